This is an optimization exercise on Yosys and OpenROAD, whose aim is small area, not a production implementation. At most, simulation tests tie the RTL to the original design; equivalence was not proved. Order is by start time. A run may have started before the one above it ended, and the first run may already hold edits. The series may have gaps, and a smaller design here may also do less where the tests do not look. The RTL of runs 1, 3, 7 and 12 was laid out without a check of its function. Power is estimated from default activity; no workload was simulated.

## flow/run.sh

```bash
#!/bin/bash
# synth_recipe.tcl (not shown) runs the flow's synth.tcl, then flattens the netlist and writes it again
# the make line also repeats each setting of config.mk as NAME=value (left out here)
make -C /OpenROAD-flow-scripts/flow DESIGN_CONFIG=/design/flow/config.mk WORK_HOME=/design/flow/orfs CLKGATE_MAP_FILE= SYNTH_SCRIPT=/design/flow/synth_recipe.tcl finish
```

## flow/constraint.sdc

```tcl
create_clock -name core_clock -period 10.0 [get_ports {clock}]
set_input_delay 2.0000 -clock core_clock [delete_from_list [all_inputs] [get_ports {clock}]]
set_output_delay 2.0000 -clock core_clock [all_outputs]
set_load 0.01 [all_outputs]
```

## flow/config.mk

```make
export PLATFORM = sky130hd
export DESIGN_NAME = PongGame_Board1
export DESIGN_NICKNAME = PongGame_Board1
export VERILOG_FILES = /design/flow/design.v
export SDC_FILE = /design/flow/constraint.sdc
export NUM_CORES = 4
export LEC_CHECK = 0
export CAP_MARGIN = 20
export CORE_MARGIN = 2
export CORE_UTILIZATION = 40
export SLEW_MARGIN = 20
```

## flow/design.v

```verilog
module FrequencyDivider #(
    parameter IN_CLOCK_FREQ  = 50000000,    
    parameter OUT_CLOCK_FREQ = 128000       
)(
    input     in_clock,          
    input     reset,             
    output    out_clock,         
    output    tick               
);
    localparam REG_WIDTH    = 32;       
    localparam ZERO         = {(REG_WIDTH){1'b0}};
    localparam CLOCK_RATIO = IN_CLOCK_FREQ/OUT_CLOCK_FREQ;  
    reg [REG_WIDTH-1:0] counter;
    reg out_clock_reg;
    wire wrap = (counter >= (CLOCK_RATIO/2 - 1));
    always @ (posedge in_clock) begin
        if (reset) begin
            counter <= ZERO;
            out_clock_reg <= 1'b0;
        end else begin
            counter <= counter + 1'b1;
            if (wrap) begin
                counter <= ZERO;
                out_clock_reg <= ~out_clock_reg;
            end
        end
    end
    assign out_clock = out_clock_reg;
    assign tick = wrap & ~out_clock_reg;
endmodule
module PlayerMovement #(
    parameter INIT_YPOS = 10'd220,
    parameter MAX_YPOS = 10'd459,
    parameter MIN_YPOS = 10'd21
)(
    input clock,
    input enable,    
    input reset,
    input inPlay,    
    input up,        
    input down,      
    output reg [9:0] yPos    
);
    localparam STATIONARY = 2'd0;
    localparam MOVEUP = 2'd1;
    localparam MOVEDOWN = 2'd2;
    reg [1:0] mode;
    always @ (up or down) begin
        if (up) begin
            mode = MOVEUP;
        end else if (down) begin
            mode = MOVEDOWN;
        end else begin
            mode = STATIONARY;
        end
    end
    always @ (posedge clock) begin
        if (reset) begin
            yPos <= INIT_YPOS;
        end else if (enable & inPlay) begin
            if (mode==MOVEUP) begin
                yPos <= yPos - 1'b1;
                if (yPos <= MIN_YPOS) begin
                    yPos <= MIN_YPOS;
                end
            end else if (mode == MOVEDOWN) begin
                yPos <= yPos + 1'b1;
                if (yPos >= MAX_YPOS) begin
                    yPos <= MAX_YPOS;
                end
            end
        end
    end
endmodule
module GameDynamics #(
    parameter INIT_XPOS = 10'd310,
    parameter INIT_YPOS = 10'd230,
    parameter MIN_YPOS = 10'd21,
    parameter MAX_YPOS = 10'd459,
    parameter MIN_XPOS = 10'd10,
    parameter MAX_XPOS = 10'd630,
    parameter PLAYER_H = 10'd80,
    parameter BALL_H = 10'd20
)(
    input clock,                 
    input rst,                   
    input Xtick,                 
    input Ytick,                 
    input reset,                 
    input newGame,               
    input inPlay,                
    input [9:0] p0_Ypos,
    input [9:0] p1_Ypos,
    output reg [9:0] ballXpos,
    output reg [9:0] ballYpos,
    output reg [3:0] p0_score,
    output reg [3:0] p1_score
);
    localparam XINC = 1'b1;
    localparam YINC = 1'b1;
    localparam INC = 1'b1;
    localparam DEC = 1'b0;
    localparam SCORE = 4'd1;
    localparam ZERO = 4'd0;
    reg xDir;
    reg yDir;
    wire p0_coll1 = (ballYpos >= p0_Ypos)&(ballYpos < (p0_Ypos + PLAYER_H));
    wire p0_coll2 = ((ballYpos + BALL_H - 1'b1) >= p0_Ypos)&((ballYpos + BALL_H - 1'b1) < (p0_Ypos + PLAYER_H));
    wire p0_collision = p0_coll1 | p0_coll2;
    wire p1_coll1 = (ballYpos >= p1_Ypos)&(ballYpos < (p1_Ypos + PLAYER_H));
    wire p1_coll2 = ((ballYpos + BALL_H - 1'b1) >= p1_Ypos)&((ballYpos + BALL_H - 1'b1) < (p1_Ypos + PLAYER_H));
    wire p1_collision = p1_coll1 | p1_coll2;
    always @(posedge clock) begin
        if (rst) begin
            ballYpos <= INIT_YPOS;
            yDir <= DEC;
        end else if (reset) begin
            ballYpos <= INIT_YPOS;
        end else if (Ytick & inPlay) begin
            if (yDir == DEC) begin
                ballYpos <= ballYpos - YINC;
                if (ballYpos <= MIN_YPOS) begin
                    yDir <= INC;
                    ballYpos <= MIN_YPOS;
                end
            end else begin
                ballYpos <= ballYpos + YINC;
                if (ballYpos >= MAX_YPOS) begin
                    yDir <= DEC;
                    ballYpos <= MAX_YPOS;
                end
            end
        end
    end
    always @(posedge clock) begin
        if (rst) begin
            ballXpos <= INIT_XPOS;
            xDir <= DEC;
            p0_score <= ZERO;
            p1_score <= ZERO;
        end else if (reset) begin
            ballXpos <= INIT_XPOS;
        end else if (Xtick) begin
            if (newGame) begin
                ballXpos <= INIT_XPOS;
                p0_score <= ZERO;
                p1_score <= ZERO;
            end else if (inPlay) begin
                if (xDir == DEC) begin
                    ballXpos <= ballXpos - XINC;
                    if (ballXpos <= MIN_XPOS) begin
                        if (p0_collision) begin
                            xDir <= INC;
                            ballXpos <= MIN_XPOS;
                        end else begin   
                            ballXpos <= INIT_XPOS;
                            p1_score <= p1_score + SCORE;
                        end
                    end
                end else begin
                    ballXpos <= ballXpos + XINC;
                    if (ballXpos >= MAX_XPOS) begin
                        if (p1_collision) begin
                            xDir <= DEC;
                            ballXpos <= MAX_XPOS;
                        end else begin
                            ballXpos <= INIT_XPOS;   
                            p0_score <= p0_score + SCORE;
                        end
                    end
                end
            end
        end
    end
endmodule
module DrawBorder #(
    parameter X1 = 10,
    parameter Y1 = 20,
    parameter X2 = 630,
    parameter Y2 = 460,
    parameter COLOUR = 24'hFFFFFF
) (
    input clock,
    input enable,        
    input reset,
    input [9:0] xAddr,
    input [9:0] yAddr,
    input inDisplay,
    output reg [23:0] colour_RGB
);
    localparam BLACK = 24'h0;
    wire left = (xAddr==X1)&(yAddr>=Y1)&(yAddr<Y2);
    wire right = (xAddr == X2)&(yAddr >= Y1)& (yAddr < Y2);
    wire top = (yAddr == Y1)&(xAddr >= X1)&(xAddr < X2);
    wire bottom = (yAddr == Y2)&(xAddr >= X1)&(xAddr < X2);
    wire inBorder = inDisplay & (left | right | top | bottom);
    always @(posedge clock) begin
        if (reset) begin
            colour_RGB <= BLACK;
        end else if (enable) begin
            if (inBorder) begin
                colour_RGB <= COLOUR;
            end else begin
                colour_RGB <= BLACK;
            end
        end
    end
endmodule
module DrawFillBox #(
    parameter WIDTH  = 5,
    parameter HEIGHT = 5
)(
    input clock,
    input enable,             
    input reset,
    input [9:0] xPos,
    input [9:0] yPos,
    input [2:0] colour,       
    input [9:0] xAddr,
    input [9:0] yAddr,
    input inDisplay,
    output reg [23:0] colour_RGB
);
    localparam BLACK   = 24'h0;
    localparam RED     = 24'hFF0000;
    localparam GREEN   = 24'h00FF00;
    localparam BLUE    = 24'h0000FF;
    localparam YELLOW  = RED|GREEN;
    localparam CYAN    = GREEN|BLUE;
    localparam MAGENTA = RED|BLUE;
    localparam WHITE   = 24'hFFFFFF;
    reg [23:0] colour_reg;
    wire inBox = inDisplay&(xAddr>=xPos)&(xAddr<(xPos+WIDTH))&(yAddr>=yPos)&(yAddr<(yPos+HEIGHT));
    always @(colour) begin
        case(colour)
            3'b100: colour_reg = RED;
            3'b010: colour_reg = GREEN;
            3'b001: colour_reg = BLUE;
            3'b110: colour_reg = YELLOW;
            3'b011: colour_reg = CYAN;
            3'b101: colour_reg = MAGENTA;
            3'b111: colour_reg = WHITE;
            default: colour_reg = RED;
        endcase
    end
    always @(posedge clock) begin
        if (reset) begin
            colour_RGB <= BLACK;
        end else if (enable) begin
            if (inBox) begin
                colour_RGB <= colour_reg;
            end else begin
                colour_RGB <= BLACK;
            end
        end
    end
endmodule
module VGA_Controller (
    input clock,             
    input enable,            
    input reset,             
    input [23:0] vga_RGB,       
    output reg [9:0] xAddr,      
    output reg [9:0] yAddr,      
    output reg inDisplay,        
    output reg vga_hs,
    output reg vga_vs,
    output reg [7:0] vga_R,
    output reg [7:0] vga_G,
    output reg [7:0] vga_B
);
    localparam H_MAX = 800;          
    localparam H_A = 96;
    localparam H_B = 48;
    localparam H_C = 640;
    localparam H_D = 16;
    localparam V_MAX = 525;          
    localparam V_A = 2;
    localparam V_B = 33;
    localparam V_C = 480;
    localparam V_D = 10;
    localparam X_START = H_A + H_B;
    localparam X_END   = H_A + H_B + H_C;
    localparam Y_START = V_A + V_B;
    localparam Y_END   = V_A + V_B + V_C;
    localparam ZERO = 10'd0;
    localparam INC = 10'd1;
    reg [9:0] h_count;
    reg [9:0] v_count;
    always@ (posedge clock) begin
      if (reset) begin
        h_count <= ZERO;
        v_count <= ZERO;
        vga_R <= 8'h00;
        vga_G <= 8'h00;
        vga_B <= 8'h00;
        vga_hs <= 1'b0;
        vga_vs <= 1'b0;
        xAddr <= ZERO;
        yAddr <= ZERO;
        inDisplay <= 1'b0;
      end else if (enable) begin
        h_count <= h_count + INC;    
        if (h_count >= H_MAX) begin
            h_count <= ZERO;
            v_count <= v_count + INC;    
            if (v_count >= V_MAX) begin
                v_count <= ZERO;
            end
        end
        if (h_count < H_A) vga_hs <= 1'b0;
        else vga_hs <= 1'b1;
        if (v_count < V_A) vga_vs <= 1'b0;
        else vga_vs <= 1'b1;
        if ((h_count >= X_START) && (h_count < X_END) && (v_count >= Y_START) && (v_count < Y_END)) begin
            xAddr <= h_count - X_START;
            yAddr <= v_count - Y_START;
            inDisplay <= 1'b1;
        end else begin
            inDisplay <= 1'b0;
            xAddr <= ZERO;
            yAddr <= ZERO;
        end
        if (inDisplay) begin
            vga_R <= vga_RGB[16+:8];
            vga_G <= vga_RGB[8+:8];
            vga_B <= vga_RGB[0+:8];
        end else begin
            vga_R <= 8'h00;
            vga_G <= 8'h00;
            vga_B <= 8'h00;
        end
      end
    end
endmodule
module WinScene (
    input clock,
    input enable,            
    input reset,             
    input inPlay,            
    input [3:0] p0_score,
    input [3:0] p1_score,
    input [2:0] p0_colour,
    input [2:0] p1_colour,
    input [9:0] xAddr,
    input [9:0] yAddr,
    input inDisplay,
    output reg [23:0] colour_RGB,
    output gameOver,
    output newGame
);
    localparam BLACK   = 24'h0;
    localparam RED     = 24'hFF0000;
    localparam GREEN   = 24'h00FF00;
    localparam BLUE    = 24'h0000FF;
    localparam YELLOW  = RED|GREEN;
    localparam CYAN    = GREEN|BLUE;
    localparam MAGENTA = RED|BLUE;
    localparam WHITE   = 24'hFFFFFF;
    localparam WIN_SCORE = 4'd10;    
    localparam T_H = 10'd80;
    localparam T_W = 10'd30;
    localparam P_X = 10'd242;
    localparam NUM_X = 10'd286;
    localparam W_X = 10'd208;
    localparam I_X = 10'd252;
    localparam N_X = 10'd276;
    localparam S_X = 10'd320;
    localparam L1_Y = 10'd150;
    localparam L2_Y = 10'd250;
    reg [2:0] colour;    
    reg [23:0] colour_reg;
    wire p = (((xAddr==P_X)&(yAddr>=L1_Y)&(yAddr<(L1_Y+T_H)))|((xAddr==P_X+T_W))&(yAddr>=L1_Y)&(yAddr<(L1_Y+T_H/2)))|(((yAddr==L1_Y)|(yAddr==L1_Y+T_H/2))&(xAddr>=P_X)&(xAddr<(P_X+T_W)));
    wire no_1 = (xAddr == NUM_X)&(yAddr>=L1_Y)&(yAddr<(L1_Y+T_H));
    wire no_2 = (((xAddr==NUM_X)&(yAddr>=L1_Y+T_H/2)&(yAddr<(L1_Y+T_H)))|((xAddr==NUM_X+T_W)&(yAddr>=L1_Y)&(yAddr<(L1_Y+T_H/2)))|(((yAddr==L1_Y)|(yAddr==L1_Y+T_H/2)|(yAddr==L1_Y+T_H))&(xAddr>=NUM_X)&(xAddr<(NUM_X+T_W))));
    wire w = (((xAddr==W_X)|(xAddr==W_X+T_W))&(yAddr>=L2_Y)&(yAddr<L2_Y+T_H))|((yAddr==L2_Y+T_H)&(xAddr>=W_X)&(xAddr<(W_X+T_W)))|((xAddr==W_X+T_W/2)&(yAddr>=L2_Y+T_H/2)&(yAddr<L2_Y+T_H));
    wire i = (xAddr == I_X)&(yAddr>=L2_Y)&(yAddr<(L2_Y+T_H));
    wire n = (((xAddr==N_X)|(xAddr==N_X+T_W))&(yAddr>=L2_Y)&(yAddr<L2_Y+T_H))|((yAddr==L2_Y)&(xAddr>=N_X)&(xAddr<(N_X+T_W)));
    wire s = (((xAddr==S_X)&(yAddr>=L2_Y)&(yAddr<(L2_Y+T_H/2)))|((xAddr==S_X+T_W)&(yAddr>=L2_Y+T_H/2)&(yAddr<(L2_Y+T_H)))|(((yAddr==L2_Y)|(yAddr==L2_Y+T_H/2)|(yAddr==L2_Y+T_H))&(xAddr>=S_X)&(xAddr<(S_X+T_W))));
    wire p0_wintext = p|no_1|w|i|n|s;
    wire p1_wintext = p|no_2|w|i|n|s;
    wire p0_win = (p0_score >= WIN_SCORE);
    wire p1_win = (p1_score >= WIN_SCORE);
    wire win = p0_win | p1_win;
    wire gameEnd = win & inPlay;
    wire drawEnable = inDisplay & gameEnd;
    assign gameOver = gameEnd;
    assign newGame = win & ~inPlay;
    always @* begin
        if (p0_win) begin
            colour = p0_colour;
        end else begin
            colour = p1_colour;
        end
    end
    always @(colour) begin
        case(colour)
            3'b100: colour_reg = RED;
            3'b010: colour_reg = GREEN;
            3'b001: colour_reg = BLUE;
            3'b110: colour_reg = YELLOW;
            3'b011: colour_reg = CYAN;
            3'b101: colour_reg = MAGENTA;
            3'b111: colour_reg = WHITE;
            default: colour_reg = RED;
        endcase
    end
    always @(posedge clock) begin
      if (reset) begin
        colour_RGB <= BLACK;
      end else if (enable) begin
        colour_RGB <= BLACK;
        if (drawEnable) begin
            if (p0_win & p0_wintext) begin
                colour_RGB <= colour_reg;
            end else if (p1_win & p1_wintext) begin
                colour_RGB <= colour_reg;
            end else begin
                colour_RGB <= BLACK;
            end
        end
      end
    end
endmodule
module HexTo7Seg #(
    parameter INVERT_OUTPUT = 0
)(
    input      [3:0] hexValue,
    output reg [6:0] sevenSeg
);
    always @ * begin
        if (INVERT_OUTPUT == 0) begin
            case (hexValue)
                4'h0: sevenSeg = 7'b0111111;
                4'h1: sevenSeg = 7'b0000110;
                4'h2: sevenSeg = 7'b1011011;
                4'h3: sevenSeg = 7'b1001111;
                4'h4: sevenSeg = 7'b1100110;
                4'h5: sevenSeg = 7'b1101101;
                4'h6: sevenSeg = 7'b1111101;
                4'h7: sevenSeg = 7'b0000111;
                4'h8: sevenSeg = 7'b1111111;
                4'h9: sevenSeg = 7'b1100111;
                4'hA: sevenSeg = 7'b1110111;
                4'hB: sevenSeg = 7'b1111100;
                4'hC: sevenSeg = 7'b0111001;
                4'hD: sevenSeg = 7'b1011110;
                4'hE: sevenSeg = 7'b1111001;
                4'hF: sevenSeg = 7'b1110001;
                default: sevenSeg = 7'b0000000;
            endcase
        end else begin
            case (hexValue)
                4'h0: sevenSeg = 7'b1000000;
                4'h1: sevenSeg = 7'b1111001;
                4'h2: sevenSeg = 7'b0100100;
                4'h3: sevenSeg = 7'b0110000;
                4'h4: sevenSeg = 7'b0011001;
                4'h5: sevenSeg = 7'b0010010;
                4'h6: sevenSeg = 7'b0000010;
                4'h7: sevenSeg = 7'b1111000;
                4'h8: sevenSeg = 7'b0000000;
                4'h9: sevenSeg = 7'b0011000;
                4'hA: sevenSeg = 7'b0001000;
                4'hB: sevenSeg = 7'b0000011;
                4'hC: sevenSeg = 7'b1000110;
                4'hD: sevenSeg = 7'b0100001;
                4'hE: sevenSeg = 7'b0000110;
                4'hF: sevenSeg = 7'b0001110;
                default: sevenSeg = 7'b1111111;
            endcase
        end
    end
endmodule
 module ScoreToLed (
    input      [3:0] scoreValue,
    output reg [9:0] led
 );
     always @ * begin
        case (scoreValue)
            4'h0: led = 10'b0000000000;
            4'h1: led = 10'b0000000001;
            4'h2: led = 10'b0000000011;
            4'h3: led = 10'b0000000111;
            4'h4: led = 10'b0000001111;
            4'h5: led = 10'b0000011111;
            4'h6: led = 10'b0000111111;
            4'h7: led = 10'b0001111111;
            4'h8: led = 10'b0011111111;
            4'h9: led = 10'b0111111111;
            4'hA: led = 10'b1111111111;
            default: led = 10'b0000000000;
        endcase
     end
endmodule
module PongGame_Board1 (
    input clock,
    input reset,             
    input [1:0] p0_move,
    input [1:0] p1_move,     
    input [2:0] p0_colour,
    input [2:0] p1_colour,   
    input p0_play,
    input p1_play,            
    output [6:0] hex0,
    output [6:0] hex5,
    output [6:0] hex4,
    output [9:0] led,
    output [3:0] p1_scoreOut,
    output vga_clk,
    output vga_hs,
    output vga_vs,
    output [7:0] vga_R,
    output [7:0] vga_G,
    output [7:0] vga_B
);
    localparam IN_FREQ = 50000000;       
    localparam VGA_FREQ   = 25000000;
    localparam PMOVE_FREQ = 250000;
    localparam BALLY_FREQ = 200000;
    localparam BALLX_FREQ = 100000;
    localparam ENV_X1 = 10'd10;
    localparam ENV_X2 = 10'd630;
    localparam ENV_Y1 = 10'd20;
    localparam ENV_Y2 = 10'd460;
    localparam PLAYER_W = 5;                 
    localparam PLAYER_H = 80;                
    localparam P0_XPOS = ENV_X1+1'b1;        
    localparam P1_XPOS = ENV_X2-PLAYER_W;    
    localparam P_INIT_YPOS = 10'd229;        
    localparam P_MAX_YPOS = ENV_Y2 - PLAYER_H - 1'b1;    
    localparam P_MIN_YPOS = ENV_Y1 + 1'b1;               
    localparam BALL_W = 15;
    localparam BALL_H = 20;
    localparam B_INIT_XPOS = 10'd310;
    localparam B_INIT_YPOS = 10'd230;
    localparam BALL_COLOUR = 3'b111;     
    localparam B_MIN_XPOS = P0_XPOS + PLAYER_W;
    localparam B_MAX_XPOS = P1_XPOS - BALL_W;
    localparam B_MIN_YPOS = ENV_Y1 + 1'b1;
    localparam B_MAX_YPOS = ENV_Y2 - BALL_H - 1'b1;
    wire vga_tick, pmove_tick, bally_tick, ballx_tick;
    wire pmove_clk, bally_clk, ballx_clk;    
    wire [9:0] p0_Ypos;
    wire [9:0] p1_Ypos;
    wire [9:0] ballXpos;
    wire [9:0] ballYpos;
    wire inPlay = p0_play&p1_play;       
    wire [3:0] p0_score;                 
    wire [3:0] p1_score;
    wire [23:0] border_RGB;
    wire [23:0] ball_RGB;
    wire [23:0] p0_RGB;
    wire [23:0] p1_RGB;
    wire [23:0] winScreen_RGB;
    wire [23:0] vga_RGB = border_RGB|ball_RGB|p0_RGB|p1_RGB|winScreen_RGB;
    wire [9:0] xAddr;
    wire [9:0] yAddr;
    wire inDisplay;   
    wire gameOver;
    wire newGame;
    wire boxReset = reset | gameOver;
    assign p1_scoreOut = p1_score;  
    assign hex5 = 7'b0001100;    
    assign hex4 = 7'b1111001;    
    VGA_Controller display(
        .clock(clock),
        .enable(vga_tick),
        .reset(reset),
        .vga_hs(vga_hs),
        .vga_vs(vga_vs),
        .vga_R(vga_R),
        .vga_B(vga_B),
        .vga_G(vga_G),
        .xAddr(xAddr),
        .yAddr(yAddr),
        .vga_RGB(vga_RGB),
        .inDisplay(inDisplay)
    );
    DrawBorder #(
        .X1(ENV_X1),
        .Y1(ENV_Y1),
        .X2(ENV_X2),
        .Y2(ENV_Y2),
        .COLOUR(24'hFFFFFF)
    )Enviro(
        .clock(clock),
        .enable(vga_tick),
        .reset(reset),
        .xAddr(xAddr),
        .yAddr(yAddr),
        .inDisplay(inDisplay),
        .colour_RGB(border_RGB)
    );
    DrawFillBox #(
        .WIDTH(BALL_W),
        .HEIGHT(BALL_H)
    )Ball(
        .clock(clock),
        .enable(vga_tick),
        .reset(boxReset),
        .xPos(ballXpos),
        .yPos(ballYpos),
        .colour(BALL_COLOUR),
        .xAddr(xAddr),
        .yAddr(yAddr),
        .inDisplay(inDisplay),
        .colour_RGB(ball_RGB)
    );
    GameDynamics #(
        .INIT_XPOS(B_INIT_XPOS),
        .INIT_YPOS(B_INIT_YPOS),
        .PLAYER_H(PLAYER_H),
        .BALL_H(BALL_H),
        .MIN_YPOS(B_MIN_YPOS),
        .MIN_XPOS(B_MIN_XPOS),
        .MAX_YPOS(B_MAX_YPOS),
        .MAX_XPOS(B_MAX_XPOS)
    )playGame(
        .clock(clock),
        .rst(reset),
        .Xtick(ballx_tick),
        .Ytick(bally_tick),
        .reset(gameOver),
        .inPlay(inPlay),
        .newGame(newGame),
        .p0_Ypos(p0_Ypos),
        .p1_Ypos(p1_Ypos),
        .ballXpos(ballXpos),
        .ballYpos(ballYpos),
        .p0_score(p0_score),
        .p1_score(p1_score)
    );
    WinScene winScene(
        .clock(clock),
        .enable(vga_tick),
        .reset(reset),
        .inPlay(inPlay),
        .p0_score(p0_score),
        .p1_score(p1_score),
        .p0_colour(p0_colour),
        .p1_colour(p1_colour),
        .xAddr(xAddr),
        .yAddr(yAddr),
        .inDisplay(inDisplay),
        .colour_RGB(winScreen_RGB),
        .gameOver(gameOver),
        .newGame(newGame)
    );
    DrawFillBox #(
        .WIDTH(PLAYER_W),
        .HEIGHT(PLAYER_H)
    )p0_paddle(
        .clock(clock),
        .enable(vga_tick),
        .reset(boxReset),
        .xPos(P0_XPOS),
        .yPos(p0_Ypos),
        .colour(p0_colour),
        .xAddr(xAddr),
        .yAddr(yAddr),
        .inDisplay(inDisplay),
        .colour_RGB(p0_RGB)
    );
    PlayerMovement #(
        .INIT_YPOS(P_INIT_YPOS),
        .MAX_YPOS(P_MAX_YPOS),
        .MIN_YPOS(P_MIN_YPOS)
    )p0_control(
        .clock(clock),
        .enable(pmove_tick),
        .reset(boxReset),
        .inPlay(inPlay),
        .up(~p0_move[0]),
        .down(~p0_move[1]),
        .yPos(p0_Ypos)
    );
    DrawFillBox #(
        .WIDTH(PLAYER_W),
        .HEIGHT(PLAYER_H)
    )p1_paddle(
        .clock(clock),
        .enable(vga_tick),
        .reset(boxReset),
        .xPos(P1_XPOS),
        .yPos(p1_Ypos),
        .colour(p1_colour),
        .xAddr(xAddr),
        .yAddr(yAddr),
        .inDisplay(inDisplay),
        .colour_RGB(p1_RGB)
    );
    PlayerMovement #(
        .INIT_YPOS(P_INIT_YPOS),
        .MAX_YPOS(P_MAX_YPOS),
        .MIN_YPOS(P_MIN_YPOS)
    )p1_control(
        .clock(clock),
        .enable(pmove_tick),
        .reset(boxReset),
        .inPlay(inPlay),
        .up(~p1_move[0]),
        .down(~p1_move[1]),
        .yPos(p1_Ypos)
    );
    FrequencyDivider #(.IN_CLOCK_FREQ(IN_FREQ), .OUT_CLOCK_FREQ(VGA_FREQ))
        div_vga (.in_clock(clock), .reset(reset), .out_clock(vga_clk), .tick(vga_tick));
    FrequencyDivider #(.IN_CLOCK_FREQ(IN_FREQ), .OUT_CLOCK_FREQ(PMOVE_FREQ))
        div_pmove (.in_clock(clock), .reset(reset), .out_clock(pmove_clk), .tick(pmove_tick));
    FrequencyDivider #(.IN_CLOCK_FREQ(IN_FREQ), .OUT_CLOCK_FREQ(BALLY_FREQ))
        div_bally (.in_clock(clock), .reset(reset), .out_clock(bally_clk), .tick(bally_tick));
    FrequencyDivider #(.IN_CLOCK_FREQ(IN_FREQ), .OUT_CLOCK_FREQ(BALLX_FREQ))
        div_ballx (.in_clock(clock), .reset(reset), .out_clock(ballx_clk), .tick(ballx_tick));
    HexTo7Seg #(
        .INVERT_OUTPUT(1)
    )player1(
        .hexValue(p0_score),
        .sevenSeg(hex0)
    );
    ScoreToLed p0_scoreled (
        .scoreValue(p0_score),
        .led(led)
    );
endmodule
```

==> out/metrics.cfg, run 1 <==
[outcome]
status = complete, no violations

[sta]
fin_worst_skew_ns = 0.0123
hold_violations = 0
period_minus_slack_ns = 5.99
max_freq_ghz = 0.167
tightest_slew_ns = 0.946
final.setup.tns_ns = 0
timing.final.crit_share_pct = 59.9
max_slew_margin_pct = 36.8
setup_viol = 0
drv_slew = 0
rsz0062_at_grt = no
finalWorstSetupSlack_ns = 4.01

[grt]
grt_usage_pct = 20.0
grt_pass1_vias = 12300
grt_start_max_net_pins = 53
globalRouteOverflowTotal = 0
grt_first_pass_wirelength_um = 63700
antenna_found_initial = 0

[cts]
cts_setup_buffers = 0
cts_sinks = 224
clk_pin_slew_ns = 0.06
clock_tree.buffer_depth = 3
cts_hold_buf = 0
cts_tree = done
clkLatencyLatePin_ns = 0.54
cts_htree_levels = 1
numCtsBuffers = 25
cts-resized-gates = 0
cts_root_buffer = clkbuf_16

[job]
max_cap_viol_count = 0

[min_path]
hold_depth = 1
min_path_type = reg -> reg
hold_start = div_pmove.counter[0]
hold_path_end = div_pmove.counter[0]

[synthesis]
ys_ff_latch = 224
synth_top_family_by_area = compound AO/OA/AOI/OAI gates
syn_area_per_cell_um2 = 8.26
synthMuxAreaShare_pct = 0.730
synth_xor_area_share_pct = 5.17
synth_flop_cell = dfxtp_1
seq_area_frac_synth_pct = 30.4
synth_edf_count = 0
synth.distinct_cells = 99
synth_adder_area_share_pct = 15.2
synth_compound_area_share_pct = 22.0
syn_inst = 1786
synth-simple-area-share_pct = 19.7
synth_top_area_cell = dfxtp_1
synth_top_area_share_pct = 30.4
yosys_warnings = 13
ys_async_sr_fraction_pct = 0
synth_area_um2 = 14700
yosys-top-cells-area = dfxtp_1 30%, ha_1 15%, nor2_1 4.7%

[final_layout]
final_common_cell = dfxtp_1
nets = 2040
design_area_um2 = 16600
reg_top3 = div_ballx.counter: 32 flops, div_bally.counter: 32 flops, div_pmove.counter: 32 flops
antennaDiodeCount = 0
layout_common_cells = 223 x dfxtp_1, 184 x nor2_1, 179 x ha_1
syn2layout_area_growth_pct = 12.4
drive_above_1_share_pct = 5.74

[critical_path]
reg2reg_depth = 17
start_kind = flop
startpoint = playGame.ballYpos[2]
critPathKind = reg -> reg
cp_max_fo = 19
end_kind = flop
cp.arrival_ns = 6.42
worstPathRequired_ns = 10.43
reg2reg_from = playGame.ballYpos[2]
r2r-end = hex0[3]
rrSetupSlack_ns = 4.01

[power_and_ir_drop]
powerDensity_nw_per_um2 = 126
p_leak_nw = 6.82
total_power_w = 0.00209
ir_worst_vdd_v = 0.000105

[drt]
viasPerCell = 5.55
antenna_left = 0
first_iter_violations = 1017
wl_um = 38400
firstDrtPassIters = 5
drc = 0
num_vias = 12900
routedWlPerCell_um = 16.5

[die]
start_util_pct = 40.5
die_w_um = 196
core_um2 = 36400
dieArea_um2 = 38400
io_pins = 76
die_y_um = 196
rows = 70

[place]
place_ws_ns = 4.08
portBuffers = 61
placed_area_um2 = 15700
routabilityCongestion = 0.927
dp_hpwl_um = 27900

==> report_power, final <==
part | internal [W] | total [W] | switching (W) | leakage (nW)
Sequential | 0.000916 | 0.000937 | 0.0000214 | 1.84
Combinational | 0.0000778 | 0.000206 | 0.000128 | 4.57
Clock | 0.000560 | 0.000941 | 0.000381 | 0.411
Total | 0.00155 | 0.00209 | 0.000531 | 6.82
==> area by class of cell <==
type	instances	area, um2
Clock buffer	35	723
Clock inverter	9	126
Fill cell	3598	19900
Inverter	99	372
Multi-Input combinational cell	1427	9600
Sequential cell	224	4490
Tap cell	468	586
Timing Repair Buffer	70	673
==> critical path, stage by stage, from the launching register on <==
cell,delay (ns)
dfxtp_1,0.75
ha_1,0.50
o2111ai_1,0.24
xnor2_1,0.45
nor3b_1,0.28
xnor2_1,0.26
ha_1,0.32
a2111o_1,0.42
o21a_1,0.21
a2111oi_4,0.45
nand2_4,0.13
a21oi_4,0.33
o21ai_1,0.14
a21oi_1,0.32
inv_1,0.14
ha_1,0.33
mux2_1,0.30
a211o_1,0.28
==> worst max-delay path by stage <==
stage,cells past startpoint,endpoint
floorplan,19,hex0[3]
CTS,17,hex0[3]
global placement,17,hex0[3]
finish,17,hex0[3]
detailed placement,17,hex0[3]
global route,17,hex0[3]
==> metal layers <==
| metal | wire length [um] | global-route usage [%] | up-vias |
|---|---|---|---|
| met5 | 0 | 0 | - |
| met4 | 837 | 4.88 | 0 |
| met3 | 1770 | 2.42 | 56 |
| met2 | 17500 | 33.2 | 354 |
| met1 | 18300 | 27.5 | 6048 |
| li1 | - | - | 6475 |
==> cells by family after synthesis <==
| logic type | Yosys count |
|---|---|
| other cells | 2 |
| fa+ha+maj | 179 |
| xor+xnor | 87 |
| buf+inv | 221 |
| mux | 9 |
| compound gates | 478 |
| flops | 224 |
| simple gates | 586 |
==> Yosys cell counts, types with 40 or more instances <==
cell / instances
buf_4: 40
ha_1: 179
xnor2_1: 53
o21ai_0: 89
nor2_1: 184
inv_1: 92
nand2_1: 113
a21oi_1: 126
clkbuf_1: 68
dfxtp_1: 224
nand3_1: 57
nor3_1: 52
==> per-stage QoR <==
stage               utilization [%]  std cells  hold slack (ns)
global route                   45.5       2332            0.467
global placement               43.1       2288            0.426
finish                         45.5       2332            0.450
CTS                            45.5       2332            0.449
detailed placement             43.1       2288            0.438
floorplan                         -       1872            0.413
==> inputs of run 2 (changes only) <==
==> flow/design.v (replaced) <==
module PongGame_Board1 (
    input clock,
    input reset,             
    input [1:0] p0_move,
    input [1:0] p1_move,
    input [2:0] p0_colour,
    input [2:0] p1_colour,
    input p0_play,
    input p1_play,
    output [6:0] hex0,
    output [6:0] hex5,
    output [6:0] hex4,
    output [9:0] led,
    output [3:0] p1_scoreOut,
    output vga_clk,
    output vga_hs,
    output vga_vs,
    output [7:0] vga_R,
    output [7:0] vga_G,
    output [7:0] vga_B
);
    localparam XO = 145;     
    localparam YO = 35;      
    reg [2:0] q8;
    reg [4:0] a25;
    reg [2:0] b5;
    wire a_wrap = a25[4] & a25[3];       
    wire b_wrap = b5[2];                 
    wire pix        = ~q8[0];
    wire pmove_tick = a_wrap & ~q8[2] & q8[1] & q8[0];           
    wire bally_tick = a_wrap & b_wrap & ~q8[0];                  
    wire ballx_tick = a_wrap & b_wrap & ~q8[1] & q8[0];          
    always @(posedge clock) begin
        if (reset) begin
            q8 <= 3'd0;
            a25 <= 5'd0;
            b5 <= 3'd0;
        end else begin
            q8 <= q8 + 3'd1;
            a25 <= a_wrap ? 5'd0 : a25 + 5'd1;
            if (a_wrap) b5 <= b_wrap ? 3'd0 : b5 + 3'd1;
        end
    end
    assign vga_clk = q8[0];
    reg [9:0] h;
    reg [9:0] v;
    reg hs, vs;
    wire h_end = h[9] & h[8] & h[5];             
    wire v_end = v[9] & v[3] & v[2] & v[0];      
    always @(posedge clock) begin
        if (reset) begin
            h <= 10'd0;
            v <= 10'd0;
            hs <= 1'b0;
            vs <= 1'b0;
        end else if (pix) begin
            h <= h_end ? 10'd0 : h + 10'd1;
            if (h_end) v <= v_end ? 10'd0 : v + 10'd1;
            hs <= (h >= 10'd96);
            vs <= (v >= 10'd2);
        end
    end
    assign vga_hs = hs;
    assign vga_vs = vs;
    wire inD = (h >= 10'd145) & (h < 10'd785) & (v >= 10'd35) & (v < 10'd515);
    reg [9:0] bx;
    reg [8:0] by;
    reg xDir, yDir;
    reg [3:0] s0, s1;
    reg [8:0] p0, p1;
    wire inPlay = p0_play & p1_play;
    wire p0_win = s0[3] & s0[1];         
    wire p1_win = s1[3] & s1[1];
    wire win = p0_win | p1_win;
    wire gameOver = win & inPlay;
    wire newGame = win & ~inPlay;
    localparam [9:0] BX_INIT = 10'd310 + XO;
    localparam [9:0] BX_MIN  = 10'd16 + XO;
    localparam [9:0] BX_MAX  = 10'd610 + XO;
    localparam [8:0] BY_INIT = 9'd230 + YO;
    localparam [8:0] BY_MIN  = 9'd21 + YO;
    localparam [8:0] BY_MAX  = 9'd439 + YO;
    localparam [8:0] P_INIT  = 9'd229 + YO;
    localparam [8:0] P_MIN   = 9'd21 + YO;
    localparam [8:0] P_MAX   = 9'd379 + YO;
    wire [9:0] c0 = {1'b0, by} - {1'b0, p0} + 10'd19;
    wire [9:0] c1 = {1'b0, by} - {1'b0, p1} + 10'd19;
    wire p0_coll = (c0 < 10'd99);
    wire p1_coll = (c1 < 10'd99);
    always @(posedge clock) begin
        if (reset) begin
            by <= BY_INIT;
            yDir <= 1'b0;
        end else if (gameOver) begin
            by <= BY_INIT;
        end else if (bally_tick & inPlay) begin
            if (!yDir) begin
                if (by == BY_MIN) yDir <= 1'b1;
                else by <= by - 9'd1;
            end else begin
                if (by == BY_MAX) yDir <= 1'b0;
                else by <= by + 9'd1;
            end
        end
    end
    always @(posedge clock) begin
        if (reset) begin
            bx <= BX_INIT;
            xDir <= 1'b0;
            s0 <= 4'd0;
            s1 <= 4'd0;
        end else if (gameOver) begin
            bx <= BX_INIT;
        end else if (ballx_tick) begin
            if (newGame) begin
                bx <= BX_INIT;
                s0 <= 4'd0;
                s1 <= 4'd0;
            end else if (inPlay) begin
                if (!xDir) begin
                    if (bx == BX_MIN) begin
                        if (p0_coll) xDir <= 1'b1;
                        else begin
                            bx <= BX_INIT;
                            s1 <= s1 + 4'd1;
                        end
                    end else bx <= bx - 10'd1;
                end else begin
                    if (bx == BX_MAX) begin
                        if (p1_coll) xDir <= 1'b0;
                        else begin
                            bx <= BX_INIT;
                            s0 <= s0 + 4'd1;
                        end
                    end else bx <= bx + 10'd1;
                end
            end
        end
    end
    wire pmove = pmove_tick & inPlay;
    always @(posedge clock) begin
        if (reset | gameOver) begin
            p0 <= P_INIT;
            p1 <= P_INIT;
        end else if (pmove) begin
            if (~p0_move[0]) begin
                if (p0 != P_MIN) p0 <= p0 - 9'd1;
            end else if (~p0_move[1]) begin
                if (p0 != P_MAX) p0 <= p0 + 9'd1;
            end
            if (~p1_move[0]) begin
                if (p1 != P_MIN) p1 <= p1 - 9'd1;
            end else if (~p1_move[1]) begin
                if (p1 != P_MAX) p1 <= p1 + 9'd1;
            end
        end
    end
    wire [9:0] dbx = h - bx;
    wire [9:0] dby = v - {1'b0, by};
    wire [9:0] dp0 = v - {1'b0, p0};
    wire [9:0] dp1 = v - {1'b0, p1};
    wire ballHit = inD & (dbx < 10'd15) & (dby < 10'd20);
    wire p0Hit = inD & (h >= 10'd11 + XO) & (h < 10'd16 + XO) & (dp0 < 10'd80);
    wire p1Hit = inD & (h >= 10'd625 + XO) & (h < 10'd630 + XO) & (dp1 < 10'd80);
    wire anyBox = ballHit | p0Hit | p1Hit;
    wire [2:0] f0 = p0_colour | {~|p0_colour, 2'b00};
    wire [2:0] f1 = p1_colour | {~|p1_colour, 2'b00};
    wire [2:0] boxCol = {3{ballHit}} | ({3{p0Hit}} & f0) | ({3{p1Hit}} & f1);
    wire inBorder = inD & (
        (((h == 10'd10 + XO) | (h == 10'd630 + XO)) & (v >= 10'd20 + YO) & (v < 10'd460 + YO)) |
        (((v == 10'd20 + YO) | (v == 10'd460 + YO)) & (h >= 10'd10 + XO) & (h < 10'd630 + XO)));
    wire t_p = ((h == (242) + XO) & ((v >= (150) + YO) & (v < (230) + YO))) | ((h == (272) + XO) & ((v >= (150) + YO) & (v < (190) + YO))) |
               (((v == (150) + YO) | (v == (190) + YO)) & ((h >= (242) + XO) & (h < (272) + XO)));
    wire t_1 = (h == (286) + XO) & ((v >= (150) + YO) & (v < (230) + YO));
    wire t_2 = ((h == (286) + XO) & ((v >= (190) + YO) & (v < (230) + YO))) | ((h == (316) + XO) & ((v >= (150) + YO) & (v < (190) + YO))) |
               (((v == (150) + YO) | (v == (190) + YO) | (v == (230) + YO)) & ((h >= (286) + XO) & (h < (316) + XO)));
    wire t_w = (((h == (208) + XO) | (h == (238) + XO)) & ((v >= (250) + YO) & (v < (330) + YO))) | ((v == (330) + YO) & ((h >= (208) + XO) & (h < (238) + XO))) |
               ((h == (223) + XO) & ((v >= (290) + YO) & (v < (330) + YO)));
    wire t_i = (h == (252) + XO) & ((v >= (250) + YO) & (v < (330) + YO));
    wire t_n = (((h == (276) + XO) | (h == (306) + XO)) & ((v >= (250) + YO) & (v < (330) + YO))) | ((v == (250) + YO) & ((h >= (276) + XO) & (h < (306) + XO)));
    wire t_s = ((h == (320) + XO) & ((v >= (250) + YO) & (v < (290) + YO))) | ((h == (350) + XO) & ((v >= (290) + YO) & (v < (330) + YO))) |
               (((v == (250) + YO) | (v == (290) + YO) | (v == (330) + YO)) & ((h >= (320) + XO) & (h < (350) + XO)));
    wire t_common = t_p | t_w | t_i | t_n | t_s;
    wire winDraw = inD & ((p0_win & (t_common | t_1)) | (p1_win & (t_common | t_2)));
    wire [2:0] winCol = p0_win ? f0 : f1;
    reg [2:0] col;
    reg isBox;
    reg [2:0] rgb;
    always @(posedge clock) begin
        if (pix) begin
            col <= {3{inBorder}} | (gameOver ? ({3{winDraw}} & winCol) : boxCol);
            isBox <= ~gameOver & anyBox;
        end else if (gameOver & isBox) begin
            col <= 3'd0;
            isBox <= 1'b0;
        end
    end
    always @(posedge clock) begin
        if (reset) rgb <= 3'd0;
        else if (pix) rgb <= inD ? col : 3'd0;
    end
    assign vga_R = {8{rgb[2]}};
    assign vga_G = {8{rgb[1]}};
    assign vga_B = {8{rgb[0]}};
    assign p1_scoreOut = s1;
    assign hex5 = 7'b0001100;
    assign hex4 = 7'b1111001;
    reg [6:0] seg;
    always @* begin
        case (s0)
            4'h0: seg = 7'b1000000;
            4'h1: seg = 7'b1111001;
            4'h2: seg = 7'b0100100;
            4'h3: seg = 7'b0110000;
            4'h4: seg = 7'b0011001;
            4'h5: seg = 7'b0010010;
            4'h6: seg = 7'b0000010;
            4'h7: seg = 7'b1111000;
            4'h8: seg = 7'b0000000;
            4'h9: seg = 7'b0011000;
            4'hA: seg = 7'b0001000;
            4'hB: seg = 7'b0000011;
            4'hC: seg = 7'b1000110;
            4'hD: seg = 7'b0100001;
            4'hE: seg = 7'b0000110;
            default: seg = 7'b0001110;
        endcase
    end
    assign hex0 = seg;
    assign led = {s0 >= 4'd10, s0 >= 4'd9, s0 >= 4'd8, s0 >= 4'd7, s0 >= 4'd6,
                  s0 >= 4'd5, s0 >= 4'd4, s0 >= 4'd3, s0 >= 4'd2, s0 >= 4'd1};
endmodule
==> run 2 against run 1 <==
Sequential share of layout area down 8.6 points. Critical path type is now in -> reg. Utilization down 0.98 points. Still clean. Non-clock buffer count shrank 3. Power down 61%. Worst hold slack improved by 0.0061 ns. Synthesized cell count down 31%. Clock skew about the same. Clock power down 63%. Fmax up 24%.
==> out/metrics.cfg, run 2 <==
[outcome]
status = complete, no violations

[sta]
setup_viol = 0
hold_violations = 0
fin_worst_skew_ns = 0.0120
period_minus_slack_ns = 4.82
rsz0062_at_grt = no
tightest_slew_ns = 1.04
max_freq_ghz = 0.207
timing.final.crit_share_pct = 48.2
max_slew_margin_pct = 30.8
drv_slew = 0
final.setup.tns_ns = 0

[final_layout]
reg_top3 = bx: 10 flops, h: 10 flops, v: 10 flops
nFillCells = 2373
antennaDiodeCount = 0
fin_util_pct = 44.5
nets = 1365
syn2layout_area_growth_pct = 9.72
final_common_cell = nor2_1
drive_above_1_share_pct = 4.77
layout_common_cells = 134 x nor2_1, 112 x ha_1, 96 x inv_1

[die]
die_y_um = 158
core_um2 = 23300
rows = 56
io_pins = 76
dieArea_um2 = 24900
die_w_um = 158
start_util_pct = 40.5

[synthesis]
synth_adder_area_share_pct = 16.1
synth_top_area_share_pct = 19.0
syn_area_per_cell_um2 = 7.69
yosys-top-cells-area = dfxtp_1 19%, ha_1 15%, nor2_1 5.3%
ys_async_sr_fraction_pct = 0
synth.distinct_cells = 93
synth_edf_count = 4
synth_flop_cell = dfxtp_1
synth-simple-area-share_pct = 24.8
synthMuxAreaShare_pct = 1.88
syn_inst = 1230
ys_ff_latch = 94
synth_xor_area_share_pct = 6.00
seq_area_frac_synth_pct = 20.3
synth_top_family_by_area = simple AND/OR/NAND/NOR gates
synth_area_um2 = 9460
synth_commonest_cells = 134 x nor2_1, 112 x ha_1, 96 x inv_1
synth_top_area_cell = dfxtp_1
synth_most_common_cell = nor2_1
synth_compound_area_share_pct = 22.0
yosys_warnings = 1

[grt]
globalRouteOverflowTotal = 0
antenna_found_initial = 0
grt_pass1_vias = 7859
grt_start_max_net_pins = 34
grt_first_pass_wirelength_um = 40600
grt_usage_pct = 20.1

[min_path]
min_path_type = reg -> reg
hold_depth = 1
hold_path_end = a25[0]
hold_start = a25[0]

[cts]
cts_hold_buf = 0
clkLatencyLatePin_ns = 0.36
cts_tree = done
cts-resized-gates = 0
cts_setup_buffers = 0
numCtsBuffers = 9
cts_htree_levels = 3
cts_sinks = 94
cts_root_buffer = clkbuf_16
clk_pin_slew_ns = 0.07
clock_tree.buffer_depth = 2

[critical_path]
reg2reg_depth = 19
worstPathRequired_ns = 10.26
end_kind = flop
cp_max_fo = 6
critPathKind = in -> reg
start_kind = input port
r2r-end = hex0[3]
reg2reg_from = p1[1]
cp.arrival_ns = 5.08
rrSetupSlack_ns = 5.24

[job]
max_cap_viol_count = 0

[place]
routabilityCongestion = 0.916
portBuffers = 61
dp_hpwl_um = 18600

[drt]
firstDrtPassIters = 5
antenna_left = 0
routedWlPerCell_um = 15.8
viasPerCell = 5.65
drc = 0
first_iter_violations = 683
wl_um = 24700
num_vias = 8792

[power_and_ir_drop]
p_leak_nw = 4.25
powerDensity_nw_per_um2 = 78.7
ir_worst_vdd_v = 0.0000677

## run 2: final cells by class
class	instances	area, um2	share of cell area (%)
timing repair buffer	67	653	6.29
inverter	96	360	3.47
sequential	94	1920	18.5
clock inverter	5	57.6	0.554
multi-input combinational	965	6760	65.1
clock buffer	10	229	2.21
tap	319	399	3.85
## run 2: worst max path at each step
stage,start,end,slack [ns]
floorplan,p1[1],hex0[3],5.83
CTS,p0_play,hex0[3],5.24
global placement,p0_play,p1[8],4.94
global route,p1[1],hex0[3],4.94
detailed placement,p1_play,p1[8],4.86
finish,p1_play,hex0[3],5.18
## run 2: where the power goes
part	total [W]	leakage (nW)	internal [W]	switching (W)
clock network	0.000350	0.143	0.000194	0.000156
registers	0.000390	0.772	0.000383	0.00000686
logic	0.0000777	3.34	0.0000332	0.0000445
## run 2: cells by family (layout without fill, tap and decap cells)
group | after synthesis | after routing
AO/OA/AOI/OAI | 301 | 301
XOR/XNOR | 64 | 64
adder cells (fa/ha/maj) | 118 | 118
buffers and inverters | 183 | 178
flip-flops | 94 | 94
multiplexers | 17 | 17
other | 2 | 14
AND/OR/NAND/NOR | 451 | 451
## run 2: worst max-delay path, stage by stage
cell             delay (ns)
clkdlybuf4s50_1        0.56
nand2_1                0.21
a21oi_1                0.42
nand2_1                0.16
nor2_1                 0.17
nand3_1                0.12
a21oi_1                0.39
inv_1                  0.16
ha_1                   0.29
inv_1                  0.11
nand2_1                0.05
mux2_2                 0.26
a22o_1                 0.19
## run 2: stage by stage
stage	setup WS, ns	hold slack [ns]	cell area, um2	std cells	total power [W]
3_5_place_dp	4.86	0.450	10100	1539	0.000476
6_report	5.18	0.456	10400	1556	0.000817
5_1_grt	4.94	0.497	10400	1556	0.000851
2_1_floorplan	5.83	0.424	9510	1242	0.000452
4_1_cts	5.24	0.459	10400	1554	0.000826
3_3_place_gp	4.94	0.446	10100	1539	0.000475
## run 2: metal layers
layer  vias up  global-route usage [%]  share of wire, %
li1       4409                       -                 -
met1      4116                    28.2                49
met2       227                    32.1                45
met3        40                    1.89               3.6
met4         0                    7.53               2.7
met5         -                       0                 0
==> inputs of run 3 (changes only) <==
--- a/flow/design.v
+++ b/flow/design.v
@@ -83,89 +83,78 @@
     localparam [8:0] P_INIT  = 9'd229 + YO;
     localparam [8:0] P_MIN   = 9'd21 + YO;
     localparam [8:0] P_MAX   = 9'd379 + YO;
-    wire [9:0] c0 = {1'b0, by} - {1'b0, p0} + 10'd19;
-    wire [9:0] c1 = {1'b0, by} - {1'b0, p1} + 10'd19;
-    wire p0_coll = (c0 < 10'd99);
-    wire p1_coll = (c1 < 10'd99);
-    always @(posedge clock) begin
-        if (reset) begin
-            by <= BY_INIT;
-            yDir <= 1'b0;
-        end else if (gameOver) begin
-            by <= BY_INIT;
-        end else if (bally_tick & inPlay) begin
-            if (!yDir) begin
-                if (by == BY_MIN) yDir <= 1'b1;
-                else by <= by - 9'd1;
-            end else begin
-                if (by == BY_MAX) yDir <= 1'b0;
-                else by <= by + 9'd1;
-            end
-        end
-    end
-    always @(posedge clock) begin
-        if (reset) begin
-            bx <= BX_INIT;
-            xDir <= 1'b0;
+    wire pcol = ((h >= 10'd11 + XO) & (h < 10'd16 + XO)) |
+                ((h >= 10'd625 + XO) & (h < 10'd630 + XO));
+    wire selP1 = pix ? h[9] : xDir;
+    wire [8:0] psel = selP1 ? p1 : p0;
+    wire [8:0] bsel = (pix & ~pcol) ? by : psel;
+    wire [9:0] asel = pix ? v : {1'b0, by};
+    wire [9:0] d = asel - {1'b0, bsel};
+    wire in20 = (d < 10'd20);
+    wire in80 = (d < 10'd80);
+    wire coll = in80 | (d >= 10'd1005);      
+    wire yt = bally_tick & inPlay & ~gameOver;
+    wire yEdge = yDir ? (by == BY_MAX) : (by == BY_MIN);
+    wire [8:0] ty;
+    assign ty[0] = yt & ~yEdge;
+    genvar gi;
+    generate for (gi = 1; gi < 9; gi = gi + 1) begin : g_ty
+        assign ty[gi] = ty[gi-1] & (by[gi-1] ^ ~yDir);
+    end endgenerate
+    always @(posedge clock) begin
+        if (reset | gameOver) by <= BY_INIT;
+        else by <= by ^ ty;
+        if (reset) yDir <= 1'b0;
+        else if (yt & yEdge) yDir <= ~yDir;
+    end
+    wire xt = ballx_tick & inPlay & ~gameOver;
+    wire xEdge = xDir ? (bx == BX_MAX) : (bx == BX_MIN);
+    wire [9:0] tx;
+    assign tx[0] = xt & ~xEdge;
+    generate for (gi = 1; gi < 10; gi = gi + 1) begin : g_tx
+        assign tx[gi] = tx[gi-1] & (bx[gi-1] ^ ~xDir);
+    end endgenerate
+    wire miss = xt & xEdge & ~coll;
+    wire newG = ballx_tick & newGame;
+    always @(posedge clock) begin
+        if (reset | gameOver | newG | miss) bx <= BX_INIT;
+        else bx <= bx ^ tx;
+        if (reset) xDir <= 1'b0;
+        else if (xt & xEdge & coll) xDir <= ~xDir;
+        if (reset | newG) begin
             s0 <= 4'd0;
             s1 <= 4'd0;
-        end else if (gameOver) begin
-            bx <= BX_INIT;
-        end else if (ballx_tick) begin
-            if (newGame) begin
-                bx <= BX_INIT;
-                s0 <= 4'd0;
-                s1 <= 4'd0;
-            end else if (inPlay) begin
-                if (!xDir) begin
-                    if (bx == BX_MIN) begin
-                        if (p0_coll) xDir <= 1'b1;
-                        else begin
-                            bx <= BX_INIT;
-                            s1 <= s1 + 4'd1;
-                        end
-                    end else bx <= bx - 10'd1;
-                end else begin
-                    if (bx == BX_MAX) begin
-                        if (p1_coll) xDir <= 1'b0;
-                        else begin
-                            bx <= BX_INIT;
-                            s0 <= s0 + 4'd1;
-                        end
-                    end else bx <= bx + 10'd1;
-                end
-            end
+        end else if (miss) begin
+            if (xDir) s0 <= s0 + 4'd1;
+            else s1 <= s1 + 4'd1;
         end
     end
     wire pmove = pmove_tick & inPlay;
+    wire up0 = ~p0_move[0], dn0 = p0_move[0] & ~p0_move[1];
+    wire up1 = ~p1_move[0], dn1 = p1_move[0] & ~p1_move[1];
+    wire [8:0] t0, t1;
+    assign t0[0] = pmove & (up0 ? (p0 != P_MIN) : (dn0 & (p0 != P_MAX)));
+    assign t1[0] = pmove & (up1 ? (p1 != P_MIN) : (dn1 & (p1 != P_MAX)));
+    generate for (gi = 1; gi < 9; gi = gi + 1) begin : g_tp
+        assign t0[gi] = t0[gi-1] & (p0[gi-1] ^ up0);
+        assign t1[gi] = t1[gi-1] & (p1[gi-1] ^ up1);
+    end endgenerate
     always @(posedge clock) begin
         if (reset | gameOver) begin
             p0 <= P_INIT;
             p1 <= P_INIT;
-        end else if (pmove) begin
-            if (~p0_move[0]) begin
-                if (p0 != P_MIN) p0 <= p0 - 9'd1;
-            end else if (~p0_move[1]) begin
-                if (p0 != P_MAX) p0 <= p0 + 9'd1;
-            end
-            if (~p1_move[0]) begin
-                if (p1 != P_MIN) p1 <= p1 - 9'd1;
-            end else if (~p1_move[1]) begin
-                if (p1 != P_MAX) p1 <= p1 + 9'd1;
-            end
+        end else begin
+            p0 <= p0 ^ t0;
+            p1 <= p1 ^ t1;
         end
     end
     wire [9:0] dbx = h - bx;
-    wire [9:0] dby = v - {1'b0, by};
-    wire [9:0] dp0 = v - {1'b0, p0};
-    wire [9:0] dp1 = v - {1'b0, p1};
-    wire ballHit = inD & (dbx < 10'd15) & (dby < 10'd20);
-    wire p0Hit = inD & (h >= 10'd11 + XO) & (h < 10'd16 + XO) & (dp0 < 10'd80);
-    wire p1Hit = inD & (h >= 10'd625 + XO) & (h < 10'd630 + XO) & (dp1 < 10'd80);
-    wire anyBox = ballHit | p0Hit | p1Hit;
+    wire ballHit = inD & (dbx < 10'd15) & in20;
+    wire padHit = inD & pcol & in80;
+    wire anyBox = ballHit | padHit;
     wire [2:0] f0 = p0_colour | {~|p0_colour, 2'b00};
     wire [2:0] f1 = p1_colour | {~|p1_colour, 2'b00};
-    wire [2:0] boxCol = {3{ballHit}} | ({3{p0Hit}} & f0) | ({3{p1Hit}} & f1);
+    wire [2:0] boxCol = {3{ballHit}} | ({3{padHit}} & (h[9] ? f1 : f0));
     wire inBorder = inD & (
         (((h == 10'd10 + XO) | (h == 10'd630 + XO)) & (v >= 10'd20 + YO) & (v < 10'd460 + YO)) |
         (((v == 10'd20 + YO) | (v == 10'd460 + YO)) & (h >= 10'd10 + XO) & (h < 10'd630 + XO)));
@@ -205,28 +194,15 @@
     assign p1_scoreOut = s1;
     assign hex5 = 7'b0001100;
     assign hex4 = 7'b1111001;
-    reg [6:0] seg;
-    always @* begin
-        case (s0)
-            4'h0: seg = 7'b1000000;
-            4'h1: seg = 7'b1111001;
-            4'h2: seg = 7'b0100100;
-            4'h3: seg = 7'b0110000;
-            4'h4: seg = 7'b0011001;
-            4'h5: seg = 7'b0010010;
-            4'h6: seg = 7'b0000010;
-            4'h7: seg = 7'b1111000;
-            4'h8: seg = 7'b0000000;
-            4'h9: seg = 7'b0011000;
-            4'hA: seg = 7'b0001000;
-            4'hB: seg = 7'b0000011;
-            4'hC: seg = 7'b1000110;
-            4'hD: seg = 7'b0100001;
-            4'hE: seg = 7'b0000110;
-            default: seg = 7'b0001110;
-        endcase
-    end
-    assign hex0 = seg;
-    assign led = {s0 >= 4'd10, s0 >= 4'd9, s0 >= 4'd8, s0 >= 4'd7, s0 >= 4'd6,
-                  s0 >= 4'd5, s0 >= 4'd4, s0 >= 4'd3, s0 >= 4'd2, s0 >= 4'd1};
+    wire [3:0] s = s0;
+    assign hex0[0] = ~s[3] & ~s[1] & (s[2] ^ s[0]);
+    assign hex0[1] = s[2] & (s[1] ^ s[0]);
+    assign hex0[2] = ~s[3] & ~s[2] & s[1] & ~s[0];
+    assign hex0[3] = (s[0] & ~(s[2] ^ s[1])) | (s[2] & ~s[1] & ~s[0]) | (s[3] & s[1]);
+    assign hex0[4] = s[0] | (s[2] & ~s[1]);
+    assign hex0[5] = (s[1] & s[0]) | (~s[3] & ~s[2] & (s[1] | s[0]));
+    assign hex0[6] = (~s[3] & ~s[2] & ~s[1]) | (s[2] & s[1] & s[0]);
+    assign led = {s[3] & s[1], s[3] & (s[1] | s[0]), s[3], s[3] | (s[2] & s[1] & s[0]),
+                  s[3] | (s[2] & s[1]), s[3] | (s[2] & (s[1] | s[0])), s[3] | s[2],
+                  s[3] | s[2] | (s[1] & s[0]), s[3] | s[2] | s[1], |s};
 endmodule
==> flow/flow/run.sh (new file) <==
#!/bin/bash
# Layout flow: the standard ORFS flow (standard.sh) with three changes
# that only affect cell sizing/selection, not the design or constraints:
#  - synthesis maps logic with an area-oriented ABC script (flow/abc_area.script)
#    instead of ORFS's speed script; everything else in synthesis is unchanged
#    (same synth_recipe.tcl, same registers and names);
#  - port buffers use the smallest buffer cell (buf_1);
#  - clock tree uses small clock buffers and no dummy loads.
set -euo pipefail
HERE=$(pwd)
SCRIPT=$HERE/flow/abc_area.script

# ORFS synth.tcl with the ABC script swapped
sed "s#log_cmd abc {\*}\$abc_args#log_cmd abc {*}[lreplace \$abc_args 1 1 $SCRIPT]#" \
    "$FLOW_HOME/scripts/synth.tcl" > "$HERE/synth_area.tcl"
grep -q "abc_area.script" "$HERE/synth_area.tcl"
# The standard flow's synthesis script, sourcing the patched synth.tcl
sed "s#\$::env(SCRIPTS_DIR)/synth.tcl#$HERE/synth_area.tcl#" synth_recipe.tcl > "$HERE/synth_recipe_area.tcl"
grep -q "synth_area.tcl" "$HERE/synth_recipe_area.tcl"

bash standard.sh \
    SYNTH_SCRIPT="$HERE/synth_recipe_area.tcl" \
    "BUFFER_PORTS_ARGS=-buffer_cell sky130_fd_sc_hd__buf_1" \
    "CTS_ARGS=-sink_clustering_enable -repair_clock_nets -dont_use_dummy_load -buf_list sky130_fd_sc_hd__clkbuf_8" \
    finish > "$HERE/standard.log" 2>&1
==> flow/flow/abc_area.script (new file) <==
strash
dc2
balance
rewrite
refactor
balance
rewrite
rewrite -z
balance
refactor -z
rewrite -z
balance
dc2
&get -n
&dch -f
&nf -R 1000
&put
==> flow/standard.sh (new file) <==
#!/bin/bash
# synth_recipe.tcl (not shown) runs the flow's synth.tcl, then flattens the netlist and writes it again
# the make line also repeats each setting of config.mk as NAME=value (left out here)
make -C /OpenROAD-flow-scripts/flow DESIGN_CONFIG=/design/flow/config.mk WORK_HOME=/design/flow/orfs CLKGATE_MAP_FILE= SYNTH_SCRIPT=/design/flow/synth_recipe.tcl "${@:-finish}"
removed: flow/run.sh
==> run 3 against run 2 <==
Still clean on timing, DRC and antenna. Critical path depth grew 10. Global-route usage shrank 0.97 points. Clock power shrank 43%. Power shrank 24%. Flip-flop and latch count shrank 7. Largest cell class unchanged. Largest power group unchanged.
==> out/metrics.cfg, run 3 <==
[critical_path]
crit_slowest_cell = dfxtp_1
critPathTopFamily = compound AO/OA/AOI/OAI gates
crit_path_frequent_cell = a21oi_1
critPathBufInv = 0
slowest_delay_ns = 0.59
start_kind = flop
crit_chain = nand2_1 > nor3_1 > nand4_1 > o21ai_0 > o21ai_0 > nor2_2 > nor2_1 > a21oi_1 > ha_1 > a21o_1 > a21o_1 > a21oi_1 > o21bai_1 > a21oi_1 > o21bai_1 > a21o_1 > a21oi_1 > xnor2_1 > or3_1 > o22ai_1 > nor3_1 > nor3_1 > o211ai_1
cp_max_fo = 18
cp.arrival_ns = 6.10
critPathKind = reg -> reg
end_kind = flop
worstPathRequired_ns = 10.21

[power_and_ir_drop]
total_power_w = 0.000623
ir_worst_vdd_v = 0.0000544
powerDensity_nw_per_um2 = 94.0
p_leak_nw = 2.45

[cts]
cts_tree = done
cts-resized-gates = 0
cts_htree_levels = 3
cts_setup_buffers = 0
cts_sinks = 87
cts_root_buffer = clkbuf_8
cts_hold_buf = 0
clock_tree.buffer_depth = 2
clkLatencyLatePin_ns = 0.38
numCtsBuffers = 9
clk_pin_slew_ns = 0.09

[synthesis]
synthMuxAreaShare_pct = 3.19
synth_compound_area_share_pct = 18.8
synth_most_common_cell = nor2_1
synth_xor_area_share_pct = 7.87
synth_top_area_cell = dfxtp_1
ys_async_sr_fraction_pct = 0
syn_area_per_cell_um2 = 7.61
yosys-top-cells-area = dfxtp_1 27%, ha_1 6.8%, a21oi_1 6.6%
synth-simple-area-share_pct = 27.3
synth.distinct_cells = 55
seq_area_frac_synth_pct = 28.6
synth_adder_area_share_pct = 7.47
synth_commonest_cells = 99 x nor2_1, 83 x dfxtp_1, 82 x a21oi_1
synth_top_area_share_pct = 26.7
synth_top_family_by_area = simple AND/OR/NAND/NOR gates
synth_edf_count = 4
ys_ff_latch = 87
syn_inst = 818
synth_flop_cell = dfxtp_1
synth_area_um2 = 6230
yosys_warnings = 1

[sta]
tightest_slew_ns = 1.07
drv_slew = 0
hold_violations = 0
period_minus_slack_ns = 5.88
final.setup.tns_ns = 0
max_freq_ghz = 0.170
setup_viol = 0
rsz0062_at_grt = no
timing.final.crit_share_pct = 58.8
fin_worst_skew_ns = 0.0226
max_slew_margin_pct = 27.8

[die]
io_pins = 76
die_w_um = 129
core_um2 = 15200
die_y_um = 129
start_util_pct = 41.0
rows = 45
dieArea_um2 = 16600

[final_layout]
nFillCells = 1597
syn2layout_area_growth_pct = 6.33
multi_input_area_um2 = 4090
layout_common_cells = 98 x nor2_1, 83 x dfxtp_1, 82 x a21oi_1
final_cells = 1055
final_common_cell = nor2_1
antennaDiodeCount = 0
drive_above_1_share_pct = 1.73
nets = 919
final-seq-area_um2 = 1780
reg_top3 = bx: 10 flops, h: 10 flops, v: 10 flops

[drt]
drc = 0
viasPerCell = 5.52
wl_um = 15500
routedWlPerCell_um = 14.7
num_vias = 5820
antenna_left = 0
firstDrtPassIters = 5
first_iter_violations = 301

[outcome]
status = complete, no violations

[place]
routabilityCongestion = 0.906
portBuffers = 61
dp_cells = 1046
dp_hpwl_um = 11800

[grt]
globalRouteOverflowTotal = 0
grt_start_max_net_pins = 31
grt_first_pass_wirelength_um = 25500
grt_usage_pct = 19.2
antenna_found_initial = 0
grt_pass1_vias = 5122

[job]
max_cap_viol_count = 0

[min_path]
min_path_type = reg -> reg

-- run 3: cell count changes in the layout (fill, tap and decap cells not counted), moves of 10 or more --
cell             before  now
a21o_1               19    8
buf_1                 0   61
clkdlybuf4s50_1      61    0
clkinv_1              0   35
ha_1                112   34
inv_1                96    0
nand3b_1             12    2
nor2_1              134   98
o21ai_0              38   50
xnor2_1              43   31
-- run 3: where the power goes --
part	internal, W	switching, W	total (W)
Sequential	0.000353	0.00000508	0.000358
Clock	0.0000807	0.000117	0.000198
Combinational	0.0000252	0.0000419	0.0000671
Total	0.000459	0.000164	0.000623
-- run 3: cell families (layout without fill, tap and decap cells) --
group	count (synthesis)	after routing
AOI/OAI and AO/OA	200	200
DFF	87	87
buffers and inverters	72	109
muxes	19	19
adders and majority gates	36	36
and+or+nand+nor	346	346
other	2	14
xor gates and xnor gates	56	56
-- run 3: through the flow --
stage                     hold slack, ns  worst slack [ns]  cell area (um2)  utilization, %
final                              0.458              4.12             6620            43.6
after global placement             0.436              4.17             6490            42.7
after floorplan                    0.418              4.61             6270               -
after global routing               0.472              3.41             6620            43.6
after CTS                          0.462              3.89             6610            43.5
after detailed placement           0.442              3.90             6490            42.7
-- run 3: final cells by class --
class / instances / area share [%]
multi-input combinational: 671 / 61.8
sequential: 87 / 26.9
timing repair buffer: 65 / 3.91
tap: 188 / 3.55
inverter: 35 / 1.98
clock buffer: 9 / 1.87
-- run 3: worst paths after layout --
kind | start | cells after the start | slack (ns) | to
worst min-delay path | a25[0] | 1 | 0.46 | a25[0]
worst max-delay path | h[9] | 23 | 4.12 | bx[0]
worst max register to register | h[9] | 23 | 4.12 | bx[0]
worst min register to register | a25[0] | 1 | 0.46 | a25[0]
-- run 3: per-layer routing --
layer,vias up,global-route usage [%],part of all wire [%]
met2,182,30.4,44
met5,-,0,0
met3,25,3.62,4.9
li1,3017,-,-
met1,2596,26.4,49
met4,0,6.01,2.0
==> inputs of run 4 (changes only) <==
==> flow/design.v (replaced) <==
module M_ticks(input clock, input reset, output pix, output pmove_tick, output bally_tick, output ballx_tick, output vga_clk);
    reg [2:0] q8;
    reg [4:0] a25;
    reg [2:0] b5;
    wire a_wrap = a25[4] & a25[3];
    wire b_wrap = b5[2];
    assign pix        = ~q8[0];
    assign pmove_tick = a_wrap & ~q8[2] & q8[1] & q8[0];
    assign bally_tick = a_wrap & b_wrap & ~q8[0];
    assign ballx_tick = a_wrap & b_wrap & ~q8[1] & q8[0];
    always @(posedge clock) begin
        if (reset) begin q8 <= 3'd0; a25 <= 5'd0; b5 <= 3'd0; end
        else begin
            q8 <= q8 + 3'd1;
            a25 <= a_wrap ? 5'd0 : a25 + 5'd1;
            if (a_wrap) b5 <= b_wrap ? 3'd0 : b5 + 3'd1;
        end
    end
    assign vga_clk = q8[0];
endmodule
module M_vga(input clock, input reset, input pix, output reg [9:0] h, output reg [9:0] v, output reg hs, output reg vs, output inD);
    wire h_end = h[9] & h[8] & h[5];
    wire v_end = v[9] & v[3] & v[2] & v[0];
    wire [9:0] th, tv;
    assign th[0] = pix;
    assign tv[0] = pix & h_end;
    genvar i;
    generate for (i = 1; i < 10; i = i + 1) begin : g
        assign th[i] = th[i-1] & h[i-1];
        assign tv[i] = tv[i-1] & v[i-1];
    end endgenerate
    always @(posedge clock) begin
        if (reset | (pix & h_end)) h <= 10'd0;
        else h <= h ^ th;
        if (reset | (pix & h_end & v_end)) v <= 10'd0;
        else v <= v ^ tv;
        if (reset) begin hs <= 1'b0; vs <= 1'b0; end
        else if (pix) begin
            hs <= (h >= 10'd96);
            vs <= (v >= 10'd2);
        end
    end
    assign inD = (h >= 10'd145) & (h < 10'd785) & (v >= 10'd35) & (v < 10'd515);
endmodule
module M_bally(input clock, input reset, input gameOver, input yt0, output reg [8:0] by);
    localparam [8:0] BY_INIT = 9'd265, BY_MIN = 9'd56, BY_MAX = 9'd474;
    reg yDir;
    wire yt = yt0 & ~gameOver;
    wire yEdge = yDir ? (by == BY_MAX) : (by == BY_MIN);
    wire [8:0] ty;
    assign ty[0] = yt & ~yEdge;
    genvar gi;
    generate for (gi = 1; gi < 9; gi = gi + 1) begin : g_ty
        assign ty[gi] = ty[gi-1] & (by[gi-1] ^ ~yDir);
    end endgenerate
    always @(posedge clock) begin
        if (reset | gameOver) by <= BY_INIT;
        else by <= by ^ ty;
        if (reset) yDir <= 1'b0;
        else if (yt & yEdge) yDir <= ~yDir;
    end
endmodule
module M_ballx(input clock, input reset, input gameOver, input newGame, input inPlay, input ballx_tick, input coll,
               output reg [9:0] bx, output reg xDir, output reg [3:0] s0, output reg [3:0] s1);
    localparam [9:0] BX_INIT = 10'd455, BX_MIN = 10'd161, BX_MAX = 10'd755;
    wire xt = ballx_tick & inPlay & ~gameOver;
    wire xEdge = xDir ? (bx == BX_MAX) : (bx == BX_MIN);
    wire [9:0] tx;
    assign tx[0] = xt & ~xEdge;
    genvar gi;
    generate for (gi = 1; gi < 10; gi = gi + 1) begin : g_tx
        assign tx[gi] = tx[gi-1] & (bx[gi-1] ^ ~xDir);
    end endgenerate
    wire miss = xt & xEdge & ~coll;
    wire newG = ballx_tick & newGame;
    always @(posedge clock) begin
        if (reset | gameOver | newG | miss) bx <= BX_INIT;
        else bx <= bx ^ tx;
        if (reset) xDir <= 1'b0;
        else if (xt & xEdge & coll) xDir <= ~xDir;
        if (reset | newG) begin s0 <= 4'd0; s1 <= 4'd0; end
        else if (miss) begin
            if (xDir) s0 <= s0 + 4'd1;
            else s1 <= s1 + 4'd1;
        end
    end
endmodule
module M_paddle(input clock, input rst, input pmove, input [1:0] mv, output reg [8:0] p0);
    localparam [8:0] P_INIT = 9'd264, P_MIN = 9'd56, P_MAX = 9'd414;
    wire up0 = ~mv[0], dn0 = mv[0] & ~mv[1];
    wire [8:0] t0;
    assign t0[0] = pmove & (up0 ? (p0 != P_MIN) : (dn0 & (p0 != P_MAX)));
    genvar gi;
    generate for (gi = 1; gi < 9; gi = gi + 1) begin : g_tp
        assign t0[gi] = t0[gi-1] & (p0[gi-1] ^ up0);
    end endgenerate
    always @(posedge clock) begin
        if (rst) p0 <= P_INIT;
        else p0 <= p0 ^ t0;
    end
endmodule
module M_sub(input pix, input [9:0] h, input [9:0] v, input [9:0] bx, input [8:0] by, input [8:0] p0, input [8:0] p1,
             input xDir, input pcol, output in20, output in80, output coll, output xin);
    wire selP1 = pix ? h[9] : xDir;
    wire [8:0] psel = selP1 ? p1 : p0;
    wire [8:0] bsel = (pix & ~pcol) ? by : psel;
    wire [9:0] asel = pix ? v : {1'b0, by};
    wire [9:0] bb = ~{1'b0, bsel};
    wire [10:0] c;
    assign c[0] = 1'b1;
    wire [9:0] d;
    genvar i;
    generate for (i = 0; i < 10; i = i + 1) begin : g
        wire p = asel[i] ^ bb[i];
        assign d[i] = p ^ c[i];
        assign c[i+1] = p ? c[i] : asel[i];
    end endgenerate
    assign in20 = (d < 10'd20);
    assign in80 = (d < 10'd80);
    assign coll = in80 | (d >= 10'd1005);
    wire [9:0] bb2 = ~bx;
    wire [10:0] c2;
    assign c2[0] = 1'b1;
    wire [9:0] dbx;
    generate for (i = 0; i < 10; i = i + 1) begin : g2
        wire p = h[i] ^ bb2[i];
        assign dbx[i] = p ^ c2[i];
        assign c2[i+1] = p ? c2[i] : h[i];
    end endgenerate
    assign xin = dbx < 10'd15;
endmodule
module M_text(input [9:0] h, input [9:0] v, output t_common, output t_1, output t_2, output inBorder, output pcol);
    localparam XO = 145;
    localparam YO = 35;
    wire t_p = ((h == (242) + XO) & ((v >= (150) + YO) & (v < (230) + YO))) | ((h == (272) + XO) & ((v >= (150) + YO) & (v < (190) + YO))) |
               (((v == (150) + YO) | (v == (190) + YO)) & ((h >= (242) + XO) & (h < (272) + XO)));
    assign t_1 = (h == (286) + XO) & ((v >= (150) + YO) & (v < (230) + YO));
    assign t_2 = ((h == (286) + XO) & ((v >= (190) + YO) & (v < (230) + YO))) | ((h == (316) + XO) & ((v >= (150) + YO) & (v < (190) + YO))) |
               (((v == (150) + YO) | (v == (190) + YO) | (v == (230) + YO)) & ((h >= (286) + XO) & (h < (316) + XO)));
    wire t_w = (((h == (208) + XO) | (h == (238) + XO)) & ((v >= (250) + YO) & (v < (330) + YO))) | ((v == (330) + YO) & ((h >= (208) + XO) & (h < (238) + XO))) |
               ((h == (223) + XO) & ((v >= (290) + YO) & (v < (330) + YO)));
    wire t_i = (h == (252) + XO) & ((v >= (250) + YO) & (v < (330) + YO));
    wire t_n = (((h == (276) + XO) | (h == (306) + XO)) & ((v >= (250) + YO) & (v < (330) + YO))) | ((v == (250) + YO) & ((h >= (276) + XO) & (h < (306) + XO)));
    wire t_s = ((h == (320) + XO) & ((v >= (250) + YO) & (v < (290) + YO))) | ((h == (350) + XO) & ((v >= (290) + YO) & (v < (330) + YO))) |
               (((v == (250) + YO) | (v == (290) + YO) | (v == (330) + YO)) & ((h >= (320) + XO) & (h < (350) + XO)));
    assign t_common = t_p | t_w | t_i | t_n | t_s;
    assign inBorder =
        (((h == 10'd10 + XO) | (h == 10'd630 + XO)) & (v >= 10'd20 + YO) & (v < 10'd460 + YO)) |
        (((v == 10'd20 + YO) | (v == 10'd460 + YO)) & (h >= 10'd10 + XO) & (h < 10'd630 + XO));
    assign pcol = ((h >= 10'd11 + XO) & (h < 10'd16 + XO)) | ((h >= 10'd625 + XO) & (h < 10'd630 + XO));
endmodule
module M_out(input clock, input reset, input pix, input inD, input gameOver, input p0_win, input p1_win,
             input [2:0] p0_colour, input [2:0] p1_colour, input h9, input xin, input in20, input in80, input pcol,
             input t_common, input t_1, input t_2, input inBorder, output reg [2:0] rgb);
    wire ballHit = inD & xin & in20;
    wire padHit = inD & pcol & in80;
    wire anyBox = ballHit | padHit;
    wire [2:0] f0 = p0_colour | {~|p0_colour, 2'b00};
    wire [2:0] f1 = p1_colour | {~|p1_colour, 2'b00};
    wire [2:0] boxCol = {3{ballHit}} | ({3{padHit}} & (h9 ? f1 : f0));
    wire winDraw = inD & ((p0_win & (t_common | t_1)) | (p1_win & (t_common | t_2)));
    wire [2:0] winCol = p0_win ? f0 : f1;
    reg [2:0] col;
    reg isBox;
    always @(posedge clock) begin
        if (pix) begin
            col <= {3{inD & inBorder}} | (gameOver ? ({3{winDraw}} & winCol) : boxCol);
            isBox <= ~gameOver & anyBox;
        end else if (gameOver & isBox) begin
            col <= 3'd0;
            isBox <= 1'b0;
        end
    end
    always @(posedge clock) begin
        if (reset) rgb <= 3'd0;
        else if (pix) rgb <= inD ? col : 3'd0;
    end
endmodule
module M_hex(input [3:0] s, output [6:0] hex0, output [9:0] led);
    assign hex0[0] = ~s[3] & ~s[1] & (s[2] ^ s[0]);
    assign hex0[1] = s[2] & (s[1] ^ s[0]);
    assign hex0[2] = ~s[3] & ~s[2] & s[1] & ~s[0];
    assign hex0[3] = (s[0] & ~(s[2] ^ s[1])) | (s[2] & ~s[1] & ~s[0]) | (s[3] & s[1]);
    assign hex0[4] = s[0] | (s[2] & ~s[1]);
    assign hex0[5] = (s[1] & s[0]) | (~s[3] & ~s[2] & (s[1] | s[0]));
    assign hex0[6] = (~s[3] & ~s[2] & ~s[1]) | (s[2] & s[1] & s[0]);
    assign led = {s[3] & s[1], s[3] & (s[1] | s[0]), s[3], s[3] | (s[2] & s[1] & s[0]),
                  s[3] | (s[2] & s[1]), s[3] | (s[2] & (s[1] | s[0])), s[3] | s[2],
                  s[3] | s[2] | (s[1] & s[0]), s[3] | s[2] | s[1], |s};
endmodule
module PongGame_Board1 (
    input clock, input reset,
    input [1:0] p0_move, input [1:0] p1_move,
    input [2:0] p0_colour, input [2:0] p1_colour,
    input p0_play, input p1_play,
    output [6:0] hex0, output [6:0] hex5, output [6:0] hex4,
    output [9:0] led, output [3:0] p1_scoreOut,
    output vga_clk, output vga_hs, output vga_vs,
    output [7:0] vga_R, output [7:0] vga_G, output [7:0] vga_B
);
    wire pix, pmove_tick, bally_tick, ballx_tick;
    M_ticks u_ticks(.clock(clock), .reset(reset), .pix(pix), .pmove_tick(pmove_tick), .bally_tick(bally_tick),
                    .ballx_tick(ballx_tick), .vga_clk(vga_clk));
    wire [9:0] h, v;
    wire inD;
    M_vga u_vga(.clock(clock), .reset(reset), .pix(pix), .h(h), .v(v), .hs(vga_hs), .vs(vga_vs), .inD(inD));
    wire [9:0] bx; wire [8:0] by, p0, p1; wire xDir; wire [3:0] s0, s1;
    wire inPlay = p0_play & p1_play;
    wire p0_win = s0[3] & s0[1];
    wire p1_win = s1[3] & s1[1];
    wire win = p0_win | p1_win;
    wire gameOver = win & inPlay;
    wire newGame = win & ~inPlay;
    wire in20, in80, coll, xin, pcol, t_common, t_1, t_2, inBorder;
    M_bally u_bally(.clock(clock), .reset(reset), .gameOver(gameOver), .yt0(bally_tick & inPlay), .by(by));
    M_ballx u_ballx(.clock(clock), .reset(reset), .gameOver(gameOver), .newGame(newGame), .inPlay(inPlay),
                    .ballx_tick(ballx_tick), .coll(coll), .bx(bx), .xDir(xDir), .s0(s0), .s1(s1));
    M_paddle u_p0(.clock(clock), .rst(reset | gameOver), .pmove(pmove_tick & inPlay), .mv(p0_move), .p0(p0));
    M_paddle u_p1(.clock(clock), .rst(reset | gameOver), .pmove(pmove_tick & inPlay), .mv(p1_move), .p0(p1));
    M_sub u_sub(.pix(pix), .h(h), .v(v), .bx(bx), .by(by), .p0(p0), .p1(p1), .xDir(xDir), .pcol(pcol),
                .in20(in20), .in80(in80), .coll(coll), .xin(xin));
    M_text u_text(.h(h), .v(v), .t_common(t_common), .t_1(t_1), .t_2(t_2), .inBorder(inBorder), .pcol(pcol));
    wire [2:0] rgb;
    M_out u_out(.clock(clock), .reset(reset), .pix(pix), .inD(inD), .gameOver(gameOver), .p0_win(p0_win), .p1_win(p1_win),
                .p0_colour(p0_colour), .p1_colour(p1_colour), .h9(h[9]), .xin(xin), .in20(in20), .in80(in80), .pcol(pcol),
                .t_common(t_common), .t_1(t_1), .t_2(t_2), .inBorder(inBorder), .rgb(rgb));
    M_hex u_hex(.s(s0), .hex0(hex0), .led(led));
    assign p1_scoreOut = s1;
    assign hex5 = 7'b0001100;
    assign hex4 = 7'b1111001;
    assign vga_R = {8{rgb[2]}};
    assign vga_G = {8{rgb[1]}};
    assign vga_B = {8{rgb[0]}};
endmodule
--- a/flow/flow/run.sh
+++ b/flow/flow/run.sh
@@ -2,8 +2,10 @@
 # Layout flow: the standard ORFS flow (standard.sh) with three changes
 # that only affect cell sizing/selection, not the design or constraints:
 #  - synthesis maps logic with an area-oriented ABC script (flow/abc_area.script)
-#    instead of ORFS's speed script; everything else in synthesis is unchanged
-#    (same synth_recipe.tcl, same registers and names);
+#    instead of ORFS's speed script, and leaves adders to ABC instead of
+#    extracting them into half/full-adder cells (ADDER_MAP_FILE empty);
+#    everything else in synthesis is unchanged (same synth_recipe.tcl, same
+#    registers and names);
 #  - port buffers use the smallest buffer cell (buf_1);
 #  - clock tree uses small clock buffers and no dummy loads.
 set -euo pipefail
@@ -20,6 +22,7 @@
 
 bash standard.sh \
     SYNTH_SCRIPT="$HERE/synth_recipe_area.tcl" \
+    ADDER_MAP_FILE= \
     "BUFFER_PORTS_ARGS=-buffer_cell sky130_fd_sc_hd__buf_1" \
     "CTS_ARGS=-sink_clustering_enable -repair_clock_nets -dont_use_dummy_load -buf_list sky130_fd_sc_hd__clkbuf_8" \
     finish > "$HERE/standard.log" 2>&1
==> flow/flow/abc_area.script (replaced) <==
strash
&get -n
&deepsyn -T 20
&put
&get -n
&dch -f
&nf -R 1000
&put
==> run 4 against run 3 <==
Non-clock buffer count decreased by 2. Worst setup slack got worse by 1.1 ns. Cell count decreased by 4.5%. Combinational power shrank 6.6%. Register-to-register slack worse by 1.1 ns. Count of clock-buffer cells in the layout unchanged. Sequential share of layout area is 2.1 points higher.
==> out/metrics.cfg, run 4 <==
[final_layout]
antennaDiodeCount = 0
design_area_um2 = 6140
reg_top3 = u_ballx.bx: 10 flops, u_vga.h: 10 flops, u_vga.v: 10 flops
nFillCells = 1467
layout_common_cells = 130 x nor2_1, 83 x dfxtp_1, 71 x nand2_1
syn2layout_area_growth_pct = 6.28
drive_above_1_share_pct = 1.45
final_common_cell = nor2_1
nets = 843
final_cells = 1007

[die]
die_y_um = 124
io_pins = 76
start_util_pct = 41.3
die_w_um = 124
core_um2 = 14000
rows = 43
dieArea_um2 = 15400

[sta]
max_freq_ghz = 0.143
period_minus_slack_ns = 7.01
drv_slew = 0
setup_viol = 0
rsz0062_at_grt = no
finalWorstSetupSlack_ns = 2.99
tightest_slew_ns = 0.833
max_slew_margin_pct = 43.9
timing.final.crit_share_pct = 70.1
fin_worst_skew_ns = 0.0296
hold_violations = 0
final.setup.tns_ns = 0

[drt]
met1Wirelength_um = 7390
firstDrtPassIters = 5
highest_layer = met4
first_iter_violations = 559
routedWlPerCell_um = 14.8
viasPerCell = 5.61
wl_um = 14900
antenna_left = 0
dr_wl_met2_um = 6510
wl_met3_um = 794
drc = 0
num_vias = 5651

[cts]
cts_htree_levels = 3
numCtsBuffers = 9
cts_tree = done
cts_hold_buf = 0
cts-resized-gates = 0
clock_tree.buffer_depth = 2
cts_sinks = 87
clkLatencyLatePin_ns = 0.38
cts_setup_buffers = 0
clk_pin_slew_ns = 0.10
cts_root_buffer = clkbuf_8

[synthesis]
synth_top_area_share_pct = 28.7
synth_most_common_cell = nor2_1
yosys-top-cells-area = dfxtp_1 29%, nor2_1 8.5%, buf_4 4.8%
synth_flop_cell = dfxtp_1
synth_area_um2 = 5780
syn_area_per_cell_um2 = 7.41
synth_edf_count = 4
seq_area_frac_synth_pct = 30.8
synth_top_area_cell = dfxtp_1
ys_ff_latch = 87
synth.distinct_cells = 57
yosys_warnings = 6
syn_inst = 780
synth_commonest_cells = 131 x nor2_1, 83 x dfxtp_1, 71 x nand2_1
ys_async_sr_fraction_pct = 0

[outcome]
status = complete, no violations

[job]
max_cap_viol_count = 0

[place]
dp_hpwl_um = 11200
portBuffers = 61
placed_area_um2 = 6020
dp_cells = 998
place_ws_ns = 3.04
routabilityCongestion = 0.896

[grt]
antenna_found_initial = 0
globalRouteOverflowTotal = 0
grt_first_pass_wirelength_um = 24400
grt_pass1_vias = 4776
grt_usage_pct = 18.9
grt_start_max_net_pins = 21

[power_and_ir_drop]
p_leak_nw = 2.15
powerDensity_nw_per_um2 = 101
ir_worst_vdd_v = 0.0000805
total_power_w = 0.000619

[critical_path]
critPathKind = reg -> reg
crit_slowest_cell = dfxtp_1
worstPathRequired_ns = 10.26
end_kind = flop
cp.arrival_ns = 7.27
crit_chain = o21ai_0 > a32o_1 > nor2_1 > nor2_1 > a22oi_1 > o21ai_0 > a311oi_1 > maj3_1 > nand2b_1 > and3_1 > nor2_1 > nor2_1 > maj3_1 > maj3_1 > xor2_1 > a21boi_0 > a21oi_1 > nand2b_1 > mux2_1 > o32ai_1 > nor2_1 > or3_1 > a21oi_1 > o21ai_0
start_kind = flop
cp_max_fo = 19
crit_path_frequent_cell = nor2_1
slowest_delay_ns = 0.69

[min_path]
min_path_type = reg -> reg

[run 4: cell types whose count changed after synthesis, sizes merged, moves of 6 or more]
cell | previous run | this run
o21bai | 9 | 2
nand3 | 32 | 20
ha | 34 | 0
nor4 | 13 | 7
mux2 | 7 | 1
a21oi | 82 | 53
clkinv | 35 | 15
nor3 | 38 | 47
nand4 | 15 | 7
nand2b | 10 | 24
nor2 | 99 | 131
a22o | 0 | 7
[run 4: final cells by class]
class                      count  area, um2  area share [%]
multi-input combinational    653       3710            60.4
sequential                    87       1780            29.0
timing repair buffer          63        244            3.97
tap                          180        225            3.67
clock buffer                   9        124            2.02
inverter                      15       56.3           0.916
[run 4: where the power goes]
group	leakage [nW]	internal [W]	total [W]	switching, W
sequential	0.714	0.000353	0.000358	0.00000502
clock	0.0647	0.0000808	0.000198	0.000118
combinational	1.37	0.0000219	0.0000627	0.0000408
[run 4: kinds of logic after synthesis]
group	Yosys count	synth area share, %
DFF	87	30.8
xor gates and xnor gates	51	7.73
other	2	0.130
buffers and inverters	52	5.78
adders and majority gates	4	0.693
muxes	11	1.93
and+or+nand+nor	380	31.6
AOI/OAI and AO/OA	193	21.3
[run 4: worst paths after layout]
check	startpoint	endpoint	slack, ns	depth (start not counted)
min reg2reg	u_ticks.q8[2]	u_ticks.q8[2]	0.46	2
min	u_ticks.q8[2]	u_ticks.q8[2]	0.46	2
max	u_vga.h[5]	u_ballx.bx[7]	2.99	24
max reg2reg	u_vga.h[5]	u_ballx.bx[7]	2.99	24
[run 4: metrics by stage]
step                      util, %  hold WS (ns)
after floorplan                 -         0.416
after global placement       43.0         0.438
after detailed placement     43.0         0.440
after CTS                    43.9         0.467
after global routing         43.9         0.476
final                        43.9         0.461
[run 4: layer usage]
layer / track usage [%] / vias up
li1: - / 2880
met4: 4.63 / 0
met1: 27.4 / 2584
met5: 0 / -
met2: 29.0 / 172
met3: 3.61 / 15
[run 4: critical path, delay by kind of cell (launching register included)]
kind / cells / cell delay [ns]
AO/OA/AOI/OAI: 10 / 2.75
multiplexers: 1 / 0.30
adder cells (fa/ha/maj): 3 / 1.06
flip-flops: 1 / 0.69
AND/OR/NAND/NOR: 9 / 1.84
XOR/XNOR: 1 / 0.25
==> inputs of run 5 (changes only) <==
--- a/flow/flow/run.sh
+++ b/flow/flow/run.sh
@@ -24,5 +24,5 @@
     SYNTH_SCRIPT="$HERE/synth_recipe_area.tcl" \
     ADDER_MAP_FILE= \
     "BUFFER_PORTS_ARGS=-buffer_cell sky130_fd_sc_hd__buf_1" \
-    "CTS_ARGS=-sink_clustering_enable -repair_clock_nets -dont_use_dummy_load -buf_list sky130_fd_sc_hd__clkbuf_8" \
+    "CTS_ARGS=-sink_clustering_enable -repair_clock_nets -dont_use_dummy_load -root_buf sky130_fd_sc_hd__clkbuf_8 -buf_list sky130_fd_sc_hd__clkbuf_4" \
     finish > "$HERE/standard.log" 2>&1
==> run 5 against run 4 <==
Still clean on timing, DRC and antenna. Global-route usage is the same. Register-to-register slack is essentially flat. Fmax did not move. Die area is the same. Count of clock-buffer cells in the layout is the same. Non-clock buffer count unchanged. Critical path depth did not move. Area after synthesis did not move. Routed wire length unchanged. Flip-flop and latch count did not move. Cell count is the same. Largest cell class unchanged. Largest power group unchanged.
==> out/metrics.cfg, run 5 <==
[final_layout]
nets = 843
antennaDiodeCount = 0
final_common_cell = nor2_1
final-seq-area_um2 = 1780
layout_common_cells = 130 x nor2_1, 83 x dfxtp_1, 71 x nand2_1
multi_input_area_um2 = 3710
reg_top3 = u_ballx.bx: 10 flops, u_vga.h: 10 flops, u_vga.v: 10 flops
fin_util_pct = 43.9
drive_above_1_share_pct = 1.45
nFillCells = 1467
syn2layout_area_growth_pct = 6.28

[job]
max_cap_viol_count = 0

[cts]
cts_htree_levels = 3
clock_tree.buffer_depth = 2
cts_hold_buf = 0
cts_root_buffer = clkbuf_8
cts-resized-gates = 0
cts_sinks = 87
numCtsBuffers = 9
cts_setup_buffers = 0
clkLatencyLatePin_ns = 0.38
clk_pin_slew_ns = 0.10
cts_tree = done

[sta]
drv_slew = 0
final.setup.tns_ns = 0
max_slew_margin_pct = 43.9
period_minus_slack_ns = 7.01
fin_worst_skew_ns = 0.0296
timing.final.crit_share_pct = 70.1
holdWs_ns = 0.461
setup_viol = 0
tightest_slew_ns = 0.833
rsz0062_at_grt = no
hold_violations = 0
max_freq_ghz = 0.143

[synthesis]
syn_inst = 780
synth_top_area_cell = dfxtp_1
synth_top_family_by_area = simple AND/OR/NAND/NOR gates
synth_compound_area_share_pct = 21.3
synth_flop_cell = dfxtp_1
synth-simple-area-share_pct = 31.6
yosys-top-cells-area = dfxtp_1 29%, nor2_1 8.5%, buf_4 4.8%
synth_commonest_cells = 131 x nor2_1, 83 x dfxtp_1, 71 x nand2_1
syn_area_per_cell_um2 = 7.41
seq_area_frac_synth_pct = 30.8
synth.distinct_cells = 57
synth_xor_area_share_pct = 7.73
synth_area_um2 = 5780
synth_adder_area_share_pct = 0.693
ys_async_sr_fraction_pct = 0
yosys_warnings = 6
synthMuxAreaShare_pct = 1.93
ys_ff_latch = 87
synth_top_area_share_pct = 28.7
synth_edf_count = 4
synth_most_common_cell = nor2_1

[min_path]
min_path_type = reg -> reg
hold_start = u_ticks.q8[2]

[power_and_ir_drop]
total_power_w = 0.000619
powerDensity_nw_per_um2 = 101
ir_worst_vdd_v = 0.0000805
p_leak_nw = 2.15

[grt]
grt_start_max_net_pins = 21
grt_first_pass_wirelength_um = 24400
globalRouteOverflowTotal = 0
antenna_found_initial = 0
grt_usage_pct = 18.9
grt_pass1_vias = 4776

[critical_path]
worstPathRequired_ns = 10.26
reg2reg_from = u_vga.h[5]
end_kind = flop
cp_max_fo = 19
start_kind = flop
startpoint = u_vga.h[5]
reg2reg_depth = 24
cp.arrival_ns = 7.27
critPathKind = reg -> reg
rrSetupSlack_ns = 2.99
r2r-end = u_ballx.bx[7]
endpoint = u_ballx.bx[7]

[drt]
wl_um = 14900
firstDrtPassIters = 5
routedWlPerCell_um = 14.8
drc = 0
viasPerCell = 5.61
first_iter_violations = 559
antenna_left = 0
num_vias = 5651

[die]
start_util_pct = 41.3
rows = 43
io_pins = 76
die_y_um = 124
die_w_um = 124
dieArea_um2 = 15400
core_um2 = 14000

[place]
portBuffers = 61
routabilityCongestion = 0.896
dp_hpwl_um = 11200

[outcome]
status = complete, no violations

-- run 5: cell counts after synthesis --
Identical to the previous run, type by type.
-- run 5: per-layer routing --
| layer | part of all wire (%) | global-route usage (%) | up-vias | routed length, um |
|---|---|---|---|---|
| met5 | 0 | 0 | - | 0 |
| met4 | 1.1 | 4.63 | 0 | 167 |
| met3 | 5.3 | 3.61 | 15 | 794 |
| met2 | 44 | 29.0 | 172 | 6510 |
| met1 | 50 | 27.4 | 2584 | 7390 |
| li1 | - | - | 2880 | - |
-- run 5: metrics by stage --
step / area, um2 / instances / setup WS [ns]
floorplan: 5830 / 792 / 4.04
global placement: 6020 / 998 / 3.34
detailed placement: 6020 / 998 / 3.04
CTS: 6140 / 1007 / 3.03
global route: 6140 / 1007 / 2.37
finish: 6140 / 1007 / 2.99
-- run 5: cells by family (layout without fill, tap and decap cells) --
logic type / count (synthesis) / after routing
multiplexers: 11 / 11
adder cells (fa/ha/maj): 4 / 4
flip-flops: 87 / 87
XOR/XNOR: 51 / 51
AND/OR/NAND/NOR: 380 / 380
buffers and inverters: 52 / 87
AO/OA/AOI/OAI: 193 / 193
other: 2 / 14
-- run 5: layout make-up --
cell class,count,area share (%)
clock buffers,9,2.02
inverters,15,0.916
multi-input cells,653,60.4
flip-flops and latches,87,29.0
well taps,180,3.67
repair buffers,63,3.97
-- run 5: worst min-delay path by stage --
stage | slack, ns | depth (start not counted) | end
2_1_floorplan | 0.42 | 2 | u_ticks.q8[2]
3_3_place_gp | 0.44 | 2 | u_ticks.q8[2]
3_5_place_dp | 0.44 | 2 | u_ticks.q8[2]
4_1_cts | 0.47 | 2 | u_ticks.q8[2]
5_1_grt | 0.48 | 2 | u_ticks.q8[2]
6_report | 0.46 | 2 | u_ticks.q8[2]
-- run 5: power by group --
| group | internal, W | total, W | switching [W] |
|---|---|---|---|
| Clock | 0.0000808 | 0.000198 | 0.000118 |
| Combinational | 0.0000219 | 0.0000627 | 0.0000408 |
| Sequential | 0.000353 | 0.000358 | 0.00000502 |
| Total | 0.000455 | 0.000619 | 0.000163 |
-- run 5: worst max-delay path: stages, from the launching register on --
cell and delay, ns:
dfxtp_1 0.69, o21ai_0 0.34, a32o_1 0.36, nor2_1 0.38
nor2_1 0.19, a22oi_1 0.36, o21ai_0 0.14, a311oi_1 0.30
maj3_1 0.26, nand2b_1 0.07, and3_1 0.17, nor2_1 0.10
nor2_1 0.07, maj3_1 0.40, maj3_1 0.40, xor2_1 0.25
a21boi_0 0.37, a21oi_1 0.16, nand2b_1 0.21, mux2_1 0.30
o32ai_1 0.51, nor2_1 0.18, or3_1 0.47, a21oi_1 0.13
o21ai_0 0.08
==> inputs of run 6 (changes only) <==
==> flow/design.v (replaced) <==
module M_ticks(input clock, input reset, output pix, output pmove_tick, output bally_tick,
               output ballx_tick, output vga_clk);
    reg [2:0] q8;
    reg [4:0] a25;
    reg [2:0] b5;
    wire a_wrap = a25[4] & a25[3];                           
    wire b_wrap = b5[2];                                     
    assign pix        = ~q8[0];
    assign pmove_tick = a_wrap & ~q8[2] & q8[1] & q8[0];     
    assign bally_tick = a_wrap & b_wrap & ~q8[0];            
    assign ballx_tick = a_wrap & b_wrap & ~q8[1] & q8[0];    
    always @(posedge clock) begin
        if (reset) begin
            q8 <= 3'd0;
            a25 <= 5'd0;
            b5 <= 3'd0;
        end else begin
            q8 <= q8 + 3'd1;
            a25 <= a_wrap ? 5'd0 : a25 + 5'd1;
            if (a_wrap) b5 <= b_wrap ? 3'd0 : b5 + 3'd1;
        end
    end
    assign vga_clk = q8[0];
endmodule
module M_vga(input clock, input reset, input pix, output reg [9:0] h, output reg [9:0] v,
             output reg hs, output reg vs, output inD);
    wire h_end = (h[9] & ~h[8] & h[7] & h[4] & h[3] & h[2] & h[1] & h[0]);      
    wire v_end = (~v[9] & v[8] & v[7] & v[6] & v[5] & v[4] & v[2] & v[1]);      
    wire [9:0] th, tv;
    assign th[0] = pix;
    assign tv[0] = pix & h_end;
    genvar i;
    generate for (i = 1; i < 10; i = i + 1) begin : g
        assign th[i] = th[i-1] & h[i-1];
        assign tv[i] = tv[i-1] & v[i-1];
    end endgenerate
    always @(posedge clock) begin
        if (reset | (pix & h_end)) h <= 10'd895;
        else h <= h ^ th;
        if (reset | (pix & h_end & v_end)) v <= 10'd1001;
        else v <= v ^ tv;
        if (reset) begin
            hs <= 1'b0;
            vs <= 1'b0;
        end else if (pix) begin
            hs <= ((h >= 10'd991) | (h < 10'd672));
            vs <= ((v >= 10'd1003) | (v < 10'd503));
        end
    end
    assign inD = ((h >= 10'd16) & (h < 10'd656)) & ((v >= 10'd12) & (v < 10'd492));
endmodule
module M_bally(input clock, input reset, input gameOver, input yt0, output reg [8:0] by);
    reg yDir;
    wire yt = yt0 & ~gameOver;
    wire yEdge = yDir ? (by[8] & by[7] & by[6] & by[1] & by[0]) : (~by[8] & ~by[7] & ~by[6] & ~by[4] & ~by[3] & ~by[2] & ~by[1]);
    wire [8:0] ty;
    assign ty[0] = yt & ~yEdge;
    genvar gi;
    generate for (gi = 1; gi < 9; gi = gi + 1) begin : g_ty
        assign ty[gi] = ty[gi-1] & (by[gi-1] ^ ~yDir);
    end endgenerate
    always @(posedge clock) begin
        if (reset | gameOver) by <= 9'd242;
        else by <= by ^ ty;
        if (reset) yDir <= 1'b0;
        else if (yt & yEdge) yDir <= ~yDir;
    end
endmodule
module M_ballx(input clock, input reset, input gameOver, input newGame, input inPlay, input ballx_tick,
               input coll, output reg [9:0] bx, output reg xDir, output reg [3:0] s0, output reg [3:0] s1);
    wire xt = ballx_tick & inPlay & ~gameOver;
    wire xEdge = xDir ? (bx[9] & bx[6] & bx[5] & bx[4] & bx[1]) : (~bx[9] & ~bx[8] & ~bx[7] & ~bx[6] & ~bx[4] & ~bx[3] & ~bx[2] & ~bx[1] & ~bx[0]);
    wire [9:0] tx;
    assign tx[0] = xt & ~xEdge;
    genvar gi;
    generate for (gi = 1; gi < 10; gi = gi + 1) begin : g_tx
        assign tx[gi] = tx[gi-1] & (bx[gi-1] ^ ~xDir);
    end endgenerate
    wire miss = xt & xEdge & ~coll;
    wire newG = ballx_tick & newGame;
    always @(posedge clock) begin
        if (reset | gameOver | newG | miss) bx <= 10'd326;
        else bx <= bx ^ tx;
        if (reset) xDir <= 1'b0;
        else if (xt & xEdge & coll) xDir <= ~xDir;
        if (reset | newG) begin
            s0 <= 4'd0;
            s1 <= 4'd0;
        end else if (miss) begin
            if (xDir) s0 <= s0 + 4'd1;
            else s1 <= s1 + 4'd1;
        end
    end
endmodule
module M_paddle(input clock, input rst, input pmove, input [1:0] mv, output reg [8:0] p);
    wire up = ~mv[0];
    wire dn = mv[0] & ~mv[1];
    wire [8:0] t;
    assign t[0] = pmove & (up ? ~(~p[8] & ~p[7] & ~p[6] & ~p[4] & ~p[3] & ~p[2] & ~p[1]) : (dn & ~(p[8] & p[7] & p[2] & p[1] & p[0])));
    genvar gi;
    generate for (gi = 1; gi < 9; gi = gi + 1) begin : g_tp
        assign t[gi] = t[gi-1] & (p[gi-1] ^ up);
    end endgenerate
    always @(posedge clock) begin
        if (rst) p <= 9'd241;
        else p <= p ^ t;
    end
endmodule
module M_sub(input pix, input psel1, input [9:0] h, input [9:0] v, input [9:0] bx, input [8:0] by,
             input [8:0] p0, input [8:0] p1, input xDir, input pcol,
             output in20, output in80, output coll, output xin);
    wire selP1 = pix ? psel1 : xDir;
    wire [8:0] psel = selP1 ? p1 : p0;
    wire [8:0] bsel = (pix & ~pcol) ? by : psel;
    wire [9:0] asel = pix ? v : {1'b0, by};
    wire [9:0] bb = ~{1'b0, bsel};
    wire [10:0] c;
    wire [9:0] d;
    assign c[0] = 1'b1;
    genvar i;
    generate for (i = 0; i < 10; i = i + 1) begin : g
        wire p = asel[i] ^ bb[i];
        assign d[i] = p ^ c[i];
        assign c[i+1] = p ? c[i] : asel[i];
    end endgenerate
    assign in20 = (d < 10'd20);
    assign in80 = (d < 10'd80);
    assign coll = in80 | (d >= 10'd1005);    
    wire [9:0] bb2 = ~bx;
    wire [10:0] c2;
    wire [9:0] dbx;
    assign c2[0] = 1'b1;
    generate for (i = 0; i < 10; i = i + 1) begin : g2
        wire p = h[i] ^ bb2[i];
        assign dbx[i] = p ^ c2[i];
        assign c2[i+1] = p ? c2[i] : h[i];
    end endgenerate
    assign xin = (dbx < 10'd15);
endmodule
module M_text(input [9:0] h, input [9:0] v, output t_common, output t_1, output t_2,
              output inBorder, output pcol);
    wire t_p = ((h == 10'd258) & ((v >= 10'd162) & (v < 10'd242))) | ((h == 10'd288) & ((v >= 10'd162) & (v < 10'd202))) |
               (((v == 10'd162) | (v == 10'd202)) & ((h >= 10'd258) & (h < 10'd288)));
    assign t_1 = (h == 10'd302) & ((v >= 10'd162) & (v < 10'd242));
    assign t_2 = ((h == 10'd302) & ((v >= 10'd202) & (v < 10'd242))) | ((h == 10'd332) & ((v >= 10'd162) & (v < 10'd202))) |
               (((v == 10'd162) | (v == 10'd202) | (v == 10'd242)) & ((h >= 10'd302) & (h < 10'd332)));
    wire t_w = (((h == 10'd224) | (h == 10'd254)) & ((v >= 10'd262) & (v < 10'd342))) | ((v == 10'd342) & ((h >= 10'd224) & (h < 10'd254))) |
               ((h == 10'd239) & ((v >= 10'd302) & (v < 10'd342)));
    wire t_i = (h == 10'd268) & ((v >= 10'd262) & (v < 10'd342));
    wire t_n = (((h == 10'd292) | (h == 10'd322)) & ((v >= 10'd262) & (v < 10'd342))) | ((v == 10'd262) & ((h >= 10'd292) & (h < 10'd322)));
    wire t_s = ((h == 10'd336) & ((v >= 10'd262) & (v < 10'd302))) | ((h == 10'd366) & ((v >= 10'd302) & (v < 10'd342))) |
               (((v == 10'd262) | (v == 10'd302) | (v == 10'd342)) & ((h >= 10'd336) & (h < 10'd366)));
    assign t_common = t_p | t_w | t_i | t_n | t_s;
    assign inBorder =
        (((h == 10'd26) | (h == 10'd646)) & ((v >= 10'd32) & (v < 10'd472))) |
        (((v == 10'd32) | (v == 10'd472)) & ((h >= 10'd26) & (h < 10'd646)));
    assign pcol = ((h >= 10'd27) & (h < 10'd32)) | ((h >= 10'd641) & (h < 10'd646));
endmodule
module M_out(input clock, input reset, input pix, input inD, input gameOver, input p0_win, input p1_win,
             input [2:0] p0_colour, input [2:0] p1_colour, input psel1, input xin, input in20, input in80,
             input pcol, input t_common, input t_1, input t_2, input inBorder, output reg [2:0] rgb);
    wire ballHit = inD & xin & in20;
    wire padHit = inD & pcol & in80;
    wire anyBox = ballHit | padHit;
    wire [2:0] f0 = p0_colour | {~|p0_colour, 2'b00};     
    wire [2:0] f1 = p1_colour | {~|p1_colour, 2'b00};
    wire [2:0] boxCol = {3{ballHit}} | ({3{padHit}} & (psel1 ? f1 : f0));
    wire winDraw = inD & ((p0_win & (t_common | t_1)) | (p1_win & (t_common | t_2)));
    wire [2:0] winCol = p0_win ? f0 : f1;
    reg [2:0] col;
    reg isBox;
    always @(posedge clock) begin
        if (pix) begin
            col <= {3{inD & inBorder}} | (gameOver ? ({3{winDraw}} & winCol) : boxCol);
            isBox <= ~gameOver & anyBox;
        end else if (gameOver & isBox) begin
            col <= 3'd0;
            isBox <= 1'b0;
        end
    end
    always @(posedge clock) begin
        if (reset) rgb <= 3'd0;
        else if (pix) rgb <= inD ? col : 3'd0;
    end
endmodule
module M_hex(input [3:0] s, output [6:0] hex0, output [9:0] led);
    assign hex0[0] = ~s[3] & ~s[1] & (s[2] ^ s[0]);
    assign hex0[1] = s[2] & (s[1] ^ s[0]);
    assign hex0[2] = ~s[3] & ~s[2] & s[1] & ~s[0];
    assign hex0[3] = (s[0] & ~(s[2] ^ s[1])) | (s[2] & ~s[1] & ~s[0]) | (s[3] & s[1]);
    assign hex0[4] = s[0] | (s[2] & ~s[1]);
    assign hex0[5] = (s[1] & s[0]) | (~s[3] & ~s[2] & (s[1] | s[0]));
    assign hex0[6] = (~s[3] & ~s[2] & ~s[1]) | (s[2] & s[1] & s[0]);
    assign led = {s[3] & s[1], s[3] & (s[1] | s[0]), s[3], s[3] | (s[2] & s[1] & s[0]),
                  s[3] | (s[2] & s[1]), s[3] | (s[2] & (s[1] | s[0])), s[3] | s[2],
                  s[3] | s[2] | (s[1] & s[0]), s[3] | s[2] | s[1], |s};
endmodule
module PongGame_Board1 (
    input clock,
    input reset,             
    input [1:0] p0_move,
    input [1:0] p1_move,
    input [2:0] p0_colour,
    input [2:0] p1_colour,
    input p0_play,
    input p1_play,
    output [6:0] hex0,
    output [6:0] hex5,
    output [6:0] hex4,
    output [9:0] led,
    output [3:0] p1_scoreOut,
    output vga_clk,
    output vga_hs,
    output vga_vs,
    output [7:0] vga_R,
    output [7:0] vga_G,
    output [7:0] vga_B
);
    wire pix, pmove_tick, bally_tick, ballx_tick;
    M_ticks u_ticks(.clock(clock), .reset(reset), .pix(pix), .pmove_tick(pmove_tick),
                    .bally_tick(bally_tick), .ballx_tick(ballx_tick), .vga_clk(vga_clk));
    wire [9:0] h, v;
    wire inD;
    M_vga u_vga(.clock(clock), .reset(reset), .pix(pix), .h(h), .v(v), .hs(vga_hs), .vs(vga_vs), .inD(inD));
    wire [9:0] bx;
    wire [8:0] by, p0, p1;
    wire xDir;
    wire [3:0] s0, s1;
    wire inPlay = p0_play & p1_play;
    wire p0_win = s0[3] & s0[1];         
    wire p1_win = s1[3] & s1[1];
    wire win = p0_win | p1_win;
    wire gameOver = win & inPlay;
    wire newGame = win & ~inPlay;
    wire psel1 = h[9];      
    wire in20, in80, coll, xin, pcol, t_common, t_1, t_2, inBorder;
    M_bally u_bally(.clock(clock), .reset(reset), .gameOver(gameOver), .yt0(bally_tick & inPlay), .by(by));
    M_ballx u_ballx(.clock(clock), .reset(reset), .gameOver(gameOver), .newGame(newGame), .inPlay(inPlay),
                    .ballx_tick(ballx_tick), .coll(coll), .bx(bx), .xDir(xDir), .s0(s0), .s1(s1));
    M_paddle u_p0(.clock(clock), .rst(reset | gameOver), .pmove(pmove_tick & inPlay), .mv(p0_move), .p(p0));
    M_paddle u_p1(.clock(clock), .rst(reset | gameOver), .pmove(pmove_tick & inPlay), .mv(p1_move), .p(p1));
    M_sub u_sub(.pix(pix), .psel1(psel1), .h(h), .v(v), .bx(bx), .by(by), .p0(p0), .p1(p1), .xDir(xDir),
                .pcol(pcol), .in20(in20), .in80(in80), .coll(coll), .xin(xin));
    M_text u_text(.h(h), .v(v), .t_common(t_common), .t_1(t_1), .t_2(t_2), .inBorder(inBorder), .pcol(pcol));
    wire [2:0] rgb;
    M_out u_out(.clock(clock), .reset(reset), .pix(pix), .inD(inD), .gameOver(gameOver), .p0_win(p0_win),
                .p1_win(p1_win), .p0_colour(p0_colour), .p1_colour(p1_colour), .psel1(psel1), .xin(xin),
                .in20(in20), .in80(in80), .pcol(pcol), .t_common(t_common), .t_1(t_1), .t_2(t_2),
                .inBorder(inBorder), .rgb(rgb));
    M_hex u_hex(.s(s0), .hex0(hex0), .led(led));
    assign p1_scoreOut = s1;
    assign hex5 = 7'b0001100;    
    assign hex4 = 7'b1111001;    
    assign vga_R = {8{rgb[2]}};
    assign vga_G = {8{rgb[1]}};
    assign vga_B = {8{rgb[0]}};
endmodule
--- a/flow/flow/run.sh
+++ b/flow/flow/run.sh
@@ -24,5 +24,5 @@
     SYNTH_SCRIPT="$HERE/synth_recipe_area.tcl" \
     ADDER_MAP_FILE= \
     "BUFFER_PORTS_ARGS=-buffer_cell sky130_fd_sc_hd__buf_1" \
-    "CTS_ARGS=-sink_clustering_enable -repair_clock_nets -dont_use_dummy_load -root_buf sky130_fd_sc_hd__clkbuf_8 -buf_list sky130_fd_sc_hd__clkbuf_4" \
+    "CTS_ARGS=-sink_clustering_enable -repair_clock_nets -dont_use_dummy_load -buf_list sky130_fd_sc_hd__clkbuf_8" \
     finish > "$HERE/standard.log" 2>&1
==> run 6 against run 5 <==
Critical endpoint is now u_ballx.bx[2]. Via count fell by 4.3%. Still clean on timing, DRC and antenna. Combinational power up 100%. Die area decreased by 4.4%. Sequential share of layout area rose by 1.3 points. Register-to-register slack better by 0.47 ns. Largest power group unchanged. Synthesized cell count is 5.6% lower. Flip-flop and latch count did not move. Area after synthesis down 4.5%. Global-route usage up 0.83 points.
==> out/metrics.cfg, run 6 <==
[outcome]
status = complete, no violations

[drt]
first_iter_violations = 457
viasPerCell = 5.65
drc = 0
firstDrtPassIters = 5
num_vias = 5409
routedWlPerCell_um = 14.6
wl_um = 14000
antenna_left = 0

[cts]
cts_hold_buf = 0
cts_root_buffer = clkbuf_8
clock_tree.buffer_depth = 2
cts_tree = done
cts_htree_levels = 3
cts-resized-gates = 0
cts_sinks = 87
clk_pin_slew_ns = 0.10
clkLatencyLatePin_ns = 0.39
cts_setup_buffers = 0
numCtsBuffers = 9

[power_and_ir_drop]
total_power_w = 0.000712
power_switching_w = 0.000223
p_comb_share_pct = 17.8
internal-power_w = 0.000490
p_seq_share_pct = 54.4
p_sw_share_pct = 31.2
powerDensity_nw_per_um2 = 121
p_leak_nw = 2.02
p_clk_share_pct = 27.9
ir_worst_vdd_v = 0.0000597

[synthesis]
syn_inst = 736
ys_ff_latch = 87
ys_async_sr_fraction_pct = 0
synth.distinct_cells = 56
synth_commonest_cells = 105 x nor2_1, 83 x dfxtp_1, 76 x nand2_1
syn_area_per_cell_um2 = 7.50
synth_area_um2 = 5520
synth_top_area_cell = dfxtp_1
yosys-top-cells-area = dfxtp_1 30%, nor2_1 7.1%, o21ai_0 6.0%
seq_area_frac_synth_pct = 32.3
yosys_warnings = 6
synth_most_common_cell = nor2_1
synth_flop_cell = dfxtp_1
synth_edf_count = 4
synth_top_area_share_pct = 30.1

[critical_path]
reg2reg_from = u_vga.h[5]
worstPathRequired_ns = 10.26
cp.arrival_ns = 6.80
critPathKind = reg -> reg
start_kind = flop
startpoint = u_vga.h[5]
end_kind = flop
crit_slowest_cell = a21oi_1
cp_max_fo = 15
slowest_delay_ns = 0.65

[die]
start_util_pct = 41.3
die_y_um = 121
die_w_um = 121
core_um2 = 13300
rows = 42
dieArea_um2 = 14800
io_pins = 76

[sta]
tightest_slew_ns = 1.02
drv_slew = 0
setup_viol = 0
max_slew_margin_pct = 31.7
hold_violations = 0
fin_worst_skew_ns = 0.0229
timing.final.crit_share_pct = 65.4
holdWs_ns = 0.482
period_minus_slack_ns = 6.54
rsz0062_at_grt = no
final.setup.tns_ns = 0
max_freq_ghz = 0.153

[final_layout]
design_area_um2 = 5870
nFillCells = 1381
reg_top3 = u_ballx.bx: 10 flops, u_vga.h: 10 flops, u_vga.v: 10 flops
syn2layout_area_growth_pct = 6.39
final-seq-area_um2 = 1780
final_common_cell = nor2_1
multi_input_area_um2 = 3460
layout_common_cells = 105 x nor2_1, 83 x dfxtp_1, 76 x nand2_1
drive_above_1_share_pct = 1.41
nets = 798
fin_util_pct = 44.0
antennaDiodeCount = 0

[place]
routabilityCongestion = 0.927
dp_hpwl_um = 10400
portBuffers = 61
placed_area_um2 = 5740

[grt]
grt_usage_pct = 19.8
grt_start_max_net_pins = 23
grt_pass1_vias = 4812
antenna_found_initial = 0
globalRouteOverflowTotal = 0
grt_first_pass_wirelength_um = 23400

[min_path]
hold_start = u_ticks.a25[0]
min_path_type = reg -> reg

[job]
max_cap_viol_count = 0

## run 6: cell count changes after synthesis, moves of 7 or more
| cell | before | now |
|---|---|---|
| nand3_1 | 20 | 28 |
| o21ai_0 | 51 | 66 |
| a21oi_1 | 53 | 61 |
| nand2b_1 | 24 | 17 |
| nor3_1 | 47 | 28 |
| nor2_1 | 131 | 105 |
## run 6: worst paths after layout
path	to	slack, ns	cells after the start
max	u_ballx.bx[2]	3.46	27
max reg2reg	u_ballx.bx[2]	3.46	27
min	u_ticks.a25[0]	0.48	1
min reg2reg	u_ticks.a25[0]	0.48	1
## run 6: per-stage QoR
| step | instances | worst slack [ns] |
|---|---|---|
| detailed placement | 949 | 3.57 |
| CTS | 958 | 3.56 |
| finish | 958 | 3.46 |
| global route | 958 | 2.73 |
| global placement | 949 | 3.96 |
| floorplan | 748 | 4.59 |
## run 6: cell type report
type | count | area share, %
Clock buffer | 9 | 2.11
Tap cell | 176 | 3.75
Multi-Input combinational cell | 611 | 58.9
Timing Repair Buffer | 62 | 4.03
Inverter | 13 | 0.831
Sequential cell | 87 | 30.3
## run 6: metal layers
layer	track usage (%)	routed length, um	vias to the layer above
li1	-	-	2701
met1	25.1	6450	2500
met2	32.5	6490	182
met3	5.17	761	26
met4	6.75	295	0
met5	0	0	-
## run 6: power by group through the flow
| stage | combinational, W | clock, W | sequential, W |
|---|---|---|---|
| after CTS | 0.000125 | 0.000205 | 0.000386 |
| after global routing | 0.000143 | 0.000218 | 0.000391 |
| final | 0.000126 | 0.000199 | 0.000387 |
| after global placement | 0.000122 | 0 | 0.000393 |
| after detailed placement | 0.000124 | 0 | 0.000394 |
| after floorplan | 0.000100 | 0 | 0.000388 |
## run 6: critical path, delay by kind of cell (launching register included)
kind	cells	cell delay (ns)
xor gates and xnor gates	1	0.25
DFF	1	0.48
and+or+nand+nor	12	2.71
AOI/OAI and AO/OA	13	2.71
adders and majority gates	1	0.25
## run 6: kinds of logic after synthesis
kind of cell	Yosys count	synth area share, %
and+or+nand+nor	334	28.8
buffers and inverters	50	5.92
muxes	10	1.86
xor gates and xnor gates	59	9.63
AOI/OAI and AO/OA	193	21.2
adders and majority gates	1	0.181
other	2	0.136
DFF	87	32.3
==> inputs of run 7 (changes only) <==
--- a/flow/design.v
+++ b/flow/design.v
@@ -24,8 +24,8 @@
 endmodule
 module M_vga(input clock, input reset, input pix, output reg [9:0] h, output reg [9:0] v,
              output reg hs, output reg vs, output inD);
-    wire h_end = (h[9] & ~h[8] & h[7] & h[4] & h[3] & h[2] & h[1] & h[0]);      
-    wire v_end = (~v[9] & v[8] & v[7] & v[6] & v[5] & v[4] & v[2] & v[1]);      
+    wire h_end = (h[9] & ~h[8] & h[7] & h[3] & h[2] & h[1] & h[0]);      
+    wire v_end = (~v[9] & v[8] & v[7] & v[6] & v[5] & v[3] & v[1]);      
     wire [9:0] th, tv;
     assign th[0] = pix;
     assign tv[0] = pix & h_end;
@@ -35,24 +35,24 @@
         assign tv[i] = tv[i-1] & v[i-1];
     end endgenerate
     always @(posedge clock) begin
-        if (reset | (pix & h_end)) h <= 10'd895;
+        if (reset | (pix & h_end)) h <= 10'd879;
         else h <= h ^ th;
-        if (reset | (pix & h_end & v_end)) v <= 10'd1001;
+        if (reset | (pix & h_end & v_end)) v <= 10'd989;
         else v <= v ^ tv;
         if (reset) begin
             hs <= 1'b0;
             vs <= 1'b0;
         end else if (pix) begin
-            hs <= ((h >= 10'd991) | (h < 10'd672));
-            vs <= ((v >= 10'd1003) | (v < 10'd503));
-        end
-    end
-    assign inD = ((h >= 10'd16) & (h < 10'd656)) & ((v >= 10'd12) & (v < 10'd492));
+            hs <= ((h >= 10'd975) | (h < 10'd656));
+            vs <= ((v >= 10'd991) | (v < 10'd491));
+        end
+    end
+    assign inD = ((h < 10'd640)) & ((v < 10'd480));
 endmodule
 module M_bally(input clock, input reset, input gameOver, input yt0, output reg [8:0] by);
     reg yDir;
     wire yt = yt0 & ~gameOver;
-    wire yEdge = yDir ? (by[8] & by[7] & by[6] & by[1] & by[0]) : (~by[8] & ~by[7] & ~by[6] & ~by[4] & ~by[3] & ~by[2] & ~by[1]);
+    wire yEdge = yDir ? (by[8] & by[7] & by[5] & by[4] & by[2] & by[1] & by[0]) : (~by[8] & ~by[7] & ~by[6] & ~by[5] & ~by[3] & ~by[1]);
     wire [8:0] ty;
     assign ty[0] = yt & ~yEdge;
     genvar gi;
@@ -60,7 +60,7 @@
         assign ty[gi] = ty[gi-1] & (by[gi-1] ^ ~yDir);
     end endgenerate
     always @(posedge clock) begin
-        if (reset | gameOver) by <= 9'd242;
+        if (reset | gameOver) by <= 9'd230;
         else by <= by ^ ty;
         if (reset) yDir <= 1'b0;
         else if (yt & yEdge) yDir <= ~yDir;
@@ -69,7 +69,7 @@
 module M_ballx(input clock, input reset, input gameOver, input newGame, input inPlay, input ballx_tick,
                input coll, output reg [9:0] bx, output reg xDir, output reg [3:0] s0, output reg [3:0] s1);
     wire xt = ballx_tick & inPlay & ~gameOver;
-    wire xEdge = xDir ? (bx[9] & bx[6] & bx[5] & bx[4] & bx[1]) : (~bx[9] & ~bx[8] & ~bx[7] & ~bx[6] & ~bx[4] & ~bx[3] & ~bx[2] & ~bx[1] & ~bx[0]);
+    wire xEdge = xDir ? (bx[9] & bx[6] & bx[5] & bx[1]) : (~bx[9] & ~bx[8] & ~bx[7] & ~bx[6] & ~bx[5] & ~bx[3] & ~bx[2] & ~bx[1] & ~bx[0]);
     wire [9:0] tx;
     assign tx[0] = xt & ~xEdge;
     genvar gi;
@@ -79,7 +79,7 @@
     wire miss = xt & xEdge & ~coll;
     wire newG = ballx_tick & newGame;
     always @(posedge clock) begin
-        if (reset | gameOver | newG | miss) bx <= 10'd326;
+        if (reset | gameOver | newG | miss) bx <= 10'd310;
         else bx <= bx ^ tx;
         if (reset) xDir <= 1'b0;
         else if (xt & xEdge & coll) xDir <= ~xDir;
@@ -96,13 +96,13 @@
     wire up = ~mv[0];
     wire dn = mv[0] & ~mv[1];
     wire [8:0] t;
-    assign t[0] = pmove & (up ? ~(~p[8] & ~p[7] & ~p[6] & ~p[4] & ~p[3] & ~p[2] & ~p[1]) : (dn & ~(p[8] & p[7] & p[2] & p[1] & p[0])));
+    assign t[0] = pmove & (up ? ~(~p[8] & ~p[7] & ~p[6] & ~p[5] & ~p[3] & ~p[1]) : (dn & ~(p[8] & p[6] & p[5] & p[4] & p[3] & p[1] & p[0])));
     genvar gi;
     generate for (gi = 1; gi < 9; gi = gi + 1) begin : g_tp
         assign t[gi] = t[gi-1] & (p[gi-1] ^ up);
     end endgenerate
     always @(posedge clock) begin
-        if (rst) p <= 9'd241;
+        if (rst) p <= 9'd229;
         else p <= p ^ t;
     end
 endmodule
@@ -139,22 +139,22 @@
 endmodule
 module M_text(input [9:0] h, input [9:0] v, output t_common, output t_1, output t_2,
               output inBorder, output pcol);
-    wire t_p = ((h == 10'd258) & ((v >= 10'd162) & (v < 10'd242))) | ((h == 10'd288) & ((v >= 10'd162) & (v < 10'd202))) |
-               (((v == 10'd162) | (v == 10'd202)) & ((h >= 10'd258) & (h < 10'd288)));
-    assign t_1 = (h == 10'd302) & ((v >= 10'd162) & (v < 10'd242));
-    assign t_2 = ((h == 10'd302) & ((v >= 10'd202) & (v < 10'd242))) | ((h == 10'd332) & ((v >= 10'd162) & (v < 10'd202))) |
-               (((v == 10'd162) | (v == 10'd202) | (v == 10'd242)) & ((h >= 10'd302) & (h < 10'd332)));
-    wire t_w = (((h == 10'd224) | (h == 10'd254)) & ((v >= 10'd262) & (v < 10'd342))) | ((v == 10'd342) & ((h >= 10'd224) & (h < 10'd254))) |
-               ((h == 10'd239) & ((v >= 10'd302) & (v < 10'd342)));
-    wire t_i = (h == 10'd268) & ((v >= 10'd262) & (v < 10'd342));
-    wire t_n = (((h == 10'd292) | (h == 10'd322)) & ((v >= 10'd262) & (v < 10'd342))) | ((v == 10'd262) & ((h >= 10'd292) & (h < 10'd322)));
-    wire t_s = ((h == 10'd336) & ((v >= 10'd262) & (v < 10'd302))) | ((h == 10'd366) & ((v >= 10'd302) & (v < 10'd342))) |
-               (((v == 10'd262) | (v == 10'd302) | (v == 10'd342)) & ((h >= 10'd336) & (h < 10'd366)));
+    wire t_p = ((h == 10'd242) & ((v >= 10'd150) & (v < 10'd230))) | ((h == 10'd272) & ((v >= 10'd150) & (v < 10'd190))) |
+               (((v == 10'd150) | (v == 10'd190)) & ((h >= 10'd242) & (h < 10'd272)));
+    assign t_1 = (h == 10'd286) & ((v >= 10'd150) & (v < 10'd230));
+    assign t_2 = ((h == 10'd286) & ((v >= 10'd190) & (v < 10'd230))) | ((h == 10'd316) & ((v >= 10'd150) & (v < 10'd190))) |
+               (((v == 10'd150) | (v == 10'd190) | (v == 10'd230)) & ((h >= 10'd286) & (h < 10'd316)));
+    wire t_w = (((h == 10'd208) | (h == 10'd238)) & ((v >= 10'd250) & (v < 10'd330))) | ((v == 10'd330) & ((h >= 10'd208) & (h < 10'd238))) |
+               ((h == 10'd223) & ((v >= 10'd290) & (v < 10'd330)));
+    wire t_i = (h == 10'd252) & ((v >= 10'd250) & (v < 10'd330));
+    wire t_n = (((h == 10'd276) | (h == 10'd306)) & ((v >= 10'd250) & (v < 10'd330))) | ((v == 10'd250) & ((h >= 10'd276) & (h < 10'd306)));
+    wire t_s = ((h == 10'd320) & ((v >= 10'd250) & (v < 10'd290))) | ((h == 10'd350) & ((v >= 10'd290) & (v < 10'd330))) |
+               (((v == 10'd250) | (v == 10'd290) | (v == 10'd330)) & ((h >= 10'd320) & (h < 10'd350)));
     assign t_common = t_p | t_w | t_i | t_n | t_s;
     assign inBorder =
-        (((h == 10'd26) | (h == 10'd646)) & ((v >= 10'd32) & (v < 10'd472))) |
-        (((v == 10'd32) | (v == 10'd472)) & ((h >= 10'd26) & (h < 10'd646)));
-    assign pcol = ((h >= 10'd27) & (h < 10'd32)) | ((h >= 10'd641) & (h < 10'd646));
+        (((h == 10'd10) | (h == 10'd630)) & ((v >= 10'd20) & (v < 10'd460))) |
+        (((v == 10'd20) | (v == 10'd460)) & ((h >= 10'd10) & (h < 10'd630)));
+    assign pcol = ((h >= 10'd11) & (h < 10'd16)) | ((h >= 10'd625) & (h < 10'd630));
 endmodule
 module M_out(input clock, input reset, input pix, input inD, input gameOver, input p0_win, input p1_win,
              input [2:0] p0_colour, input [2:0] p1_colour, input psel1, input xin, input in20, input in80,
==> run 7 against run 6 <==
Register-to-register slack lost 0.26 ns. Cell area rose by 1.6%. Fmax fell by 3.8%. Worst hold slack got worse by 0.011 ns. Count of clock-buffer cells in the layout unchanged. Critical path depth is 5 higher. Sequential share of layout area decreased by 0.48 points. Worst setup slack worse by 0.26 ns. Global-route usage down 0.098 points.
==> out/metrics.cfg, run 7 <==
[synthesis]
synth-simple-area-share_pct = 28.9
synth_adder_area_share_pct = 0.357
yosys_warnings = 6
synth_most_common_cell = nor2_1
synth_commonest_cells = 106 x nor2_1, 83 x dfxtp_1, 76 x nand2_1
synth_flop_cell = dfxtp_1
synth_area_um2 = 5610
ys_ff_latch = 87
seq_area_frac_synth_pct = 31.8
synth.distinct_cells = 54
synth_top_area_cell = dfxtp_1
yosys-top-cells-area = dfxtp_1 30%, nor2_1 7.1%, xnor2_1 5.9%
syn_area_per_cell_um2 = 7.43
synth_xor_area_share_pct = 9.38
synth_edf_count = 4
ys_async_sr_fraction_pct = 0
synth_compound_area_share_pct = 21.7
syn_inst = 754
synth_top_area_share_pct = 29.6
synthMuxAreaShare_pct = 1.43
synth_top_family_by_area = simple AND/OR/NAND/NOR gates

[power_and_ir_drop]
p_clk_share_pct = 29.3
p_leak_nw = 2.01
ir_worst_vdd_v = 0.0000586
power_switching_w = 0.000193
powerDensity_nw_per_um2 = 112
internal-power_w = 0.000476
p_sw_share_pct = 28.8
p_comb_share_pct = 14.6
p_seq_share_pct = 56.1

[critical_path]
start_kind = flop
crit_slowest_cell = dfxtp_1
cp.arrival_ns = 7.06
end_kind = flop
critPathKind = reg -> reg
slowest_delay_ns = 0.63
worstPathRequired_ns = 10.26
cp_max_fo = 16
crit_path_frequent_cell = nor2_1
critPathBufInv = 3
critPathTopFamily = simple AND/OR/NAND/NOR gates

[cts]
clkLatencyLatePin_ns = 0.38
cts_setup_buffers = 0
cts_tree = done
cts_sinks = 87
numCtsBuffers = 9
cts_root_buffer = clkbuf_8
clock_tree.buffer_depth = 2
cts-resized-gates = 0
cts_hold_buf = 0
cts_htree_levels = 3
clk_pin_slew_ns = 0.07

[final_layout]
antennaDiodeCount = 0
syn2layout_area_growth_pct = 6.43
drive_above_1_share_pct = 1.37
design_area_um2 = 5970
final_common_cell = nor2_1
fin_util_pct = 43.3
nets = 817
layout_common_cells = 106 x nor2_1, 83 x dfxtp_1, 76 x nand2_1
nFillCells = 1470
reg_top3 = u_ballx.bx: 10 flops, u_vga.h: 10 flops, u_vga.v: 10 flops

[drt]
firstDrtPassIters = 5
viasPerCell = 5.53
drc = 0
first_iter_violations = 421
antenna_left = 0
num_vias = 5422
routedWlPerCell_um = 14.7
wl_um = 14400

[sta]
rsz0062_at_grt = no
finalWorstSetupSlack_ns = 3.20
timing.final.crit_share_pct = 68.0
tightest_slew_ns = 1.04
holdWs_ns = 0.471
final.setup.tns_ns = 0
setup_viol = 0
drv_slew = 0
max_slew_margin_pct = 30.4
hold_violations = 0
period_minus_slack_ns = 6.80
max_freq_ghz = 0.147
fin_worst_skew_ns = 0.0233

[die]
die_y_um = 122
die_w_um = 122
core_um2 = 13800
rows = 43
start_util_pct = 40.7
io_pins = 76
dieArea_um2 = 15000

[grt]
grt_pass1_vias = 4660
antenna_found_initial = 0
grt_start_max_net_pins = 35
grt_usage_pct = 19.7
globalRouteOverflowTotal = 0
grt_first_pass_wirelength_um = 23200

[min_path]
min_path_type = reg -> reg

[outcome]
status = complete, no violations

[place]
place_ws_ns = 3.25
dp_hpwl_um = 10600
portBuffers = 61
placed_area_um2 = 5840
routabilityCongestion = 0.917

[job]
max_cap_viol_count = 0

-- run 7: cell types whose count changed in the layout (fill, tap and decap cells not counted), sizes merged, moves of 6 or more --
cell	previous run	this run
o21ai	66	59
xor2	29	22
a21oi	61	54
xnor2	29	38
clkinv	13	20
and2	6	13
o21a	0	6
-- run 7: area by class of cell --
class                      instances  area, um2  share of cell area [%]
sequential                        87       1780                    29.9
tap                              180        225                    3.78
clock buffer                       9        124                    2.08
inverter                          20       75.1                    1.26
multi-input combinational        622       3520                    58.9
timing repair buffer              63        244                    4.09
-- run 7: per-layer routing --
layer,wire length (um),GRT usage [%],up-vias
met4,220,6.03,0
li1,-,-,2751
met3,1010,3.90,20
met1,6840,27.5,2465
met2,6350,30.5,186
met5,0,0,-
-- run 7: cells by family (layout without fill, tap and decap cells) --
kind of cell | Yosys count | count (layout)
mux | 8 | 8
other cells | 2 | 14
fa+ha+maj | 2 | 2
xor+xnor | 60 | 60
simple gates | 342 | 342
buf+inv | 57 | 92
compound gates | 196 | 196
flops | 87 | 87
-- run 7: worst min-delay path: cells and delay by family, from the launching register on --
kind                   cells  cell delay (ns)
buffers and inverters      1             0.04
AOI/OAI and AO/OA          1             0.06
DFF                        1             0.31
-- run 7: final timing paths --
| kind | slack (ns) | startpoint | end | cells after the start |
|---|---|---|---|---|
| min | 0.47 | u_vga.hs | u_vga.hs | 2 |
| max reg2reg | 3.20 | u_vga.h[4] | u_ballx.bx[8] | 32 |
| max | 3.20 | u_vga.h[4] | u_ballx.bx[8] | 32 |
| min reg2reg | 0.47 | u_vga.hs | u_vga.hs | 2 |
-- run 7: power by group through the flow --
| stage | clock network, W | logic [W] | registers, W |
|---|---|---|---|
| 6_report | 0.000196 | 0.0000976 | 0.000375 |
| 5_1_grt | 0.000218 | 0.000110 | 0.000377 |
| 4_1_cts | 0.000205 | 0.0000974 | 0.000375 |
| 3_5_place_dp | 0 | 0.0000969 | 0.000383 |
| 3_3_place_gp | 0 | 0.0000977 | 0.000383 |
| 2_1_floorplan | 0 | 0.0000777 | 0.000379 |
-- run 7: stage by stage --
stage               cells  power (W)
finish                981   0.000669
global route          981   0.000704
detailed placement    972   0.000480
floorplan             766   0.000457
global placement      972   0.000480
CTS                   981   0.000677
==> inputs of run 8 (changes only) <==
==> flow/design.v: back to that of run 6 <==
--- a/flow/flow/run.sh
+++ b/flow/flow/run.sh
@@ -23,6 +23,7 @@
 bash standard.sh \
     SYNTH_SCRIPT="$HERE/synth_recipe_area.tcl" \
     ADDER_MAP_FILE= \
+    SKIP_REPAIR_TIE_FANOUT=1 \
     "BUFFER_PORTS_ARGS=-buffer_cell sky130_fd_sc_hd__buf_1" \
     "CTS_ARGS=-sink_clustering_enable -repair_clock_nets -dont_use_dummy_load -buf_list sky130_fd_sc_hd__clkbuf_8" \
     finish > "$HERE/standard.log" 2>&1
==> run 8 against run 7 <==
Critical path type unchanged. Clock skew shrank 0.0093 ns. Sequential share of layout area grew 0.71 points. Still clean. Non-clock buffer count shrank 1. Register-to-register slack better by 0.08 ns. Cell count shrank 3.6%. Flip-flop and latch count stayed put.
==> out/metrics.cfg, run 8 <==
[cts]
cts_htree_levels = 3
cts_setup_buffers = 0
clkLatencyLatePin_ns = 0.38
cts_tree = done
cts_sinks = 87
cts-resized-gates = 0
cts_root_buffer = clkbuf_8
numCtsBuffers = 9
cts_hold_buf = 0
clk_pin_slew_ns = 0.09
clock_tree.buffer_depth = 2

[power_and_ir_drop]
p_comb_share_pct = 17.8
p_leak_nw = 1.98
p_seq_share_pct = 53.9
powerDensity_nw_per_um2 = 123
total_power_w = 0.000718
p_sw_share_pct = 31.8
p_clk_share_pct = 28.2
internal-power_w = 0.000490
ir_worst_vdd_v = 0.0000803
power_switching_w = 0.000228

[job]
max_cap_viol_count = 0

[critical_path]
startpoint = u_vga.h[5]
critPathTopFamily = compound AO/OA/AOI/OAI gates
cp_max_fo = 15
reg2reg_from = u_vga.h[5]
crit_slowest_cell = a21oi_1
critPathBufInv = 0
slowest_delay_ns = 0.68
start_kind = flop
worstPathRequired_ns = 10.26
cp.arrival_ns = 6.98
critPathKind = reg -> reg
end_kind = flop

[synthesis]
yosys-top-cells-area = dfxtp_1 30%, nor2_1 7.1%, o21ai_0 6.0%
seq_area_frac_synth_pct = 32.3
syn_area_per_cell_um2 = 7.50
synth_commonest_cells = 105 x nor2_1, 83 x dfxtp_1, 76 x nand2_1
synth.distinct_cells = 56
synth_edf_count = 4
syn_inst = 736
ys_async_sr_fraction_pct = 0
synth_top_area_share_pct = 30.1
synth_area_um2 = 5520
yosys_warnings = 6
synth_flop_cell = dfxtp_1
synth_most_common_cell = nor2_1
synth_top_area_cell = dfxtp_1
ys_ff_latch = 87

[sta]
holdWs_ns = 0.475
max_slew_margin_pct = 35.4
period_minus_slack_ns = 6.72
setup_viol = 0
rsz0062_at_grt = no
final.setup.tns_ns = 0
tightest_slew_ns = 0.966
finalWorstSetupSlack_ns = 3.28
max_freq_ghz = 0.149
fin_worst_skew_ns = 0.0140
timing.final.crit_share_pct = 67.2
hold_violations = 0
drv_slew = 0

[grt]
grt_start_max_net_pins = 23
grt_usage_pct = 19.9
antenna_found_initial = 0
use_met2_pct = 33.3
met3_usage_pct = 4.75
globalRouteOverflowTotal = 0
grt_first_pass_wirelength_um = 23200
global_route.peak_usage_layer = met2
grt_pass1_vias = 4756
gr-usage-met1_pct = 24.3

[final_layout]
final-seq-area_um2 = 1780
design_area_um2 = 5830
layout_common_cells = 105 x nor2_1, 83 x dfxtp_1, 76 x nand2_1
syn2layout_area_growth_pct = 5.58
antennaDiodeCount = 0
drive_above_1_share_pct = 1.43
final_common_cell = nor2_1
nets = 786
reg_top3 = u_ballx.bx: 10 flops, u_vga.h: 10 flops, u_vga.v: 10 flops
multi_input_area_um2 = 3420
nFillCells = 1380

[die]
core_um2 = 13300
die_y_um = 121
dieArea_um2 = 14800
start_util_pct = 41.3
io_pins = 76
die_w_um = 121
rows = 42

[drt]
firstDrtPassIters = 5
drc = 0
num_vias = 5346
viasPerCell = 5.65
wl_um = 14400
first_iter_violations = 359
antenna_left = 0
routedWlPerCell_um = 15.3

[place]
dp_hpwl_um = 10700
routabilityCongestion = 0.939
place_ws_ns = 3.49
placed_area_um2 = 5700
portBuffers = 61

[min_path]
min_path_type = reg -> reg
hold_start = u_ticks.a25[1]

[outcome]
status = complete, no violations

run 8: cell count changes in the layout (fill, tap and decap cells not counted), sizes merged, moves of 6 or more:
cell,delta
o21ai,+7
xnor2,-9
a21oi,+7
o21a,-6
clkinv,-7
and2,-7
xor2,+7
conb,-12
run 8: layout make-up:
class                           count  area share [%]
Clock buffer                        9            2.13
Inverter                           13           0.837
Multi-Input combinational cell    599            58.6
Sequential cell                    87            30.6
Tap cell                          176            3.78
Timing Repair Buffer               62            4.06
run 8: cell families after synthesis:
logic type / Yosys count / share of synthesized area (%)
simple gates: 334 / 28.8
compound gates: 193 / 21.2
flops: 87 / 32.3
xor+xnor: 59 / 9.63
buf+inv: 50 / 5.92
mux: 10 / 1.86
other cells: 2 / 0.136
fa+ha+maj: 1 / 0.181
run 8: path summary, 6_finish.rpt:
check                         to  slack (ns)  depth (start not counted)
hold reg to reg   u_ticks.a25[1]        0.47                          1
setup reg to reg   u_ballx.bx[2]        3.28                         27
hold / removal    u_ticks.a25[1]        0.47                          1
setup / recovery   u_ballx.bx[2]        3.28                         27
run 8: power groups by stage:
stage	registers [W]	logic (W)	clock network, W
6_report	0.000387	0.000128	0.000203
3_5_place_dp	0.000394	0.000125	0
5_1_grt	0.000390	0.000142	0.000222
4_1_cts	0.000386	0.000126	0.000210
3_3_place_gp	0.000393	0.000122	0
2_1_floorplan	0.000388	0.000100	0
run 8: worst reg2reg max path, delay by kind of cell, from the launching register on:
family / cells / cell delay [ns]
flops: 1 / 0.49
compound gates: 13 / 2.86
xor+xnor: 1 / 0.24
fa+ha+maj: 1 / 0.25
simple gates: 12 / 2.79
run 8: layer usage:
metal	part of all wire, %	wire length, um
met1	44	6370
met2	48	6950
met3	5.3	769
met4	2.3	338
met5	0	0
run 8: metrics by stage:
step           util [%]  instances
5_1_grt            43.7        946
4_1_cts            43.6        946
3_3_place_gp       42.7        937
3_5_place_dp       42.7        937
2_1_floorplan         -        736
6_report           43.7        946
==> inputs of run 9 (changes only) <==
--- a/flow/flow/run.sh
+++ b/flow/flow/run.sh
@@ -25,5 +25,5 @@
     ADDER_MAP_FILE= \
     SKIP_REPAIR_TIE_FANOUT=1 \
     "BUFFER_PORTS_ARGS=-buffer_cell sky130_fd_sc_hd__buf_1" \
-    "CTS_ARGS=-sink_clustering_enable -repair_clock_nets -dont_use_dummy_load -buf_list sky130_fd_sc_hd__clkbuf_8" \
+    "CTS_ARGS=-sink_clustering_enable -repair_clock_nets -dont_use_dummy_load -buf_list sky130_fd_sc_hd__clkbuf_16 -sink_clustering_size 50 -sink_clustering_max_diameter 500" \
     finish > "$HERE/standard.log" 2>&1
==> run 9 against run 8 <==
Area after synthesis unchanged. Flip-flop and latch count stayed put. Sequential power hardly changed. Combinational power is essentially flat. Clock power is 42% higher. Worst hold slack worse by 0.0038 ns. Die area unchanged. Power increased by 12%. Cell area up 1.7%. First-iteration DRC count is 15% higher. Register-to-register slack worse by 0.02 ns. Highest routed layer unchanged.
==> out/metrics.cfg, run 9 <==
[synthesis]
synth.distinct_cells = 56
synth_top_area_cell = dfxtp_1
syn_inst = 736
seq_area_frac_synth_pct = 32.3
yosys_warnings = 6
synth_most_common_cell = nor2_1
ys_ff_latch = 87
synth_area_um2 = 5520
synth_flop_cell = dfxtp_1
yosys-top-cells-area = dfxtp_1 30%, nor2_1 7.1%, o21ai_0 6.0%
ys_async_sr_fraction_pct = 0
synth_top_area_share_pct = 30.1
syn_area_per_cell_um2 = 7.50
synth_edf_count = 4
synth_commonest_cells = 105 x nor2_1, 83 x dfxtp_1, 76 x nand2_1

[final_layout]
antennaDiodeCount = 0
layout_common_cells = 105 x nor2_1, 83 x dfxtp_1, 76 x nand2_1
drive_above_1_share_pct = 1.43
final_common_cell = nor2_1
reg_top3 = u_ballx.bx: 10 flops, u_vga.h: 10 flops, u_vga.v: 10 flops
nets = 786
syn2layout_area_growth_pct = 7.41

[die]
die_w_um = 121
start_util_pct = 41.3
die_y_um = 121
core_um2 = 13300
rows = 42
dieArea_um2 = 14800
io_pins = 76

[drt]
routedWlPerCell_um = 15.2
first_iter_violations = 412
antenna_left = 0
viasPerCell = 5.66
drc = 0
firstDrtPassIters = 5
num_vias = 5355
wl_um = 14400

[power_and_ir_drop]
powerDensity_nw_per_um2 = 135
ir_worst_vdd_v = 0.0000858
p_leak_nw = 2.02

[grt]
globalRouteOverflowTotal = 0
grt_pass1_vias = 4752
antenna_found_initial = 0
grt_start_max_net_pins = 23
grt_first_pass_wirelength_um = 23200
grt_usage_pct = 19.9

[sta]
rsz0062_at_grt = no
max_freq_ghz = 0.149
final.setup.tns_ns = 0
fin_worst_skew_ns = 0.00951
tightest_slew_ns = 0.944
setup_viol = 0
hold_violations = 0
finalWorstSetupSlack_ns = 3.27
timing.final.crit_share_pct = 67.3
period_minus_slack_ns = 6.73
drv_slew = 0
max_slew_margin_pct = 36.8

[place]
portBuffers = 61
dp_hpwl_um = 10700
place_ws_ns = 3.49
routabilityCongestion = 0.939

[critical_path]
worstPathRequired_ns = 10.22
end_kind = flop
critPathKind = reg -> reg
start_kind = flop
cp.arrival_ns = 6.96
cp_max_fo = 15

[min_path]
min_path_type = reg -> reg

[cts]
cts_root_buffer = clkbuf_16
cts_tree = done
numCtsBuffers = 9
clkLatencyLatePin_ns = 0.35
cts-resized-gates = 0
clk_pin_slew_ns = 0.06
cts_setup_buffers = 0
cts_htree_levels = 3
cts_sinks = 87
clock_tree.buffer_depth = 2
cts_hold_buf = 0

[job]
max_cap_viol_count = 0

[outcome]
status = complete, no violations

-- run 9: worst max-delay path: stages, from the launching register on --
cell	delay [ns]
dfxtp_1	0.48
nor3_1	0.41
nand2_1	0.17
nor3b_1	0.30
nor2_1	0.07
a21oi_1	0.67
nor2_1	0.29
a22oi_1	0.35
o21ai_0	0.15
a22o_1	0.20
o21ai_0	0.12
nor2_1	0.07
a21oi_1	0.21
maj3_1	0.26
nor2_1	0.06
a21oi_1	0.22
a21oi_1	0.14
xnor2_1	0.24
a21oi_1	0.10
o21bai_1	0.20
nand2_1	0.12
a211oi_1	0.24
o21ai_0	0.15
nor2_1	0.16
a41oi_1	0.09
nor2b_1	0.21
or3_1	0.51
or3b_1	0.42
-- run 9: area by class of cell --
type	count	area (um2)
flip-flops and latches	87	1780
repair buffers	62	236
clock buffers	9	225
fillers	1367	7420
inverters	13	48.8
well taps	176	220
multi-input cells	599	3420
-- run 9: path summary, 6_finish.rpt --
path                  start              to  slack, ns  depth (start not counted)
max              u_vga.h[5]   u_ballx.bx[2]       3.27                         27
min          u_ticks.a25[1]  u_ticks.a25[1]       0.47                          1
max reg2reg      u_vga.h[5]   u_ballx.bx[2]       3.27                         27
min reg2reg  u_ticks.a25[1]  u_ticks.a25[1]       0.47                          1
-- run 9: stage by stage --
step           instances  cell area (um2)  hold slack (ns)  power (W)  utilization (%)
4_1_cts              946             5920            0.470   0.000810             44.4
3_3_place_gp         937             5700            0.445   0.000515             42.7
5_1_grt              946             5930            0.505   0.000844             44.4
6_report             946             5930            0.471   0.000803             44.4
2_1_floorplan        736             5520            0.430   0.000489                -
3_5_place_dp         937             5700            0.462   0.000520             42.7
-- run 9: kinds of logic (layout without fill, tap and decap cells) --
| group | count (synthesis) | after routing | synth area share (%) |
|---|---|---|---|
| compound gates | 193 | 193 | 21.2 |
| xor+xnor | 59 | 59 | 9.63 |
| fa+ha+maj | 1 | 1 | 0.181 |
| buf+inv | 50 | 84 | 5.92 |
| flops | 87 | 87 | 32.3 |
| mux | 10 | 10 | 1.86 |
| other cells | 2 | 2 | 0.136 |
| simple gates | 334 | 334 | 28.8 |
-- run 9: power breakdown --
part	switching (W)	internal, W
Combinational	0.0000780	0.0000497
Clock	0.000129	0.000158
Sequential	0.0000277	0.000360
Total	0.000235	0.000568
-- run 9: metal layers --
layer / vias up / wire, um / global-route usage, %
li1: 2702 / - / -
met1: 2481 / 6450 / 24.3
met2: 147 / 6930 / 33.4
met3: 25 / 741 / 5.73
met4: 0 / 294 / 6.75
met5: - / 0 / 0
==> inputs of run 10 (changes only) <==
--- a/flow/flow/run.sh
+++ b/flow/flow/run.sh
@@ -25,5 +25,5 @@
     ADDER_MAP_FILE= \
     SKIP_REPAIR_TIE_FANOUT=1 \
     "BUFFER_PORTS_ARGS=-buffer_cell sky130_fd_sc_hd__buf_1" \
-    "CTS_ARGS=-sink_clustering_enable -repair_clock_nets -dont_use_dummy_load -buf_list sky130_fd_sc_hd__clkbuf_16 -sink_clustering_size 50 -sink_clustering_max_diameter 500" \
+    "CTS_ARGS=-sink_clustering_enable -repair_clock_nets -dont_use_dummy_load -buf_list sky130_fd_sc_hd__clkbuf_8 -sink_clustering_size 30 -sink_clustering_max_diameter 300 -sink_clustering_levels 1" \
     finish > "$HERE/standard.log" 2>&1
==> run 10 against run 9 <==
Routed wire length rose by 0.13%. Register-to-register slack better by 0.02 ns. Sequential share of layout area is 0.52 points higher. Flip-flop and latch count unchanged. Worst setup slack improved by 0.015 ns. Global-route usage unchanged. Non-clock buffer count did not move. Clock power down about 30%. First-iteration DRC count decreased by 13%. Count of clock-buffer cells in the layout did not move.
==> out/metrics.cfg, run 10 <==
[synthesis]
synth_area_um2 = 5520
syn_inst = 736
synth_top_area_share_pct = 30.1
seq_area_frac_synth_pct = 32.3
syn_area_per_cell_um2 = 7.50
synth_top_area_cell = dfxtp_1
synth.distinct_cells = 56
yosys_warnings = 6
ys_ff_latch = 87
ys_async_sr_fraction_pct = 0
synth_most_common_cell = nor2_1
synth_flop_cell = dfxtp_1
yosys-top-cells-area = dfxtp_1 30%, nor2_1 7.1%, o21ai_0 6.0%
synth_commonest_cells = 105 x nor2_1, 83 x dfxtp_1, 76 x nand2_1
synth_edf_count = 4

[cts]
cts_setup_buffers = 0
cts_sinks = 87
numCtsBuffers = 9
clkLatencyLatePin_ns = 0.38
cts_hold_buf = 0
clk_pin_slew_ns = 0.09
cts_tree = done
cts-resized-gates = 0
cts_root_buffer = clkbuf_8
cts_htree_levels = 3
clock_tree.buffer_depth = 2

[drt]
first_iter_violations = 359
firstDrtPassIters = 5
drc = 0
wl_um = 14400
viasPerCell = 5.65
routedWlPerCell_um = 15.3
antenna_left = 0
num_vias = 5346

[die]
die_w_um = 121
io_pins = 76
dieArea_um2 = 14800
start_util_pct = 41.3
die_y_um = 121
core_um2 = 13300
rows = 42

[critical_path]
cp_max_fo = 15
crit_slowest_cell = a21oi_1
reg2reg_depth = 27
critPathKind = reg -> reg
end_kind = flop
worstPathRequired_ns = 10.26
rrSetupSlack_ns = 3.28
start_kind = flop
slowest_delay_ns = 0.68
cp.arrival_ns = 6.98

[place]
dp_cells = 937
routabilityCongestion = 0.939
portBuffers = 61
dp_hpwl_um = 10700

[final_layout]
nFillCells = 1380
final_common_cell = nor2_1
layout_common_cells = 105 x nor2_1, 83 x dfxtp_1, 76 x nand2_1
final_cells = 946
final-seq-area_um2 = 1780
syn2layout_area_growth_pct = 5.58
nets = 786
reg_top3 = u_ballx.bx: 10 flops, u_vga.h: 10 flops, u_vga.v: 10 flops
multi_input_area_um2 = 3420
drive_above_1_share_pct = 1.43
antennaDiodeCount = 0

[job]
max_cap_viol_count = 0

[sta]
fin_worst_skew_ns = 0.0140
final.setup.tns_ns = 0
max_slew_margin_pct = 35.4
rsz0062_at_grt = no
setup_viol = 0
timing.final.crit_share_pct = 67.2
drv_slew = 0
period_minus_slack_ns = 6.72
tightest_slew_ns = 0.966
max_freq_ghz = 0.149
hold_violations = 0

[outcome]
status = complete, no violations

[power_and_ir_drop]
powerDensity_nw_per_um2 = 123
p_leak_nw = 1.98
ir_worst_vdd_v = 0.0000803

[grt]
grt_usage_pct = 19.9
antenna_found_initial = 0
grt_pass1_vias = 4756
globalRouteOverflowTotal = 0
grt_start_max_net_pins = 23
grt_first_pass_wirelength_um = 23200

[min_path]
hold_depth = 1
min_path_type = reg -> reg

## run 10: final timing paths
check | start | to
hold reg to reg | u_ticks.a25[1] | u_ticks.a25[1]
setup reg to reg | u_vga.h[5] | u_ballx.bx[2]
hold / removal | u_ticks.a25[1] | u_ticks.a25[1]
setup / recovery | u_vga.h[5] | u_ballx.bx[2]
## run 10: through the flow
| step | setup WS, ns | power [W] | utilization (%) | hold slack, ns | cell area [um2] |
|---|---|---|---|---|---|
| finish | 3.28 | 0.000718 | 43.7 | 0.475 | 5830 |
| global route | 2.75 | 0.000753 | 43.7 | 0.508 | 5830 |
| CTS | 3.46 | 0.000723 | 43.6 | 0.474 | 5820 |
| detailed placement | 3.49 | 0.000520 | 42.7 | 0.462 | 5700 |
| global placement | 3.96 | 0.000515 | 42.7 | 0.445 | 5700 |
| floorplan | 4.59 | 0.000489 | - | 0.430 | 5520 |
## run 10: power breakdown
group / total [W] / internal [W] / leakage [nW] / switching, W
combinational: 0.000128 / 0.0000497 / 1.20 / 0.0000782
clock: 0.000203 / 0.0000807 / 0.0647 / 0.000122
sequential: 0.000387 / 0.000359 / 0.716 / 0.0000279
## run 10: area by class of cell
cell class / count / area share, %
tap: 176 / 3.78
timing repair buffer: 62 / 4.06
sequential: 87 / 30.6
multi-input combinational: 599 / 58.6
clock buffer: 9 / 2.13
inverter: 13 / 0.837
## run 10: critical path: cells and delay by family (launching register included)
kind,cells,cell delay (ns)
AO/OA/AOI/OAI,13,2.86
XOR/XNOR,1,0.24
adder cells (fa/ha/maj),1,0.25
flip-flops,1,0.49
AND/OR/NAND/NOR,12,2.77
## run 10: kinds of logic (layout without fill, tap and decap cells)
| family | count (synthesis) | count (layout) | synth area share, % |
|---|---|---|---|
| other | 2 | 2 | 0.136 |
| AND/OR/NAND/NOR | 334 | 334 | 28.8 |
| flip-flops | 87 | 87 | 32.3 |
| XOR/XNOR | 59 | 59 | 9.63 |
| adder cells (fa/ha/maj) | 1 | 1 | 0.181 |
| buffers and inverters | 50 | 84 | 5.92 |
| AO/OA/AOI/OAI | 193 | 193 | 21.2 |
| multiplexers | 10 | 10 | 1.86 |
## run 10: metal layers
layer  GRT usage (%)  share of wire [%]  vias to the layer above
met5               0                  0                        -
met4            8.33                2.3                        0
met3            4.75                5.3                       27
met2            33.3                 48                      157
met1            24.3                 44                     2468
li1                -                  -                     2694
==> inputs of run 11 (changes only) <==
==> flow/flow/run.sh (replaced) <==
#!/bin/bash
# Layout flow: the standard ORFS flow (standard.sh) with changes that only
# affect how the netlist is mapped and how cells are sized/selected, not the
# design, the constraints or the registers:
#  - synthesis maps logic with an area-oriented ABC script (flow/abc_area.script),
#    run with several random seeds, keeping the smallest result
#    (flow/multi_abc.tcl), instead of ORFS's speed script; adders are left to
#    ABC instead of being extracted into half/full-adder cells (ADDER_MAP_FILE
#    empty); everything else in synthesis is unchanged (same synth_recipe.tcl,
#    same registers and names);
#  - port buffers use the smallest buffer cell (buf_1);
#  - the constant outputs share one tie cell per value (no tie-fanout repair);
#  - the clock tree uses clkbuf_8 buffers and no dummy loads.
set -euo pipefail
HERE=$(pwd)
FLOWDIR=$HERE/flow

for s in 0 1 2 3 4 5; do
    sed "s/SEED/$s/" "$FLOWDIR/abc_area.script" > "$HERE/abc_seed_$s.script"
done

# ORFS synth.tcl with the ABC call replaced by the multi-seed mapping
sed "s#log_cmd abc {\*}\$abc_args#set my_flow_dir $HERE; source $FLOWDIR/multi_abc.tcl#" \
    "$FLOW_HOME/scripts/synth.tcl" > "$HERE/synth_area.tcl"
grep -q "multi_abc.tcl" "$HERE/synth_area.tcl"
# The standard flow's synthesis script, sourcing the patched synth.tcl
sed "s#\$::env(SCRIPTS_DIR)/synth.tcl#$HERE/synth_area.tcl#" synth_recipe.tcl > "$HERE/synth_recipe_area.tcl"
grep -q "synth_area.tcl" "$HERE/synth_recipe_area.tcl"

bash standard.sh \
    SYNTH_SCRIPT="$HERE/synth_recipe_area.tcl" \
    ADDER_MAP_FILE= \
    SKIP_REPAIR_TIE_FANOUT=1 \
    "BUFFER_PORTS_ARGS=-buffer_cell sky130_fd_sc_hd__buf_1" \
    "CTS_ARGS=-sink_clustering_enable -repair_clock_nets -dont_use_dummy_load -buf_list sky130_fd_sc_hd__clkbuf_8" \
    finish > "$HERE/standard.log" 2>&1
==> flow/flow/abc_area.script (replaced) <==
strash
&get -n
&deepsyn -S SEED -T 20
&put
&get -n
&dch -f
&nf -R 1000
&put
==> flow/flow/multi_abc.tcl (new file) <==
# Technology mapping with an area-oriented ABC script, tried with several
# random seeds of ABC's &deepsyn; the smallest mapped netlist is kept.
# Sourced by synth_area.tcl in place of ORFS's single "abc" call, with
# abc_args and lib_args as ORFS's synth.tcl sets them; my_flow_dir is
# set by run.sh.
design -save my_pre_abc
set my_best_area -1
set my_best_seed -1
foreach my_seed {0 1 2 3 4 5} {
  design -load my_pre_abc
  set my_script [file join $my_flow_dir abc_seed_$my_seed.script]
  log_cmd abc {*}[lreplace $abc_args 1 1 $my_script]
  set my_stat [tee -q -s result.string stat {*}$lib_args]
  if { ![regexp {Chip area for (?:top )?module '[^']*': ([0-9.]+)} $my_stat -> my_area] } {
    error "multi_abc: no area in stat output"
  }
  puts "multi_abc: seed $my_seed area $my_area"
  if { $my_best_area < 0 || $my_area < $my_best_area } {
    set my_best_area $my_area
    set my_best_seed $my_seed
    design -save my_best_abc
  }
}
design -load my_best_abc
puts "multi_abc: kept seed $my_best_seed area $my_best_area"
==> run 11 against run 10 <==
Synthesized cell count stayed put. Cell area unchanged. Sequential share of layout area is the same. Cell count did not move. Fmax did not move. Flip-flop and latch count is the same. Clock power is essentially flat. Clock skew stayed put. Still clean on timing, DRC and antenna. Count of clock-buffer cells in the layout is the same. Largest power group unchanged. Worst setup slack unchanged. Sequential power is essentially flat. Critical path depth stayed put.
==> out/metrics.cfg, run 11 <==
[sta]
max_slew_margin_pct = 35.4
max_freq_ghz = 0.149
tightest_slew_ns = 0.966
final.setup.tns_ns = 0
rsz0062_at_grt = no
period_minus_slack_ns = 6.72
setup_viol = 0
fin_worst_skew_ns = 0.0140
drv_slew = 0
hold_violations = 0
timing.final.crit_share_pct = 67.2

[grt]
grt_first_pass_wirelength_um = 23200
grt_start_max_net_pins = 23
globalRouteOverflowTotal = 0
grt_pass1_vias = 4756
grt_usage_pct = 19.9
antenna_found_initial = 0

[place]
dp_hpwl_um = 10700
routabilityCongestion = 0.939
portBuffers = 61

[cts]
numCtsBuffers = 9
cts-resized-gates = 0
clock_tree.buffer_depth = 2
cts_sinks = 87
cts_setup_buffers = 0
cts_root_buffer = clkbuf_8
cts_tree = done
cts_htree_levels = 3
clk_pin_slew_ns = 0.09
cts_hold_buf = 0
clkLatencyLatePin_ns = 0.38

[synthesis]
yosys_warnings = 6
synth_xor_area_share_pct = 9.64
seq_area_frac_synth_pct = 32.3
synth.distinct_cells = 56
synth_top_area_share_pct = 30.1
synth_area_um2 = 5520
synth_adder_area_share_pct = 0.181
synth_most_common_cell = nor2_1
syn_area_per_cell_um2 = 7.50
synth-simple-area-share_pct = 28.8
synth_commonest_cells = 105 x nor2_1, 83 x dfxtp_1, 76 x nand2_1
synthMuxAreaShare_pct = 1.86
ys_async_sr_fraction_pct = 0
synth_top_area_cell = dfxtp_1
syn_inst = 736
synth_compound_area_share_pct = 21.2
ys_ff_latch = 87
synth_edf_count = 4
synth_top_family_by_area = simple AND/OR/NAND/NOR gates
yosys-top-cells-area = dfxtp_1 30%, nor2_1 7.1%, o21ai_0 6.0%
synth_flop_cell = dfxtp_1

[critical_path]
worstPathRequired_ns = 10.26
critPathKind = reg -> reg
cp.arrival_ns = 6.98
end_kind = flop
cp_max_fo = 15
start_kind = flop

[final_layout]
nets = 786
fin_util_pct = 43.7
nFillCells = 1380
antennaDiodeCount = 0
reg_top3 = u_ballx.bx: 10 flops, u_vga.h: 10 flops, u_vga.v: 10 flops
drive_above_1_share_pct = 1.43
syn2layout_area_growth_pct = 5.58
layout_common_cells = 105 x nor2_1, 83 x dfxtp_1, 76 x nand2_1
final_common_cell = nor2_1

[die]
dieArea_um2 = 14800
core_um2 = 13300
die_w_um = 121
rows = 42
io_pins = 76
start_util_pct = 41.3
die_y_um = 121

[power_and_ir_drop]
p_seq_share_pct = 53.9
powerDensity_nw_per_um2 = 123
p_sw_share_pct = 31.8
p_clk_share_pct = 28.2
internal-power_w = 0.000490
ir_worst_vdd_v = 0.0000803
p_comb_share_pct = 17.8
power_switching_w = 0.000228
p_leak_nw = 1.98

[drt]
num_vias = 5346
wl_um = 14400
routedWlPerCell_um = 15.3
antenna_left = 0
firstDrtPassIters = 5
first_iter_violations = 359
drc = 0
viasPerCell = 5.65

[min_path]
min_path_type = reg -> reg

[outcome]
status = complete, no violations

[job]
max_cap_viol_count = 0

-- run 11: cell counts in the layout (fill, tap and decap cells not counted) --
Identical to the previous run, type by type.
-- run 11: final timing paths --
check,startpoint,end,slack (ns),cells past startpoint
max reg2reg,u_vga.h[5],u_ballx.bx[2],3.28,27
min reg2reg,u_ticks.a25[1],u_ticks.a25[1],0.47,1
max,u_vga.h[5],u_ballx.bx[2],3.28,27
min,u_ticks.a25[1],u_ticks.a25[1],0.47,1
-- run 11: area by class of cell --
| type | count | area, um2 | share of cell area, % |
|---|---|---|---|
| Clock buffer | 9 | 124 | 2.13 |
| Inverter | 13 | 48.8 | 0.837 |
| Multi-Input combinational cell | 599 | 3420 | 58.6 |
| Sequential cell | 87 | 1780 | 30.6 |
| Tap cell | 176 | 220 | 3.78 |
| Timing Repair Buffer | 62 | 236 | 4.06 |
-- run 11: power groups by stage --
stage	Clock, W	Sequential [W]	Combinational (W)
4_1_cts	0.000210	0.000386	0.000126
2_1_floorplan	0	0.000388	0.000100
3_3_place_gp	0	0.000393	0.000122
5_1_grt	0.000222	0.000390	0.000142
3_5_place_dp	0	0.000394	0.000125
6_report	0.000203	0.000387	0.000128
-- run 11: metrics by stage --
step	instances	power, W	hold slack [ns]	setup slack, ns	cell area [um2]
finish	946	0.000718	0.475	3.28	5830
global route	946	0.000753	0.508	2.75	5830
CTS	946	0.000723	0.474	3.46	5820
detailed placement	937	0.000520	0.462	3.49	5700
global placement	937	0.000515	0.445	3.96	5700
floorplan	736	0.000489	0.430	4.59	5520
-- run 11: worst max-delay path, cell delays in order, from the launching register on --
cell and delay, ns:
dfxtp_1 0.49, nor3_1 0.40, nand2_1 0.17, nor3b_1 0.30
nor2_1 0.07, a21oi_1 0.68, nor2_1 0.29, a22oi_1 0.34
o21ai_0 0.17, a22o_1 0.20, o21ai_0 0.12, nor2_1 0.07
a21oi_1 0.21, maj3_1 0.25, nor2_1 0.06, a21oi_1 0.22
a21oi_1 0.14, xnor2_1 0.24, a21oi_1 0.10, o21bai_1 0.20
nand2_1 0.12, a211oi_1 0.24, o21ai_0 0.15, nor2_1 0.16
a41oi_1 0.09, nor2b_1 0.21, or3_1 0.50, or3b_1 0.42
-- run 11: cells by family after synthesis --
kind of cell	after synthesis
other cells	2
compound gates	193
buf+inv	50
xor+xnor	59
simple gates	334
flops	87
fa+ha+maj	1
mux	10
-- run 11: routing by layer --
| metal | part of all wire, % | GRT usage (%) | up-vias |
|---|---|---|---|
| met5 | 0 | 0 | - |
| met4 | 2.3 | 8.33 | 0 |
| met3 | 5.3 | 4.75 | 27 |
| met2 | 48 | 33.3 | 157 |
| met1 | 44 | 24.3 | 2468 |
| li1 | - | - | 2694 |
==> inputs of run 12 (changes only) <==
--- a/flow/design.v
+++ b/flow/design.v
@@ -43,8 +43,8 @@
             hs <= 1'b0;
             vs <= 1'b0;
         end else if (pix) begin
-            hs <= ((h >= 10'd991) | (h < 10'd672));
-            vs <= ((v >= 10'd1003) | (v < 10'd503));
+            hs <= ((h >= 10'd991) | (h < 10'd768));
+            vs <= ((v >= 10'd1003) | (v < 10'd512));
         end
     end
     assign inD = ((h >= 10'd16) & (h < 10'd656)) & ((v >= 10'd12) & (v < 10'd492));
@@ -139,21 +139,21 @@
 endmodule
 module M_text(input [9:0] h, input [9:0] v, output t_common, output t_1, output t_2,
               output inBorder, output pcol);
-    wire t_p = ((h == 10'd258) & ((v >= 10'd162) & (v < 10'd242))) | ((h == 10'd288) & ((v >= 10'd162) & (v < 10'd202))) |
-               (((v == 10'd162) | (v == 10'd202)) & ((h >= 10'd258) & (h < 10'd288)));
-    assign t_1 = (h == 10'd302) & ((v >= 10'd162) & (v < 10'd242));
-    assign t_2 = ((h == 10'd302) & ((v >= 10'd202) & (v < 10'd242))) | ((h == 10'd332) & ((v >= 10'd162) & (v < 10'd202))) |
-               (((v == 10'd162) | (v == 10'd202) | (v == 10'd242)) & ((h >= 10'd302) & (h < 10'd332)));
-    wire t_w = (((h == 10'd224) | (h == 10'd254)) & ((v >= 10'd262) & (v < 10'd342))) | ((v == 10'd342) & ((h >= 10'd224) & (h < 10'd254))) |
-               ((h == 10'd239) & ((v >= 10'd302) & (v < 10'd342)));
-    wire t_i = (h == 10'd268) & ((v >= 10'd262) & (v < 10'd342));
-    wire t_n = (((h == 10'd292) | (h == 10'd322)) & ((v >= 10'd262) & (v < 10'd342))) | ((v == 10'd262) & ((h >= 10'd292) & (h < 10'd322)));
-    wire t_s = ((h == 10'd336) & ((v >= 10'd262) & (v < 10'd302))) | ((h == 10'd366) & ((v >= 10'd302) & (v < 10'd342))) |
-               (((v == 10'd262) | (v == 10'd302) | (v == 10'd342)) & ((h >= 10'd336) & (h < 10'd366)));
+    wire t_p = ((h[8] & ~h[7] & ~h[6] & ~h[5] & ~h[4] & ~h[3] & ~h[2] & h[1] & ~h[0]) & ((v >= 10'd162) & (v < 10'd242))) | ((h[8] & ~h[7] & ~h[6] & h[5] & ~h[4] & ~h[3] & ~h[2] & ~h[1] & ~h[0]) & ((v >= 10'd162) & (v < 10'd202))) |
+               (((~v[8] & v[7] & ~v[6] & v[5] & ~v[4] & ~v[3] & ~v[2] & v[1] & ~v[0]) | (~v[8] & v[7] & v[6] & ~v[5] & ~v[4] & v[3] & ~v[2] & v[1] & ~v[0])) & ((h >= 10'd258) & (h < 10'd288)));
+    assign t_1 = (h[8] & ~h[7] & ~h[6] & h[5] & ~h[4] & h[3] & h[2] & h[1] & ~h[0]) & ((v >= 10'd162) & (v < 10'd242));
+    assign t_2 = ((h[8] & ~h[7] & ~h[6] & h[5] & ~h[4] & h[3] & h[2] & h[1] & ~h[0]) & ((v >= 10'd202) & (v < 10'd242))) | ((h[8] & ~h[7] & h[6] & ~h[5] & ~h[4] & h[3] & h[2] & ~h[1] & ~h[0]) & ((v >= 10'd162) & (v < 10'd202))) |
+               (((~v[8] & v[7] & ~v[6] & v[5] & ~v[4] & ~v[3] & ~v[2] & v[1] & ~v[0]) | (~v[8] & v[7] & v[6] & ~v[5] & ~v[4] & v[3] & ~v[2] & v[1] & ~v[0]) | (~v[8] & v[7] & v[6] & v[5] & v[4] & ~v[3] & ~v[2] & v[1] & ~v[0])) & ((h >= 10'd302) & (h < 10'd332)));
+    wire t_w = (((~h[8] & h[7] & h[6] & h[5] & ~h[4] & ~h[3] & ~h[2] & ~h[1] & ~h[0]) | (~h[8] & h[7] & h[6] & h[5] & h[4] & h[3] & h[2] & h[1] & ~h[0])) & ((v >= 10'd262) & (v < 10'd342))) | ((v[8] & ~v[7] & v[6] & ~v[5] & v[4] & ~v[3] & v[2] & v[1] & ~v[0]) & ((h >= 10'd224) & (h < 10'd254))) |
+               ((~h[8] & h[7] & h[6] & h[5] & ~h[4] & h[3] & h[2] & h[1] & h[0]) & ((v >= 10'd302) & (v < 10'd342)));
+    wire t_i = (h[8] & ~h[7] & ~h[6] & ~h[5] & ~h[4] & h[3] & h[2] & ~h[1] & ~h[0]) & ((v >= 10'd262) & (v < 10'd342));
+    wire t_n = (((h[8] & ~h[7] & ~h[6] & h[5] & ~h[4] & ~h[3] & h[2] & ~h[1] & ~h[0]) | (h[8] & ~h[7] & h[6] & ~h[5] & ~h[4] & ~h[3] & ~h[2] & h[1] & ~h[0])) & ((v >= 10'd262) & (v < 10'd342))) | ((v[8] & ~v[7] & ~v[6] & ~v[5] & ~v[4] & ~v[3] & v[2] & v[1] & ~v[0]) & ((h >= 10'd292) & (h < 10'd322)));
+    wire t_s = ((h[8] & ~h[7] & h[6] & ~h[5] & h[4] & ~h[3] & ~h[2] & ~h[1] & ~h[0]) & ((v >= 10'd262) & (v < 10'd302))) | ((h[8] & ~h[7] & h[6] & h[5] & ~h[4] & h[3] & h[2] & h[1] & ~h[0]) & ((v >= 10'd302) & (v < 10'd342))) |
+               (((v[8] & ~v[7] & ~v[6] & ~v[5] & ~v[4] & ~v[3] & v[2] & v[1] & ~v[0]) | (v[8] & ~v[7] & ~v[6] & v[5] & ~v[4] & v[3] & v[2] & v[1] & ~v[0]) | (v[8] & ~v[7] & v[6] & ~v[5] & v[4] & ~v[3] & v[2] & v[1] & ~v[0])) & ((h >= 10'd336) & (h < 10'd366)));
     assign t_common = t_p | t_w | t_i | t_n | t_s;
     assign inBorder =
-        (((h == 10'd26) | (h == 10'd646)) & ((v >= 10'd32) & (v < 10'd472))) |
-        (((v == 10'd32) | (v == 10'd472)) & ((h >= 10'd26) & (h < 10'd646)));
+        (((~h[9] & ~h[8] & ~h[7] & ~h[6] & ~h[5] & h[4] & h[3] & ~h[2] & h[1] & ~h[0]) | (h[9] & ~h[8] & h[7] & ~h[4] & ~h[3] & h[2] & h[1] & ~h[0])) & ((v >= 10'd32) & (v < 10'd472))) |
+        (((~v[8] & ~v[7] & ~v[6] & v[5] & ~v[4] & ~v[3] & ~v[2] & ~v[1] & ~v[0]) | (~v[9] & v[8] & v[7] & v[6] & v[4] & v[3] & ~v[2] & ~v[1] & ~v[0])) & ((h >= 10'd26) & (h < 10'd646)));
     assign pcol = ((h >= 10'd27) & (h < 10'd32)) | ((h >= 10'd641) & (h < 10'd646));
 endmodule
 module M_out(input clock, input reset, input pix, input inD, input gameOver, input p0_win, input p1_win,
--- a/flow/flow/run.sh
+++ b/flow/flow/run.sh
@@ -2,8 +2,8 @@
 # Layout flow: the standard ORFS flow (standard.sh) with changes that only
 # affect how the netlist is mapped and how cells are sized/selected, not the
 # design, the constraints or the registers:
-#  - synthesis maps logic with an area-oriented ABC script (flow/abc_area.script),
-#    run with several random seeds, keeping the smallest result
+#  - synthesis maps logic with area-oriented ABC scripts (flow/abc_*.script,
+#    the &deepsyn one with several random seeds), keeping the smallest result
 #    (flow/multi_abc.tcl), instead of ORFS's speed script; adders are left to
 #    ABC instead of being extracted into half/full-adder cells (ADDER_MAP_FILE
 #    empty); everything else in synthesis is unchanged (same synth_recipe.tcl,
@@ -15,8 +15,11 @@
 HERE=$(pwd)
 FLOWDIR=$HERE/flow
 
-for s in 0 1 2 3 4 5; do
-    sed "s/SEED/$s/" "$FLOWDIR/abc_area.script" > "$HERE/abc_seed_$s.script"
+for s in 0 1 2 3 4 5 6 7; do
+    sed "s/SEED/$s/" "$FLOWDIR/abc_deepsyn.script" > "$HERE/abc_s$s.script"
+done
+for n in resyn amap map; do
+    cp "$FLOWDIR/abc_$n.script" "$HERE/abc_$n.script"
 done
 
 # ORFS synth.tcl with the ABC call replaced by the multi-seed mapping
==> flow/flow/abc_amap.script (new file) <==
strash
balance
rewrite
refactor
balance
rewrite
rewrite -z
balance
refactor -z
rewrite -z
balance
dch -f
amap
==> flow/flow/abc_deepsyn.script (new file) <==
strash
&get -n
&deepsyn -S SEED -T 20
&put
&get -n
&dch -f
&nf -R 1000
&put
==> flow/flow/abc_map.script (new file) <==
strash
dc2
balance
rewrite
refactor
balance
rewrite
rewrite -z
balance
refactor -z
rewrite -z
balance
dch -f
map -a
==> flow/flow/abc_resyn.script (new file) <==
strash
dc2
balance
rewrite
refactor
balance
rewrite
rewrite -z
balance
refactor -z
rewrite -z
balance
dc2
&get -n
&dch -f
&nf -R 1000
&put
==> flow/flow/multi_abc.tcl (replaced) <==
# Technology mapping with area-oriented ABC scripts: &deepsyn with several
# random seeds, and three classic area scripts; the smallest mapped netlist
# is kept.
# Sourced by synth_area.tcl in place of ORFS's single "abc" call, with
# abc_args and lib_args as ORFS's synth.tcl sets them; my_flow_dir is
# set by run.sh.
design -save my_pre_abc
set my_best_area -1
set my_best_seed -1
foreach my_seed {s0 s1 s2 s3 s4 s5 s6 s7 resyn amap map} {
  design -load my_pre_abc
  set my_script [file join $my_flow_dir abc_$my_seed.script]
  log_cmd abc {*}[lreplace $abc_args 1 1 $my_script]
  set my_stat [tee -q -s result.string stat {*}$lib_args]
  if { ![regexp {Chip area for (?:top )?module '[^']*': ([0-9.]+)} $my_stat -> my_area] } {
    error "multi_abc: no area in stat output"
  }
  puts "multi_abc: seed $my_seed area $my_area"
  if { $my_best_area < 0 || $my_area < $my_best_area } {
    set my_best_area $my_area
    set my_best_seed $my_seed
    design -save my_best_abc
  }
}
design -load my_best_abc
puts "multi_abc: kept seed $my_best_seed area $my_best_area"
removed: flow/flow/abc_area.script
==> run 12 against run 11 <==
Area after synthesis shrank 0.41%. Global-route usage up 0.47 points. Clock power decreased by 3%. Flip-flop and latch count did not move. Largest cell class unchanged. Cell count grew 1.2%. Synthesized cell count increased by 1.4%. Combinational power shrank about 10%. Routed wire length increased by 1.1%.
==> out/metrics.cfg, run 12 <==
[power_and_ir_drop]
p_sw_share_pct = 30.6
power_switching_w = 0.000213
internal-power_w = 0.000483
p_leak_nw = 2.01
p_seq_share_pct = 55.3
powerDensity_nw_per_um2 = 120
p_comb_share_pct = 16.6
total_power_w = 0.000696
p_clk_share_pct = 28.2
ir_worst_vdd_v = 0.0000895

[drt]
num_vias = 5418
first_iter_violations = 343
viasPerCell = 5.66
firstDrtPassIters = 5
drc = 0
antenna_left = 0
routedWlPerCell_um = 15.2
wl_um = 14600

[synthesis]
syn_area_per_cell_um2 = 7.37
synth_edf_count = 4
ys_async_sr_fraction_pct = 0
yosys_warnings = 6
syn_inst = 746
synth_area_um2 = 5500
seq_area_frac_synth_pct = 32.4
yosys-top-cells-area = dfxtp_1 30%, nor2_1 6.8%, a21oi_1 6.2%
synth_adder_area_share_pct = 0.364
synth_top_area_cell = dfxtp_1
synth.distinct_cells = 53
synth_commonest_cells = 100 x nor2_1, 84 x nand2_1, 83 x dfxtp_1
synth_top_area_share_pct = 30.2
synth_xor_area_share_pct = 7.01
synth_compound_area_share_pct = 21.7
synth-simple-area-share_pct = 29.2
synth_flop_cell = dfxtp_1
synthMuxAreaShare_pct = 2.78
synth_most_common_cell = nor2_1
ys_ff_latch = 87
synth_top_family_by_area = simple AND/OR/NAND/NOR gates

[critical_path]
critPathTopFamily = compound AO/OA/AOI/OAI gates
cp.depth = 24
start_kind = flop
worstPathRequired_ns = 10.24
critPathBufInv = 1
crit_chain = or3_1 > a31oi_1 > nand2_1 > nand2_1 > o22ai_1 > a31oi_1 > xor2_1 > nand2_1 > nor2_1 > a211oi_1 > maj3_1 > maj3_1 > nand2b_1 > a211oi_1 > nor2_1 > xnor2_1 > a221oi_1 > o21ai_0 > a31oi_1 > nor4b_1 > clkinv_1 > o22ai_1 > o21ai_0 > nand3_1
cp_max_fo = 17
reg2reg_depth = 24
end_kind = flop
crit_slowest_cell = nor4b_1
slowest_delay_ns = 0.60
critPathKind = reg -> reg
cp.arrival_ns = 7.04

[cts]
cts_root_buffer = clkbuf_8
clock_tree.buffer_depth = 2
cts_tree = done
cts_htree_levels = 3
numCtsBuffers = 9
clk_pin_slew_ns = 0.10
clkLatencyLatePin_ns = 0.39
cts_sinks = 87
cts_setup_buffers = 0
cts_hold_buf = 0
cts-resized-gates = 0

[die]
dieArea_um2 = 14700
io_pins = 76
start_util_pct = 41.2
die_y_um = 121
core_um2 = 13300
rows = 42
die_w_um = 121

[min_path]
min_path_type = reg -> reg
hold_depth = 1

[sta]
drv_slew = 0
hold_violations = 0
rsz0062_at_grt = no
final.setup.tns_ns = 0
timing.final.crit_share_pct = 68.0
setup_viol = 0
fin_worst_skew_ns = 0.0395
period_minus_slack_ns = 6.80
holdWs_ns = 0.448
max_slew_margin_pct = 35.3
tightest_slew_ns = 0.971
max_freq_ghz = 0.147

[final_layout]
nets = 797
nFillCells = 1396
final_common_cell = nor2_1
syn2layout_area_growth_pct = 5.69
layout_common_cells = 99 x nor2_1, 84 x nand2_1, 83 x dfxtp_1
drive_above_1_share_pct = 1.54
reg_top3 = u_ballx.bx: 10 flops, u_vga.h: 10 flops, u_vga.v: 10 flops
antennaDiodeCount = 0
fin_util_pct = 43.5

[grt]
antenna_found_initial = 1
grt_pass1_vias = 4830
grt_first_pass_wirelength_um = 23800
grt_usage_pct = 20.3
globalRouteOverflowTotal = 0
grt_start_max_net_pins = 26

[place]
dp_hpwl_um = 10900
portBuffers = 61
routabilityCongestion = 0.859

[job]
max_cap_viol_count = 0

[outcome]
status = complete, no violations

-- run 12: cell types whose count changed after synthesis, sizes merged, moves of 6 or more --
cell    previous run  this run
nand2             76        84
o211ai             4        11
xor2              29        22
a22oi              7         1
xnor2             29        22
a21oi             61        68
clkinv            13        20
-- run 12: cell type report --
class | count | area (um2) | area share [%]
multi-input cells | 602 | 3360 | 57.9
clock buffers | 9 | 124 | 2.13
flip-flops and latches | 87 | 1780 | 30.7
inverters | 20 | 75.1 | 1.29
well taps | 176 | 220 | 3.79
repair buffers | 63 | 244 | 4.20
-- run 12: power groups by stage --
| stage | Combinational (W) | Sequential (W) | Clock (W) |
|---|---|---|---|
| 3_3_place_gp | 0.000112 | 0.000391 | 0 |
| 2_1_floorplan | 0.0000879 | 0.000387 | 0 |
| 6_report | 0.000115 | 0.000385 | 0.000196 |
| 3_5_place_dp | 0.000113 | 0.000392 | 0 |
| 4_1_cts | 0.000114 | 0.000384 | 0.000205 |
| 5_1_grt | 0.000129 | 0.000388 | 0.000218 |
-- run 12: metrics by stage --
step           std cells  cell area, um2  worst slack [ns]
2_1_floorplan        746            5500              4.39
3_3_place_gp         948            5680              3.66
3_5_place_dp         948            5680              3.35
4_1_cts              957            5810              3.32
5_1_grt              957            5810              2.49
6_report             957            5810              3.20
-- run 12: final timing paths --
| kind | slack (ns) | endpoint | start |
|---|---|---|---|
| max | 3.20 | u_out.col[2] | u_vga.h[2] |
| min | 0.45 | u_out.rgb[0] | u_out.col[0] |
| max reg2reg | 3.20 | u_out.col[2] | u_vga.h[2] |
| min reg2reg | 0.45 | u_out.rgb[0] | u_out.col[0] |
-- run 12: per-layer routing --
metal / vias up / wire length [um] / track usage [%]
met4: 0 / 448 / 7.76
met5: - / 0 / 0
li1: 2728 / - / -
met3: 31 / 914 / 4.79
met2: 175 / 6780 / 33.0
met1: 2484 / 6440 / 26.1
-- run 12: cell families (layout without fill, tap and decap cells) --
| logic type | count (synthesis) | count (layout) |
|---|---|---|
| AOI/OAI and AO/OA | 201 | 201 |
| xor gates and xnor gates | 44 | 44 |
| adders and majority gates | 2 | 2 |
| buffers and inverters | 57 | 92 |
| DFF | 87 | 87 |
| muxes | 15 | 15 |
| other | 2 | 2 |
| and+or+nand+nor | 338 | 338 |
==> inputs of run 13 (changes only) <==
--- a/flow/design.v
+++ b/flow/design.v
@@ -161,18 +161,18 @@
              input pcol, input t_common, input t_1, input t_2, input inBorder, output reg [2:0] rgb);
     wire ballHit = inD & xin & in20;
     wire padHit = inD & pcol & in80;
-    wire anyBox = ballHit | padHit;
-    wire [2:0] f0 = p0_colour | {~|p0_colour, 2'b00};     
-    wire [2:0] f1 = p1_colour | {~|p1_colour, 2'b00};
-    wire [2:0] boxCol = {3{ballHit}} | ({3{padHit}} & (psel1 ? f1 : f0));
     wire winDraw = inD & ((p0_win & (t_common | t_1)) | (p1_win & (t_common | t_2)));
-    wire [2:0] winCol = p0_win ? f0 : f1;
+    wire useP1 = gameOver ? ~p0_win : psel1;
+    wire [2:0] pc = useP1 ? p1_colour : p0_colour;
+    wire [2:0] f = pc | {~|pc, 2'b00};                   
+    wire white = (inD & inBorder) | (~gameOver & ballHit);
+    wire coloured = gameOver ? winDraw : padHit;
     reg [2:0] col;
     reg isBox;
     always @(posedge clock) begin
         if (pix) begin
-            col <= {3{inD & inBorder}} | (gameOver ? ({3{winDraw}} & winCol) : boxCol);
-            isBox <= ~gameOver & anyBox;
+            col <= {3{white}} | ({3{coloured}} & f);
+            isBox <= ~gameOver & (ballHit | padHit);
         end else if (gameOver & isBox) begin
             col <= 3'd0;
             isBox <= 1'b0;
--- a/flow/flow/run.sh
+++ b/flow/flow/run.sh
@@ -2,9 +2,9 @@
 # Layout flow: the standard ORFS flow (standard.sh) with changes that only
 # affect how the netlist is mapped and how cells are sized/selected, not the
 # design, the constraints or the registers:
-#  - synthesis maps logic with area-oriented ABC scripts (flow/abc_*.script,
-#    the &deepsyn one with several random seeds), keeping the smallest result
-#    (flow/multi_abc.tcl), instead of ORFS's speed script; adders are left to
+#  - synthesis maps logic with an area-oriented ABC script
+#    (flow/abc_deepsyn.script) run with several random seeds, keeping the
+#    smallest result (flow/multi_abc.tcl), instead of ORFS's speed script; adders are left to
 #    ABC instead of being extracted into half/full-adder cells (ADDER_MAP_FILE
 #    empty); everything else in synthesis is unchanged (same synth_recipe.tcl,
 #    same registers and names);
@@ -15,11 +15,8 @@
 HERE=$(pwd)
 FLOWDIR=$HERE/flow
 
-for s in 0 1 2 3 4 5 6 7; do
+for s in 0 1 2 3 4 5 6 7 8 9; do
     sed "s/SEED/$s/" "$FLOWDIR/abc_deepsyn.script" > "$HERE/abc_s$s.script"
-done
-for n in resyn amap map; do
-    cp "$FLOWDIR/abc_$n.script" "$HERE/abc_$n.script"
 done
 
 # ORFS synth.tcl with the ABC call replaced by the multi-seed mapping
--- a/flow/flow/multi_abc.tcl
+++ b/flow/flow/multi_abc.tcl
@@ -1,13 +1,13 @@
-# Technology mapping with area-oriented ABC scripts: &deepsyn with several
-# random seeds, and three classic area scripts; the smallest mapped netlist
-# is kept.
+# Technology mapping with an area-oriented ABC script (flow/abc_deepsyn.script),
+# run with several random seeds of ABC's &deepsyn; the smallest mapped
+# netlist is kept.
 # Sourced by synth_area.tcl in place of ORFS's single "abc" call, with
 # abc_args and lib_args as ORFS's synth.tcl sets them; my_flow_dir is
 # set by run.sh.
 design -save my_pre_abc
 set my_best_area -1
 set my_best_seed -1
-foreach my_seed {s0 s1 s2 s3 s4 s5 s6 s7 resyn amap map} {
+foreach my_seed {s0 s1 s2 s3 s4 s5 s6 s7 s8 s9} {
   design -load my_pre_abc
   set my_script [file join $my_flow_dir abc_$my_seed.script]
   log_cmd abc {*}[lreplace $abc_args 1 1 $my_script]
removed: flow/flow/abc_amap.script
removed: flow/flow/abc_map.script
removed: flow/flow/abc_resyn.script
==> run 13 against run 12 <==
Sequential power about the same. Count of clock-buffer cells in the layout unchanged. Largest power group unchanged. Die area fell by 0.35%. Critical path type unchanged. Still clean. First-iteration DRC count increased by 4.7%. Register-to-register slack better by 0.66 ns. Non-clock buffer count rose by 2. Largest cell class unchanged. Via count down 4.5%. Clock power hardly changed. Worst setup slack gained 0.66 ns. Power up 0.43%. Critical path depth unchanged. Global-route usage fell by 0.82 points.
==> out/metrics.cfg, run 13 <==
[sta]
setup_viol = 0
max_slew_margin_pct = 29.2
period_minus_slack_ns = 6.15
hold_violations = 0
max_freq_ghz = 0.163
timing.final.crit_share_pct = 61.5
tightest_slew_ns = 1.06
fin_worst_skew_ns = 0.0259
finalWorstSetupSlack_ns = 3.85
drv_slew = 0
final.setup.tns_ns = 0
rsz0062_at_grt = no

[drt]
viasPerCell = 5.52
wl_met3_um = 609
highest_layer = met4
wl_um = 14000
firstDrtPassIters = 7
dr_wl_met2_um = 6670
met1Wirelength_um = 6380
routedWlPerCell_um = 15.0
drc = 0
first_iter_violations = 359
antenna_left = 0
num_vias = 5172

[cts]
cts-resized-gates = 0
cts_hold_buf = 0
numCtsBuffers = 9
cts_sinks = 87
cts_setup_buffers = 0
cts_root_buffer = clkbuf_8
clkLatencyLatePin_ns = 0.38
clock_tree.buffer_depth = 2
clk_pin_slew_ns = 0.08
cts_tree = done
cts_htree_levels = 3

[job]
max_cap_viol_count = 0

[synthesis]
seq_area_frac_synth_pct = 32.5
syn_inst = 724
ys_async_sr_fraction_pct = 0
synth_top_area_cell = dfxtp_1
synth_most_common_cell = nor2_1
synth_edf_count = 4
yosys_warnings = 6
synth_commonest_cells = 104 x nor2_1, 83 x dfxtp_1, 64 x nand2_1
synth_area_um2 = 5480
yosys-top-cells-area = dfxtp_1 30%, nor2_1 7.1%, xnor2_1 5.6%
syn_area_per_cell_um2 = 7.56
synth.distinct_cells = 52
synth_top_area_share_pct = 30.3
synth_flop_cell = dfxtp_1
ys_ff_latch = 87

[critical_path]
start_kind = flop
cp_max_fo = 17
slowest_delay_ns = 0.67
cp.arrival_ns = 6.41
worstPathRequired_ns = 10.26
critPathTopFamily = compound AO/OA/AOI/OAI gates
critPathBufInv = 1
crit_slowest_cell = dfxtp_1
crit_chain = o21ai_0 > nor3_1 > a21oi_1 > nor2b_1 > buf_4 > o21ai_0 > nand2_1 > maj3_1 > maj3_1 > o21ai_0 > maj3_1 > xor2_1 > o22ai_1 > xor2_1 > xor2_1 > o21a_1 > maj3_1 > nor2_1 > nand4bb_1 > o31ai_1 > nor2_1 > nor3_1 > o21ai_0 > a21o_1
end_kind = flop
critPathKind = reg -> reg

[final_layout]
final_common_cell = nor2_1
antennaDiodeCount = 0
design_area_um2 = 5810
reg_top3 = u_ballx.bx: 10 flops, u_vga.h: 10 flops, u_vga.v: 10 flops
layout_common_cells = 103 x nor2_1, 83 x dfxtp_1, 64 x nand2_1
final_cells = 937
multi_input_area_um2 = 3360
nFillCells = 1360
drive_above_1_share_pct = 1.97
final-seq-area_um2 = 1780
nets = 777
syn2layout_area_growth_pct = 6.05

[power_and_ir_drop]
ir_worst_vdd_v = 0.0000774
total_power_w = 0.000699
powerDensity_nw_per_um2 = 120
p_leak_nw = 2.06

[outcome]
status = complete, no violations

[place]
dp_cells = 928
place_ws_ns = 3.67
portBuffers = 61
routabilityCongestion = 0.915
dp_hpwl_um = 10400
placed_area_um2 = 5680

[grt]
grt_start_max_net_pins = 24
grt_pass1_vias = 4695
antenna_found_initial = 0
grt_first_pass_wirelength_um = 23000
globalRouteOverflowTotal = 0
grt_usage_pct = 19.5

[die]
dieArea_um2 = 14600
rows = 42
die_y_um = 121
io_pins = 76
core_um2 = 13300
die_w_um = 121
start_util_pct = 41.2

[min_path]
min_path_type = reg -> reg

==> run 13: cell count changes after synthesis, sizes merged, moves of 6 or more <==
cell,change
nor3,+12
xnor2,+13
o211ai,-9
a21oi,-10
a211oi,-6
nand2,-20
==> run 13: metal layers <==
layer	vias up	global-route usage [%]
li1	2616	-
met1	2407	25.5
met2	125	32.1
met3	24	3.90
met4	0	6.61
met5	-	0
==> run 13: report_power, final <==
| group | total [W] | leakage [nW] | switching, W | internal, W |
|---|---|---|---|---|
| clock | 0.000193 | 0.0647 | 0.000112 | 0.0000806 |
| sequential | 0.000382 | 0.716 | 0.0000236 | 0.000358 |
| combinational | 0.000124 | 1.28 | 0.0000742 | 0.0000498 |
| total | 0.000699 | 2.06 | 0.000210 | 0.000489 |
==> run 13: stage by stage <==
step,utilization [%],hold slack [ns]
final,43.7,0.470
after global routing,43.7,0.503
after CTS,43.7,0.473
after detailed placement,42.7,0.455
after global placement,42.7,0.442
after floorplan,-,0.433
==> run 13: final cells by class <==
type                       count  share of cell area, %
multi-input combinational    584                   57.9
sequential                    87                   30.7
timing repair buffer          65                   4.46
tap                          176                   3.79
clock buffer                   9                   2.13
inverter                      16                   1.03
==> run 13: logic make-up after synthesis <==
group / Yosys count / synth area share (%)
compound gates: 174 / 18.9
fa+ha+maj: 4 / 0.731
other cells: 2 / 0.137
xor+xnor: 60 / 9.60
flops: 87 / 32.5
mux: 20 / 3.72
buf+inv: 53 / 6.17
simple gates: 324 / 28.2
==> run 13: path summary, 6_finish.rpt <==
| kind | from | to | slack (ns) | cells past startpoint |
|---|---|---|---|---|
| setup reg to reg | u_vga.h[2] | u_ballx.bx[8] | 3.85 | 24 |
| hold reg to reg | u_out.col[0] | u_out.rgb[0] | 0.47 | 1 |
| hold / removal | u_out.col[0] | u_out.rgb[0] | 0.47 | 1 |
| setup / recovery | u_vga.h[2] | u_ballx.bx[8] | 3.85 | 24 |
==> inputs of run 14 (changes only) <==
--- a/flow/design.v
+++ b/flow/design.v
@@ -1,24 +1,21 @@
 module M_ticks(input clock, input reset, output pix, output pmove_tick, output bally_tick,
                output ballx_tick, output vga_clk);
-    reg [2:0] q8;
-    reg [4:0] a25;
-    reg [2:0] b5;
-    wire a_wrap = a25[4] & a25[3];                           
-    wire b_wrap = b5[2];                                     
+    reg [2:0] q8;        
+    reg [4:0] a;         
+    reg [2:0] b;         
+    wire a_wrap = a[4] & ~a[3] & ~a[1] & ~a[0];              
+    wire b_wrap = b[1] & b[0];                               
     assign pix        = ~q8[0];
     assign pmove_tick = a_wrap & ~q8[2] & q8[1] & q8[0];     
     assign bally_tick = a_wrap & b_wrap & ~q8[0];            
     assign ballx_tick = a_wrap & b_wrap & ~q8[1] & q8[0];    
     always @(posedge clock) begin
-        if (reset) begin
-            q8 <= 3'd0;
-            a25 <= 5'd0;
-            b5 <= 3'd0;
-        end else begin
-            q8 <= q8 + 3'd1;
-            a25 <= a_wrap ? 5'd0 : a25 + 5'd1;
-            if (a_wrap) b5 <= b_wrap ? 3'd0 : b5 + 3'd1;
-        end
+        if (reset) q8 <= 3'd0;
+        else q8 <= {q8[2] ^ (q8[1] & q8[0]), q8[1] ^ q8[0], ~q8[0]};
+        if (reset | a_wrap) a <= 5'd0;
+        else a <= {a[3:0], ~(a[4] ^ a[2])};
+        if (reset | (a_wrap & b_wrap)) b <= 3'd0;
+        else if (a_wrap) b <= {b[1:0], ~(b[2] ^ b[0])};
     end
     assign vga_clk = q8[0];
 endmodule
--- a/flow/flow/run.sh
+++ b/flow/flow/run.sh
@@ -3,9 +3,9 @@
 # affect how the netlist is mapped and how cells are sized/selected, not the
 # design, the constraints or the registers:
 #  - synthesis maps logic with an area-oriented ABC script
-#    (flow/abc_deepsyn.script) run with several random seeds, keeping the
-#    smallest result (flow/multi_abc.tcl), instead of ORFS's speed script; adders are left to
-#    ABC instead of being extracted into half/full-adder cells (ADDER_MAP_FILE
+#    (flow/abc_deepsyn.script) run with several sets of random seeds, keeping
+#    the smallest result (flow/multi_abc.tcl), instead of ORFS's speed script;
+#    adders are left to ABC instead of being extracted into half/full-adder cells (ADDER_MAP_FILE
 #    empty); everything else in synthesis is unchanged (same synth_recipe.tcl,
 #    same registers and names);
 #  - port buffers use the smallest buffer cell (buf_1);
@@ -15,8 +15,10 @@
 HERE=$(pwd)
 FLOWDIR=$HERE/flow
 
-for s in 0 1 2 3 4 5 6 7 8 9; do
-    sed "s/SEED/$s/" "$FLOWDIR/abc_deepsyn.script" > "$HERE/abc_s$s.script"
+for s in 0 1 2 3 4; do
+    sed -e "s/SEED0/$s/" -e "s/SEED1/$((s + 10))/" -e "s/SEED2/$((s + 20))/" -e "s/SEED3/$((s + 30))/" \
+        -e "s/SEED4/$((s + 40))/" -e "s/SEED5/$((s + 50))/" -e "s/SEED6/$((s + 60))/" -e "s/SEED7/$((s + 70))/" \
+        "$FLOWDIR/abc_deepsyn.script" > "$HERE/abc_s$s.script"
 done
 
 # ORFS synth.tcl with the ABC call replaced by the multi-seed mapping
==> flow/flow/abc_deepsyn.script (replaced) <==
strash
&get -n
&deepsyn -S SEED0 -T 20
&put
&get -n
&deepsyn -S SEED1 -T 20
&put
&get -n
&deepsyn -S SEED2 -T 20
&put
&get -n
&deepsyn -S SEED3 -T 20
&put
&get -n
&deepsyn -S SEED4 -T 20
&put
&get -n
&deepsyn -S SEED5 -T 20
&put
&get -n
&deepsyn -S SEED6 -T 20
&put
&get -n
&deepsyn -S SEED7 -T 20
&put
&get -n
&dch -f
&nf -R 1000
&put
--- a/flow/flow/multi_abc.tcl
+++ b/flow/flow/multi_abc.tcl
@@ -1,13 +1,13 @@
-# Technology mapping with an area-oriented ABC script (flow/abc_deepsyn.script),
-# run with several random seeds of ABC's &deepsyn; the smallest mapped
-# netlist is kept.
+# Technology mapping with an area-oriented ABC script (flow/abc_deepsyn.script:
+# eight rounds of &deepsyn, then mapping), run with several sets of random
+# seeds; the smallest mapped netlist is kept.
 # Sourced by synth_area.tcl in place of ORFS's single "abc" call, with
 # abc_args and lib_args as ORFS's synth.tcl sets them; my_flow_dir is
 # set by run.sh.
 design -save my_pre_abc
 set my_best_area -1
 set my_best_seed -1
-foreach my_seed {s0 s1 s2 s3 s4 s5 s6 s7 s8 s9} {
+foreach my_seed {s0 s1 s2 s3 s4} {
   design -load my_pre_abc
   set my_script [file join $my_flow_dir abc_$my_seed.script]
   log_cmd abc {*}[lreplace $abc_args 1 1 $my_script]
==> run 14 against run 13 <==
Still clean on timing, DRC and antenna. Via count is 6.7% higher. Worst setup slack better by 0.49 ns. Area after synthesis is 0.32% higher. Non-clock buffer count is 1 lower. Flip-flop and latch count stayed put. Clock power hardly changed. Die area is 0.31% higher. Cell area is 0.11% higher. Fmax is 8.7% higher. Power is 2.3% higher. Utilization is 0.13 points lower. Largest cell class unchanged.
==> out/metrics.cfg, run 14 <==
[outcome]
status = complete, no violations

[place]
routabilityCongestion = 0.906
dp_hpwl_um = 11000
dp_cells = 938
portBuffers = 61

[cts]
cts_root_buffer = clkbuf_8
clk_pin_slew_ns = 0.09
clkLatencyLatePin_ns = 0.39
cts_setup_buffers = 0
cts_tree = done
numCtsBuffers = 9
cts-resized-gates = 0
cts_htree_levels = 3
cts_sinks = 87
clock_tree.buffer_depth = 2
cts_hold_buf = 0

[synthesis]
syn_area_per_cell_um2 = 7.47
yosys-top-cells-area = dfxtp_1 30%, nor2_1 6.4%, a21oi_1 5.7%
synth_top_area_cell = dfxtp_1
synth_area_um2 = 5490
ys_async_sr_fraction_pct = 0
synth.distinct_cells = 55
synth_commonest_cells = 93 x nor2_1, 83 x dfxtp_1, 71 x nand2_1
synth_edf_count = 4
synth_flop_cell = dfxtp_1
seq_area_frac_synth_pct = 32.4
synth_most_common_cell = nor2_1
synth_top_area_share_pct = 30.2
syn_inst = 735
ys_ff_latch = 87
yosys_warnings = 6

[job]
max_cap_viol_count = 0

[critical_path]
crit_slowest_cell = a21oi_1
critPathKind = reg -> reg
end_kind = flop
worstPathRequired_ns = 10.27
cp_max_fo = 27
slowest_delay_ns = 0.49
cp.arrival_ns = 5.93
startpoint = u_ticks.q8[0]
critPathBufInv = 1
critPathTopFamily = compound AO/OA/AOI/OAI gates
start_kind = flop
reg2reg_from = u_ticks.q8[0]

[grt]
grt_usage_pct = 20.4
grt_first_pass_wirelength_um = 23800
grt_start_max_net_pins = 28
grt_pass1_vias = 4901
globalRouteOverflowTotal = 0
antenna_found_initial = 0

[drt]
viasPerCell = 5.83
firstDrtPassIters = 6
first_iter_violations = 482
routedWlPerCell_um = 15.7
wl_um = 14900
num_vias = 5518
drc = 0
antenna_left = 0

[sta]
final.setup.tns_ns = 0
timing.final.crit_share_pct = 56.5
max_freq_ghz = 0.177
setup_viol = 0
fin_worst_skew_ns = 0.0258
tightest_slew_ns = 0.909
drv_slew = 0
hold_violations = 0
max_slew_margin_pct = 39.4
rsz0062_at_grt = no
period_minus_slack_ns = 5.65

[min_path]
hold_start = u_out.col[1]
min_path_type = reg -> reg

[final_layout]
final_cells = 947
nets = 787
syn2layout_area_growth_pct = 5.83
layout_common_cells = 92 x nor2_1, 83 x dfxtp_1, 71 x nand2_1
nFillCells = 1393
final_common_cell = nor2_1
antennaDiodeCount = 0
drive_above_1_share_pct = 1.69
reg_top3 = u_ballx.bx: 10 flops, u_vga.h: 10 flops, u_vga.v: 10 flops

[power_and_ir_drop]
p_leak_nw = 2.01
ir_worst_vdd_v = 0.0000518
powerDensity_nw_per_um2 = 123

[die]
io_pins = 76
die_w_um = 121
core_um2 = 13300
die_y_um = 121
rows = 42
start_util_pct = 41.2
dieArea_um2 = 14700

==> run 14: cell count changes after synthesis, moves of 4 or more <==
cell	before	now
a21oi_1	58	63
a31oi_1	4	8
and3_1	19	15
maj3_1	4	0
mux2i_1	17	9
nand2_1	64	71
nand3_1	27	32
nor2_1	104	93
nor2b_1	9	23
o311ai_0	1	6
xnor2_1	35	20
==> run 14: power breakdown <==
group	leakage, nW	switching (W)	internal (W)
Combinational	1.23	0.0000815	0.0000498
Clock	0.0647	0.000116	0.0000805
Sequential	0.716	0.0000279	0.000359
==> run 14: kinds of logic (layout without fill, tap and decap cells) <==
logic type | Yosys count | in the layout | share of synthesized area, %
other cells | 2 | 2 | 0.137
compound gates | 203 | 203 | 22.5
mux | 12 | 12 | 2.25
simple gates | 335 | 335 | 29.5
flops | 87 | 87 | 32.4
buf+inv | 51 | 87 | 6.01
xor+xnor | 45 | 45 | 7.17
==> run 14: cell type report <==
cell class	count	area, um2	area share [%]
clock buffer	9	124	2.13
timing repair buffer	64	251	4.33
sequential	87	1780	30.6
tap	176	220	3.79
multi-input combinational	597	3380	58.2
inverter	14	52.6	0.904
==> run 14: metal layers <==
layer	part of all wire, %	global-route usage, %	vias to the layer above
li1	-	-	2711
met1	46	26.9	2548
met2	45	32.5	237
met3	7.5	4.79	22
met4	2.0	7.47	0
met5	0	0	-
==> run 14: final timing paths <==
kind	end	slack, ns	depth (start not counted)
max	u_ballx.bx[8]	4.35	25
min	u_out.rgb[1]	0.44	1
max reg2reg	u_ballx.bx[8]	4.35	25
min reg2reg	u_out.rgb[1]	0.44	1
==> run 14: metrics by stage <==
step / instance area [um2] / util (%) / setup WS (ns) / hold slack [ns] / total power [W]
6_report: 5810 / 43.6 / 4.35 / 0.438 / 0.000715
5_1_grt: 5810 / 43.6 / 3.78 / 0.447 / 0.000753
4_1_cts: 5810 / 43.5 / 4.49 / 0.441 / 0.000717
3_5_place_dp: 5690 / 42.6 / 4.57 / 0.453 / 0.000522
3_3_place_gp: 5690 / 42.6 / 4.82 / 0.442 / 0.000519
2_1_floorplan: 5490 / - / 5.03 / 0.428 / 0.000489
==> inputs of run 15 (changes only) <==
--- a/flow/design.v
+++ b/flow/design.v
@@ -1,21 +1,24 @@
 module M_ticks(input clock, input reset, output pix, output pmove_tick, output bally_tick,
                output ballx_tick, output vga_clk);
-    reg [2:0] q8;        
-    reg [4:0] a;         
-    reg [2:0] b;         
-    wire a_wrap = a[4] & ~a[3] & ~a[1] & ~a[0];              
-    wire b_wrap = b[1] & b[0];                               
+    reg [2:0] q8;
+    reg [4:0] a25;
+    reg [2:0] b5;
+    wire a_wrap = a25[4] & a25[3];                           
+    wire b_wrap = b5[2];                                     
     assign pix        = ~q8[0];
     assign pmove_tick = a_wrap & ~q8[2] & q8[1] & q8[0];     
     assign bally_tick = a_wrap & b_wrap & ~q8[0];            
     assign ballx_tick = a_wrap & b_wrap & ~q8[1] & q8[0];    
     always @(posedge clock) begin
-        if (reset) q8 <= 3'd0;
-        else q8 <= {q8[2] ^ (q8[1] & q8[0]), q8[1] ^ q8[0], ~q8[0]};
-        if (reset | a_wrap) a <= 5'd0;
-        else a <= {a[3:0], ~(a[4] ^ a[2])};
-        if (reset | (a_wrap & b_wrap)) b <= 3'd0;
-        else if (a_wrap) b <= {b[1:0], ~(b[2] ^ b[0])};
+        if (reset) begin
+            q8 <= 3'd0;
+            a25 <= 5'd0;
+            b5 <= 3'd0;
+        end else begin
+            q8 <= q8 + 3'd1;
+            a25 <= a_wrap ? 5'd0 : a25 + 5'd1;
+            if (a_wrap) b5 <= b_wrap ? 3'd0 : b5 + 3'd1;
+        end
     end
     assign vga_clk = q8[0];
 endmodule
--- a/flow/flow/run.sh
+++ b/flow/flow/run.sh
@@ -3,9 +3,9 @@
 # affect how the netlist is mapped and how cells are sized/selected, not the
 # design, the constraints or the registers:
 #  - synthesis maps logic with an area-oriented ABC script
-#    (flow/abc_deepsyn.script) run with several sets of random seeds, keeping
-#    the smallest result (flow/multi_abc.tcl), instead of ORFS's speed script;
-#    adders are left to ABC instead of being extracted into half/full-adder cells (ADDER_MAP_FILE
+#    (flow/abc_deepsyn.script) run with several random seeds, keeping the
+#    smallest result (flow/multi_abc.tcl), instead of ORFS's speed script; adders are left to
+#    ABC instead of being extracted into half/full-adder cells (ADDER_MAP_FILE
 #    empty); everything else in synthesis is unchanged (same synth_recipe.tcl,
 #    same registers and names);
 #  - port buffers use the smallest buffer cell (buf_1);
@@ -15,10 +15,8 @@
 HERE=$(pwd)
 FLOWDIR=$HERE/flow
 
-for s in 0 1 2 3 4; do
-    sed -e "s/SEED0/$s/" -e "s/SEED1/$((s + 10))/" -e "s/SEED2/$((s + 20))/" -e "s/SEED3/$((s + 30))/" \
-        -e "s/SEED4/$((s + 40))/" -e "s/SEED5/$((s + 50))/" -e "s/SEED6/$((s + 60))/" -e "s/SEED7/$((s + 70))/" \
-        "$FLOWDIR/abc_deepsyn.script" > "$HERE/abc_s$s.script"
+for s in $(seq 0 19); do
+    sed "s/SEED/$s/" "$FLOWDIR/abc_deepsyn.script" > "$HERE/abc_s$s.script"
 done
 
 # ORFS synth.tcl with the ABC call replaced by the multi-seed mapping
==> flow/flow/abc_deepsyn.script (replaced) <==
strash
&get -n
&deepsyn -S SEED -T 20
&put
&get -n
&dch -f
&nf -R 1000
&put
--- a/flow/flow/multi_abc.tcl
+++ b/flow/flow/multi_abc.tcl
@@ -1,13 +1,13 @@
-# Technology mapping with an area-oriented ABC script (flow/abc_deepsyn.script:
-# eight rounds of &deepsyn, then mapping), run with several sets of random
-# seeds; the smallest mapped netlist is kept.
+# Technology mapping with an area-oriented ABC script (flow/abc_deepsyn.script),
+# run with several random seeds of ABC's &deepsyn; the smallest mapped
+# netlist is kept.
 # Sourced by synth_area.tcl in place of ORFS's single "abc" call, with
 # abc_args and lib_args as ORFS's synth.tcl sets them; my_flow_dir is
 # set by run.sh.
 design -save my_pre_abc
 set my_best_area -1
 set my_best_seed -1
-foreach my_seed {s0 s1 s2 s3 s4} {
+foreach my_seed {s0 s1 s2 s3 s4 s5 s6 s7 s8 s9 s10 s11 s12 s13 s14 s15 s16 s17 s18 s19} {
   design -load my_pre_abc
   set my_script [file join $my_flow_dir abc_$my_seed.script]
   log_cmd abc {*}[lreplace $abc_args 1 1 $my_script]
==> run 15 against run 14 <==
Clock power is essentially flat. Sequential share of layout area up 0.16 points. Non-clock buffer count fell by 1. Count of clock-buffer cells in the layout did not move. Sequential power is essentially flat. Still clean on timing, DRC and antenna. Cell area shrank 0.52%. Routed wire length shrank 3.6%. Flip-flop and latch count unchanged. Synthesized cell count is 1.6% lower. First-iteration DRC count shrank 6.2%. Highest routed layer unchanged. Largest power group unchanged. Worst setup slack lost 0.97 ns. Critical endpoint is now u_out.col[1]. Global-route usage down 0.27 points.
==> out/metrics.cfg, run 15 <==
[critical_path]
reg2reg_from = u_vga.h[6]
end_kind = flop
rrSetupSlack_ns = 3.37
cp_max_fo = 16
start_kind = flop
r2r-end = u_out.col[1]
cp.arrival_ns = 6.74
reg2reg_depth = 26
worstPathRequired_ns = 10.11
critPathKind = reg -> reg

[sta]
timing.final.crit_share_pct = 66.3
finalWorstSetupSlack_ns = 3.37
final.setup.tns_ns = 0
max_slew_margin_pct = 33.0
rsz0062_at_grt = no
max_freq_ghz = 0.151
tightest_slew_ns = 1.01
hold_violations = 0
setup_viol = 0
holdWs_ns = 0.473
drv_slew = 0
fin_worst_skew_ns = 0.0169
period_minus_slack_ns = 6.63

[place]
place_ws_ns = 3.47
routabilityCongestion = 0.876
portBuffers = 61
dp_hpwl_um = 10600
dp_cells = 925

[cts]
cts_hold_buf = 0
cts_root_buffer = clkbuf_8
cts_setup_buffers = 0
cts-resized-gates = 0
numCtsBuffers = 9
cts_sinks = 87
cts_tree = done
clk_pin_slew_ns = 0.08
clock_tree.buffer_depth = 2
clkLatencyLatePin_ns = 0.38
cts_htree_levels = 3

[min_path]
hold_path_end = u_ticks.a25[0]
min_path_type = reg -> reg
hold_start = u_ticks.a25[0]
hold_depth = 1

[synthesis]
synth_commonest_cells = 93 x nor2_1, 83 x dfxtp_1, 72 x nand2_1
syn_inst = 723
synth.distinct_cells = 58
synth_most_common_cell = nor2_1
ys_ff_latch = 87
ys_async_sr_fraction_pct = 0
synth_top_area_share_pct = 30.4
yosys_warnings = 6
synth_area_um2 = 5470
synth_flop_cell = dfxtp_1
synth_top_area_cell = dfxtp_1
seq_area_frac_synth_pct = 32.5
syn_area_per_cell_um2 = 7.57
yosys-top-cells-area = dfxtp_1 30%, nor2_1 6.4%, a21oi_1 5.8%
synth_edf_count = 4

[final_layout]
syn2layout_area_growth_pct = 5.67
fin_util_pct = 43.5
antennaDiodeCount = 0
final_common_cell = nor2_1
nets = 774
final-seq-area_um2 = 1780
reg_top3 = u_ballx.bx: 10 flops, u_vga.h: 10 flops, u_vga.v: 10 flops
nFillCells = 1364
multi_input_area_um2 = 3380
layout_common_cells = 93 x nor2_1, 83 x dfxtp_1, 72 x nand2_1
final_cells = 934
drive_above_1_share_pct = 1.45

[grt]
globalRouteOverflowTotal = 0
grt_pass1_vias = 4819
grt_first_pass_wirelength_um = 23700
antenna_found_initial = 0
grt_start_max_net_pins = 24
grt_usage_pct = 20.1

[drt]
routedWlPerCell_um = 15.3
antenna_left = 0
wl_um = 14300
viasPerCell = 5.63
firstDrtPassIters = 5
first_iter_violations = 452
num_vias = 5263
drc = 0

[power_and_ir_drop]
powerDensity_nw_per_um2 = 120
ir_worst_vdd_v = 0.0000652
p_leak_nw = 1.93

[die]
dieArea_um2 = 14600
rows = 42
die_w_um = 121
die_y_um = 121
io_pins = 76
start_util_pct = 41.2
core_um2 = 13300

[outcome]
status = complete, no violations

[job]
max_cap_viol_count = 0

-- run 15: changes by cell type in the layout (fill, tap and decap cells not counted), sizes merged, moves of 5 or more --
cell    delta
a22o       -6
and3       -5
a222oi     +6
o21ai     -15
o311ai     -5
nand2b    +21
nor3       -7
xnor2     +10
a21o       -6
-- run 15: report_power, final --
part,internal (W),switching [W],leakage (nW)
Sequential,0.000360,0.0000288,0.716
Clock,0.0000805,0.000112,0.0647
Combinational,0.0000464,0.0000682,1.15
Total,0.000487,0.000209,1.93
-- run 15: area by class of cell --
type | instances | area share (%)
clock buffers | 9 | 2.14
inverters | 10 | 0.649
multi-input cells | 589 | 58.4
flip-flops and latches | 87 | 30.8
well taps | 176 | 3.81
repair buffers | 63 | 4.22
-- run 15: cells by family (layout without fill, tap and decap cells) --
family / after synthesis / after routing / synth area share [%]
compound gates: 183 / 183 / 20.6
xor+xnor: 55 / 55 / 8.80
fa+ha+maj: 3 / 3 / 0.549
buf+inv: 47 / 82 / 5.76
flops: 87 / 87 / 32.5
mux: 9 / 9 / 1.67
other cells: 2 / 2 / 0.137
simple gates: 337 / 337 / 29.9
-- run 15: critical path: stages, from the launching register on --
cell and delay, ns:
dfxtp_1 0.69, or2_0 0.23, or4_1 0.17, nor3_1 0.07, a31oi_1 0.25, nor2b_1 0.67, or2_0 0.26, o22ai_1 0.12
a2111oi_0 0.47, maj3_1 0.27, nand2b_1 0.08, and2_0 0.19, maj3_1 0.39, o21ai_0 0.32, maj3_1 0.28, xor2_1 0.22
o211ai_1 0.16, o21a_1 0.21, nor2_1 0.17, nor2_1 0.07, o21ai_0 0.07, a21oi_1 0.08, nand2_1 0.14, nor4_1 0.07
a31oi_1 0.26, nor2_1 0.11, a221o_1 0.36
-- run 15: worst max path at each step --
stage                           from  cells past startpoint  slack (ns)      endpoint
after floorplan           u_vga.h[6]                     26        4.54  u_out.col[0]
after global placement    u_vga.h[6]                     26        3.83  u_out.col[0]
after detailed placement  u_vga.h[6]                     26        3.47  u_out.col[1]
after CTS                 u_vga.h[6]                     26        3.43  u_out.col[1]
after global routing      u_vga.h[6]                     26        2.65  u_out.col[1]
final                     u_vga.h[6]                     26        3.37  u_out.col[1]
-- run 15: metal layers --
| metal | track usage, % | up-vias | routed length (um) |
|---|---|---|---|
| met1 | 27.3 | 2466 | 6610 |
| met4 | 6.69 | 0 | 257 |
| met3 | 3.71 | 25 | 727 |
| li1 | - | 2637 | - |
| met5 | 0 | - | 0 |
| met2 | 32.2 | 135 | 6730 |
-- run 15: per-stage QoR --
step	power (W)	instance area (um2)
CTS	0.000701	5780
detailed placement	0.000509	5660
global route	0.000728	5780
floorplan	0.000479	5470
finish	0.000696	5780
global placement	0.000507	5660

[port drivers added, routing unchanged]
The flow's constraints put no driver on any port. The routed layouts listed below were extracted and timed again, unchanged, in two steps.
Step 1 (the two cells are an assumption about what drives the block):
set clk [get_ports {clock}]
set_driving_cell -lib_cell sky130_fd_sc_hd__clkbuf_16 $clk
set_driving_cell -lib_cell sky130_fd_sc_hd__buf_2 [delete_from_list [all_inputs] $clk]
Step 2 also shifts input and output timing later by t, the mid clock arrival at the registers, as if the neighbouring blocks saw the same clock.
Slacks: ideal ports / drivers / drivers and shift; pairs: ideal ports / drivers.
run	t (ns)	setup slack, ns	worst setup path at the end	latest minus earliest clock arrival (ns)	worst register clock-pin slew, ns
run 1	0.592	4.006 / 4.006 / 4.006	register to register	0.012 / 0.012	0.06 / 0.06
run 2	0.397	5.177 / 5.198 / 4.802	input to register	0.013 / 0.013	0.07 / 0.07
run 3	0.406	4.116 / 4.116 / 4.116	register to register	0.023 / 0.023	0.09 / 0.09
run 4	0.398	2.986 / 2.986 / 2.986	register to register	0.036 / 0.036	0.10 / 0.10
run 5	0.398	2.986 / 2.986 / 2.986	register to register	0.036 / 0.036	0.10 / 0.10
run 6	0.410	3.460 / 3.460 / 3.460	register to register	0.023 / 0.023	0.10 / 0.10
run 7	0.401	3.201 / 3.201 / 3.201	register to register	0.023 / 0.023	0.09 / 0.09
run 8	0.415	3.282 / 3.282 / 3.282	register to register	0.014 / 0.014	0.09 / 0.09
run 9	0.388	3.267 / 3.267 / 3.267	register to register	0.010 / 0.010	0.06 / 0.06
run 10	0.415	3.282 / 3.282 / 3.282	register to register	0.014 / 0.014	0.09 / 0.09
run 11	0.415	3.282 / 3.282 / 3.282	register to register	0.014 / 0.014	0.09 / 0.09
run 12	0.400	3.197 / 3.197 / 3.197	register to register	0.040 / 0.039	0.10 / 0.10
run 13	0.397	3.854 / 3.854 / 3.854	register to register	0.026 / 0.026	0.09 / 0.09
run 14	0.412	4.347 / 4.347 / 4.347	register to register	0.026 / 0.026	0.09 / 0.09
run 15	0.401	3.373 / 3.373 / 3.373	register to register	0.018 / 0.018	0.08 / 0.08
After both steps setup and hold are still met in every run listed. The setup slack of run 2, which loses most, moves by +0.021 ns with the drivers and by -0.375 ns with both steps.
